What follows belongs to an exercise in optimizing a design on an open flow for small area, a short achievable clock period and few clock cycles; a production flow would make more cautious choices. At most, simulation tests tie the RTL to the original design; equivalence was not proved. The runs stand in the order in which they began. Some may have run side by side, so a run need not build on the results above it, and the first need not be the original design. Not every run is shown, and edits may drop behaviour that the tests do not exercise. For runs 2, 9, 10, 12 and 16, only the layout was checked, not whether the RTL still works.

==> design/flow/design.v <==
module Bin2BCD #(parameter DATA_WIDTH=32, parameter NUM_DIGS=10)(
	input wire clk,         			 
	input wire rst,      	  			 
	input wire en,         				 
	input wire [DATA_WIDTH-1:0] din,	 
	output reg [4*NUM_DIGS-1:0] digs,    
	output reg done        				 
);
	localparam IDLE_STATE = 1'b0;
	localparam CONVERT_STATE = 1'b1;
	reg state;
	reg [DATA_WIDTH-1:0] data_reg;     
	reg [$clog2(4*NUM_DIGS)-1:0] dig_index; 	 
    always @(posedge clk)
    begin
		if(!rst)
		begin
			done <= 0;
			state <= IDLE_STATE;
			data_reg <= 0;
			digs <= 0;
			dig_index <= 0;
		end
		else
		begin
			case (state)
				IDLE_STATE :
				begin
					done <= 0;
					if (en)
					begin
					  state <= CONVERT_STATE;
					  data_reg <= din;
					  dig_index <= 0;
					end
					else
					begin
					  state <= IDLE_STATE;
					end
				end
				CONVERT_STATE:
				begin
				  digs[(dig_index*4) +: 4] <= data_reg % 10;
                    data_reg <= data_reg / 10;
                    if (dig_index == NUM_DIGS-1) begin
                        done <= 1;
                        state <= IDLE_STATE;
                    end else begin
                        dig_index <= dig_index + 1;
                    end
				end
			endcase
		end
    end   
endmodule
==> design/flow/run.sh <==
#!/bin/bash
# synth_recipe.tcl (not shown) runs the flow's synth.tcl, then flattens the netlist and writes it again
# the make line also repeats each setting of config.mk as NAME=value (left out here)
make -C /OpenROAD-flow-scripts/flow DESIGN_CONFIG=/design/flow/config.mk WORK_HOME=/design/flow/orfs CLKGATE_MAP_FILE= SYNTH_SCRIPT=/design/flow/synth_recipe.tcl finish
==> design/flow/config.mk <==
export PLATFORM = sky130hd
export DESIGN_NAME = Bin2BCD
export DESIGN_NICKNAME = Bin2BCD
export VERILOG_FILES = /design/flow/design.v
export SDC_FILE = /design/flow/constraint.sdc
export NUM_CORES = 4
export LEC_CHECK = 0
export CAP_MARGIN = 20
export CORE_MARGIN = 2
export CORE_UTILIZATION = 40
export SLEW_MARGIN = 20
==> design/flow/constraint.sdc <==
create_clock -name core_clock -period 15.0 [get_ports {clk}]
set_input_delay 3.0000 -clock core_clock [delete_from_list [all_inputs] [get_ports {clk}]]
set_output_delay 3.0000 -clock core_clock [all_outputs]
set_load 0.01 [all_outputs]
==> results.sh, run 1 <==
export IMPL_crit_type="flip-flop to flip-flop"
export IMPL_vias=9187
export IMPL_io_buffers=75
export IMPL_path_clk_slew_ns=0.06
export IMPL_wl_per_cell_microns=17.21
export IMPL_hpwl_microns=17840
export IMPL_antenna_found_initial=0
export IMPL_yosysWarnings=1
export IMPL_min_period_ns=13.58
export IMPL_grt_setup_unrepaired="no"
export IMPL_yosys_area_top_type="dfxtp_1"
export IMPL_slew_violations=0
export IMPL_die_x_microns=152.7
export IMPL_fp_row_count=54
export IMPL_setup_viol=0
export IMPL_area_growth_pct=11.15
export IMPL_status="timing/DRC/antenna clean"
export IMPL_cts_root_buf="clkbuf_16"
export IMPL_synth_area_leaders="dfxtp_1 18%, mux2i_1 6.0%, o21ai_0 4.7%"
export IMPL_worstMarginPinSlew_ns=1.079
export IMPL_synthDominantCellAreaShare_pct=18.11
export IMPL_ys_types=117
export IMPL_grt_ovfl_total=0
export IMPL_synth_seq_area_share_pct=18.11
export IMPL_core_area_sq_um=21760
export IMPL_synth_common_cells="107 x nor2_1, 104 x nand2_1, 83 x o21ai_0, 80 x dfxtp_1, 76 x a21oi_1"
export IMPL_drive_gt1_share_pct=8.237
export IMPL_syn_avg_cell_area_sq_um=7.278
export IMPL_final_nets=1249
export IMPL_fin_tns_setup_ns=0
export IMPL_crit_path_end_kind="flip-flop"
export IMPL_grt_pass1_vias=8415
export IMPL_syn_area_sq_um=8842
export IMPL_drtPass1Iterations=5
export IMPL_post_cts_buffers=0
export IMPL_wl_microns=25720
export IMPL_cts_max_level=3
export IMPL_grt_max_degree=77
export IMPL_fillCellCount=2204
export IMPL_maxCapViolCount=0
export IMPL_chipHeight_microns=152.7
export IMPL_io_pins=76
export IMPL_synthFlopType="dfxtp_1"
export IMPL_initial_core_util_pct=40.64
export IMPL_max_stage_delay_ns=0.89
export IMPL_diodes=0
export IMPL_remaining_drc_errors=0
export IMPL_avgViaCountPerCell=6.149
export IMPL_critPathSlowestCell="a2111oi_4"
export IMPL_drtIter0Drc=764
export IMPL_gp_congestion=0.8985
export IMPL_insertion_delay_ns=0.34
export IMPL_max_freq_mhz=73.62
export IMPL_synthMostInstantiatedCell="nor2_1"
export IMPL_clock_skew_ns=0.007650
export IMPL_cpMostUsedCell="nor4_1"
export IMPL_largest_register_ffs=40
export IMPL_cts_sinks=80
export IMPL_postSynthCellCount=1215
export IMPL_grt_usage_pct=21.24
export IMPL_async_reset_ff_share_pct=0
export IMPL_cts_made_buffers=9
export IMPL_ys_seq_elements=80
export IMPL_ant_nets=0
export IMPL_synth_nets=1255
export IMPL_period_share_pct=90.55
export IMPL_cts_path_max_buffers=2
export IMPL_start_kind="flip-flop"
export IMPL_slew_limit_headroom_pct=28.03
export IMPL_crit_path_max_fanout=17
export IMPL_grt_pass1_wl_microns=42790
export IMPL_critPathArrivalTime_ns=13.82
export IMPL_die_area_sq_um=23310
export IMPL_post_cts_resized=0
export IMPL_final_hold_viol_count=0
export IMPL_tritoncts="built"
export IMPL_required_ns=15.23
export IMPL_synth_edf_count=0
export IMPL_cts_hold_buf=0
export IMPL_hp_class="flip-flop to flip-flop"
[final timing paths]
kind	start	endpoint	slack [ns]	cells past startpoint
worst max register to register	data_reg[27]	digs[3]	1.42	42
worst max-delay path	data_reg[27]	digs[3]	1.42	42
worst min register to register	digs[2]	digs[2]	0.54	1
worst min-delay path	digs[2]	digs[2]	0.54	1
[metal layers]
| layer | part of all wire, % | global-route usage, % | routed length [microns] | up-vias |
|---|---|---|---|---|
| li1 | - | - | - | 4603 |
| met4 | 1.5 | 4.982 | 389 | 0 |
| met3 | 7.3 | 5.148 | 1874 | 34 |
| met5 | 0 | 0 | 0 | - |
| met1 | 47 | 30.32 | 12070 | 4222 |
| met2 | 44 | 32.27 | 11390 | 328 |
[cell type report]
cell class                      count  area, sq um  share of cell area (%)
Timing Repair Buffer               81        785.8                   7.995
Clock inverter                      7        53.80                  0.5474
Tap cell                          280        350.3                   3.565
Clock buffer                        9        225.2                   2.292
Sequential cell                    80         1603                   16.31
Multi-Input combinational cell    993         6645                   67.61
Inverter                           44        165.2                   1.680
[cells in the final DEF, fill, tap and decap left out, types with 6 or more instances in the layout]
| cell | Yosys | layout |
|---|---|---|
| nor2_1 | 107 | 107 |
| nand2_1 | 104 | 104 |
| o21ai_0 | 83 | 83 |
| dfxtp_1 | 80 | 79 |
| a21oi_1 | 76 | 76 |
| clkdlybuf4s50_1 | 0 | 73 |
| mux2i_1 | 53 | 52 |
| nand3_1 | 48 | 48 |
| nor3_1 | 45 | 45 |
| inv_1 | 38 | 38 |
| and2_1 | 36 | 36 |
| nor4_1 | 27 | 27 |
| xnor2_1 | 22 | 22 |
| nor2b_1 | 21 | 21 |
| a31oi_1 | 20 | 20 |
| and3_1 | 13 | 13 |
| o211a_1 | 13 | 13 |
| o211ai_1 | 13 | 13 |
| a211oi_1 | 13 | 13 |
| nand4_1 | 12 | 12 |
| o221a_1 | 12 | 12 |
| o22ai_1 | 11 | 11 |
| o21a_1 | 10 | 10 |
| a21o_1 | 9 | 9 |
| mux2_2 | 9 | 9 |
| clkbuf_16 | 0 | 9 |
| a211o_1 | 8 | 8 |
| nor3b_1 | 8 | 8 |
| a22oi_1 | 7 | 7 |
| o31ai_1 | 7 | 7 |
| or3_1 | 7 | 7 |
| o32ai_1 | 6 | 6 |
| a32oi_1 | 6 | 6 |
| buf_4 | 5 | 6 |
[worst max-delay path: cells and delay by family (launching register included)]
family / cells / cell delay (ns)
DFF: 1 / 0.64
adders and majority gates: 1 / 0.20
and+or+nand+nor: 13 / 4.51
AOI/OAI and AO/OA: 20 / 5.75
muxes: 3 / 1.21
xor gates and xnor gates: 3 / 0.77
buffers and inverters: 2 / 0.40
[through the flow]
step	hold WS (ns)	utilization (%)	instances	setup WS (ns)	cell area, sq um
5_1_grt	0.5775	45.17	1494	0.2749	9828
4_1_cts	0.5377	45.17	1494	1.635	9828
2_1_floorplan	0.5281	-	1215	4.650	8842
3_3_place_gp	0.5161	43.89	1478	1.780	9549
6_report	0.5436	45.17	1494	1.417	9828
3_5_place_dp	0.5231	43.89	1478	1.684	9549
[logic make-up after synthesis]
group | synth area share (%)
and+or+nand+nor | 28.60
DFF | 18.11
buffers and inverters | 6.778
adders and majority gates | 0.8207
xor gates and xnor gates | 2.858
muxes | 7.528
AOI/OAI and AO/OA | 35.30
Testbench counts, summed over its fixed seeds: cycles 35,208.
Power of run 1 is not shown: default switching activity piles up to over one toggle a cycle in this logic, so the estimate is an artifact.
==> run 2: changes to the inputs <==
==> design/flow/design.v (replaced) <==
module Bin2BCD(input wire clk, input wire rst, input wire en, input wire [31:0] din,
  output wire [39:0] digs, output reg done);
  wire [0:0] i_q0 = 1'b0, i_q1 = 1'b0, i_q2 = 1'b0;
  wire [0:0] i_c = din[31];
  wire [0:0] x1_h, x1_q0, x1_q1, x1_q2;
  assign x1_h[0] = 1'b0;
  assign x1_q0[0] = i_c[0];
  assign x1_q1[0] = 1'b0;
  assign x1_q2[0] = 1'b0;
  wire [0:0] x1_c = din[30];
  wire [0:0] x1_Q0 = x1_q0;
  wire [0:0] x1_Q1 = x1_q1;
  wire [0:0] x1_Q2 = x1_q2;
  wire [0:0] x2_h, x2_q0, x2_q1, x2_q2;
  assign x2_h[0] = 1'b0;
  assign x2_q0[0] = ~((x1_Q0[0] & x1_c[0]) | ~(x1_Q0[0] | x1_c[0]));
  assign x2_q1[0] = ~(~x1_Q0[0] | x1_c[0]);
  assign x2_q2[0] = (x1_Q0[0] & x1_c[0]);
  wire [0:0] x2_c = din[29];
  wire [0:0] x2_Q0 = x2_q0;
  wire [0:0] x2_Q1 = x2_q1;
  wire [0:0] x2_Q2 = x2_q2;
  wire [0:0] x3_h, x3_q0, x3_q1, x3_q2;
  assign x3_h[0] = ((x2_Q1[0] & x2_c[0]) | x2_Q2[0]);
  assign x3_q0[0] = ~((x2_Q0[0] & x2_c[0]) | ~(x2_Q0[0] | x2_Q2[0] | x2_c[0]) | x2_Q1[0]);
  assign x3_q1[0] = ~((x2_Q0[0] & x2_c[0]) | ~((x2_Q2[0] & x2_c[0]) | x2_Q0[0]));
  assign x3_q2[0] = ~((x2_Q1[0] & x2_c[0]) | ~((x2_Q1[0] | x2_c[0]) & x2_Q0[0]));
  wire [1:0] x3_c = {x3_h[0:0], din[28]};
  wire [1:0] x3_Q0 = {1'b0, x3_q0};
  wire [1:0] x3_Q1 = {1'b0, x3_q1};
  wire [1:0] x3_Q2 = {1'b0, x3_q2};
  wire [1:0] x4_h, x4_q0, x4_q1, x4_q2;
  assign x4_h[0:0] = ((x3_Q1[0:0] & x3_c[0:0]) | x3_Q2[0:0]);
  assign x4_q0[0:0] = ~((x3_Q0[0:0] & x3_c[0:0]) | ~(x3_Q0[0:0] | x3_Q2[0:0] | x3_c[0:0]) | x3_Q1[0:0]);
  assign x4_q1[0:0] = ~((x3_Q0[0:0] & x3_c[0:0]) | ~((x3_Q2[0:0] & x3_c[0:0]) | x3_Q0[0:0]));
  assign x4_q2[0:0] = ~((x3_Q0[0:0] & x3_Q1[0:0] & x3_c[0:0]) | ~((x3_Q0[0:0] & x3_c[0:0]) | x3_Q1[0:0]));
  assign x4_h[1] = 1'b0;
  assign x4_q0[1] = x3_c[1];
  assign x4_q1[1] = 1'b0;
  assign x4_q2[1] = 1'b0;
  wire [1:0] x4_c = {x4_h[0:0], din[27]};
  wire [1:0] x4_Q0 = x4_q0;
  wire [1:0] x4_Q1 = x4_q1;
  wire [1:0] x4_Q2 = x4_q2;
  wire [1:0] x5_h, x5_q0, x5_q1, x5_q2;
  assign x5_h[0:0] = ((x4_Q1[0:0] & x4_c[0:0]) | x4_Q2[0:0]);
  assign x5_q0[0:0] = ~((x4_Q0[0:0] & x4_c[0:0]) | ~(x4_Q0[0:0] | x4_Q2[0:0] | x4_c[0:0]) | x4_Q1[0:0]);
  assign x5_q1[0:0] = ~((x4_Q0[0:0] & x4_c[0:0]) | ~((x4_Q2[0:0] & x4_c[0:0]) | x4_Q0[0:0]));
  assign x5_q2[0:0] = ~((x4_Q0[0:0] & x4_Q1[0:0] & x4_c[0:0]) | ~((x4_Q0[0:0] & x4_c[0:0]) | x4_Q1[0:0]));
  assign x5_h[1] = 1'b0;
  assign x5_q0[1] = ~((x4_Q0[1] & x4_c[1]) | ~(x4_Q0[1] | x4_c[1]));
  assign x5_q1[1] = ~(~x4_Q0[1] | x4_c[1]);
  assign x5_q2[1] = (x4_Q0[1] & x4_c[1]);
  wire [1:0] x5_c = {x5_h[0:0], din[26]};
  wire [1:0] x5_Q0 = x5_q0;
  wire [1:0] x5_Q1 = x5_q1;
  wire [1:0] x5_Q2 = x5_q2;
  wire [1:0] x6_h, x6_q0, x6_q1, x6_q2;
  assign x6_h[0:0] = ((x5_Q1[0:0] & x5_c[0:0]) | x5_Q2[0:0]);
  assign x6_q0[0:0] = ~((x5_Q0[0:0] & x5_c[0:0]) | ~(x5_Q0[0:0] | x5_Q2[0:0] | x5_c[0:0]) | x5_Q1[0:0]);
  assign x6_q1[0:0] = ~((x5_Q0[0:0] & x5_c[0:0]) | ~((x5_Q2[0:0] & x5_c[0:0]) | x5_Q0[0:0]));
  assign x6_q2[0:0] = ~((x5_Q0[0:0] & x5_Q1[0:0] & x5_c[0:0]) | ~((x5_Q0[0:0] & x5_c[0:0]) | x5_Q1[0:0]));
  assign x6_h[1] = ((x5_Q1[1] & x5_c[1]) | x5_Q2[1]);
  assign x6_q0[1] = ~((x5_Q0[1] & x5_c[1]) | ~(x5_Q0[1] | x5_Q2[1] | x5_c[1]) | x5_Q1[1]);
  assign x6_q1[1] = ~(~x5_Q0[1] | x5_c[1]);
  assign x6_q2[1] = ~((x5_Q1[1] & x5_c[1]) | ~((x5_Q1[1] | x5_c[1]) & x5_Q0[1]));
  wire [2:0] x6_c = {x6_h[1:0], din[25]};
  wire [2:0] x6_Q0 = {1'b0, x6_q0};
  wire [2:0] x6_Q1 = {1'b0, x6_q1};
  wire [2:0] x6_Q2 = {1'b0, x6_q2};
  wire [2:0] x7_h, x7_q0, x7_q1, x7_q2;
  assign x7_h[1:0] = ((x6_Q1[1:0] & x6_c[1:0]) | x6_Q2[1:0]);
  assign x7_q0[1:0] = ~((x6_Q0[1:0] & x6_c[1:0]) | ~(x6_Q0[1:0] | x6_Q2[1:0] | x6_c[1:0]) | x6_Q1[1:0]);
  assign x7_q1[1:0] = ~((x6_Q0[1:0] & x6_c[1:0]) | ~((x6_Q2[1:0] & x6_c[1:0]) | x6_Q0[1:0]));
  assign x7_q2[1:0] = ~((x6_Q0[1:0] & x6_Q1[1:0] & x6_c[1:0]) | ~((x6_Q0[1:0] & x6_c[1:0]) | x6_Q1[1:0]));
  assign x7_h[2] = 1'b0;
  assign x7_q0[2] = x6_c[2];
  assign x7_q1[2] = 1'b0;
  assign x7_q2[2] = 1'b0;
  wire [2:0] x7_c = {x7_h[1:0], din[24]};
  wire [2:0] x7_Q0 = x7_q0;
  wire [2:0] x7_Q1 = x7_q1;
  wire [2:0] x7_Q2 = x7_q2;
  wire [2:0] x8_h, x8_q0, x8_q1, x8_q2;
  assign x8_h[1:0] = ((x7_Q1[1:0] & x7_c[1:0]) | x7_Q2[1:0]);
  assign x8_q0[1:0] = ~((x7_Q0[1:0] & x7_c[1:0]) | ~(x7_Q0[1:0] | x7_Q2[1:0] | x7_c[1:0]) | x7_Q1[1:0]);
  assign x8_q1[1:0] = ~((x7_Q0[1:0] & x7_c[1:0]) | ~((x7_Q2[1:0] & x7_c[1:0]) | x7_Q0[1:0]));
  assign x8_q2[1:0] = ~((x7_Q0[1:0] & x7_Q1[1:0] & x7_c[1:0]) | ~((x7_Q0[1:0] & x7_c[1:0]) | x7_Q1[1:0]));
  assign x8_h[2] = 1'b0;
  assign x8_q0[2] = (x7_Q0[2] | x7_c[2]);
  assign x8_q1[2] = x7_Q0[2];
  assign x8_q2[2] = 1'b0;
  wire [2:0] x8_c = {x8_h[1:0], din[23]};
  wire [2:0] x8_Q0 = x8_q0;
  wire [2:0] x8_Q1 = x8_q1;
  wire [2:0] x8_Q2 = x8_q2;
  wire [2:0] x9_h, x9_q0, x9_q1, x9_q2;
  assign x9_h[1:0] = ((x8_Q1[1:0] & x8_c[1:0]) | x8_Q2[1:0]);
  assign x9_q0[1:0] = ~((x8_Q0[1:0] & x8_c[1:0]) | ~(x8_Q0[1:0] | x8_Q2[1:0] | x8_c[1:0]) | x8_Q1[1:0]);
  assign x9_q1[1:0] = ~((x8_Q0[1:0] & x8_c[1:0]) | ~((x8_Q2[1:0] & x8_c[1:0]) | x8_Q0[1:0]));
  assign x9_q2[1:0] = ~((x8_Q0[1:0] & x8_Q1[1:0] & x8_c[1:0]) | ~((x8_Q0[1:0] & x8_c[1:0]) | x8_Q1[1:0]));
  assign x9_h[2] = (x8_Q0[2] & x8_Q1[2] & x8_c[2]);
  assign x9_q0[2] = ~((x8_Q0[2] & x8_c[2]) | ~(x8_Q0[2] | x8_c[2]) | x8_Q1[2]);
  assign x9_q1[2] = ~(~x8_Q0[2] | x8_c[2]);
  assign x9_q2[2] = ~((x8_Q1[2] & x8_c[2]) | ~((x8_Q1[2] | x8_c[2]) & x8_Q0[2]));
  wire [3:0] x9_c = {x9_h[2:0], din[22]};
  wire [3:0] x9_Q0 = {1'b0, x9_q0};
  wire [3:0] x9_Q1 = {1'b0, x9_q1};
  wire [3:0] x9_Q2 = {1'b0, x9_q2};
  wire [3:0] x10_h, x10_q0, x10_q1, x10_q2;
  assign x10_h[2:0] = ((x9_Q1[2:0] & x9_c[2:0]) | x9_Q2[2:0]);
  assign x10_q0[2:0] = ~((x9_Q0[2:0] & x9_c[2:0]) | ~(x9_Q0[2:0] | x9_Q2[2:0] | x9_c[2:0]) | x9_Q1[2:0]);
  assign x10_q1[2:0] = ~((x9_Q0[2:0] & x9_c[2:0]) | ~((x9_Q2[2:0] & x9_c[2:0]) | x9_Q0[2:0]));
  assign x10_q2[2:0] = ~((x9_Q0[2:0] & x9_Q1[2:0] & x9_c[2:0]) | ~((x9_Q0[2:0] & x9_c[2:0]) | x9_Q1[2:0]));
  assign x10_h[3] = 1'b0;
  assign x10_q0[3] = x9_c[3];
  assign x10_q1[3] = 1'b0;
  assign x10_q2[3] = 1'b0;
  wire [3:0] x10_c = {x10_h[2:0], din[21]};
  wire [3:0] x10_Q0 = x10_q0;
  wire [3:0] x10_Q1 = x10_q1;
  wire [3:0] x10_Q2 = x10_q2;
  wire [3:0] x11_h, x11_q0, x11_q1, x11_q2;
  assign x11_h[2:0] = ((x10_Q1[2:0] & x10_c[2:0]) | x10_Q2[2:0]);
  assign x11_q0[2:0] = ~((x10_Q0[2:0] & x10_c[2:0]) | ~(x10_Q0[2:0] | x10_Q2[2:0] | x10_c[2:0]) | x10_Q1[2:0]);
  assign x11_q1[2:0] = ~((x10_Q0[2:0] & x10_c[2:0]) | ~((x10_Q2[2:0] & x10_c[2:0]) | x10_Q0[2:0]));
  assign x11_q2[2:0] = ~((x10_Q0[2:0] & x10_Q1[2:0] & x10_c[2:0]) | ~((x10_Q0[2:0] & x10_c[2:0]) | x10_Q1[2:0]));
  assign x11_h[3] = 1'b0;
  assign x11_q0[3] = (x10_Q0[3] | x10_c[3]);
  assign x11_q1[3] = x10_Q0[3];
  assign x11_q2[3] = 1'b0;
  wire [3:0] x11_c = {x11_h[2:0], din[20]};
  wire [3:0] x11_Q0 = x11_q0;
  wire [3:0] x11_Q1 = x11_q1;
  wire [3:0] x11_Q2 = x11_q2;
  wire [3:0] x12_h, x12_q0, x12_q1, x12_q2;
  assign x12_h[2:0] = ((x11_Q1[2:0] & x11_c[2:0]) | x11_Q2[2:0]);
  assign x12_q0[2:0] = ~((x11_Q0[2:0] & x11_c[2:0]) | ~(x11_Q0[2:0] | x11_Q2[2:0] | x11_c[2:0]) | x11_Q1[2:0]);
  assign x12_q1[2:0] = ~((x11_Q0[2:0] & x11_c[2:0]) | ~((x11_Q2[2:0] & x11_c[2:0]) | x11_Q0[2:0]));
  assign x12_q2[2:0] = ~((x11_Q0[2:0] & x11_Q1[2:0] & x11_c[2:0]) | ~((x11_Q0[2:0] & x11_c[2:0]) | x11_Q1[2:0]));
  assign x12_h[3] = 1'b0;
  assign x12_q0[3] = ~((x11_Q0[3] & x11_c[3]) | ~(x11_Q0[3] | x11_c[3]) | x11_Q1[3]);
  assign x12_q1[3] = ~(~x11_Q0[3] | x11_c[3]);
  assign x12_q2[3] = ((x11_Q1[3] | x11_c[3]) & x11_Q0[3]);
  wire [3:0] x12_c = {x12_h[2:0], din[19]};
  wire [3:0] x12_Q0 = x12_q0;
  wire [3:0] x12_Q1 = x12_q1;
  wire [3:0] x12_Q2 = x12_q2;
  wire [3:0] x13_h, x13_q0, x13_q1, x13_q2;
  assign x13_h[2:0] = ((x12_Q1[2:0] & x12_c[2:0]) | x12_Q2[2:0]);
  assign x13_q0[2:0] = ~((x12_Q0[2:0] & x12_c[2:0]) | ~(x12_Q0[2:0] | x12_Q2[2:0] | x12_c[2:0]) | x12_Q1[2:0]);
  assign x13_q1[2:0] = ~((x12_Q0[2:0] & x12_c[2:0]) | ~((x12_Q2[2:0] & x12_c[2:0]) | x12_Q0[2:0]));
  assign x13_q2[2:0] = ~((x12_Q0[2:0] & x12_Q1[2:0] & x12_c[2:0]) | ~((x12_Q0[2:0] & x12_c[2:0]) | x12_Q1[2:0]));
  assign x13_h[3] = ((x12_Q1[3] & x12_c[3]) | x12_Q2[3]);
  assign x13_q0[3] = ~((x12_Q0[3] & x12_c[3]) | ~(x12_Q0[3] | x12_Q2[3] | x12_c[3]) | x12_Q1[3]);
  assign x13_q1[3] = ~((x12_Q0[3] & x12_c[3]) | ~((x12_Q2[3] & x12_c[3]) | x12_Q0[3]));
  assign x13_q2[3] = ~((x12_Q1[3] & x12_c[3]) | ~((x12_Q0[3] & x12_c[3]) | x12_Q1[3]));
  wire [4:0] x13_c = {x13_h[3:0], din[18]};
  wire [4:0] x13_Q0 = {1'b0, x13_q0};
  wire [4:0] x13_Q1 = {1'b0, x13_q1};
  wire [4:0] x13_Q2 = {1'b0, x13_q2};
  wire [4:0] x14_h, x14_q0, x14_q1, x14_q2;
  assign x14_h[3:0] = ((x13_Q1[3:0] & x13_c[3:0]) | x13_Q2[3:0]);
  assign x14_q0[3:0] = ~((x13_Q0[3:0] & x13_c[3:0]) | ~(x13_Q0[3:0] | x13_Q2[3:0] | x13_c[3:0]) | x13_Q1[3:0]);
  assign x14_q1[3:0] = ~((x13_Q0[3:0] & x13_c[3:0]) | ~((x13_Q2[3:0] & x13_c[3:0]) | x13_Q0[3:0]));
  assign x14_q2[3:0] = ~((x13_Q0[3:0] & x13_Q1[3:0] & x13_c[3:0]) | ~((x13_Q0[3:0] & x13_c[3:0]) | x13_Q1[3:0]));
  assign x14_h[4] = 1'b0;
  assign x14_q0[4] = x13_c[4];
  assign x14_q1[4] = 1'b0;
  assign x14_q2[4] = 1'b0;
  wire [4:0] x14_c = {x14_h[3:0], din[17]};
  wire [4:0] x14_Q0 = x14_q0;
  wire [4:0] x14_Q1 = x14_q1;
  wire [4:0] x14_Q2 = x14_q2;
  wire [4:0] x15_h, x15_q0, x15_q1, x15_q2;
  assign x15_h[3:0] = ((x14_Q1[3:0] & x14_c[3:0]) | x14_Q2[3:0]);
  assign x15_q0[3:0] = ~((x14_Q0[3:0] & x14_c[3:0]) | ~(x14_Q0[3:0] | x14_Q2[3:0] | x14_c[3:0]) | x14_Q1[3:0]);
  assign x15_q1[3:0] = ~((x14_Q0[3:0] & x14_c[3:0]) | ~((x14_Q2[3:0] & x14_c[3:0]) | x14_Q0[3:0]));
  assign x15_q2[3:0] = ~((x14_Q0[3:0] & x14_Q1[3:0] & x14_c[3:0]) | ~((x14_Q0[3:0] & x14_c[3:0]) | x14_Q1[3:0]));
  assign x15_h[4] = 1'b0;
  assign x15_q0[4] = ~((x14_Q0[4] & x14_c[4]) | ~(x14_Q0[4] | x14_c[4]));
  assign x15_q1[4] = ~(~x14_Q0[4] | x14_c[4]);
  assign x15_q2[4] = (x14_Q0[4] & x14_c[4]);
  wire [4:0] x15_c = {x15_h[3:0], din[16]};
  wire [4:0] x15_Q0 = x15_q0;
  wire [4:0] x15_Q1 = x15_q1;
  wire [4:0] x15_Q2 = x15_q2;
  always @(posedge clk) done <= rst & en;
  reg [4:0] r_q0, r_q1, r_q2, r_c;
  reg [15:0] r_lo;
  always @(posedge clk) begin
    r_q0 <= x15_Q0; r_q1 <= x15_Q1; r_q2 <= x15_Q2; r_c <= x15_c;
    r_lo <= din[15:0];
  end
  wire [4:0] y16_h, y16_q0, y16_q1, y16_q2;
  assign y16_h[3:0] = ((r_q1[3:0] & r_c[3:0]) | r_q2[3:0]);
  assign y16_q0[3:0] = ~((r_q0[3:0] & r_c[3:0]) | ~(r_q0[3:0] | r_q2[3:0] | r_c[3:0]) | r_q1[3:0]);
  assign y16_q1[3:0] = ~((r_q0[3:0] & r_c[3:0]) | ~((r_q2[3:0] & r_c[3:0]) | r_q0[3:0]));
  assign y16_q2[3:0] = ~((r_q0[3:0] & r_q1[3:0] & r_c[3:0]) | ~((r_q0[3:0] & r_c[3:0]) | r_q1[3:0]));
  assign y16_h[4] = ((r_q1[4] & r_c[4]) | r_q2[4]);
  assign y16_q0[4] = ~((r_q0[4] & r_c[4]) | ~(r_q0[4] | r_q2[4] | r_c[4]) | r_q1[4]);
  assign y16_q1[4] = ~(~r_q0[4] | r_c[4]);
  assign y16_q2[4] = ~((r_q1[4] & r_c[4]) | ~((r_q1[4] | r_c[4]) & r_q0[4]));
  wire [5:0] y16_c = {y16_h[4:0], r_lo[15]};
  wire [5:0] y16_Q0 = {1'b0, y16_q0};
  wire [5:0] y16_Q1 = {1'b0, y16_q1};
  wire [5:0] y16_Q2 = {1'b0, y16_q2};
  wire [5:0] y17_h, y17_q0, y17_q1, y17_q2;
  assign y17_h[4:0] = ((y16_Q1[4:0] & y16_c[4:0]) | y16_Q2[4:0]);
  assign y17_q0[4:0] = ~((y16_Q0[4:0] & y16_c[4:0]) | ~(y16_Q0[4:0] | y16_Q2[4:0] | y16_c[4:0]) | y16_Q1[4:0]);
  assign y17_q1[4:0] = ~((y16_Q0[4:0] & y16_c[4:0]) | ~((y16_Q2[4:0] & y16_c[4:0]) | y16_Q0[4:0]));
  assign y17_q2[4:0] = ~((y16_Q0[4:0] & y16_Q1[4:0] & y16_c[4:0]) | ~((y16_Q0[4:0] & y16_c[4:0]) | y16_Q1[4:0]));
  assign y17_h[5] = 1'b0;
  assign y17_q0[5] = y16_c[5];
  assign y17_q1[5] = 1'b0;
  assign y17_q2[5] = 1'b0;
  wire [5:0] y17_c = {y17_h[4:0], r_lo[14]};
  wire [5:0] y17_Q0 = y17_q0;
  wire [5:0] y17_Q1 = y17_q1;
  wire [5:0] y17_Q2 = y17_q2;
  wire [5:0] y18_h, y18_q0, y18_q1, y18_q2;
  assign y18_h[4:0] = ((y17_Q1[4:0] & y17_c[4:0]) | y17_Q2[4:0]);
  assign y18_q0[4:0] = ~((y17_Q0[4:0] & y17_c[4:0]) | ~(y17_Q0[4:0] | y17_Q2[4:0] | y17_c[4:0]) | y17_Q1[4:0]);
  assign y18_q1[4:0] = ~((y17_Q0[4:0] & y17_c[4:0]) | ~((y17_Q2[4:0] & y17_c[4:0]) | y17_Q0[4:0]));
  assign y18_q2[4:0] = ~((y17_Q0[4:0] & y17_Q1[4:0] & y17_c[4:0]) | ~((y17_Q0[4:0] & y17_c[4:0]) | y17_Q1[4:0]));
  assign y18_h[5] = 1'b0;
  assign y18_q0[5] = (y17_Q0[5] | y17_c[5]);
  assign y18_q1[5] = y17_Q0[5];
  assign y18_q2[5] = 1'b0;
  wire [5:0] y18_c = {y18_h[4:0], r_lo[13]};
  wire [5:0] y18_Q0 = y18_q0;
  wire [5:0] y18_Q1 = y18_q1;
  wire [5:0] y18_Q2 = y18_q2;
  wire [5:0] y19_h, y19_q0, y19_q1, y19_q2;
  assign y19_h[4:0] = ((y18_Q1[4:0] & y18_c[4:0]) | y18_Q2[4:0]);
  assign y19_q0[4:0] = ~((y18_Q0[4:0] & y18_c[4:0]) | ~(y18_Q0[4:0] | y18_Q2[4:0] | y18_c[4:0]) | y18_Q1[4:0]);
  assign y19_q1[4:0] = ~((y18_Q0[4:0] & y18_c[4:0]) | ~((y18_Q2[4:0] & y18_c[4:0]) | y18_Q0[4:0]));
  assign y19_q2[4:0] = ~((y18_Q0[4:0] & y18_Q1[4:0] & y18_c[4:0]) | ~((y18_Q0[4:0] & y18_c[4:0]) | y18_Q1[4:0]));
  assign y19_h[5] = (y18_Q0[5] & y18_Q1[5] & y18_c[5]);
  assign y19_q0[5] = ~((y18_Q0[5] & y18_c[5]) | ~(y18_Q0[5] | y18_c[5]) | y18_Q1[5]);
  assign y19_q1[5] = ~(~y18_Q0[5] | y18_c[5]);
  assign y19_q2[5] = ~((y18_Q1[5] & y18_c[5]) | ~((y18_Q1[5] | y18_c[5]) & y18_Q0[5]));
  wire [6:0] y19_c = {y19_h[5:0], r_lo[12]};
  wire [6:0] y19_Q0 = {1'b0, y19_q0};
  wire [6:0] y19_Q1 = {1'b0, y19_q1};
  wire [6:0] y19_Q2 = {1'b0, y19_q2};
  wire [6:0] y20_h, y20_q0, y20_q1, y20_q2;
  assign y20_h[5:0] = ((y19_Q1[5:0] & y19_c[5:0]) | y19_Q2[5:0]);
  assign y20_q0[5:0] = ~((y19_Q0[5:0] & y19_c[5:0]) | ~(y19_Q0[5:0] | y19_Q2[5:0] | y19_c[5:0]) | y19_Q1[5:0]);
  assign y20_q1[5:0] = ~((y19_Q0[5:0] & y19_c[5:0]) | ~((y19_Q2[5:0] & y19_c[5:0]) | y19_Q0[5:0]));
  assign y20_q2[5:0] = ~((y19_Q0[5:0] & y19_Q1[5:0] & y19_c[5:0]) | ~((y19_Q0[5:0] & y19_c[5:0]) | y19_Q1[5:0]));
  assign y20_h[6] = 1'b0;
  assign y20_q0[6] = y19_c[6];
  assign y20_q1[6] = 1'b0;
  assign y20_q2[6] = 1'b0;
  wire [6:0] y20_c = {y20_h[5:0], r_lo[11]};
  wire [6:0] y20_Q0 = y20_q0;
  wire [6:0] y20_Q1 = y20_q1;
  wire [6:0] y20_Q2 = y20_q2;
  wire [6:0] y21_h, y21_q0, y21_q1, y21_q2;
  assign y21_h[5:0] = ((y20_Q1[5:0] & y20_c[5:0]) | y20_Q2[5:0]);
  assign y21_q0[5:0] = ~((y20_Q0[5:0] & y20_c[5:0]) | ~(y20_Q0[5:0] | y20_Q2[5:0] | y20_c[5:0]) | y20_Q1[5:0]);
  assign y21_q1[5:0] = ~((y20_Q0[5:0] & y20_c[5:0]) | ~((y20_Q2[5:0] & y20_c[5:0]) | y20_Q0[5:0]));
  assign y21_q2[5:0] = ~((y20_Q0[5:0] & y20_Q1[5:0] & y20_c[5:0]) | ~((y20_Q0[5:0] & y20_c[5:0]) | y20_Q1[5:0]));
  assign y21_h[6] = 1'b0;
  assign y21_q0[6] = (y20_Q0[6] | y20_c[6]);
  assign y21_q1[6] = y20_Q0[6];
  assign y21_q2[6] = 1'b0;
  wire [6:0] y21_c = {y21_h[5:0], r_lo[10]};
  wire [6:0] y21_Q0 = y21_q0;
  wire [6:0] y21_Q1 = y21_q1;
  wire [6:0] y21_Q2 = y21_q2;
  wire [6:0] y22_h, y22_q0, y22_q1, y22_q2;
  assign y22_h[5:0] = ((y21_Q1[5:0] & y21_c[5:0]) | y21_Q2[5:0]);
  assign y22_q0[5:0] = ~((y21_Q0[5:0] & y21_c[5:0]) | ~(y21_Q0[5:0] | y21_Q2[5:0] | y21_c[5:0]) | y21_Q1[5:0]);
  assign y22_q1[5:0] = ~((y21_Q0[5:0] & y21_c[5:0]) | ~((y21_Q2[5:0] & y21_c[5:0]) | y21_Q0[5:0]));
  assign y22_q2[5:0] = ~((y21_Q0[5:0] & y21_Q1[5:0] & y21_c[5:0]) | ~((y21_Q0[5:0] & y21_c[5:0]) | y21_Q1[5:0]));
  assign y22_h[6] = 1'b0;
  assign y22_q0[6] = ~((y21_Q0[6] & y21_c[6]) | ~(y21_Q0[6] | y21_c[6]) | y21_Q1[6]);
  assign y22_q1[6] = ~(~y21_Q0[6] | y21_c[6]);
  assign y22_q2[6] = ((y21_Q1[6] | y21_c[6]) & y21_Q0[6]);
  wire [6:0] y22_c = {y22_h[5:0], r_lo[9]};
  wire [6:0] y22_Q0 = y22_q0;
  wire [6:0] y22_Q1 = y22_q1;
  wire [6:0] y22_Q2 = y22_q2;
  wire [6:0] y23_h, y23_q0, y23_q1, y23_q2;
  assign y23_h[5:0] = ((y22_Q1[5:0] & y22_c[5:0]) | y22_Q2[5:0]);
  assign y23_q0[5:0] = ~((y22_Q0[5:0] & y22_c[5:0]) | ~(y22_Q0[5:0] | y22_Q2[5:0] | y22_c[5:0]) | y22_Q1[5:0]);
  assign y23_q1[5:0] = ~((y22_Q0[5:0] & y22_c[5:0]) | ~((y22_Q2[5:0] & y22_c[5:0]) | y22_Q0[5:0]));
  assign y23_q2[5:0] = ~((y22_Q0[5:0] & y22_Q1[5:0] & y22_c[5:0]) | ~((y22_Q0[5:0] & y22_c[5:0]) | y22_Q1[5:0]));
  assign y23_h[6] = ((y22_Q1[6] & y22_c[6]) | y22_Q2[6]);
  assign y23_q0[6] = ~((y22_Q0[6] & y22_c[6]) | ~(y22_Q0[6] | y22_Q2[6] | y22_c[6]) | y22_Q1[6]);
  assign y23_q1[6] = ~((y22_Q0[6] & y22_c[6]) | ~((y22_Q2[6] & y22_c[6]) | y22_Q0[6]));
  assign y23_q2[6] = ~((y22_Q1[6] & y22_c[6]) | ~((y22_Q0[6] & y22_c[6]) | y22_Q1[6]));
  wire [7:0] y23_c = {y23_h[6:0], r_lo[8]};
  wire [7:0] y23_Q0 = {1'b0, y23_q0};
  wire [7:0] y23_Q1 = {1'b0, y23_q1};
  wire [7:0] y23_Q2 = {1'b0, y23_q2};
  wire [7:0] y24_h, y24_q0, y24_q1, y24_q2;
  assign y24_h[6:0] = ((y23_Q1[6:0] & y23_c[6:0]) | y23_Q2[6:0]);
  assign y24_q0[6:0] = ~((y23_Q0[6:0] & y23_c[6:0]) | ~(y23_Q0[6:0] | y23_Q2[6:0] | y23_c[6:0]) | y23_Q1[6:0]);
  assign y24_q1[6:0] = ~((y23_Q0[6:0] & y23_c[6:0]) | ~((y23_Q2[6:0] & y23_c[6:0]) | y23_Q0[6:0]));
  assign y24_q2[6:0] = ~((y23_Q0[6:0] & y23_Q1[6:0] & y23_c[6:0]) | ~((y23_Q0[6:0] & y23_c[6:0]) | y23_Q1[6:0]));
  assign y24_h[7] = 1'b0;
  assign y24_q0[7] = y23_c[7];
  assign y24_q1[7] = 1'b0;
  assign y24_q2[7] = 1'b0;
  wire [7:0] y24_c = {y24_h[6:0], r_lo[7]};
  wire [7:0] y24_Q0 = y24_q0;
  wire [7:0] y24_Q1 = y24_q1;
  wire [7:0] y24_Q2 = y24_q2;
  wire [7:0] y25_h, y25_q0, y25_q1, y25_q2;
  assign y25_h[6:0] = ((y24_Q1[6:0] & y24_c[6:0]) | y24_Q2[6:0]);
  assign y25_q0[6:0] = ~((y24_Q0[6:0] & y24_c[6:0]) | ~(y24_Q0[6:0] | y24_Q2[6:0] | y24_c[6:0]) | y24_Q1[6:0]);
  assign y25_q1[6:0] = ~((y24_Q0[6:0] & y24_c[6:0]) | ~((y24_Q2[6:0] & y24_c[6:0]) | y24_Q0[6:0]));
  assign y25_q2[6:0] = ~((y24_Q0[6:0] & y24_Q1[6:0] & y24_c[6:0]) | ~((y24_Q0[6:0] & y24_c[6:0]) | y24_Q1[6:0]));
  assign y25_h[7] = 1'b0;
  assign y25_q0[7] = ~((y24_Q0[7] & y24_c[7]) | ~(y24_Q0[7] | y24_c[7]));
  assign y25_q1[7] = ~(~y24_Q0[7] | y24_c[7]);
  assign y25_q2[7] = (y24_Q0[7] & y24_c[7]);
  wire [7:0] y25_c = {y25_h[6:0], r_lo[6]};
  wire [7:0] y25_Q0 = y25_q0;
  wire [7:0] y25_Q1 = y25_q1;
  wire [7:0] y25_Q2 = y25_q2;
  wire [7:0] y26_h, y26_q0, y26_q1, y26_q2;
  assign y26_h[6:0] = ((y25_Q1[6:0] & y25_c[6:0]) | y25_Q2[6:0]);
  assign y26_q0[6:0] = ~((y25_Q0[6:0] & y25_c[6:0]) | ~(y25_Q0[6:0] | y25_Q2[6:0] | y25_c[6:0]) | y25_Q1[6:0]);
  assign y26_q1[6:0] = ~((y25_Q0[6:0] & y25_c[6:0]) | ~((y25_Q2[6:0] & y25_c[6:0]) | y25_Q0[6:0]));
  assign y26_q2[6:0] = ~((y25_Q0[6:0] & y25_Q1[6:0] & y25_c[6:0]) | ~((y25_Q0[6:0] & y25_c[6:0]) | y25_Q1[6:0]));
  assign y26_h[7] = ((y25_Q1[7] & y25_c[7]) | y25_Q2[7]);
  assign y26_q0[7] = ~((y25_Q0[7] & y25_c[7]) | ~(y25_Q0[7] | y25_Q2[7] | y25_c[7]) | y25_Q1[7]);
  assign y26_q1[7] = ~(~y25_Q0[7] | y25_c[7]);
  assign y26_q2[7] = ~((y25_Q1[7] & y25_c[7]) | ~((y25_Q1[7] | y25_c[7]) & y25_Q0[7]));
  wire [8:0] y26_c = {y26_h[7:0], r_lo[5]};
  wire [8:0] y26_Q0 = {1'b0, y26_q0};
  wire [8:0] y26_Q1 = {1'b0, y26_q1};
  wire [8:0] y26_Q2 = {1'b0, y26_q2};
  wire [8:0] y27_h, y27_q0, y27_q1, y27_q2;
  assign y27_h[7:0] = ((y26_Q1[7:0] & y26_c[7:0]) | y26_Q2[7:0]);
  assign y27_q0[7:0] = ~((y26_Q0[7:0] & y26_c[7:0]) | ~(y26_Q0[7:0] | y26_Q2[7:0] | y26_c[7:0]) | y26_Q1[7:0]);
  assign y27_q1[7:0] = ~((y26_Q0[7:0] & y26_c[7:0]) | ~((y26_Q2[7:0] & y26_c[7:0]) | y26_Q0[7:0]));
  assign y27_q2[7:0] = ~((y26_Q0[7:0] & y26_Q1[7:0] & y26_c[7:0]) | ~((y26_Q0[7:0] & y26_c[7:0]) | y26_Q1[7:0]));
  assign y27_h[8] = 1'b0;
  assign y27_q0[8] = y26_c[8];
  assign y27_q1[8] = 1'b0;
  assign y27_q2[8] = 1'b0;
  wire [8:0] y27_c = {y27_h[7:0], r_lo[4]};
  wire [8:0] y27_Q0 = y27_q0;
  wire [8:0] y27_Q1 = y27_q1;
  wire [8:0] y27_Q2 = y27_q2;
  wire [8:0] y28_h, y28_q0, y28_q1, y28_q2;
  assign y28_h[7:0] = ((y27_Q1[7:0] & y27_c[7:0]) | y27_Q2[7:0]);
  assign y28_q0[7:0] = ~((y27_Q0[7:0] & y27_c[7:0]) | ~(y27_Q0[7:0] | y27_Q2[7:0] | y27_c[7:0]) | y27_Q1[7:0]);
  assign y28_q1[7:0] = ~((y27_Q0[7:0] & y27_c[7:0]) | ~((y27_Q2[7:0] & y27_c[7:0]) | y27_Q0[7:0]));
  assign y28_q2[7:0] = ~((y27_Q0[7:0] & y27_Q1[7:0] & y27_c[7:0]) | ~((y27_Q0[7:0] & y27_c[7:0]) | y27_Q1[7:0]));
  assign y28_h[8] = 1'b0;
  assign y28_q0[8] = (y27_Q0[8] | y27_c[8]);
  assign y28_q1[8] = y27_Q0[8];
  assign y28_q2[8] = 1'b0;
  wire [8:0] y28_c = {y28_h[7:0], r_lo[3]};
  wire [8:0] y28_Q0 = y28_q0;
  wire [8:0] y28_Q1 = y28_q1;
  wire [8:0] y28_Q2 = y28_q2;
  wire [8:0] y29_h, y29_q0, y29_q1, y29_q2;
  assign y29_h[7:0] = ((y28_Q1[7:0] & y28_c[7:0]) | y28_Q2[7:0]);
  assign y29_q0[7:0] = ~((y28_Q0[7:0] & y28_c[7:0]) | ~(y28_Q0[7:0] | y28_Q2[7:0] | y28_c[7:0]) | y28_Q1[7:0]);
  assign y29_q1[7:0] = ~((y28_Q0[7:0] & y28_c[7:0]) | ~((y28_Q2[7:0] & y28_c[7:0]) | y28_Q0[7:0]));
  assign y29_q2[7:0] = ~((y28_Q0[7:0] & y28_Q1[7:0] & y28_c[7:0]) | ~((y28_Q0[7:0] & y28_c[7:0]) | y28_Q1[7:0]));
  assign y29_h[8] = (y28_Q0[8] & y28_Q1[8] & y28_c[8]);
  assign y29_q0[8] = ~((y28_Q0[8] & y28_c[8]) | ~(y28_Q0[8] | y28_c[8]) | y28_Q1[8]);
  assign y29_q1[8] = ~(~y28_Q0[8] | y28_c[8]);
  assign y29_q2[8] = ~((y28_Q1[8] & y28_c[8]) | ~((y28_Q1[8] | y28_c[8]) & y28_Q0[8]));
  wire [9:0] y29_c = {y29_h[8:0], r_lo[2]};
  wire [9:0] y29_Q0 = {1'b0, y29_q0};
  wire [9:0] y29_Q1 = {1'b0, y29_q1};
  wire [9:0] y29_Q2 = {1'b0, y29_q2};
  wire [9:0] y30_h, y30_q0, y30_q1, y30_q2;
  assign y30_h[8:0] = ((y29_Q1[8:0] & y29_c[8:0]) | y29_Q2[8:0]);
  assign y30_q0[8:0] = ~((y29_Q0[8:0] & y29_c[8:0]) | ~(y29_Q0[8:0] | y29_Q2[8:0] | y29_c[8:0]) | y29_Q1[8:0]);
  assign y30_q1[8:0] = ~((y29_Q0[8:0] & y29_c[8:0]) | ~((y29_Q2[8:0] & y29_c[8:0]) | y29_Q0[8:0]));
  assign y30_q2[8:0] = ~((y29_Q0[8:0] & y29_Q1[8:0] & y29_c[8:0]) | ~((y29_Q0[8:0] & y29_c[8:0]) | y29_Q1[8:0]));
  assign y30_h[9] = 1'b0;
  assign y30_q0[9] = y29_c[9];
  assign y30_q1[9] = 1'b0;
  assign y30_q2[9] = 1'b0;
  wire [9:0] y30_c = {y30_h[8:0], r_lo[1]};
  wire [9:0] y30_Q0 = y30_q0;
  wire [9:0] y30_Q1 = y30_q1;
  wire [9:0] y30_Q2 = y30_q2;
  wire [9:0] y31_h, y31_q0, y31_q1, y31_q2;
  assign y31_h[8:0] = ((y30_Q1[8:0] & y30_c[8:0]) | y30_Q2[8:0]);
  assign y31_q0[8:0] = ~((y30_Q0[8:0] & y30_c[8:0]) | ~(y30_Q0[8:0] | y30_Q2[8:0] | y30_c[8:0]) | y30_Q1[8:0]);
  assign y31_q1[8:0] = ~((y30_Q0[8:0] & y30_c[8:0]) | ~((y30_Q2[8:0] & y30_c[8:0]) | y30_Q0[8:0]));
  assign y31_q2[8:0] = ~((y30_Q0[8:0] & y30_Q1[8:0] & y30_c[8:0]) | ~((y30_Q0[8:0] & y30_c[8:0]) | y30_Q1[8:0]));
  assign y31_h[9] = 1'b0;
  assign y31_q0[9] = (y30_Q0[9] | y30_c[9]);
  assign y31_q1[9] = y30_Q0[9];
  assign y31_q2[9] = 1'b0;
  wire [9:0] y31_c = {y31_h[8:0], r_lo[0]};
  wire [9:0] y31_Q0 = y31_q0;
  wire [9:0] y31_Q1 = y31_q1;
  wire [9:0] y31_Q2 = y31_q2;
  wire [9:0] o_b0 = ~(~(y31_Q0 | y31_Q2) | y31_Q1);
  wire [9:0] o_b1 = ~((y31_Q1 & y31_Q2) | ~(y31_Q1 | y31_Q2));
  wire [9:0] o_b2 = ~(~y31_Q1 | y31_Q0);
  assign digs = {o_b2[9], o_b1[9], o_b0[9], y31_c[9], o_b2[8], o_b1[8], o_b0[8], y31_c[8], o_b2[7], o_b1[7], o_b0[7], y31_c[7], o_b2[6], o_b1[6], o_b0[6], y31_c[6], o_b2[5], o_b1[5], o_b0[5], y31_c[5], o_b2[4], o_b1[4], o_b0[4], y31_c[4], o_b2[3], o_b1[3], o_b0[3], y31_c[3], o_b2[2], o_b1[2], o_b0[2], y31_c[2], o_b2[1], o_b1[1], o_b0[1], y31_c[1], o_b2[0], o_b1[0], o_b0[0], y31_c[0]};
endmodule
==> design/flow/flow/run.sh (new file) <==
#!/bin/bash
set -euo pipefail
W=$PWD
rm -rf "$W/scripts_abc"
cp -r "$FLOW_HOME/scripts" "$W/scripts_abc"
cp "$W/flow/abc.script" "$W/scripts_abc/abc_speed.script"
bash "$W/standard.sh" SCRIPTS_DIR="$W/scripts_abc" ADDER_MAP_FILE= finish > "$W/standard_flow.log" 2>&1
==> design/flow/flow/abc.script (new file) <==
strash
dc2
dch -f
amap
==> design/flow/standard.sh (new file) <==
#!/bin/bash
# synth_recipe.tcl (not shown) runs the flow's synth.tcl, then flattens the netlist and writes it again
# the make line also repeats each setting of config.mk as NAME=value (left out here)
make -C /OpenROAD-flow-scripts/flow DESIGN_CONFIG=/design/flow/config.mk WORK_HOME=/design/flow/orfs CLKGATE_MAP_FILE= SYNTH_SCRIPT=/design/flow/synth_recipe.tcl "${@:-finish}"
removed: design/flow/run.sh
==> results.sh, run 2 <==
export IMPL_io_buffers=74
export IMPL_initial_core_util_pct=40.56
export IMPL_antenna_found_initial=0
export IMPL_synth_area_leaders="o21ai_0 15%, nor2_1 14%, dfxtp_1 11%"
export IMPL_required_ns=12.00
export IMPL_busiest_layer="met2"
export IMPL_cts_root_buf="clkbuf_16"
export IMPL_synthDominantCellAreaShare_pct=14.78
export IMPL_grt_pass1_wl_microns=26430
export IMPL_yosys_area_top_type="o21ai_0"
export IMPL_die_x_microns=135.7
export IMPL_use_met1_pct=21.28
export IMPL_slew_limit_headroom_pct=60.38
export IMPL_syn_area_sq_um=6942
export IMPL_max_stage_delay_ns=0.53
export IMPL_diodes=0
export IMPL_drive_gt1_share_pct=0.5861
export IMPL_cts_max_level=2
export IMPL_grt_pass1_vias=6907
export IMPL_crit_path_end_kind="output port"
export IMPL_synthMostInstantiatedCell="nor2_1"
export IMPL_fp_row_count=48
export IMPL_cts_sinks=37
export IMPL_cpMostUsedCell="clkinv_1"
export IMPL_layout_cells_non_filler=1590
export IMPL_chipHeight_microns=135.7
export IMPL_cts_hold_buf=0
export IMPL_grt_usage_pct=16.00
export IMPL_maxCapViolCount=0
export IMPL_period_share_pct=78.37
export IMPL_synth_nets=1320
export IMPL_status="timing/DRC/antenna clean"
export IMPL_ys_seq_elements=37
export IMPL_gp_congestion=0.7589
export IMPL_core_area_sq_um=17120
export IMPL_max_freq_mhz=85.06
export IMPL_ant_nets=0
export IMPL_min_period_ns=11.76
export IMPL_drtIter0Drc=287
export IMPL_synthFlopType="dfxtp_1"
export IMPL_final_cell_mix="261 x nor2_1, 205 x o21ai_0, 187 x clkinv_1, 130 x nand2_1, 86 x a21oi_1"
export IMPL_synth_seq_area_share_pct=10.67
export IMPL_grt_max_degree=14
export IMPL_path_clk_slew_ns=0.06
export IMPL_hpwl_microns=12370
export IMPL_fillCellCount=1829
export IMPL_wl_per_cell_microns=9.306
export IMPL_largest_register="r_lo"
export IMPL_post_cts_resized=0
export IMPL_grt_met2_usage_pct=28.45
export IMPL_setup_viol=0
export IMPL_final_nets=1399
export IMPL_fin_worst_hold_slack_ns=3.155
export IMPL_hp_class="primary input to flip-flop"
export IMPL_vias=8257
export IMPL_post_cts_buffers=0
export IMPL_placed_cells=1582
export IMPL_synth_common_cells="261 x nor2_1, 205 x o21ai_0, 187 x clkinv_1, 130 x nand2_1, 86 x a21oi_1"
export IMPL_met3_usage_pct=2.132
export IMPL_ys_types=34
export IMPL_final_common_cell="nor2_1"
export IMPL_cts_path_max_buffers=2
export IMPL_start_kind="flip-flop"
export IMPL_grt_setup_unrepaired="no"
export IMPL_crit_type="flip-flop to output port"
export IMPL_slew_violations=0
export IMPL_cts_made_buffers=5
export IMPL_synth_edf_count=0
export IMPL_grt_ovfl_total=0
export IMPL_avgViaCountPerCell=5.193
export IMPL_postSynthCellCount=1285
export IMPL_remaining_drc_errors=0
export IMPL_final_hold_viol_count=0
export IMPL_area_growth_pct=16.98
export IMPL_die_area_sq_um=18420
export IMPL_crit_path_max_fanout=4
export IMPL_critPathArrivalTime_ns=8.76
export IMPL_drtPass1Iterations=5
export IMPL_async_reset_ff_share_pct=0
export IMPL_critPathSlowestCell="clkdlybuf4s50_1"
export IMPL_largest_register_ffs=16
export IMPL_tritoncts="built"
export IMPL_yosysWarnings=1
export IMPL_worstMarginPinSlew_ns=0.5880
export IMPL_fin_tns_setup_ns=0
export IMPL_io_pins=76
export IMPL_wl_microns=14800
export IMPL_syn_avg_cell_area_sq_um=5.402
-- run 2: changes by cell type after synthesis, sizes merged, moves of 51 or more --
cell	change
nor2	+150
a31oi	+51
clkinv	+182
mux2i	-53
o21ai	+114
o21a	+66
clkbuf	-62
-- run 2: worst paths after layout --
check                   start  endpoint  slack (ns)  cells after the start
worst min-delay path  din[16]    r_c[0]        3.15                      1
worst max-delay path   r_c[2]  digs[10]        3.24                     43
-- run 2: logic make-up (layout without fill, tap and decap cells) --
logic type / after synthesis / in the layout / share of synthesized area (%)
AO/OA/AOI/OAI: 574 / 574 / 49.68
buffers and inverters: 189 / 269 / 10.33
other: 1 / 1 / 0.05402
AND/OR/NAND/NOR: 484 / 484 / 29.27
flip-flops: 37 / 37 / 10.67
-- run 2: final cells by class --
cell class                      count  area (sq um)  area share (%)
Timing Repair Buffer               74         740.7           9.122
Inverter                          187         701.9           8.644
Clock buffer                        5         125.1           1.541
Sequential cell                    37         740.7           9.122
Tap cell                          225         281.5           3.467
Multi-Input combinational cell   1059          5484           67.53
Clock inverter                      3         46.29          0.5701
-- run 2: critical path: cells and delay by family (launching register included) --
family          cells  cell delay [ns]
compound gates     18             4.25
simple gates       16             2.37
flops               1             0.32
buf+inv             9             1.53
-- run 2: routing by layer --
metal / vias up / share of wire, %
met5: - / 0
met4: 0 / 0.60
met3: 9 / 2.5
met2: 68 / 45
met1: 3470 / 52
li1: 4710 / -
-- run 2: metrics by stage --
stage                     setup slack, ns  utilization (%)  instance area, sq um
final                               3.244            47.44                  8120
after global routing                2.051            47.44                  8120
after CTS                           3.288            47.44                  8120
after detailed placement            3.635            46.44                  7949
after global placement              3.767            46.44                  7949
after floorplan                     4.962                -                  6942
Power of run 2 is left out for the same reason.
==> run 3: changes to the inputs <==
--- a/design/flow/design.v
+++ b/design/flow/design.v
@@ -187,57 +187,57 @@
   wire [4:0] x15_Q2 = x15_q2;
+  wire [4:0] x16_h, x16_q0, x16_q1, x16_q2;
+  assign x16_h[3:0] = ((x15_Q1[3:0] & x15_c[3:0]) | x15_Q2[3:0]);
+  assign x16_q0[3:0] = ~((x15_Q0[3:0] & x15_c[3:0]) | ~(x15_Q0[3:0] | x15_Q2[3:0] | x15_c[3:0]) | x15_Q1[3:0]);
+  assign x16_q1[3:0] = ~((x15_Q0[3:0] & x15_c[3:0]) | ~((x15_Q2[3:0] & x15_c[3:0]) | x15_Q0[3:0]));
+  assign x16_q2[3:0] = ~((x15_Q0[3:0] & x15_Q1[3:0] & x15_c[3:0]) | ~((x15_Q0[3:0] & x15_c[3:0]) | x15_Q1[3:0]));
+  assign x16_h[4] = ((x15_Q1[4] & x15_c[4]) | x15_Q2[4]);
+  assign x16_q0[4] = ~((x15_Q0[4] & x15_c[4]) | ~(x15_Q0[4] | x15_Q2[4] | x15_c[4]) | x15_Q1[4]);
+  assign x16_q1[4] = ~(~x15_Q0[4] | x15_c[4]);
+  assign x16_q2[4] = ~((x15_Q1[4] & x15_c[4]) | ~((x15_Q1[4] | x15_c[4]) & x15_Q0[4]));
+  wire [5:0] x16_c = {x16_h[4:0], din[15]};
+  wire [5:0] x16_Q0 = {1'b0, x16_q0};
+  wire [5:0] x16_Q1 = {1'b0, x16_q1};
+  wire [5:0] x16_Q2 = {1'b0, x16_q2};
+  wire [5:0] x17_h, x17_q0, x17_q1, x17_q2;
+  assign x17_h[4:0] = ((x16_Q1[4:0] & x16_c[4:0]) | x16_Q2[4:0]);
+  assign x17_q0[4:0] = ~((x16_Q0[4:0] & x16_c[4:0]) | ~(x16_Q0[4:0] | x16_Q2[4:0] | x16_c[4:0]) | x16_Q1[4:0]);
+  assign x17_q1[4:0] = ~((x16_Q0[4:0] & x16_c[4:0]) | ~((x16_Q2[4:0] & x16_c[4:0]) | x16_Q0[4:0]));
+  assign x17_q2[4:0] = ~((x16_Q0[4:0] & x16_Q1[4:0] & x16_c[4:0]) | ~((x16_Q0[4:0] & x16_c[4:0]) | x16_Q1[4:0]));
+  assign x17_h[5] = 1'b0;
+  assign x17_q0[5] = x16_c[5];
+  assign x17_q1[5] = 1'b0;
+  assign x17_q2[5] = 1'b0;
+  wire [5:0] x17_c = {x17_h[4:0], din[14]};
+  wire [5:0] x17_Q0 = x17_q0;
+  wire [5:0] x17_Q1 = x17_q1;
+  wire [5:0] x17_Q2 = x17_q2;
+  wire [5:0] x18_h, x18_q0, x18_q1, x18_q2;
+  assign x18_h[4:0] = ((x17_Q1[4:0] & x17_c[4:0]) | x17_Q2[4:0]);
+  assign x18_q0[4:0] = ~((x17_Q0[4:0] & x17_c[4:0]) | ~(x17_Q0[4:0] | x17_Q2[4:0] | x17_c[4:0]) | x17_Q1[4:0]);
+  assign x18_q1[4:0] = ~((x17_Q0[4:0] & x17_c[4:0]) | ~((x17_Q2[4:0] & x17_c[4:0]) | x17_Q0[4:0]));
+  assign x18_q2[4:0] = ~((x17_Q0[4:0] & x17_Q1[4:0] & x17_c[4:0]) | ~((x17_Q0[4:0] & x17_c[4:0]) | x17_Q1[4:0]));
+  assign x18_h[5] = 1'b0;
+  assign x18_q0[5] = (x17_Q0[5] | x17_c[5]);
+  assign x18_q1[5] = x17_Q0[5];
+  assign x18_q2[5] = 1'b0;
+  wire [5:0] x18_c = {x18_h[4:0], din[13]};
+  wire [5:0] x18_Q0 = x18_q0;
+  wire [5:0] x18_Q1 = x18_q1;
+  wire [5:0] x18_Q2 = x18_q2;
   always @(posedge clk) done <= rst & en;
-  reg [4:0] r_q0, r_q1, r_q2, r_c;
-  reg [15:0] r_lo;
+  reg [5:0] r_q0, r_q1, r_q2, r_c;
+  reg [12:0] r_lo;
   always @(posedge clk) begin
-    r_q0 <= x15_Q0; r_q1 <= x15_Q1; r_q2 <= x15_Q2; r_c <= x15_c;
-    r_lo <= din[15:0];
+    r_q0 <= x18_Q0; r_q1 <= x18_Q1; r_q2 <= x18_Q2; r_c <= x18_c;
+    r_lo <= din[12:0];
   end
-  wire [4:0] y16_h, y16_q0, y16_q1, y16_q2;
-  assign y16_h[3:0] = ((r_q1[3:0] & r_c[3:0]) | r_q2[3:0]);
-  assign y16_q0[3:0] = ~((r_q0[3:0] & r_c[3:0]) | ~(r_q0[3:0] | r_q2[3:0] | r_c[3:0]) | r_q1[3:0]);
-  assign y16_q1[3:0] = ~((r_q0[3:0] & r_c[3:0]) | ~((r_q2[3:0] & r_c[3:0]) | r_q0[3:0]));
-  assign y16_q2[3:0] = ~((r_q0[3:0] & r_q1[3:0] & r_c[3:0]) | ~((r_q0[3:0] & r_c[3:0]) | r_q1[3:0]));
-  assign y16_h[4] = ((r_q1[4] & r_c[4]) | r_q2[4]);
-  assign y16_q0[4] = ~((r_q0[4] & r_c[4]) | ~(r_q0[4] | r_q2[4] | r_c[4]) | r_q1[4]);
-  assign y16_q1[4] = ~(~r_q0[4] | r_c[4]);
-  assign y16_q2[4] = ~((r_q1[4] & r_c[4]) | ~((r_q1[4] | r_c[4]) & r_q0[4]));
-  wire [5:0] y16_c = {y16_h[4:0], r_lo[15]};
-  wire [5:0] y16_Q0 = {1'b0, y16_q0};
-  wire [5:0] y16_Q1 = {1'b0, y16_q1};
-  wire [5:0] y16_Q2 = {1'b0, y16_q2};
-  wire [5:0] y17_h, y17_q0, y17_q1, y17_q2;
-  assign y17_h[4:0] = ((y16_Q1[4:0] & y16_c[4:0]) | y16_Q2[4:0]);
-  assign y17_q0[4:0] = ~((y16_Q0[4:0] & y16_c[4:0]) | ~(y16_Q0[4:0] | y16_Q2[4:0] | y16_c[4:0]) | y16_Q1[4:0]);
-  assign y17_q1[4:0] = ~((y16_Q0[4:0] & y16_c[4:0]) | ~((y16_Q2[4:0] & y16_c[4:0]) | y16_Q0[4:0]));
-  assign y17_q2[4:0] = ~((y16_Q0[4:0] & y16_Q1[4:0] & y16_c[4:0]) | ~((y16_Q0[4:0] & y16_c[4:0]) | y16_Q1[4:0]));
-  assign y17_h[5] = 1'b0;
-  assign y17_q0[5] = y16_c[5];
-  assign y17_q1[5] = 1'b0;
-  assign y17_q2[5] = 1'b0;
-  wire [5:0] y17_c = {y17_h[4:0], r_lo[14]};
-  wire [5:0] y17_Q0 = y17_q0;
-  wire [5:0] y17_Q1 = y17_q1;
-  wire [5:0] y17_Q2 = y17_q2;
-  wire [5:0] y18_h, y18_q0, y18_q1, y18_q2;
-  assign y18_h[4:0] = ((y17_Q1[4:0] & y17_c[4:0]) | y17_Q2[4:0]);
-  assign y18_q0[4:0] = ~((y17_Q0[4:0] & y17_c[4:0]) | ~(y17_Q0[4:0] | y17_Q2[4:0] | y17_c[4:0]) | y17_Q1[4:0]);
-  assign y18_q1[4:0] = ~((y17_Q0[4:0] & y17_c[4:0]) | ~((y17_Q2[4:0] & y17_c[4:0]) | y17_Q0[4:0]));
-  assign y18_q2[4:0] = ~((y17_Q0[4:0] & y17_Q1[4:0] & y17_c[4:0]) | ~((y17_Q0[4:0] & y17_c[4:0]) | y17_Q1[4:0]));
-  assign y18_h[5] = 1'b0;
-  assign y18_q0[5] = (y17_Q0[5] | y17_c[5]);
-  assign y18_q1[5] = y17_Q0[5];
-  assign y18_q2[5] = 1'b0;
-  wire [5:0] y18_c = {y18_h[4:0], r_lo[13]};
-  wire [5:0] y18_Q0 = y18_q0;
-  wire [5:0] y18_Q1 = y18_q1;
-  wire [5:0] y18_Q2 = y18_q2;
   wire [5:0] y19_h, y19_q0, y19_q1, y19_q2;
-  assign y19_h[4:0] = ((y18_Q1[4:0] & y18_c[4:0]) | y18_Q2[4:0]);
-  assign y19_q0[4:0] = ~((y18_Q0[4:0] & y18_c[4:0]) | ~(y18_Q0[4:0] | y18_Q2[4:0] | y18_c[4:0]) | y18_Q1[4:0]);
-  assign y19_q1[4:0] = ~((y18_Q0[4:0] & y18_c[4:0]) | ~((y18_Q2[4:0] & y18_c[4:0]) | y18_Q0[4:0]));
-  assign y19_q2[4:0] = ~((y18_Q0[4:0] & y18_Q1[4:0] & y18_c[4:0]) | ~((y18_Q0[4:0] & y18_c[4:0]) | y18_Q1[4:0]));
-  assign y19_h[5] = (y18_Q0[5] & y18_Q1[5] & y18_c[5]);
-  assign y19_q0[5] = ~((y18_Q0[5] & y18_c[5]) | ~(y18_Q0[5] | y18_c[5]) | y18_Q1[5]);
-  assign y19_q1[5] = ~(~y18_Q0[5] | y18_c[5]);
-  assign y19_q2[5] = ~((y18_Q1[5] & y18_c[5]) | ~((y18_Q1[5] | y18_c[5]) & y18_Q0[5]));
+  assign y19_h[4:0] = ((r_q1[4:0] & r_c[4:0]) | r_q2[4:0]);
+  assign y19_q0[4:0] = ~((r_q0[4:0] & r_c[4:0]) | ~(r_q0[4:0] | r_q2[4:0] | r_c[4:0]) | r_q1[4:0]);
+  assign y19_q1[4:0] = ~((r_q0[4:0] & r_c[4:0]) | ~((r_q2[4:0] & r_c[4:0]) | r_q0[4:0]));
+  assign y19_q2[4:0] = ~((r_q0[4:0] & r_q1[4:0] & r_c[4:0]) | ~((r_q0[4:0] & r_c[4:0]) | r_q1[4:0]));
+  assign y19_h[5] = (r_q0[5] & r_q1[5] & r_c[5]);
+  assign y19_q0[5] = ~((r_q0[5] & r_c[5]) | ~(r_q0[5] | r_c[5]) | r_q1[5]);
+  assign y19_q1[5] = ~(~r_q0[5] | r_c[5]);
+  assign y19_q2[5] = ~((r_q1[5] & r_c[5]) | ~((r_q1[5] | r_c[5]) & r_q0[5]));
   wire [6:0] y19_c = {y19_h[5:0], r_lo[12]};
==> results.sh, run 3 <==
export IMPL_die_x_microns=134.9
export IMPL_synth_area_leaders="o21ai_0 17%, nor2_1 13%, dfxtp_1 11%"
export IMPL_status="timing/DRC/antenna clean"
export IMPL_max_stage_delay_ns=0.54
export IMPL_slew_limit_headroom_pct=61.29
export IMPL_fin_tns_setup_ns=0
export IMPL_post_cts_buffers=0
export IMPL_grt_usage_pct=16.30
export IMPL_drtIter0Drc=302
export IMPL_yosys_area_top_type="o21ai_0"
export IMPL_synthFlopType="dfxtp_1"
export IMPL_final_hold_viol_count=0
export IMPL_remaining_drc_errors=0
export IMPL_area_growth_pct=16.82
export IMPL_ant_nets=0
export IMPL_fp_row_count=47
export IMPL_synth_compound_area_share_pct=49.47
export IMPL_crit_buf_inv=10
export IMPL_final_cell_mix="238 x nor2_1, 228 x o21ai_0, 176 x clkinv_1, 152 x nand2_1, 100 x a21oi_1"
export IMPL_crit_type="flip-flop to output port"
export IMPL_cts_hold_buf=0
export IMPL_critPathSlowestCell="clkdlybuf4s50_1"
export IMPL_drive_gt1_share_pct=0.5908
export IMPL_finish_instance_area_sq_um=8010
export IMPL_wl_microns=14530
export IMPL_critPathArrivalTime_ns=7.37
export IMPL_synth_nets=1309
export IMPL_post_cts_resized=0
export IMPL_seq_area_sq_um=740.7
export IMPL_cts_sinks=37
export IMPL_synth_common_cells="238 x nor2_1, 228 x o21ai_0, 176 x clkinv_1, 152 x nand2_1, 100 x a21oi_1"
export IMPL_tritoncts="built"
export IMPL_crit_path_max_fanout=5
export IMPL_cts_root_buf="clkbuf_16"
export IMPL_crit_family="compound AO/OA/AOI/OAI gates"
export IMPL_synth_xor_area_share_pct=0
export IMPL_synth_top_family_by_area="compound AO/OA/AOI/OAI gates"
export IMPL_synth_simple_area_share_pct=29.82
export IMPL_hpwl_microns=12240
export IMPL_grt_ovfl_total=0
export IMPL_slew_violations=0
export IMPL_min_period_ns=10.37
export IMPL_hp_class="primary input to flip-flop"
export IMPL_fillCellCount=1800
export IMPL_syn_area_sq_um=6857
export IMPL_grt_max_degree=13
export IMPL_yosys_area_share_adder_pct=0
export IMPL_multiInputGateArea_sq_um=5440
export IMPL_core_area_sq_um=16640
export IMPL_final_common_cell="nor2_1"
export IMPL_crit_path_end_kind="output port"
export IMPL_maxCapViolCount=0
export IMPL_largest_register="r_lo"
export IMPL_wl_per_cell_microns=9.233
export IMPL_cts_path_max_buffers=2
export IMPL_synthDominantCellAreaShare_pct=16.64
export IMPL_period_share_pct=69.11
export IMPL_antenna_found_initial=0
export IMPL_setup_viol=0
export IMPL_avgViaCountPerCell=5.207
export IMPL_cts_made_buffers=5
export IMPL_synth_seq_area_share_pct=10.80
export IMPL_diodes=0
export IMPL_io_buffers=74
export IMPL_path_clk_slew_ns=0.06
export IMPL_grt_pass1_wl_microns=26840
export IMPL_ys_seq_elements=37
export IMPL_start_kind="flip-flop"
export IMPL_largest_register_ffs=13
export IMPL_drtPass1Iterations=5
export IMPL_final_nets=1388
export IMPL_io_pins=76
export IMPL_grt_pass1_vias=7081
export IMPL_place_area_sq_um=7858
export IMPL_synth_edf_count=0
export IMPL_die_area_sq_um=18200
export IMPL_synth_mux_area_share_pct=0
export IMPL_ys_types=35
export IMPL_max_freq_mhz=96.47
export IMPL_chipHeight_microns=134.9
export IMPL_cts_max_level=2
export IMPL_vias=8196
export IMPL_gp_congestion=0.7520
export IMPL_initial_core_util_pct=41.20
export IMPL_synthMostInstantiatedCell="nor2_1"
export IMPL_yosysWarnings=1
export IMPL_grt_setup_unrepaired="no"
export IMPL_worstMarginPinSlew_ns=0.5733
export IMPL_async_reset_ff_share_pct=0
export IMPL_required_ns=12.00
export IMPL_postSynthCellCount=1274
export IMPL_syn_avg_cell_area_sq_um=5.382
==> run 3: final cells by class <==
type / instances / area share (%)
sequential: 37 / 9.247
multi-input combinational: 1059 / 67.92
inverter: 176 / 8.247
timing repair buffer: 74 / 9.247
tap: 220 / 3.436
clock buffer: 6 / 1.734
clock inverter: 2 / 0.1718
==> run 3: worst paths after layout <==
kind	endpoint	cells past startpoint	startpoint
hold / removal	r_lo[7]	1	din[7]
setup / recovery	digs[22]	37	r_c[4]
==> run 3: metal layers <==
layer | global-route usage (%) | part of all wire (%) | up-vias | routed length [microns]
li1 | - | - | 4664 | -
met1 | 21.19 | 53 | 3454 | 7681
met2 | 29.53 | 44 | 74 | 6423
met3 | 2.252 | 2.6 | 4 | 384
met4 | 1.637 | 0.30 | 0 | 44
met5 | 0 | 0 | - | 0
==> run 3: stage by stage <==
stage | std cells | worst slack (ns) | hold slack (ns) | util [%]
3_5_place_dp | 1566 | 4.714 | 3.452 | 47.21
6_report | 1574 | 4.634 | 3.161 | 48.13
3_3_place_gp | 1566 | 4.959 | 3.451 | 47.21
5_1_grt | 1574 | 3.526 | 3.152 | 48.13
4_1_cts | 1574 | 4.710 | 3.157 | 48.13
2_1_floorplan | 1274 | 6.199 | 3.028 | -
==> run 3: kinds of logic after synthesis <==
family                 after synthesis
other                                1
AOI/OAI and AO/OA                  572
DFF                                 37
and+or+nand+nor                    486
buffers and inverters              178
Testbench counts for the RTL of run 3, summed over its fixed seeds: cycles 3,208.
Power of run 3 is left out for the same reason.
==> run 4: changes to the inputs <==
--- a/design/flow/config.mk
+++ b/design/flow/config.mk
@@ -9,3 +9,4 @@
 export CORE_MARGIN = 2
-export CORE_UTILIZATION = 40
+export CORE_UTILIZATION = 70
+export SETUP_SLACK_MARGIN = 4
 export SLEW_MARGIN = 20
==> results.sh, run 4 <==
export IMPL_status="timing/DRC/antenna clean"
export IMPL_die_area_sq_um=10600
export IMPL_io_buffers=74
export IMPL_final_nets=1388
export IMPL_worstMarginPinSlew_ns=0.6314
export IMPL_yosysWarnings=1
export IMPL_drtIter0Drc=272
export IMPL_grt_usage_pct=28.23
export IMPL_diodes=0
export IMPL_final_hold_viol_count=0
export IMPL_critPathArrivalTime_ns=7.19
export IMPL_synthMostInstantiatedCell="nor2_1"
export IMPL_grt_pass1_vias=6986
export IMPL_crit_path_end_kind="output port"
export IMPL_grt_pass1_wl_microns=26030
export IMPL_cts_path_max_buffers=2
export IMPL_wl_microns=15100
export IMPL_multiInputGateArea_sq_um=5469
export IMPL_ant_nets=0
export IMPL_slew_limit_headroom_pct=57.46
export IMPL_chipHeight_microns=103.0
export IMPL_max_stage_delay_ns=0.55
export IMPL_ys_seq_elements=37
export IMPL_max_freq_mhz=98.10
export IMPL_synth_nets=1309
export IMPL_grt_max_degree=13
export IMPL_cts_root_buf="clkbuf_8"
export IMPL_fp_row_count=36
export IMPL_required_ns=12.00
export IMPL_remaining_drc_errors=0
export IMPL_yosys_area_top_type="o21ai_0"
export IMPL_seq_area_sq_um=740.7
export IMPL_io_pins=76
export IMPL_cts_sinks=37
export IMPL_min_period_ns=10.19
export IMPL_path_clk_slew_ns=0.08
export IMPL_final_common_cell="nor2_1"
export IMPL_crit_family="simple AND/OR/NAND/NOR gates"
export IMPL_largest_register_ffs=13
export IMPL_fillCellCount=779
export IMPL_cts_max_level=2
export IMPL_synth_seq_area_share_pct=10.80
export IMPL_largest_register="r_lo"
export IMPL_synthFlopType="dfxtp_1"
export IMPL_synth_edf_count=0
export IMPL_start_kind="flip-flop"
export IMPL_syn_avg_cell_area_sq_um=5.382
export IMPL_synth_area_leaders="o21ai_0 17%, nor2_1 13%, dfxtp_1 11%"
export IMPL_ys_types=35
export IMPL_core_area_sq_um=9639
export IMPL_postSynthCellCount=1274
export IMPL_hpwl_microns=12410
export IMPL_fin_tns_setup_ns=0
export IMPL_grt_ovfl_total=0
export IMPL_tritoncts="built"
export IMPL_async_reset_ff_share_pct=0
export IMPL_synth_common_cells="238 x nor2_1, 228 x o21ai_0, 176 x clkinv_1, 152 x nand2_1, 100 x a21oi_1"
export IMPL_period_share_pct=67.96
export IMPL_finalCoreUtilization_pct=81.68
export IMPL_holdPathEnd="r_lo[8]"
export IMPL_cpMostUsedCell="nand2_1"
export IMPL_maxCapViolCount=0
export IMPL_cts_made_buffers=5
export IMPL_antenna_found_initial=0
export IMPL_crit_buf_inv=5
export IMPL_critPathSlowestCell="clkdlybuf4s50_1"
export IMPL_avgViaCountPerCell=5.714
export IMPL_hp_start="din[8]"
export IMPL_syn_area_sq_um=6857
export IMPL_crit_type="flip-flop to output port"
export IMPL_wl_per_cell_microns=10.15
export IMPL_final_cell_mix="238 x nor2_1, 211 x o21ai_0, 176 x clkinv_1, 152 x nand2_1, 100 x a21oi_1"
export IMPL_vias=8497
export IMPL_gp_congestion=0.8687
export IMPL_crit_path_max_fanout=4
export IMPL_drive_gt1_share_pct=1.034
export IMPL_hp_class="primary input to flip-flop"
export IMPL_area_growth_pct=14.84
export IMPL_grt_setup_unrepaired="yes"
export IMPL_hold_depth=1
export IMPL_drtPass1Iterations=5
export IMPL_initial_core_util_pct=71.13
export IMPL_die_x_microns=103.0
export IMPL_slew_violations=0
export IMPL_synthDominantCellAreaShare_pct=16.64
export IMPL_setup_viol=0
-- run 4: metal layers --
layer	vias to the layer above	wire length [microns]	track usage [%]
met5	-	0	0
li1	4663	-	-
met4	0	162	5.972
met2	108	7315	53.65
met3	18	398	4.000
met1	3708	7221	33.43
-- run 4: metrics by stage --
stage / instance area, sq um / setup slack, ns / hold WS [ns] / instances
after floorplan: 6857 / 6.199 / 3.028 / 1274
after global placement: 7749 / 5.034 / 3.451 / 1479
after detailed placement: 7749 / 4.713 / 3.452 / 1479
after CTS: 7845 / 4.544 / 3.131 / 1487
after global routing: 7874 / 3.996 / 3.126 / 1487
final: 7874 / 4.807 / 3.134 / 1487
-- run 4: repair_timing --
action,4_1_cts,5_1_grt
setup buffers,0,0
setup endpoints to repair,0,32
resized for setup,0,24
hold endpoints to repair,0,0
hold buffers,0,0
-- run 4: how the worst max path moves through the flow --
stage	from	endpoint	slack, ns	cells after the start
6_report	r_c[0]	digs[10]	4.81	40
3_5_place_dp	din[29]	r_q2[2]	4.71	39
2_1_floorplan	din[31]	r_q2[1]	6.20	37
5_1_grt	r_c[4]	digs[22]	4.00	39
3_3_place_gp	din[29]	r_q2[2]	5.03	38
4_1_cts	r_c[4]	digs[26]	4.54	38
-- run 4: kinds of logic after synthesis --
logic type             synth area share, %
AOI/OAI and AO/OA                    49.47
buffers and inverters                9.854
other                              0.05469
DFF                                  10.80
and+or+nand+nor                      29.82
-- run 4: layout make-up --
type                       count  area share [%]
timing repair buffer          74           9.407
inverter                     176           8.390
tap                          133           2.113
clock inverter                 2          0.1748
multi-input combinational   1059           69.46
clock buffer                   6           1.049
sequential                    37           9.407
Power of run 4 is left out for the same reason.
==> run 5: changes to the inputs <==
--- a/design/flow/config.mk
+++ b/design/flow/config.mk
@@ -10,3 +10,3 @@
 export CORE_UTILIZATION = 70
-export SETUP_SLACK_MARGIN = 4
+export SETUP_SLACK_MARGIN = 5
 export SLEW_MARGIN = 20
==> results.sh, run 5 <==
export IMPL_status="did not finish"
export IMPL_lastStage="global routing"
export IMPL_error="[ERROR GRT-0232] Routing congestion too high. Check the congestion heatmap in the GUI."
export IMPL_cts_max_level=2
export IMPL_syn_area_sq_um=6857
export IMPL_io_pins=76
export IMPL_cts_hold_buf=0
export IMPL_synth_edf_count=0
export IMPL_synthFlopType="dfxtp_1"
export IMPL_synth_seq_area_share_pct=10.80
export IMPL_grt_usage_pct=84.49
export IMPL_chipHeight_microns=103.0
export IMPL_placed_cells=1479
export IMPL_postSynthCellCount=1274
export IMPL_syn_avg_cell_area_sq_um=5.382
export IMPL_worst_path_end_type="top-level output"
export IMPL_grt_worst_endpoint="digs[14]"
export IMPL_die_x_microns=103.0
export IMPL_hpwl_microns=12410
export IMPL_fp_row_count=36
export IMPL_async_reset_ff_share_pct=0
export IMPL_cts_sinks=37
export IMPL_cts_path_max_buffers=2
export IMPL_ys_types=35
export IMPL_yosysWarnings=1
export IMPL_initial_core_util_pct=71.13
export IMPL_ys_seq_elements=37
export IMPL_grt_max_degree=13
export IMPL_synth_nets=1309
export IMPL_cts_made_buffers=5
export IMPL_cts_root_buf="clkbuf_8"
export IMPL_synth_common_cells="238 x nor2_1, 228 x o21ai_0, 176 x clkinv_1, 152 x nand2_1, 100 x a21oi_1"
export IMPL_grt_ovfl_total=263
export IMPL_synthDominantCellAreaShare_pct=16.64
export IMPL_io_buffers=74
export IMPL_yosys_area_top_type="o21ai_0"
export IMPL_synthMostInstantiatedCell="nor2_1"
export IMPL_gp_congestion=0.8687
export IMPL_synth_area_leaders="o21ai_0 17%, nor2_1 13%, dfxtp_1 11%"
[run 5: cell counts after synthesis]
Identical to the previous run, type by type.
[run 5: worst min path at each step]
stage                     startpoint      end  slack [ns]
after CTS                     din[1]  r_lo[1]        3.13
after detailed placement      din[1]  r_lo[1]        3.45
after floorplan              din[13]   r_c[0]        3.03
after global placement        din[0]  r_lo[0]        3.45
[run 5: metal layers]
| metal | global-route usage [%] | GRT overflow |
|---|---|---|
| met1 | 76.69 | 3 |
| met2 | 105.7 | 184 |
| met3 | 68.27 | 4 |
| met4 | 96.86 | 72 |
| met5 | 28.37 | 0 |
[run 5: cells by family after synthesis]
family | synth area share, %
DFF | 10.80
and+or+nand+nor | 29.82
AOI/OAI and AO/OA | 49.47
other | 0.05469
buffers and inverters | 9.854
[run 5: timing repair]
action	4_1_cts
resized for setup	20
cloned	0
setup buffers	1
pin swaps	1
setup endpoints to repair	26
[run 5: through the flow]
step / setup slack, ns / hold slack, ns / utilization [%] / area [sq um]
CTS: 5.010 / 3.131 / 81.83 / 7888
detailed placement: 4.713 / 3.452 / 80.39 / 7749
global placement: 5.034 / 3.451 / 80.39 / 7749
floorplan: 6.199 / 3.028 / - / 6857
==> run 6: changes to the inputs <==
==> design/flow/flow/abc.script (replaced) <==
strash
balance
rewrite
refactor
balance
rewrite
rewrite -z
balance
refactor -z
rewrite -z
balance
dch -f
amap
--- a/design/flow/config.mk
+++ b/design/flow/config.mk
@@ -10,3 +10,3 @@
 export CORE_UTILIZATION = 70
-export SETUP_SLACK_MARGIN = 5
+export SETUP_SLACK_MARGIN = 4
 export SLEW_MARGIN = 20
==> results.sh, run 6 <==
export IMPL_die_area_sq_um=10230
export IMPL_synth_edf_count=0
export IMPL_slew_limit_headroom_pct=65.11
export IMPL_cts_made_buffers=5
export IMPL_tritoncts="built"
export IMPL_multiInputGateArea_sq_um=5228
export IMPL_cts_root_buf="clkbuf_8"
export IMPL_max_freq_mhz=101.7
export IMPL_postSynthCellCount=1267
export IMPL_worstMarginPinSlew_ns=0.5179
export IMPL_yosys_area_top_type="o21ai_0"
export IMPL_largest_register="r_lo"
export IMPL_wl_microns=13880
export IMPL_synth_common_cells="305 x nor2_1, 240 x o21ai_0, 169 x a21oi_1, 166 x clkinv_1, 141 x nand2_1"
export IMPL_setup_viol=0
export IMPL_final_hold_viol_count=0
export IMPL_hpwl_microns=11510
export IMPL_gp_congestion=0.8281
export IMPL_final_nets=1381
export IMPL_critPathSlowestCell="clkdlybuf4s50_1"
export IMPL_critPathArrivalTime_ns=10.06
export IMPL_grt_ovfl_total=0
export IMPL_drtPass1Iterations=5
export IMPL_min_period_ns=9.828
export IMPL_place_area_sq_um=7471
export IMPL_syn_avg_cell_area_sq_um=5.214
export IMPL_grt_setup_unrepaired="no"
export IMPL_cpMostUsedCell="nor2_1"
export IMPL_slew_violations=0
export IMPL_period_share_pct=65.52
export IMPL_ys_seq_elements=37
export IMPL_grt_max_degree=13
export IMPL_largest_register_ffs=13
export IMPL_hp_class="primary input to flip-flop"
export IMPL_io_buffers=74
export IMPL_finalCoreUtilization_pct=82.29
export IMPL_ant_nets=0
export IMPL_final_cell_mix="305 x nor2_1, 239 x o21ai_0, 169 x a21oi_1, 166 x clkinv_1, 141 x nand2_1"
export IMPL_max_stage_delay_ns=0.57
export IMPL_drive_gt1_share_pct=0.5939
export IMPL_status="timing/DRC/antenna clean"
export IMPL_initial_core_util_pct=71.84
export IMPL_synthFlopType="dfxtp_1"
export IMPL_syn_area_sq_um=6606
export IMPL_synth_seq_area_share_pct=11.21
export IMPL_fp_row_count=35
export IMPL_finish_instance_area_sq_um=7567
export IMPL_remaining_drc_errors=0
export IMPL_grt_usage_pct=27.77
export IMPL_synthMostInstantiatedCell="nor2_1"
export IMPL_grt_pass1_vias=6924
export IMPL_yosysWarnings=1
export IMPL_path_clk_slew_ns=0.08
export IMPL_die_x_microns=101.1
export IMPL_crit_family="compound AO/OA/AOI/OAI gates"
export IMPL_synth_area_leaders="o21ai_0 18%, nor2_1 17%, a21oi_1 13%"
export IMPL_antenna_found_initial=0
export IMPL_synth_nets=1302
export IMPL_io_pins=76
export IMPL_drtIter0Drc=229
export IMPL_chipHeight_microns=101.1
export IMPL_grt_pass1_wl_microns=25340
export IMPL_crit_path_end_kind="flip-flop"
export IMPL_fin_tns_setup_ns=0
export IMPL_fillCellCount=740
export IMPL_cts_max_level=2
export IMPL_synthDominantCellAreaShare_pct=18.18
export IMPL_crit_type="primary input to flip-flop"
export IMPL_async_reset_ff_share_pct=0
export IMPL_vias=8149
export IMPL_required_ns=15.23
export IMPL_maxCapViolCount=0
export IMPL_start_kind="primary input"
export IMPL_diodes=0
export IMPL_area_growth_pct=14.55
export IMPL_cts_hold_buf=0
export IMPL_cts_sinks=37
export IMPL_core_area_sq_um=9196
export IMPL_crit_buf_inv=3
export IMPL_final_common_cell="nor2_1"
export IMPL_avgViaCountPerCell=5.589
export IMPL_wl_per_cell_microns=9.519
export IMPL_cts_path_max_buffers=2
export IMPL_crit_path_max_fanout=7
export IMPL_seq_area_sq_um=740.7
export IMPL_ys_types=32
## run 6: changes by cell type after synthesis, moves of 11 or more
cell,change
a21oi_1,+69
o21a_1,+45
or2_0,-27
o21ai_0,+12
nand2_1,-11
nor2b_1,-25
a31oi_1,-58
o22ai_1,-28
nor2_1,+67
o31ai_1,-19
## run 6: final timing paths
| path | cells past startpoint | slack [ns] | start | endpoint |
|---|---|---|---|---|
| setup / recovery | 39 | 5.17 | din[30] | r_q2[2] |
| hold / removal | 1 | 3.14 | din[7] | r_lo[7] |
## run 6: per-stage QoR
stage / worst slack, ns / hold slack [ns] / instances
global placement: 5.493 / 3.451 / 1450
CTS: 5.217 / 3.139 / 1458
global route: 4.034 / 3.132 / 1458
floorplan: 6.474 / 3.028 / 1267
finish: 5.172 / 3.141 / 1458
detailed placement: 5.097 / 3.454 / 1450
## run 6: cell families after synthesis
kind of cell	Yosys count	share of synthesized area (%)
flip-flops	37	11.21
buffers and inverters	168	9.659
AO/OA/AOI/OAI	583	50.87
AND/OR/NAND/NOR	478	28.20
other	1	0.05676
## run 6: final cells by class
cell class                      count  area share [%]
Inverter                          166           8.234
Tap cell                          111           1.835
Multi-Input combinational cell   1062           69.08
Sequential cell                    37           9.788
Clock inverter                      2          0.1819
Timing Repair Buffer               74           9.788
Clock buffer                        6           1.091
## run 6: metal layers
metal	vias to the layer above	wire length (microns)	GRT usage [%]
met3	14	394	2.968
met1	3481	6936	33.45
met4	0	122	4.470
met2	109	6426	53.54
met5	-	0	0
li1	4545	-	-
## run 6: repair_timing
item | CTS | global route
setup endpoints to repair | 0 | 2
setup buffers | 0 | 0
hold endpoints to repair | 0 | 0
gates resized for setup | 0 | 1
Power of run 6 is left out for the same reason.
==> run 7: changes to the inputs <==
--- a/design/flow/config.mk
+++ b/design/flow/config.mk
@@ -9,4 +9,3 @@
 export CORE_MARGIN = 2
-export CORE_UTILIZATION = 70
-export SETUP_SLACK_MARGIN = 4
+export CORE_UTILIZATION = 60
 export SLEW_MARGIN = 20
==> results.sh, run 7 <==
export IMPL_status="timing/DRC/antenna clean"
export IMPL_vias=7968
export IMPL_async_reset_ff_share_pct=0
export IMPL_ys_types=32
export IMPL_grt_pass1_wl_microns=23290
export IMPL_slew_violations=0
export IMPL_slew_limit_headroom_pct=66.72
export IMPL_final_hold_viol_count=0
export IMPL_hp_start="din[7]"
export IMPL_critPathArrivalTime_ns=6.79
export IMPL_final_common_cell="nor2_1"
export IMPL_period_share_pct=65.27
export IMPL_yosysWarnings=1
export IMPL_synth_common_cells="305 x nor2_1, 240 x o21ai_0, 169 x a21oi_1, 166 x clkinv_1, 141 x nand2_1"
export IMPL_hpwl_microns=11230
export IMPL_synth_edf_count=0
export IMPL_area_growth_pct=15.09
export IMPL_fin_tns_setup_ns=0
export IMPL_use_met1_pct=28.32
export IMPL_io_pins=76
export IMPL_largest_register="r_lo"
export IMPL_final_nets=1381
export IMPL_antenna_found_initial=0
export IMPL_ys_seq_elements=37
export IMPL_synth_nets=1302
export IMPL_drtPass1Iterations=5
export IMPL_met3_usage_pct=2.690
export IMPL_syn_avg_cell_area_sq_um=5.214
export IMPL_die_area_sq_um=11870
export IMPL_ant_nets=0
export IMPL_chipHeight_microns=108.9
export IMPL_max_stage_delay_ns=0.58
export IMPL_synthFlopType="dfxtp_1"
export IMPL_max_freq_mhz=102.1
export IMPL_grt_usage_pct=22.32
export IMPL_grt_max_degree=13
export IMPL_cts_made_buffers=5
export IMPL_hp_class="primary input to flip-flop"
export IMPL_grt_pass1_vias=6426
export IMPL_setup_viol=0
export IMPL_post_cts_buffers=0
export IMPL_remaining_drc_errors=0
export IMPL_finalCoreUtilization_pct=70.45
export IMPL_start_kind="flip-flop"
export IMPL_fp_row_count=38
export IMPL_tritoncts="built"
export IMPL_drive_gt1_share_pct=0.5939
export IMPL_largest_register_ffs=13
export IMPL_syn_area_sq_um=6606
export IMPL_crit_path_max_fanout=3
export IMPL_synthMostInstantiatedCell="nor2_1"
export IMPL_final_cell_mix="305 x nor2_1, 240 x o21ai_0, 169 x a21oi_1, 166 x clkinv_1, 141 x nand2_1"
export IMPL_io_buffers=74
export IMPL_critPathSlowestCell="clkdlybuf4s50_1"
export IMPL_required_ns=12.00
export IMPL_cts_root_buf="clkbuf_8"
export IMPL_wl_per_cell_microns=8.880
export IMPL_crit_type="flip-flop to output port"
export IMPL_avgViaCountPerCell=5.358
export IMPL_post_cts_resized=0
export IMPL_fillCellCount=1067
export IMPL_finish_instance_area_sq_um=7604
export IMPL_postSynthCellCount=1267
export IMPL_cts_max_level=2
export IMPL_synthDominantCellAreaShare_pct=18.18
export IMPL_synth_area_leaders="o21ai_0 18%, nor2_1 17%, a21oi_1 13%"
export IMPL_grt_ovfl_total=0
export IMPL_hold_depth=1
export IMPL_crit_buf_inv=3
export IMPL_cts_path_max_buffers=2
export IMPL_busiest_layer="met2"
export IMPL_wl_microns=13200
export IMPL_cts_sinks=37
export IMPL_path_clk_slew_ns=0.09
export IMPL_core_area_sq_um=10790
export IMPL_cts_hold_buf=0
export IMPL_cpMostUsedCell="o21ai_0"
export IMPL_die_x_microns=108.9
export IMPL_synth_seq_area_share_pct=11.21
export IMPL_min_period_ns=9.791
export IMPL_crit_path_end_kind="output port"
export IMPL_maxCapViolCount=0
export IMPL_worstMarginPinSlew_ns=0.4940
export IMPL_initial_core_util_pct=61.21
export IMPL_place_area_sq_um=7507
export IMPL_crit_family="compound AO/OA/AOI/OAI gates"
export IMPL_grt_setup_unrepaired="no"
export IMPL_yosys_area_top_type="o21ai_0"
export IMPL_gp_congestion=0.7756
export IMPL_diodes=0
export IMPL_holdPathEnd="r_lo[7]"
export IMPL_drtIter0Drc=326
export IMPL_grt_met2_usage_pct=40.95
-- run 7: cell counts after synthesis --
No cell type changed its count.
-- run 7: kinds of logic after synthesis --
logic type             Yosys count  share of synthesized area, %
DFF                             37                         11.21
and+or+nand+nor                478                         28.20
other                            1                       0.05676
buffers and inverters          168                         9.659
AOI/OAI and AO/OA              583                         50.87
-- run 7: routing by layer --
layer	vias up	wire length, microns
met5	-	0
met4	0	106
met3	10	297
met2	81	5837
met1	3325	6962
li1	4552	-
-- run 7: how the worst max path moves through the flow --
stage / end / slack [ns] / cells past startpoint / startpoint
6_report: digs[5] / 5.21 / 33 / r_c[0]
5_1_grt: digs[5] / 4.21 / 33 / r_c[0]
4_1_cts: digs[5] / 5.26 / 33 / r_c[0]
3_5_place_dp: r_q2[2] / 5.20 / 39 / din[30]
3_3_place_gp: r_q2[2] / 5.47 / 39 / din[30]
2_1_floorplan: r_q0[3] / 6.47 / 38 / din[30]
-- run 7: metrics by stage --
step                      worst slack, ns  instances  hold WS (ns)
final                               5.209       1487         3.128
after global routing                4.207       1487         3.126
after CTS                           5.256       1487         3.129
after detailed placement            5.198       1479         3.452
after global placement              5.474       1479         3.450
after floorplan                     6.474       1267         3.028
-- run 7: cell type report --
cell class	instances	area, sq um	share of cell area [%]
clock inverter	2	13.76	0.1810
tap	140	175.2	2.304
sequential	37	740.7	9.742
clock buffer	6	82.58	1.086
timing repair buffer	74	740.7	9.742
inverter	166	623.1	8.195
multi-input combinational	1062	5228	68.75
Power of run 7 is left out for the same reason.
==> run 8: changes to the inputs <==
==> design/flow/flow/run.sh (replaced) <==
#!/bin/bash
set -euo pipefail
W=$PWD
rm -rf "$W/scripts_abc"
cp -r "$FLOW_HOME/scripts" "$W/scripts_abc"
cp "$W/flow/abc.script" "$W/scripts_abc/abc_speed.script"
bash "$W/standard.sh" SCRIPTS_DIR="$W/scripts_abc" ADDER_MAP_FILE= BUFFER_PORTS_ARGS="-buffer_cell sky130_fd_sc_hd__buf_2" finish > "$W/standard_flow.log" 2>&1
--- a/design/flow/flow/abc.script
+++ b/design/flow/flow/abc.script
@@ -11,2 +11,3 @@
 balance
+dc2
 dch -f
==> results.sh, run 8 <==
export IMPL_ys_types=31
export IMPL_remaining_drc_errors=0
export IMPL_synth_edf_count=0
export IMPL_die_x_microns=108.2
export IMPL_drtPass1Iterations=4
export IMPL_final_cell_mix="306 x nor2_1, 231 x o21ai_0, 188 x a21oi_1, 145 x clkinv_1, 137 x nand2_1"
export IMPL_hp_class="primary input to flip-flop"
export IMPL_synthMostInstantiatedCell="nor2_1"
export IMPL_setup_viol=0
export IMPL_cts_max_level=2
export IMPL_hpwl_microns=10990
export IMPL_initial_core_util_pct=60.92
export IMPL_ys_seq_elements=37
export IMPL_cts_root_buf="clkbuf_8"
export IMPL_antenna_found_initial=0
export IMPL_critPathArrivalTime_ns=6.27
export IMPL_gp_congestion=0.7955
export IMPL_required_ns=12.00
export IMPL_period_share_pct=61.83
export IMPL_largest_register_ffs=13
export IMPL_post_cts_buffers=0
export IMPL_path_clk_slew_ns=0.08
export IMPL_crit_type="flip-flop to output port"
export IMPL_core_area_sq_um=10700
export IMPL_grt_pass1_vias=6325
export IMPL_maxCapViolCount=0
export IMPL_fin_tns_setup_ns=0
export IMPL_max_freq_mhz=107.8
export IMPL_cts_sinks=37
export IMPL_worstMarginPinSlew_ns=0.6944
export IMPL_fp_row_count=38
export IMPL_synthFlopType="dfxtp_1"
export IMPL_synth_nets=1284
export IMPL_synth_common_cells="306 x nor2_1, 231 x o21ai_0, 188 x a21oi_1, 145 x clkinv_1, 137 x nand2_1"
export IMPL_tritoncts="built"
export IMPL_grt_pass1_wl_microns=23540
export IMPL_cpMostUsedCell="o21ai_0"
export IMPL_final_hold_viol_count=0
export IMPL_yosys_area_top_type="o21ai_0"
export IMPL_avgViaCountPerCell=5.300
export IMPL_syn_area_sq_um=6518
export IMPL_area_growth_pct=9.618
export IMPL_wl_per_cell_microns=8.837
export IMPL_grt_setup_unrepaired="no"
export IMPL_crit_path_max_fanout=3
export IMPL_cts_path_max_buffers=2
export IMPL_max_stage_delay_ns=0.33
export IMPL_async_reset_ff_share_pct=0
export IMPL_drtIter0Drc=286
export IMPL_final_nets=1363
export IMPL_start_kind="flip-flop"
export IMPL_die_area_sq_um=11710
export IMPL_synthDominantCellAreaShare_pct=17.74
export IMPL_crit_path_end_kind="output port"
export IMPL_diodes=0
export IMPL_chipHeight_microns=108.2
export IMPL_slew_limit_headroom_pct=52.51
export IMPL_drive_gt1_share_pct=6.170
export IMPL_synth_area_leaders="o21ai_0 18%, nor2_1 18%, a21oi_1 14%"
export IMPL_grt_max_degree=13
export IMPL_cts_made_buffers=5
export IMPL_slew_violations=0
export IMPL_yosysWarnings=1
export IMPL_status="timing/DRC/antenna clean"
export IMPL_io_buffers=74
export IMPL_syn_avg_cell_area_sq_um=5.218
export IMPL_post_cts_resized=0
export IMPL_postSynthCellCount=1249
export IMPL_grt_usage_pct=22.83
export IMPL_cts_hold_buf=0
export IMPL_critPathSlowestCell="dfxtp_1"
export IMPL_grt_ovfl_total=0
export IMPL_vias=7785
export IMPL_wl_microns=12980
export IMPL_synth_seq_area_share_pct=11.36
export IMPL_io_pins=76
export IMPL_final_common_cell="nor2_1"
export IMPL_ant_nets=0
export IMPL_largest_register="r_lo"
export IMPL_finalCoreUtilization_pct=66.78
export IMPL_min_period_ns=9.275
run 8: changes by cell type in the layout (fill, tap and decap cells not counted), sizes merged, moves of 5 or more:
cell,delta
clkinv,-21
clkdlybuf4s50,-74
a21oi,+19
o311ai,-5
o21ai,-9
buf,+74
run 8: worst max-delay path: cells and delay by family, from the launching register on:
kind	cells	cell delay [ns]
AND/OR/NAND/NOR	16	1.91
AO/OA/AOI/OAI	14	3.58
buffers and inverters	1	0.16
flip-flops	1	0.33
run 8: layout make-up:
cell class / instances / area, sq um
fill: 1112 / 3553
multi-input combinational: 1065 / 5218
tap: 140 / 175.2
timing repair buffer: 74 / 370.4
inverter: 145 / 544.3
sequential: 37 / 740.7
clock inverter: 2 / 13.76
clock buffer: 6 / 82.58
run 8: final timing paths:
check	from	end	slack [ns]	depth (start not counted)
hold / removal	din[11]	r_lo[11]	2.80	1
setup / recovery	r_c[3]	digs[13]	5.73	31
run 8: cell families (layout without fill, tap and decap cells):
group	Yosys count	after routing	synth area share, %
flip-flops	37	37	11.36
AND/OR/NAND/NOR	482	482	29.05
buffers and inverters	147	227	8.581
other	1	1	0.05754
AO/OA/AOI/OAI	582	582	50.95
run 8: per-layer routing:
layer	global-route usage, %	vias to the layer above	part of all wire [%]
met2	40.43	67	44
met1	29.68	3231	53
met5	0	-	0
met3	3.617	2	2.8
met4	3.571	0	0.29
li1	-	4485	-
run 8: metrics by stage:
step	std cells	setup WS [ns]	hold slack (ns)	instance area (sq um)
2_1_floorplan	1249	6.619	3.028	6518
3_3_place_gp	1461	6.008	3.103	7048
3_5_place_dp	1461	5.829	3.104	7048
4_1_cts	1469	5.744	2.795	7144
5_1_grt	1469	4.625	2.782	7144
6_report	1469	5.725	2.804	7144
Power of run 8 is left out for the same reason.
==> run 9: changes to the inputs <==
--- a/design/flow/design.v
+++ b/design/flow/design.v
@@ -226,29 +226,29 @@
   wire [5:0] x18_Q2 = x18_q2;
+  wire [5:0] x19_h, x19_q0, x19_q1, x19_q2;
+  assign x19_h[4:0] = ((x18_Q1[4:0] & x18_c[4:0]) | x18_Q2[4:0]);
+  assign x19_q0[4:0] = ~((x18_Q0[4:0] & x18_c[4:0]) | ~(x18_Q0[4:0] | x18_Q2[4:0] | x18_c[4:0]) | x18_Q1[4:0]);
+  assign x19_q1[4:0] = ~((x18_Q0[4:0] & x18_c[4:0]) | ~((x18_Q2[4:0] & x18_c[4:0]) | x18_Q0[4:0]));
+  assign x19_q2[4:0] = ~((x18_Q0[4:0] & x18_Q1[4:0] & x18_c[4:0]) | ~((x18_Q0[4:0] & x18_c[4:0]) | x18_Q1[4:0]));
+  assign x19_h[5] = (x18_Q0[5] & x18_Q1[5] & x18_c[5]);
+  assign x19_q0[5] = ~((x18_Q0[5] & x18_c[5]) | ~(x18_Q0[5] | x18_c[5]) | x18_Q1[5]);
+  assign x19_q1[5] = ~(~x18_Q0[5] | x18_c[5]);
+  assign x19_q2[5] = ~((x18_Q1[5] & x18_c[5]) | ~((x18_Q1[5] | x18_c[5]) & x18_Q0[5]));
+  wire [6:0] x19_c = {x19_h[5:0], din[12]};
+  wire [6:0] x19_Q0 = {1'b0, x19_q0};
+  wire [6:0] x19_Q1 = {1'b0, x19_q1};
+  wire [6:0] x19_Q2 = {1'b0, x19_q2};
   always @(posedge clk) done <= rst & en;
-  reg [5:0] r_q0, r_q1, r_q2, r_c;
-  reg [12:0] r_lo;
+  reg [6:0] r_q0, r_q1, r_q2, r_c;
+  reg [11:0] r_lo;
   always @(posedge clk) begin
-    r_q0 <= x18_Q0; r_q1 <= x18_Q1; r_q2 <= x18_Q2; r_c <= x18_c;
-    r_lo <= din[12:0];
+    r_q0 <= x19_Q0; r_q1 <= x19_Q1; r_q2 <= x19_Q2; r_c <= x19_c;
+    r_lo <= din[11:0];
   end
-  wire [5:0] y19_h, y19_q0, y19_q1, y19_q2;
-  assign y19_h[4:0] = ((r_q1[4:0] & r_c[4:0]) | r_q2[4:0]);
-  assign y19_q0[4:0] = ~((r_q0[4:0] & r_c[4:0]) | ~(r_q0[4:0] | r_q2[4:0] | r_c[4:0]) | r_q1[4:0]);
-  assign y19_q1[4:0] = ~((r_q0[4:0] & r_c[4:0]) | ~((r_q2[4:0] & r_c[4:0]) | r_q0[4:0]));
-  assign y19_q2[4:0] = ~((r_q0[4:0] & r_q1[4:0] & r_c[4:0]) | ~((r_q0[4:0] & r_c[4:0]) | r_q1[4:0]));
-  assign y19_h[5] = (r_q0[5] & r_q1[5] & r_c[5]);
-  assign y19_q0[5] = ~((r_q0[5] & r_c[5]) | ~(r_q0[5] | r_c[5]) | r_q1[5]);
-  assign y19_q1[5] = ~(~r_q0[5] | r_c[5]);
-  assign y19_q2[5] = ~((r_q1[5] & r_c[5]) | ~((r_q1[5] | r_c[5]) & r_q0[5]));
-  wire [6:0] y19_c = {y19_h[5:0], r_lo[12]};
-  wire [6:0] y19_Q0 = {1'b0, y19_q0};
-  wire [6:0] y19_Q1 = {1'b0, y19_q1};
-  wire [6:0] y19_Q2 = {1'b0, y19_q2};
   wire [6:0] y20_h, y20_q0, y20_q1, y20_q2;
-  assign y20_h[5:0] = ((y19_Q1[5:0] & y19_c[5:0]) | y19_Q2[5:0]);
-  assign y20_q0[5:0] = ~((y19_Q0[5:0] & y19_c[5:0]) | ~(y19_Q0[5:0] | y19_Q2[5:0] | y19_c[5:0]) | y19_Q1[5:0]);
-  assign y20_q1[5:0] = ~((y19_Q0[5:0] & y19_c[5:0]) | ~((y19_Q2[5:0] & y19_c[5:0]) | y19_Q0[5:0]));
-  assign y20_q2[5:0] = ~((y19_Q0[5:0] & y19_Q1[5:0] & y19_c[5:0]) | ~((y19_Q0[5:0] & y19_c[5:0]) | y19_Q1[5:0]));
+  assign y20_h[5:0] = ((r_q1[5:0] & r_c[5:0]) | r_q2[5:0]);
+  assign y20_q0[5:0] = ~((r_q0[5:0] & r_c[5:0]) | ~(r_q0[5:0] | r_q2[5:0] | r_c[5:0]) | r_q1[5:0]);
+  assign y20_q1[5:0] = ~((r_q0[5:0] & r_c[5:0]) | ~((r_q2[5:0] & r_c[5:0]) | r_q0[5:0]));
+  assign y20_q2[5:0] = ~((r_q0[5:0] & r_q1[5:0] & r_c[5:0]) | ~((r_q0[5:0] & r_c[5:0]) | r_q1[5:0]));
   assign y20_h[6] = 1'b0;
-  assign y20_q0[6] = y19_c[6];
+  assign y20_q0[6] = r_c[6];
   assign y20_q1[6] = 1'b0;
==> design/flow/flow/run.sh (replaced) <==
#!/bin/bash
set -euo pipefail
W=$PWD
rm -rf "$W/scripts_abc"
cp -r "$FLOW_HOME/scripts" "$W/scripts_abc"
cp "$W/flow/abc.script" "$W/scripts_abc/abc_speed.script"
bash "$W/standard.sh" SCRIPTS_DIR="$W/scripts_abc" ADDER_MAP_FILE= BUFFER_PORTS_ARGS="-buffer_cell sky130_fd_sc_hd__buf_1" finish > "$W/standard_flow.log" 2>&1
==> results.sh, run 9 <==
export IMPL_finish_instance_area_sq_um=7092
export IMPL_ys_seq_elements=38
export IMPL_seq_area_sq_um=760.7
export IMPL_maxCapViolCount=0
export IMPL_min_period_ns=9.471
export IMPL_path_clk_slew_ns=0.08
export IMPL_chipHeight_microns=108.4
export IMPL_grt_pass1_wl_microns=23130
export IMPL_initial_core_util_pct=60.86
export IMPL_largest_register="r_lo"
export IMPL_synth_area_leaders="nor2_1 18%, o21ai_0 17%, a21oi_1 14%"
export IMPL_io_buffers=74
export IMPL_critPathArrivalTime_ns=9.71
export IMPL_start_kind="primary input"
export IMPL_syn_area_sq_um=6540
export IMPL_avgViaCountPerCell=5.288
export IMPL_holdPathEnd="r_lo[0]"
export IMPL_cpMostUsedCell="nor2_1"
export IMPL_vias=7794
export IMPL_grt_pass1_vias=6317
export IMPL_cts_hold_buf=0
export IMPL_synth_seq_area_share_pct=11.63
export IMPL_diodes=0
export IMPL_yosysWarnings=1
export IMPL_max_freq_mhz=105.6
export IMPL_cts_sinks=38
export IMPL_grt_usage_pct=22.27
export IMPL_hold_depth=1
export IMPL_area_growth_pct=8.437
export IMPL_critPathSlowestCell="o32ai_1"
export IMPL_synth_common_cells="321 x nor2_1, 218 x o21ai_0, 187 x a21oi_1, 147 x clkinv_1, 139 x nand2_1"
export IMPL_die_x_microns=108.4
export IMPL_max_stage_delay_ns=0.50
export IMPL_gp_congestion=0.8243
export IMPL_hpwl_microns=10760
export IMPL_final_nets=1368
export IMPL_syn_avg_cell_area_sq_um=5.215
export IMPL_synthMostInstantiatedCell="nor2_1"
export IMPL_cts_path_max_buffers=2
export IMPL_die_area_sq_um=11750
export IMPL_grt_setup_unrepaired="no"
export IMPL_post_cts_resized=0
export IMPL_grt_ovfl_total=0
export IMPL_ys_types=29
export IMPL_drtPass1Iterations=5
export IMPL_worstMarginPinSlew_ns=0.5035
export IMPL_slew_limit_headroom_pct=66.33
export IMPL_async_reset_ff_share_pct=0
export IMPL_fp_row_count=38
export IMPL_final_common_cell="nor2_1"
export IMPL_ant_nets=0
export IMPL_fin_tns_setup_ns=0
export IMPL_yosys_area_top_type="nor2_1"
export IMPL_multiInputGateArea_sq_um=5213
export IMPL_place_area_sq_um=6978
export IMPL_hp_class="primary input to flip-flop"
export IMPL_crit_type="primary input to flip-flop"
export IMPL_antenna_found_initial=0
export IMPL_grt_max_degree=14
export IMPL_cts_root_buf="clkbuf_8"
export IMPL_crit_path_max_fanout=6
export IMPL_dp_worst_setup_slack_ns=5.304
export IMPL_post_cts_buffers=0
export IMPL_synth_edf_count=0
export IMPL_largest_register_ffs=12
export IMPL_wl_microns=12610
export IMPL_final_cell_mix="321 x nor2_1, 218 x o21ai_0, 187 x a21oi_1, 147 x clkinv_1, 139 x nand2_1"
export IMPL_core_area_sq_um=10750
export IMPL_tritoncts="built"
export IMPL_hp_start="din[0]"
export IMPL_setup_ws_ns=5.529
export IMPL_crit_path_end_kind="flip-flop"
export IMPL_cts_max_level=2
export IMPL_period_share_pct=63.14
export IMPL_slew_violations=0
export IMPL_drive_gt1_share_pct=0.5997
export IMPL_status="timing/DRC/antenna clean"
export IMPL_wl_per_cell_microns=8.558
export IMPL_io_pins=76
export IMPL_postSynthCellCount=1254
export IMPL_synthDominantCellAreaShare_pct=18.42
export IMPL_fillCellCount=1081
export IMPL_required_ns=15.24
export IMPL_cts_made_buffers=5
export IMPL_remaining_drc_errors=0
export IMPL_setup_viol=0
export IMPL_drtIter0Drc=276
export IMPL_final_hold_viol_count=0
export IMPL_synth_nets=1289
export IMPL_synthFlopType="dfxtp_1"
[run 9: cell count changes after synthesis, sizes merged, moves of 2 or more]
| cell | previous run | this run |
|---|---|---|
| clkinv | 145 | 147 |
| nor3 | 9 | 6 |
| nor2b | 8 | 5 |
| o21ai | 231 | 218 |
| nand2 | 137 | 139 |
| a211oi | 3 | 1 |
| nor2 | 306 | 321 |
| a31oi | 2 | 4 |
| o22ai | 6 | 9 |
| or2 | 13 | 15 |
| o21bai | 9 | 11 |
| o32ai | 0 | 2 |
| or3 | 2 | 0 |
[run 9: through the flow]
stage | instances | util [%] | hold WS [ns]
after floorplan | 1254 | - | 3.028
after global placement | 1466 | 64.94 | 3.092
after detailed placement | 1466 | 64.94 | 3.093
after CTS | 1474 | 66.00 | 2.777
after global routing | 1474 | 66.00 | 2.766
final | 1474 | 66.00 | 2.784
[run 9: critical path, delay by kind of cell]
kind                   cells  cell delay (ns)
AOI/OAI and AO/OA         21             4.35
and+or+nand+nor           15             1.70
buffers and inverters      5             0.64
[run 9: layout make-up]
type,instances,area share (%)
repair buffers,74,3.917
clock buffers,5,0.9704
clock inverters,3,0.6351
multi-input cells,1067,73.50
well taps,140,2.470
inverters,147,7.781
flip-flops and latches,38,10.73
[run 9: worst max-delay path by stage]
stage	from	end	slack, ns	depth (start not counted)
CTS	din[30]	r_q0[4]	5.58	41
floorplan	din[30]	r_q0[2]	6.38	38
detailed placement	din[30]	r_q0[5]	5.30	40
global route	din[30]	r_q0[2]	4.39	40
finish	din[30]	r_q0[4]	5.53	41
global placement	din[30]	r_q0[4]	5.63	41
[run 9: metal layers]
metal / track usage (%) / share of wire, %
met4: 3.297 / 0.54
met3: 2.954 / 2.3
met5: 0 / 0
met1: 29.34 / 54
met2: 39.38 / 43
[run 9: cells by family after synthesis]
logic type             synth area share [%]
flip-flops                            11.63
other                               0.05734
AO/OA/AOI/OAI                         50.32
buffers and inverters                 8.666
AND/OR/NAND/NOR                       29.33
Power of run 9 is left out for the same reason.
==> run 10: changes to the inputs <==
--- a/design/flow/config.mk
+++ b/design/flow/config.mk
@@ -9,3 +9,3 @@
 export CORE_MARGIN = 2
-export CORE_UTILIZATION = 60
+export CORE_UTILIZATION = 75
 export SLEW_MARGIN = 20
==> results.sh, run 10 <==
export IMPL_required_ns=15.24
export IMPL_status="timing/DRC/antenna clean"
export IMPL_critPathArrivalTime_ns=9.60
export IMPL_crit_family="compound AO/OA/AOI/OAI gates"
export IMPL_io_buffers=74
export IMPL_syn_avg_cell_area_sq_um=5.215
export IMPL_cts_max_level=2
export IMPL_synthDominantCellAreaShare_pct=18.42
export IMPL_gp_congestion=0.8771
export IMPL_crit_path_max_fanout=6
export IMPL_post_cts_resized=0
export IMPL_syn_area_sq_um=6540
export IMPL_vias=8142
export IMPL_ys_types=29
export IMPL_area_growth_pct=8.265
export IMPL_start_kind="primary input"
export IMPL_slew_violations=0
export IMPL_crit_type="primary input to flip-flop"
export IMPL_ant_nets=0
export IMPL_synth_seq_area_share_pct=11.63
export IMPL_chipHeight_microns=97.38
export IMPL_core_area_sq_um=8593
export IMPL_min_period_ns=9.367
export IMPL_antenna_found_initial=0
export IMPL_grt_ovfl_total=0
export IMPL_initial_core_util_pct=76.11
export IMPL_hp_class="primary input to flip-flop"
export IMPL_remaining_drc_errors=0
export IMPL_avgViaCountPerCell=5.646
export IMPL_ys_seq_elements=38
export IMPL_final_cell_mix="321 x nor2_1, 218 x o21ai_0, 187 x a21oi_1, 147 x clkinv_1, 139 x nand2_1"
export IMPL_io_pins=76
export IMPL_grt_max_degree=13
export IMPL_largest_register="r_lo"
export IMPL_setup_viol=0
export IMPL_use_met1_pct=34.49
export IMPL_wl_per_cell_microns=9.477
export IMPL_crit_path_end_kind="flip-flop"
export IMPL_synth_area_leaders="nor2_1 18%, o21ai_0 17%, a21oi_1 14%"
export IMPL_seq_area_sq_um=760.7
export IMPL_synth_nets=1289
export IMPL_grt_pass1_vias=7288
export IMPL_fin_tns_setup_ns=0
export IMPL_cts_sinks=38
export IMPL_cts_path_max_buffers=2
export IMPL_die_x_microns=97.38
export IMPL_fp_row_count=34
export IMPL_critPathSlowestCell="o32ai_1"
export IMPL_max_freq_mhz=106.8
export IMPL_path_clk_slew_ns=0.08
export IMPL_setup_ws_ns=5.633
export IMPL_grt_usage_pct=30.00
export IMPL_grt_met2_usage_pct=58.57
export IMPL_diodes=0
export IMPL_yosys_area_top_type="nor2_1"
export IMPL_synthFlopType="dfxtp_1"
export IMPL_drive_gt1_share_pct=0.5997
export IMPL_hpwl_microns=11200
export IMPL_grt_setup_unrepaired="no"
export IMPL_crit_buf_inv=5
export IMPL_cpMostUsedCell="nor2_1"
export IMPL_dp_worst_setup_slack_ns=5.387
export IMPL_cts_hold_buf=0
export IMPL_cts_root_buf="clkbuf_8"
export IMPL_die_area_sq_um=9483
export IMPL_wl_microns=13670
export IMPL_multiInputGateArea_sq_um=5213
export IMPL_grt_pass1_wl_microns=26080
export IMPL_postSynthCellCount=1254
export IMPL_final_hold_viol_count=0
export IMPL_period_share_pct=62.45
export IMPL_tritoncts="built"
export IMPL_final_nets=1368
export IMPL_post_cts_buffers=0
export IMPL_synth_edf_count=0
export IMPL_met3_usage_pct=4.101
export IMPL_drtPass1Iterations=5
export IMPL_max_stage_delay_ns=0.46
export IMPL_async_reset_ff_share_pct=0
export IMPL_drtIter0Drc=218
export IMPL_cts_made_buffers=5
export IMPL_yosysWarnings=1
export IMPL_final_common_cell="nor2_1"
export IMPL_maxCapViolCount=0
export IMPL_busiest_layer="met2"
export IMPL_largest_register_ffs=12
export IMPL_synth_common_cells="321 x nor2_1, 218 x o21ai_0, 187 x a21oi_1, 147 x clkinv_1, 139 x nand2_1"
export IMPL_synthMostInstantiatedCell="nor2_1"
export IMPL_fillCellCount=669
==> run 10: cell counts after synthesis <==
No cell type changed its count.
==> run 10: kinds of logic after synthesis <==
group	Yosys count	synth area share, %
flip-flops	38	11.63
AND/OR/NAND/NOR	492	29.33
AO/OA/AOI/OAI	574	50.32
other	1	0.05734
buffers and inverters	149	8.666
==> run 10: final cells by class <==
type,instances,area share [%]
multi-input combinational,1067,73.62
sequential,38,10.74
inverter,147,7.793
timing repair buffer,74,3.923
tap,108,1.908
clock buffer,6,1.166
clock inverter,2,0.8482
==> run 10: path summary, 6_finish.rpt <==
check	start	endpoint	slack, ns	depth (start not counted)
worst min-delay path	din[3]	r_lo[3]	2.79	1
worst max-delay path	din[30]	r_q0[4]	5.63	41
==> run 10: per-stage QoR <==
| stage | hold slack (ns) | std cells | utilization [%] | cell area [sq um] |
|---|---|---|---|---|
| floorplan | 3.028 | 1254 | - | 6540 |
| CTS | 2.785 | 1442 | 82.40 | 7081 |
| global route | 2.780 | 1442 | 82.40 | 7081 |
| detailed placement | 3.093 | 1434 | 80.74 | 6938 |
| finish | 2.786 | 1442 | 82.40 | 7081 |
| global placement | 3.091 | 1434 | 80.74 | 6938 |
==> run 10: per-layer routing <==
metal	up-vias	share of wire, %	routed length, microns
met4	0	0.70	95
met5	-	0	0
met3	11	2.7	375
met2	101	48	6527
li1	4504	-	-
met1	3526	49	6667
Power of run 10 is left out for the same reason.
==> run 11: changes to the inputs <==
==> design/flow/design.v: back to that of run 3 <==
--- a/design/flow/config.mk
+++ b/design/flow/config.mk
@@ -9,3 +9,3 @@
 export CORE_MARGIN = 2
-export CORE_UTILIZATION = 75
+export CORE_UTILIZATION = 60
 export SLEW_MARGIN = 20
==> results.sh, run 11 <==
export IMPL_status="timing/DRC/antenna clean"
export IMPL_synth_simple_area_share_pct=29.05
export IMPL_cts_sinks=37
export IMPL_crit_type="flip-flop to output port"
export IMPL_die_x_microns=108.2
export IMPL_critPathArrivalTime_ns=6.41
export IMPL_area_growth_pct=8.197
export IMPL_io_buffers=74
export IMPL_wl_microns=12950
export IMPL_cts_max_level=2
export IMPL_largest_register="r_lo"
export IMPL_gp_congestion=0.8003
export IMPL_path_clk_slew_ns=0.07
export IMPL_final_nets=1363
export IMPL_avgViaCountPerCell=5.319
export IMPL_cts_path_max_buffers=2
export IMPL_final_common_cell="nor2_1"
export IMPL_start_kind="flip-flop"
export IMPL_slew_limit_headroom_pct=51.06
export IMPL_final_cell_mix="306 x nor2_1, 231 x o21ai_0, 188 x a21oi_1, 145 x clkinv_1, 137 x nand2_1"
export IMPL_yosys_area_top_type="o21ai_0"
export IMPL_synth_nets=1284
export IMPL_fin_tns_setup_ns=0
export IMPL_synth_compound_area_share_pct=50.95
export IMPL_ys_seq_elements=37
export IMPL_largest_register_ffs=13
export IMPL_synth_edf_count=0
export IMPL_synth_xor_area_share_pct=0
export IMPL_syn_avg_cell_area_sq_um=5.218
export IMPL_maxCapViolCount=0
export IMPL_initial_core_util_pct=60.92
export IMPL_drtPass1Iterations=7
export IMPL_worstMarginPinSlew_ns=0.7156
export IMPL_synth_area_leaders="o21ai_0 18%, nor2_1 18%, a21oi_1 14%"
export IMPL_grt_pass1_wl_microns=23520
export IMPL_tritoncts="built"
export IMPL_slew_violations=0
export IMPL_antenna_found_initial=0
export IMPL_diodes=0
export IMPL_grt_pass1_vias=6540
export IMPL_finalCoreUtilization_pct=65.92
export IMPL_syn_area_sq_um=6518
export IMPL_fp_row_count=38
export IMPL_hp_class="primary input to flip-flop"
export IMPL_grt_ovfl_total=0
export IMPL_max_stage_delay_ns=0.34
export IMPL_grt_usage_pct=22.79
export IMPL_cts_root_buf="clkbuf_8"
export IMPL_final_hold_viol_count=0
export IMPL_grt_setup_unrepaired="no"
export IMPL_synth_seq_area_share_pct=11.36
export IMPL_yosysWarnings=1
export IMPL_synthMostInstantiatedCell="nor2_1"
export IMPL_synthDominantCellAreaShare_pct=17.74
export IMPL_max_freq_mhz=106.3
export IMPL_min_period_ns=9.406
export IMPL_io_pins=76
export IMPL_dp_worst_setup_slack_ns=5.739
export IMPL_drtIter0Drc=208
export IMPL_ant_nets=0
export IMPL_hpwl_microns=11010
export IMPL_async_reset_ff_share_pct=0
export IMPL_synth_mux_area_share_pct=0
export IMPL_crit_path_max_fanout=3
export IMPL_core_area_sq_um=10700
export IMPL_cpMostUsedCell="o21ai_0"
export IMPL_die_area_sq_um=11710
export IMPL_synthFlopType="dfxtp_1"
export IMPL_post_cts_resized=0
export IMPL_required_ns=12.00
export IMPL_critPathSlowestCell="o21ai_0"
export IMPL_synth_common_cells="306 x nor2_1, 231 x o21ai_0, 188 x a21oi_1, 145 x clkinv_1, 137 x nand2_1"
export IMPL_drive_gt1_share_pct=0.6020
export IMPL_post_cts_buffers=0
export IMPL_period_share_pct=62.70
export IMPL_wl_per_cell_microns=8.816
export IMPL_yosys_area_share_adder_pct=0
export IMPL_setup_ws_ns=5.594
export IMPL_vias=7813
export IMPL_cts_made_buffers=5
export IMPL_chipHeight_microns=108.2
export IMPL_setup_viol=0
export IMPL_cts_hold_buf=0
export IMPL_synth_top_family_by_area="compound AO/OA/AOI/OAI gates"
export IMPL_grt_max_degree=13
export IMPL_postSynthCellCount=1249
export IMPL_remaining_drc_errors=0
export IMPL_crit_path_end_kind="output port"
export IMPL_ys_types=31
run 11: worst max-delay path, delay by kind of cell (launching register included):
kind	cells	cell delay, ns
compound gates	14	3.67
buf+inv	1	0.17
simple gates	16	1.92
flops	1	0.33
run 11: cell type report:
type                            instances  area, sq um
Timing Repair Buffer                   74        277.8
Inverter                              145        544.3
Multi-Input combinational cell       1065         5218
Clock inverter                          2        13.76
Tap cell                              140        175.2
Clock buffer                            6        82.58
Fill cell                            1118         3646
Sequential cell                        37        740.7
run 11: final timing paths:
path / from / end / cells past startpoint
worst max-delay path: r_c[2] / digs[9] / 31
worst min-delay path: din[4] / r_lo[4] / 1
run 11: per-layer routing:
metal | part of all wire [%] | vias up | track usage [%]
met4 | 0.45 | 0 | 3.022
met5 | 0 | - | 0
met2 | 44 | 58 | 42.50
met1 | 53 | 3275 | 27.67
met3 | 2.7 | 4 | 4.340
li1 | - | 4476 | -
run 11: through the flow:
stage                     hold slack, ns  cell area [sq um]  instances
after global routing               2.761               7052       1469
after global placement             3.094               6955       1461
after detailed placement           3.093               6955       1461
final                              2.781               7052       1469
after floorplan                    3.028               6518       1249
after CTS                          2.773               7052       1469
run 11: kinds of logic (layout without fill, tap and decap cells):
| logic type | count (synthesis) | after routing |
|---|---|---|
| and+or+nand+nor | 482 | 482 |
| DFF | 37 | 37 |
| AOI/OAI and AO/OA | 582 | 582 |
| other | 1 | 1 |
| buffers and inverters | 147 | 227 |
Testbench counts for the RTL of run 11, summed over its fixed seeds: cycles 3,208.
Power of run 11 is left out for the same reason.
==> run 12: changes to the inputs <==
--- a/design/flow/design.v
+++ b/design/flow/design.v
@@ -213,31 +213,31 @@
   wire [5:0] x17_Q2 = x17_q2;
-  wire [5:0] x18_h, x18_q0, x18_q1, x18_q2;
-  assign x18_h[4:0] = ((x17_Q1[4:0] & x17_c[4:0]) | x17_Q2[4:0]);
-  assign x18_q0[4:0] = ~((x17_Q0[4:0] & x17_c[4:0]) | ~(x17_Q0[4:0] | x17_Q2[4:0] | x17_c[4:0]) | x17_Q1[4:0]);
-  assign x18_q1[4:0] = ~((x17_Q0[4:0] & x17_c[4:0]) | ~((x17_Q2[4:0] & x17_c[4:0]) | x17_Q0[4:0]));
-  assign x18_q2[4:0] = ~((x17_Q0[4:0] & x17_Q1[4:0] & x17_c[4:0]) | ~((x17_Q0[4:0] & x17_c[4:0]) | x17_Q1[4:0]));
-  assign x18_h[5] = 1'b0;
-  assign x18_q0[5] = (x17_Q0[5] | x17_c[5]);
-  assign x18_q1[5] = x17_Q0[5];
-  assign x18_q2[5] = 1'b0;
-  wire [5:0] x18_c = {x18_h[4:0], din[13]};
-  wire [5:0] x18_Q0 = x18_q0;
-  wire [5:0] x18_Q1 = x18_q1;
-  wire [5:0] x18_Q2 = x18_q2;
   always @(posedge clk) done <= rst & en;
   reg [5:0] r_q0, r_q1, r_q2, r_c;
-  reg [12:0] r_lo;
+  reg [13:0] r_lo;
   always @(posedge clk) begin
-    r_q0 <= x18_Q0; r_q1 <= x18_Q1; r_q2 <= x18_Q2; r_c <= x18_c;
-    r_lo <= din[12:0];
+    r_q0 <= x17_Q0; r_q1 <= x17_Q1; r_q2 <= x17_Q2; r_c <= x17_c;
+    r_lo <= din[13:0];
   end
+  wire [5:0] y18_h, y18_q0, y18_q1, y18_q2;
+  assign y18_h[4:0] = ((r_q1[4:0] & r_c[4:0]) | r_q2[4:0]);
+  assign y18_q0[4:0] = ~((r_q0[4:0] & r_c[4:0]) | ~(r_q0[4:0] | r_q2[4:0] | r_c[4:0]) | r_q1[4:0]);
+  assign y18_q1[4:0] = ~((r_q0[4:0] & r_c[4:0]) | ~((r_q2[4:0] & r_c[4:0]) | r_q0[4:0]));
+  assign y18_q2[4:0] = ~((r_q0[4:0] & r_q1[4:0] & r_c[4:0]) | ~((r_q0[4:0] & r_c[4:0]) | r_q1[4:0]));
+  assign y18_h[5] = 1'b0;
+  assign y18_q0[5] = (r_q0[5] | r_c[5]);
+  assign y18_q1[5] = r_q0[5];
+  assign y18_q2[5] = 1'b0;
+  wire [5:0] y18_c = {y18_h[4:0], r_lo[13]};
+  wire [5:0] y18_Q0 = y18_q0;
+  wire [5:0] y18_Q1 = y18_q1;
+  wire [5:0] y18_Q2 = y18_q2;
   wire [5:0] y19_h, y19_q0, y19_q1, y19_q2;
-  assign y19_h[4:0] = ((r_q1[4:0] & r_c[4:0]) | r_q2[4:0]);
-  assign y19_q0[4:0] = ~((r_q0[4:0] & r_c[4:0]) | ~(r_q0[4:0] | r_q2[4:0] | r_c[4:0]) | r_q1[4:0]);
-  assign y19_q1[4:0] = ~((r_q0[4:0] & r_c[4:0]) | ~((r_q2[4:0] & r_c[4:0]) | r_q0[4:0]));
-  assign y19_q2[4:0] = ~((r_q0[4:0] & r_q1[4:0] & r_c[4:0]) | ~((r_q0[4:0] & r_c[4:0]) | r_q1[4:0]));
-  assign y19_h[5] = (r_q0[5] & r_q1[5] & r_c[5]);
-  assign y19_q0[5] = ~((r_q0[5] & r_c[5]) | ~(r_q0[5] | r_c[5]) | r_q1[5]);
-  assign y19_q1[5] = ~(~r_q0[5] | r_c[5]);
-  assign y19_q2[5] = ~((r_q1[5] & r_c[5]) | ~((r_q1[5] | r_c[5]) & r_q0[5]));
+  assign y19_h[4:0] = ((y18_Q1[4:0] & y18_c[4:0]) | y18_Q2[4:0]);
+  assign y19_q0[4:0] = ~((y18_Q0[4:0] & y18_c[4:0]) | ~(y18_Q0[4:0] | y18_Q2[4:0] | y18_c[4:0]) | y18_Q1[4:0]);
+  assign y19_q1[4:0] = ~((y18_Q0[4:0] & y18_c[4:0]) | ~((y18_Q2[4:0] & y18_c[4:0]) | y18_Q0[4:0]));
+  assign y19_q2[4:0] = ~((y18_Q0[4:0] & y18_Q1[4:0] & y18_c[4:0]) | ~((y18_Q0[4:0] & y18_c[4:0]) | y18_Q1[4:0]));
+  assign y19_h[5] = (y18_Q0[5] & y18_Q1[5] & y18_c[5]);
+  assign y19_q0[5] = ~((y18_Q0[5] & y18_c[5]) | ~(y18_Q0[5] | y18_c[5]) | y18_Q1[5]);
+  assign y19_q1[5] = ~(~y18_Q0[5] | y18_c[5]);
+  assign y19_q2[5] = ~((y18_Q1[5] & y18_c[5]) | ~((y18_Q1[5] | y18_c[5]) & y18_Q0[5]));
   wire [6:0] y19_c = {y19_h[5:0], r_lo[12]};
@@ -391,7 +391,7 @@
   assign y31_h[8:0] = ((y30_Q1[8:0] & y30_c[8:0]) | y30_Q2[8:0]);
-  assign y31_q0[8:0] = ~((y30_Q0[8:0] & y30_c[8:0]) | ~(y30_Q0[8:0] | y30_Q2[8:0] | y30_c[8:0]) | y30_Q1[8:0]);
-  assign y31_q1[8:0] = ~((y30_Q0[8:0] & y30_c[8:0]) | ~((y30_Q2[8:0] & y30_c[8:0]) | y30_Q0[8:0]));
-  assign y31_q2[8:0] = ~((y30_Q0[8:0] & y30_Q1[8:0] & y30_c[8:0]) | ~((y30_Q0[8:0] & y30_c[8:0]) | y30_Q1[8:0]));
+  assign y31_q0[8:0] = ((y30_Q2[8:0] | y30_c[8:0]) & ~((y30_Q1[8:0] | y30_Q2[8:0]) & y30_c[8:0]));
+  assign y31_q1[8:0] = ~(~((y30_Q2[8:0] & y30_c[8:0]) | y30_Q0[8:0]) ^ y30_Q1[8:0]);
+  assign y31_q2[8:0] = ~((y30_Q0[8:0] & y30_c[8:0]) | ~((y30_Q0[8:0] | y30_c[8:0]) & y30_Q1[8:0]));
   assign y31_h[9] = 1'b0;
-  assign y31_q0[9] = (y30_Q0[9] | y30_c[9]);
+  assign y31_q0[9] = y30_c[9];
   assign y31_q1[9] = y30_Q0[9];
@@ -402,6 +402,3 @@
   wire [9:0] y31_Q2 = y31_q2;
-  wire [9:0] o_b0 = ~(~(y31_Q0 | y31_Q2) | y31_Q1);
-  wire [9:0] o_b1 = ~((y31_Q1 & y31_Q2) | ~(y31_Q1 | y31_Q2));
-  wire [9:0] o_b2 = ~(~y31_Q1 | y31_Q0);
-  assign digs = {o_b2[9], o_b1[9], o_b0[9], y31_c[9], o_b2[8], o_b1[8], o_b0[8], y31_c[8], o_b2[7], o_b1[7], o_b0[7], y31_c[7], o_b2[6], o_b1[6], o_b0[6], y31_c[6], o_b2[5], o_b1[5], o_b0[5], y31_c[5], o_b2[4], o_b1[4], o_b0[4], y31_c[4], o_b2[3], o_b1[3], o_b0[3], y31_c[3], o_b2[2], o_b1[2], o_b0[2], y31_c[2], o_b2[1], o_b1[1], o_b0[1], y31_c[1], o_b2[0], o_b1[0], o_b0[0], y31_c[0]};
+  assign digs = {y31_Q2[9], y31_Q1[9], y31_Q0[9], y31_c[9], y31_Q2[8], y31_Q1[8], y31_Q0[8], y31_c[8], y31_Q2[7], y31_Q1[7], y31_Q0[7], y31_c[7], y31_Q2[6], y31_Q1[6], y31_Q0[6], y31_c[6], y31_Q2[5], y31_Q1[5], y31_Q0[5], y31_c[5], y31_Q2[4], y31_Q1[4], y31_Q0[4], y31_c[4], y31_Q2[3], y31_Q1[3], y31_Q0[3], y31_c[3], y31_Q2[2], y31_Q1[2], y31_Q0[2], y31_c[2], y31_Q2[1], y31_Q1[1], y31_Q0[1], y31_c[1], y31_Q2[0], y31_Q1[0], y31_Q0[0], y31_c[0]};
 endmodule
==> results.sh, run 12 <==
export IMPL_status="timing/DRC/antenna clean"
export IMPL_antenna_found_initial=0
export IMPL_required_ns=12.00
export IMPL_avgViaCountPerCell=5.392
export IMPL_use_met1_pct=29.67
export IMPL_post_cts_resized=0
export IMPL_largest_register="r_lo"
export IMPL_worstMarginPinSlew_ns=0.6059
export IMPL_path_clk_slew_ns=0.07
export IMPL_synth_edf_count=0
export IMPL_finish_instance_area_sq_um=6924
export IMPL_place_area_sq_um=6828
export IMPL_core_area_sq_um=10320
export IMPL_synth_seq_area_share_pct=11.58
export IMPL_wl_per_cell_microns=8.937
export IMPL_vias=7743
export IMPL_cts_root_buf="clkbuf_8"
export IMPL_ys_types=38
export IMPL_finalCoreUtilization_pct=67.07
export IMPL_grt_ovfl_total=0
export IMPL_met3_usage_pct=3.647
export IMPL_synthFlopType="dfxtp_1"
export IMPL_max_freq_mhz=103.8
export IMPL_hold_depth=1
export IMPL_hpwl_microns=10740
export IMPL_synthDominantCellAreaShare_pct=19.02
export IMPL_yosysWarnings=1
export IMPL_post_cts_buffers=0
export IMPL_ys_seq_elements=37
export IMPL_initial_core_util_pct=61.94
export IMPL_fp_row_count=37
export IMPL_grt_met2_usage_pct=42.13
export IMPL_drtIter0Drc=279
export IMPL_tritoncts="built"
export IMPL_final_hold_viol_count=0
export IMPL_async_reset_ff_share_pct=0
export IMPL_cts_made_buffers=5
export IMPL_final_common_cell="nor2_1"
export IMPL_cts_sinks=37
export IMPL_gp_congestion=0.7999
export IMPL_slew_limit_headroom_pct=59.18
export IMPL_holdPathEnd="r_lo[11]"
export IMPL_drive_gt1_share_pct=0.6154
export IMPL_period_share_pct=64.20
export IMPL_final_cell_mix="312 x nor2_1, 243 x o21ai_0, 151 x a21oi_1, 138 x nand2_1, 129 x clkinv_1"
export IMPL_die_x_microns=107.2
export IMPL_synth_common_cells="312 x nor2_1, 243 x o21ai_0, 151 x a21oi_1, 138 x nand2_1, 129 x clkinv_1"
export IMPL_io_buffers=74
export IMPL_fin_tns_setup_ns=0
export IMPL_synth_area_leaders="o21ai_0 19%, nor2_1 18%, a21oi_1 12%"
export IMPL_slew_violations=0
export IMPL_setup_viol=0
export IMPL_cts_max_level=2
export IMPL_ant_nets=0
export IMPL_largest_register_ffs=14
export IMPL_crit_path_max_fanout=4
export IMPL_hp_class="primary input to flip-flop"
export IMPL_synthMostInstantiatedCell="nor2_1"
export IMPL_hp_start="din[11]"
export IMPL_syn_area_sq_um=6395
export IMPL_crit_type="flip-flop to output port"
export IMPL_grt_pass1_wl_microns=23790
export IMPL_postSynthCellCount=1220
export IMPL_busiest_layer="met2"
export IMPL_syn_avg_cell_area_sq_um=5.242
export IMPL_remaining_drc_errors=0
export IMPL_grt_usage_pct=23.24
export IMPL_diodes=0
export IMPL_critPathSlowestCell="or3_1"
export IMPL_final_nets=1334
export IMPL_die_area_sq_um=11500
export IMPL_critPathArrivalTime_ns=6.63
export IMPL_wl_microns=12830
export IMPL_max_stage_delay_ns=0.41
export IMPL_grt_pass1_vias=6508
export IMPL_cts_hold_buf=0
export IMPL_yosys_area_top_type="o21ai_0"
export IMPL_io_pins=76
export IMPL_grt_max_degree=13
export IMPL_grt_setup_unrepaired="no"
export IMPL_chipHeight_microns=107.2
export IMPL_maxCapViolCount=0
export IMPL_start_kind="flip-flop"
export IMPL_min_period_ns=9.631
export IMPL_synth_nets=1255
export IMPL_fillCellCount=1026
export IMPL_area_growth_pct=8.276
export IMPL_drtPass1Iterations=5
export IMPL_crit_path_end_kind="output port"
export IMPL_cpMostUsedCell="o21ai_0"
export IMPL_crit_start="r_c[4]"
export IMPL_cts_path_max_buffers=2
[run 12: cell types whose count changed in the layout (fill, tap and decap cells not counted), moves of 9 or more]
cell      before  now
o21a_1       104   88
o21ai_0      231  243
clkinv_1     145  129
a21o_1        10    1
a21oi_1      188  151
o22ai_1        6   15
[run 12: layer usage]
| metal | vias up | part of all wire (%) |
|---|---|---|
| li1 | 4417 | - |
| met1 | 3258 | 54 |
| met2 | 60 | 43 |
| met3 | 8 | 2.2 |
| met4 | 0 | 0.64 |
| met5 | - | 0 |
[run 12: area by class of cell]
cell class,count,area [sq um],area share [%]
sequential,37,740.7,10.70
inverter,129,484.2,6.993
timing repair buffer,74,277.8,4.012
clock inverter,2,13.76,0.1988
tap,136,170.2,2.458
multi-input combinational,1052,5155,74.45
clock buffer,6,82.58,1.193
[run 12: cells by family after synthesis]
group / after synthesis / share of synthesized area [%]
compound gates: 554 / 49.64
xor+xnor: 1 / 0.1370
buf+inv: 131 / 7.807
flops: 37 / 11.58
other cells: 1 / 0.05864
simple gates: 496 / 30.78
[run 12: how the worst max path moves through the flow]
| stage | to | slack [ns] | cells past startpoint |
|---|---|---|---|
| global route | digs[15] | 4.38 | 28 |
| global placement | r_q0[3] | 5.82 | 31 |
| detailed placement | r_q0[3] | 5.49 | 34 |
| finish | digs[23] | 5.37 | 33 |
| CTS | digs[23] | 5.43 | 33 |
| floorplan | digs[23] | 6.44 | 32 |
[run 12: worst max-delay path, delay by kind of cell, from the launching register on]
family / cells / cell delay (ns)
buf+inv: 5 / 0.60
simple gates: 12 / 2.04
compound gates: 16 / 3.36
flops: 1 / 0.34
[run 12: per-stage QoR]
step	hold slack, ns	instances	setup WS, ns
5_1_grt	2.781	1436	4.382
3_5_place_dp	3.094	1428	5.494
6_report	2.789	1436	5.369
3_3_place_gp	3.093	1428	5.820
4_1_cts	2.781	1436	5.433
2_1_floorplan	3.028	1220	6.445
Power of run 12 is left out for the same reason.
==> run 13: changes to the inputs <==
--- a/design/flow/design.v
+++ b/design/flow/design.v
@@ -213,31 +213,31 @@
   wire [5:0] x17_Q2 = x17_q2;
+  wire [5:0] x18_h, x18_q0, x18_q1, x18_q2;
+  assign x18_h[4:0] = ((x17_Q1[4:0] & x17_c[4:0]) | x17_Q2[4:0]);
+  assign x18_q0[4:0] = ~((x17_Q0[4:0] & x17_c[4:0]) | ~(x17_Q0[4:0] | x17_Q2[4:0] | x17_c[4:0]) | x17_Q1[4:0]);
+  assign x18_q1[4:0] = ~((x17_Q0[4:0] & x17_c[4:0]) | ~((x17_Q2[4:0] & x17_c[4:0]) | x17_Q0[4:0]));
+  assign x18_q2[4:0] = ~((x17_Q0[4:0] & x17_Q1[4:0] & x17_c[4:0]) | ~((x17_Q0[4:0] & x17_c[4:0]) | x17_Q1[4:0]));
+  assign x18_h[5] = 1'b0;
+  assign x18_q0[5] = (x17_Q0[5] | x17_c[5]);
+  assign x18_q1[5] = x17_Q0[5];
+  assign x18_q2[5] = 1'b0;
+  wire [5:0] x18_c = {x18_h[4:0], din[13]};
+  wire [5:0] x18_Q0 = x18_q0;
+  wire [5:0] x18_Q1 = x18_q1;
+  wire [5:0] x18_Q2 = x18_q2;
   always @(posedge clk) done <= rst & en;
   reg [5:0] r_q0, r_q1, r_q2, r_c;
-  reg [13:0] r_lo;
+  reg [12:0] r_lo;
   always @(posedge clk) begin
-    r_q0 <= x17_Q0; r_q1 <= x17_Q1; r_q2 <= x17_Q2; r_c <= x17_c;
-    r_lo <= din[13:0];
+    r_q0 <= x18_Q0; r_q1 <= x18_Q1; r_q2 <= x18_Q2; r_c <= x18_c;
+    r_lo <= din[12:0];
   end
-  wire [5:0] y18_h, y18_q0, y18_q1, y18_q2;
-  assign y18_h[4:0] = ((r_q1[4:0] & r_c[4:0]) | r_q2[4:0]);
-  assign y18_q0[4:0] = ~((r_q0[4:0] & r_c[4:0]) | ~(r_q0[4:0] | r_q2[4:0] | r_c[4:0]) | r_q1[4:0]);
-  assign y18_q1[4:0] = ~((r_q0[4:0] & r_c[4:0]) | ~((r_q2[4:0] & r_c[4:0]) | r_q0[4:0]));
-  assign y18_q2[4:0] = ~((r_q0[4:0] & r_q1[4:0] & r_c[4:0]) | ~((r_q0[4:0] & r_c[4:0]) | r_q1[4:0]));
-  assign y18_h[5] = 1'b0;
-  assign y18_q0[5] = (r_q0[5] | r_c[5]);
-  assign y18_q1[5] = r_q0[5];
-  assign y18_q2[5] = 1'b0;
-  wire [5:0] y18_c = {y18_h[4:0], r_lo[13]};
-  wire [5:0] y18_Q0 = y18_q0;
-  wire [5:0] y18_Q1 = y18_q1;
-  wire [5:0] y18_Q2 = y18_q2;
   wire [5:0] y19_h, y19_q0, y19_q1, y19_q2;
-  assign y19_h[4:0] = ((y18_Q1[4:0] & y18_c[4:0]) | y18_Q2[4:0]);
-  assign y19_q0[4:0] = ~((y18_Q0[4:0] & y18_c[4:0]) | ~(y18_Q0[4:0] | y18_Q2[4:0] | y18_c[4:0]) | y18_Q1[4:0]);
-  assign y19_q1[4:0] = ~((y18_Q0[4:0] & y18_c[4:0]) | ~((y18_Q2[4:0] & y18_c[4:0]) | y18_Q0[4:0]));
-  assign y19_q2[4:0] = ~((y18_Q0[4:0] & y18_Q1[4:0] & y18_c[4:0]) | ~((y18_Q0[4:0] & y18_c[4:0]) | y18_Q1[4:0]));
-  assign y19_h[5] = (y18_Q0[5] & y18_Q1[5] & y18_c[5]);
-  assign y19_q0[5] = ~((y18_Q0[5] & y18_c[5]) | ~(y18_Q0[5] | y18_c[5]) | y18_Q1[5]);
-  assign y19_q1[5] = ~(~y18_Q0[5] | y18_c[5]);
-  assign y19_q2[5] = ~((y18_Q1[5] & y18_c[5]) | ~((y18_Q1[5] | y18_c[5]) & y18_Q0[5]));
+  assign y19_h[4:0] = ((r_q1[4:0] & r_c[4:0]) | r_q2[4:0]);
+  assign y19_q0[4:0] = ~((r_q0[4:0] & r_c[4:0]) | ~(r_q0[4:0] | r_q2[4:0] | r_c[4:0]) | r_q1[4:0]);
+  assign y19_q1[4:0] = ~((r_q0[4:0] & r_c[4:0]) | ~((r_q2[4:0] & r_c[4:0]) | r_q0[4:0]));
+  assign y19_q2[4:0] = ~((r_q0[4:0] & r_q1[4:0] & r_c[4:0]) | ~((r_q0[4:0] & r_c[4:0]) | r_q1[4:0]));
+  assign y19_h[5] = (r_q0[5] & r_q1[5] & r_c[5]);
+  assign y19_q0[5] = ~((r_q0[5] & r_c[5]) | ~(r_q0[5] | r_c[5]) | r_q1[5]);
+  assign y19_q1[5] = ~(~r_q0[5] | r_c[5]);
+  assign y19_q2[5] = ~((r_q1[5] & r_c[5]) | ~((r_q1[5] | r_c[5]) & r_q0[5]));
   wire [6:0] y19_c = {y19_h[5:0], r_lo[12]};
==> results.sh, run 13 <==
export IMPL_io_buffers=74
export IMPL_grt_pass1_wl_microns=23520
export IMPL_synthDominantCellAreaShare_pct=18.95
export IMPL_synth_edf_count=0
export IMPL_crit_path_end_kind="output port"
export IMPL_crit_path_max_fanout=4
export IMPL_grt_pass1_vias=6397
export IMPL_ant_nets=0
export IMPL_remaining_drc_errors=0
export IMPL_path_clk_slew_ns=0.08
export IMPL_cts_made_buffers=5
export IMPL_post_cts_buffers=0
export IMPL_synth_area_leaders="o21ai_0 19%, nor2_1 18%, a21oi_1 13%"
export IMPL_max_freq_mhz=108.7
export IMPL_max_stage_delay_ns=0.50
export IMPL_crit_family="compound AO/OA/AOI/OAI gates"
export IMPL_area_growth_pct=8.314
export IMPL_critPathSlowestCell="o311ai_0"
export IMPL_grt_setup_unrepaired="no"
export IMPL_ys_seq_elements=37
export IMPL_crit_type="flip-flop to output port"
export IMPL_required_ns=12.00
export IMPL_worstMarginPinSlew_ns=0.5413
export IMPL_ys_types=35
export IMPL_final_common_cell="nor2_1"
export IMPL_syn_avg_cell_area_sq_um=5.214
export IMPL_vias=7763
export IMPL_cpMostUsedCell="o21ai_0"
export IMPL_cts_root_buf="clkbuf_8"
export IMPL_postSynthCellCount=1221
export IMPL_hp_class="primary input to flip-flop"
export IMPL_critPathArrivalTime_ns=6.20
export IMPL_crit_buf_inv=4
export IMPL_grt_max_degree=13
export IMPL_post_cts_resized=0
export IMPL_tritoncts="built"
export IMPL_final_hold_viol_count=0
export IMPL_drive_gt1_share_pct=0.6149
export IMPL_setup_viol=0
export IMPL_synthMostInstantiatedCell="nor2_1"
export IMPL_chipHeight_microns=107.0
export IMPL_cts_sinks=37
export IMPL_antenna_found_initial=0
export IMPL_async_reset_ff_share_pct=0
export IMPL_gp_congestion=0.8152
export IMPL_final_nets=1335
export IMPL_largest_register_ffs=13
export IMPL_fin_tns_setup_ns=0
export IMPL_final_cell_mix="313 x nor2_1, 241 x o21ai_0, 168 x a21oi_1, 136 x clkinv_1, 130 x nand2_1"
export IMPL_wl_microns=12880
export IMPL_wl_per_cell_microns=8.965
export IMPL_drtPass1Iterations=5
export IMPL_maxCapViolCount=0
export IMPL_status="timing/DRC/antenna clean"
export IMPL_grt_usage_pct=22.97
export IMPL_yosysWarnings=1
export IMPL_slew_violations=0
export IMPL_grt_ovfl_total=0
export IMPL_crit_path_end="digs[19]"
export IMPL_synthFlopType="dfxtp_1"
export IMPL_crit_cells=31
export IMPL_slew_limit_headroom_pct=63.46
export IMPL_core_area_sq_um=10320
export IMPL_min_period_ns=9.195
export IMPL_diodes=0
export IMPL_synth_nets=1256
export IMPL_cts_path_max_buffers=2
export IMPL_yosys_area_top_type="o21ai_0"
export IMPL_die_x_microns=107.0
export IMPL_synth_common_cells="313 x nor2_1, 241 x o21ai_0, 168 x a21oi_1, 136 x clkinv_1, 130 x nand2_1"
export IMPL_crit_start="r_q0[4]"
export IMPL_die_area_sq_um=11450
export IMPL_period_share_pct=61.30
export IMPL_fp_row_count=37
export IMPL_largest_register="r_lo"
export IMPL_io_pins=76
export IMPL_cts_hold_buf=0
export IMPL_drtIter0Drc=298
export IMPL_avgViaCountPerCell=5.402
export IMPL_hp_start="din[11]"
export IMPL_initial_core_util_pct=61.67
export IMPL_start_kind="flip-flop"
export IMPL_cts_max_level=2
export IMPL_synth_seq_area_share_pct=11.64
export IMPL_syn_area_sq_um=6366
export IMPL_hpwl_microns=10950
==> run 13: final cells by class <==
cell class / count / area, sq um
multi-input combinational: 1046 / 5100
inverter: 136 / 510.5
sequential: 37 / 740.7
tap: 136 / 170.2
fill: 1074 / 3428
timing repair buffer: 74 / 277.8
clock buffer: 6 / 82.58
clock inverter: 2 / 13.76
==> run 13: through the flow <==
step	cells	util (%)	instance area (sq um)	setup WS, ns	hold WS, ns
after floorplan	1221	-	6366	6.753	3.028
after global placement	1429	65.86	6799	6.058	3.092
after detailed placement	1429	65.86	6799	5.777	3.095
after CTS	1437	66.79	6895	5.800	2.790
after global routing	1437	66.79	6895	4.770	2.777
final	1437	66.79	6895	5.805	2.787
==> run 13: cells by family (layout without fill, tap and decap cells) <==
family | Yosys count | count (layout) | share of synthesized area, %
buffers and inverters | 138 | 218 | 8.255
other | 1 | 1 | 0.05891
AO/OA/AOI/OAI | 564 | 564 | 50.43
AND/OR/NAND/NOR | 481 | 481 | 29.62
flip-flops | 37 | 37 | 11.64
==> run 13: worst min-delay path by stage <==
| stage | end | slack [ns] | cells past startpoint |
|---|---|---|---|
| final | r_lo[11] | 2.79 | 1 |
| after global routing | r_lo[5] | 2.78 | 1 |
| after CTS | r_lo[11] | 2.79 | 1 |
| after detailed placement | r_lo[7] | 3.09 | 1 |
| after global placement | r_lo[0] | 3.09 | 1 |
| after floorplan | r_c[0] | 3.03 | 0 |
==> run 13: per-layer routing <==
layer  wire length, microns  GRT usage (%)  vias up
met3                    268          2.979        7
met5                      0              0        -
met1                   6742          28.88     3270
met4                     40          2.505        0
met2                   5831          42.90       62
li1                       -              -     4424
Testbench counts for the RTL of run 13, summed over its fixed seeds: cycles 3,208.
Power of run 13 is left out for the same reason.
==> run 14: changes to the inputs <==
==> design/flow/flow/run.sh (replaced) <==
#!/bin/bash
set -euo pipefail
W=$PWD
rm -rf "$W/scripts_abc"
cp -r "$FLOW_HOME/scripts" "$W/scripts_abc"
cp "$W/flow/abc.script" "$W/scripts_abc/abc_speed.script"
bash "$W/standard.sh" SCRIPTS_DIR="$W/scripts_abc" ADDER_MAP_FILE= BUFFER_PORTS_ARGS="-buffer_cell sky130_fd_sc_hd__buf_1" SETUP_SLACK_MARGIN=7 SETUP_MOVE_SEQUENCE=sizeup,swap SKIP_INCREMENTAL_REPAIR=1 finish > "$W/standard_flow.log" 2>&1
==> results.sh, run 14 <==
export IMPL_hpwl_microns=10780
export IMPL_critPathArrivalTime_ns=5.76
export IMPL_synth_seq_area_share_pct=11.64
export IMPL_grt_ovfl_total=0
export IMPL_gp_congestion=0.8583
export IMPL_placed_cells=1429
export IMPL_syn_area_sq_um=6366
export IMPL_grt_max_degree=12
export IMPL_setup_viol=0
export IMPL_grt_pass1_vias=7650
export IMPL_yosys_area_share_adder_pct=0
export IMPL_largest_register="r_lo"
export IMPL_status="timing/DRC/antenna clean"
export IMPL_max_freq_mhz=114.1
export IMPL_crit_start="r_c[3]"
export IMPL_holdPathEnd="r_lo[9]"
export IMPL_start_kind="flip-flop"
export IMPL_diodes=0
export IMPL_io_pins=76
export IMPL_crit_path_max_fanout=5
export IMPL_cts_hold_buf=0
export IMPL_yosysWarnings=1
export IMPL_ys_seq_elements=37
export IMPL_synth_top_family_by_area="compound AO/OA/AOI/OAI gates"
export IMPL_yosys_area_top_type="o21ai_0"
export IMPL_fp_row_count=37
export IMPL_tritoncts="built"
export IMPL_drive_gt1_share_pct=25.69
export IMPL_cts_sinks=37
export IMPL_area_growth_pct=29.28
export IMPL_drtPass1Iterations=5
export IMPL_worstMarginPinSlew_ns=0.5151
export IMPL_hp_start="din[9]"
export IMPL_min_period_ns=8.763
export IMPL_final_common_cell="nor2_1"
export IMPL_chipHeight_microns=107.0
export IMPL_avgViaCountPerCell=5.820
export IMPL_fin_tns_setup_ns=0
export IMPL_cts_made_buffers=5
export IMPL_synth_compound_area_share_pct=50.43
export IMPL_required_ns=12.00
export IMPL_hp_class="primary input to flip-flop"
export IMPL_synth_area_leaders="o21ai_0 19%, nor2_1 18%, a21oi_1 13%"
export IMPL_synthMostInstantiatedCell="nor2_1"
export IMPL_synth_mux_area_share_pct=0
export IMPL_remaining_drc_errors=0
export IMPL_grt_usage_pct=29.37
export IMPL_synth_common_cells="313 x nor2_1, 241 x o21ai_0, 168 x a21oi_1, 136 x clkinv_1, 130 x nand2_1"
export IMPL_post_cts_buffers=0
export IMPL_async_reset_ff_share_pct=0
export IMPL_cts_path_max_buffers=2
export IMPL_synth_nets=1256
export IMPL_critPathSlowestCell="or3_1"
export IMPL_crit_type="flip-flop to output port"
export IMPL_layout_cells_non_filler=1436
export IMPL_antenna_found_initial=0
export IMPL_crit_path_end_kind="output port"
export IMPL_wl_microns=16590
export IMPL_path_clk_slew_ns=0.09
export IMPL_io_buffers=74
export IMPL_synth_xor_area_share_pct=0
export IMPL_final_hold_viol_count=0
export IMPL_hold_depth=1
export IMPL_synthDominantCellAreaShare_pct=18.95
export IMPL_final_nets=1335
export IMPL_drtIter0Drc=374
export IMPL_slew_limit_headroom_pct=65.66
export IMPL_largest_register_ffs=13
export IMPL_vias=8358
export IMPL_grt_pass1_wl_microns=29600
export IMPL_postSynthCellCount=1221
export IMPL_synthFlopType="dfxtp_1"
export IMPL_synth_edf_count=0
export IMPL_cpMostUsedCell="o21a_1"
export IMPL_initial_core_util_pct=61.67
export IMPL_wl_per_cell_microns=11.55
export IMPL_cts_max_level=2
export IMPL_synth_simple_area_share_pct=29.62
export IMPL_post_cts_resized=490
export IMPL_final_cell_mix="224 x nor2_1, 125 x clkinv_1, 121 x nand2_1, 100 x o21ai_0, 85 x o21a_1"
export IMPL_max_stage_delay_ns=0.37
export IMPL_syn_avg_cell_area_sq_um=5.214
export IMPL_maxCapViolCount=0
export IMPL_ys_types=35
export IMPL_die_area_sq_um=11450
export IMPL_slew_violations=0
export IMPL_ant_nets=0
export IMPL_die_x_microns=107.0
export IMPL_period_share_pct=58.42
export IMPL_cts_root_buf="clkbuf_8"
export IMPL_core_area_sq_um=10320
==> run 14: cell families after synthesis <==
logic type	count (synthesis)
DFF	37
other	1
and+or+nand+nor	481
AOI/OAI and AO/OA	564
buffers and inverters	138
==> run 14: worst max-delay path by stage <==
stage	endpoint	slack [ns]	cells past startpoint
after floorplan	digs[19]	7.01	30
after global placement	r_q0[4]	6.23	40
after detailed placement	r_q0[4]	5.99	40
after CTS	r_q0[0]	6.66	48
after global routing	r_q0[0]	5.57	46
final	digs[22]	6.24	29
==> run 14: routing by layer <==
layer  up-vias  share of wire, %  GRT usage [%]
met2       147                51          58.05
li1       4437                 -              -
met5         -                 0              0
met3        39               2.8          4.012
met4         0               1.8          6.679
met1      3735                45          32.82
==> run 14: critical path: cells and delay by family, from the launching register on <==
kind	cells	cell delay [ns]
buffers and inverters	2	0.32
and+or+nand+nor	14	2.33
DFF	1	0.35
AOI/OAI and AO/OA	13	2.45
==> run 14: metrics by stage <==
step	hold slack, ns	util [%]	worst slack (ns)	instance area [sq um]
CTS	2.790	79.72	6.664	8230
finish	2.787	79.72	6.237	8230
floorplan	3.028	-	7.007	6427
global route	2.780	79.72	5.566	8230
global placement	3.092	66.45	6.228	6860
detailed placement	3.095	66.45	5.989	6860
==> run 14: area by class of cell <==
cell class / count / area [sq um]
Tap cell: 136 / 170.2
Sequential cell: 37 / 747.0
Clock inverter: 2 / 35.03
Inverter: 136 / 524.3
Fill cell: 787 / 2093
Timing Repair Buffer: 74 / 312.8
Multi-Input combinational cell: 1046 / 6372
Clock buffer: 5 / 68.82
Power of run 14 is left out for the same reason.
==> run 15: changes to the inputs <==
==> design/flow/flow/run.sh (replaced) <==
#!/bin/bash
set -euo pipefail
W=$PWD
rm -rf "$W/scripts_abc"
cp -r "$FLOW_HOME/scripts" "$W/scripts_abc"
cp "$W/flow/abc.script" "$W/scripts_abc/abc_speed.script"
bash "$W/standard.sh" SCRIPTS_DIR="$W/scripts_abc" ADDER_MAP_FILE= BUFFER_PORTS_ARGS="-buffer_cell sky130_fd_sc_hd__buf_1" SETUP_SLACK_MARGIN=6 SETUP_MOVE_SEQUENCE=sizeup,swap SKIP_INCREMENTAL_REPAIR=1 finish > "$W/standard_flow.log" 2>&1
==> results.sh, run 15 <==
export IMPL_status="timing/DRC/antenna clean"
export IMPL_cts_hold_buf=0
export IMPL_synth_area_leaders="o21ai_0 19%, nor2_1 18%, a21oi_1 13%"
export IMPL_synth_seq_area_share_pct=11.64
export IMPL_async_reset_ff_share_pct=0
export IMPL_synth_simple_area_share_pct=29.62
export IMPL_synth_mux_area_share_pct=0
export IMPL_wl_met3_microns=267
export IMPL_synthDominantCellAreaShare_pct=18.95
export IMPL_cts_made_buffers=5
export IMPL_fin_worst_hold_slack_ns=2.787
export IMPL_cts_max_level=2
export IMPL_synthMostInstantiatedCell="nor2_1"
export IMPL_yosysWarnings=1
export IMPL_drive_gt1_share_pct=0.6149
export IMPL_path_clk_slew_ns=0.08
export IMPL_grt_max_degree=13
export IMPL_chipHeight_microns=107.0
export IMPL_setup_ws_ns=5.957
export IMPL_fillCellCount=1074
export IMPL_initial_core_util_pct=61.67
export IMPL_area_growth_pct=8.314
export IMPL_wl_met2_microns=5825
export IMPL_synthFlopType="dfxtp_1"
export IMPL_ys_seq_elements=37
export IMPL_crit_path_end_kind="flip-flop"
export IMPL_max_stage_delay_ns=0.37
export IMPL_hp_class="primary input to flip-flop"
export IMPL_yosys_area_top_type="o21ai_0"
export IMPL_grt_usage_pct=22.96
export IMPL_slew_violations=0
export IMPL_max_freq_mhz=110.6
export IMPL_cpMostUsedCell="nor2_1"
export IMPL_die_area_sq_um=11450
export IMPL_synth_common_cells="313 x nor2_1, 241 x o21ai_0, 168 x a21oi_1, 136 x clkinv_1, 130 x nand2_1"
export IMPL_setup_viol=0
export IMPL_drtPass1Iterations=5
export IMPL_post_cts_resized=7
export IMPL_crit_start="din[30]"
export IMPL_synth_edf_count=0
export IMPL_ant_nets=0
export IMPL_antenna_found_initial=0
export IMPL_synth_nets=1256
export IMPL_grt_pass1_wl_microns=23500
export IMPL_core_area_sq_um=10320
export IMPL_diodes=0
export IMPL_grt_pass1_vias=6391
export IMPL_gp_congestion=0.8152
export IMPL_grt_ovfl_total=0
export IMPL_min_period_ns=9.043
export IMPL_critPathSlowestCell="a311oi_1"
export IMPL_drtIter0Drc=289
export IMPL_maxCapViolCount=0
export IMPL_crit_type="primary input to flip-flop"
export IMPL_dr_max_layer_used="met4"
export IMPL_syn_avg_cell_area_sq_um=5.214
export IMPL_fp_row_count=37
export IMPL_io_pins=76
export IMPL_crit_path_max_fanout=6
export IMPL_cts_root_buf="clkbuf_8"
export IMPL_dp_worst_setup_slack_ns=5.777
export IMPL_crit_buf_inv=1
export IMPL_largest_register_ffs=13
export IMPL_remaining_drc_errors=0
export IMPL_wl_met1_microns=6746
export IMPL_final_nets=1335
export IMPL_final_common_cell="nor2_1"
export IMPL_synth_top_family_by_area="compound AO/OA/AOI/OAI gates"
export IMPL_required_ns=15.18
export IMPL_final_hold_viol_count=0
export IMPL_critPathArrivalTime_ns=9.23
export IMPL_synth_compound_area_share_pct=50.43
export IMPL_cts_path_max_buffers=2
export IMPL_cts_sinks=37
export IMPL_tritoncts="built"
export IMPL_finalCoreUtilization_pct=66.79
export IMPL_avgViaCountPerCell=5.404
export IMPL_crit_family="compound AO/OA/AOI/OAI gates"
export IMPL_wl_microns=12880
export IMPL_start_kind="primary input"
export IMPL_ys_types=35
export IMPL_final_cell_mix="313 x nor2_1, 235 x o21ai_0, 168 x a21oi_1, 136 x clkinv_1, 130 x nand2_1"
export IMPL_syn_area_sq_um=6366
export IMPL_io_buffers=74
export IMPL_postSynthCellCount=1221
export IMPL_hpwl_microns=10950
export IMPL_die_x_microns=107.0
export IMPL_wl_per_cell_microns=8.963
export IMPL_period_share_pct=60.29
export IMPL_hp_start="din[11]"
export IMPL_fin_tns_setup_ns=0
export IMPL_yosys_area_share_adder_pct=0
export IMPL_post_cts_buffers=0
export IMPL_synth_xor_area_share_pct=0
export IMPL_largest_register="r_lo"
export IMPL_vias=7765
run 15: cell types whose count changed in the layout (fill, tap and decap cells not counted), sizes merged:
cell / previous run / this run
clkinv: 137 / 138
clkbuf: 5 / 6
bufinv: 1 / 0
run 15: per-stage QoR:
step,std cells,instance area [sq um]
detailed placement,1429,6799
global route,1437,6895
floorplan,1221,6366
finish,1437,6895
global placement,1429,6799
CTS,1437,6895
run 15: cell families after synthesis:
group | after synthesis
DFF | 37
other | 1
buffers and inverters | 138
and+or+nand+nor | 481
AOI/OAI and AO/OA | 564
run 15: area by class of cell:
class	count	area (sq um)	share of cell area, %
flip-flops and latches	37	740.7	10.74
inverters	136	510.5	7.403
clock inverters	2	13.76	0.1996
multi-input cells	1046	5100	73.96
clock buffers	6	82.58	1.198
well taps	136	170.2	2.468
repair buffers	74	277.8	4.028
run 15: final timing paths:
path                   end  slack [ns]  cells after the start
setup / recovery    r_c[4]        5.96                     36
hold / removal    r_lo[11]        2.79                      1
run 15: layer usage:
layer | GRT usage, % | vias to the layer above
li1 | - | 4427
met1 | 28.88 | 3269
met2 | 42.86 | 62
met3 | 2.979 | 7
met4 | 2.505 | 0
met5 | 0 | -
Power of run 15 is left out for the same reason.
==> run 16: changes to the inputs <==
==> design/flow/design.v: back to that of run 12 <==
==> design/flow/flow/run.sh (replaced) <==
#!/bin/bash
set -euo pipefail
W=$PWD
rm -rf "$W/scripts_abc"
cp -r "$FLOW_HOME/scripts" "$W/scripts_abc"
cp "$W/flow/abc.script" "$W/scripts_abc/abc_speed.script"
bash "$W/standard.sh" SCRIPTS_DIR="$W/scripts_abc" ADDER_MAP_FILE= BUFFER_PORTS_ARGS="-buffer_cell sky130_fd_sc_hd__buf_1" SETUP_SLACK_MARGIN=6.5 SETUP_MOVE_SEQUENCE=sizeup,swap SKIP_INCREMENTAL_REPAIR=1 finish > "$W/standard_flow.log" 2>&1
==> results.sh, run 16 <==
export IMPL_final_hold_viol_count=0
export IMPL_async_reset_ff_share_pct=0
export IMPL_grt_pass1_wl_microns=24990
export IMPL_critPathSlowestCell="or3_1"
export IMPL_drive_gt1_share_pct=9.077
export IMPL_hpwl_microns=10910
export IMPL_hp_class="primary input to flip-flop"
export IMPL_drtIter0Drc=300
export IMPL_ant_nets=0
export IMPL_wl_per_cell_microns=9.478
export IMPL_cts_made_buffers=5
export IMPL_slew_violations=0
export IMPL_tritoncts="built"
export IMPL_required_ns=12.00
export IMPL_synth_common_cells="312 x nor2_1, 243 x o21ai_0, 151 x a21oi_1, 138 x nand2_1, 129 x clkinv_1"
export IMPL_crit_path_end_kind="output port"
export IMPL_cts_hold_buf=0
export IMPL_die_area_sq_um=11500
export IMPL_max_freq_mhz=113.5
export IMPL_synthMostInstantiatedCell="nor2_1"
export IMPL_io_buffers=74
export IMPL_final_cell_mix="286 x nor2_1, 156 x o21ai_0, 135 x nand2_1, 135 x a21oi_1, 124 x clkinv_1"
export IMPL_min_period_ns=8.809
export IMPL_yosys_area_top_type="o21ai_0"
export IMPL_synthFlopType="dfxtp_1"
export IMPL_grt_pass1_vias=6803
export IMPL_crit_path_max_fanout=4
export IMPL_synth_seq_area_share_pct=11.58
export IMPL_gp_congestion=0.7790
export IMPL_grt_ovfl_total=0
export IMPL_finish_instance_area_sq_um=7340
export IMPL_io_pins=76
export IMPL_synth_area_leaders="o21ai_0 19%, nor2_1 18%, a21oi_1 12%"
export IMPL_ys_seq_elements=37
export IMPL_largest_register_ffs=14
export IMPL_initial_core_util_pct=61.94
export IMPL_fp_row_count=37
export IMPL_maxCapViolCount=0
export IMPL_area_growth_pct=14.77
export IMPL_path_clk_slew_ns=0.07
export IMPL_core_area_sq_um=10320
export IMPL_synth_nets=1255
export IMPL_cpMostUsedCell="nor2_1"
export IMPL_cts_path_max_buffers=2
export IMPL_cts_sinks=37
export IMPL_post_cts_buffers=0
export IMPL_start_kind="flip-flop"
export IMPL_synth_edf_count=0
export IMPL_grt_usage_pct=24.47
export IMPL_antenna_found_initial=0
export IMPL_cts_root_buf="clkbuf_8"
export IMPL_final_common_cell="nor2_1"
export IMPL_status="timing/DRC/antenna clean"
export IMPL_avgViaCountPerCell=5.495
export IMPL_drtPass1Iterations=6
export IMPL_crit_type="flip-flop to output port"
export IMPL_place_area_sq_um=6838
export IMPL_period_share_pct=58.73
export IMPL_remaining_drc_errors=0
export IMPL_chipHeight_microns=107.2
export IMPL_yosysWarnings=1
export IMPL_largest_register="r_lo"
export IMPL_grt_max_degree=13
export IMPL_fillCellCount=991
export IMPL_syn_area_sq_um=6395
export IMPL_max_stage_delay_ns=0.34
export IMPL_critPathArrivalTime_ns=5.81
export IMPL_setup_viol=0
export IMPL_cts_max_level=2
export IMPL_fin_tns_setup_ns=0
export IMPL_vias=7891
export IMPL_dp_worst_setup_slack_ns=5.513
export IMPL_diodes=0
export IMPL_post_cts_resized=212
export IMPL_synthDominantCellAreaShare_pct=19.02
export IMPL_postSynthCellCount=1220
export IMPL_wl_microns=13610
export IMPL_setup_ws_ns=6.191
export IMPL_ys_types=38
export IMPL_final_nets=1334
export IMPL_die_x_microns=107.2
export IMPL_syn_avg_cell_area_sq_um=5.242
-- run 16: metal layers --
layer | vias up | share of wire (%) | track usage, %
met5 | - | 0 | 0
met4 | 0 | 0.59 | 3.896
met3 | 10 | 2.5 | 3.343
met2 | 71 | 47 | 46.38
met1 | 3371 | 50 | 29.51
li1 | 4439 | - | -
-- run 16: final timing paths --
check	start	endpoint	slack [ns]	depth (start not counted)
min	din[0]	r_lo[0]	2.79	1
max	r_c[4]	digs[27]	6.19	33
-- run 16: area by class of cell --
class                   instances  area (sq um)  area share, %
clock inverters                 2         13.76         0.1875
clock buffers                   6         82.58          1.125
multi-input cells            1052          5550          75.62
flip-flops and latches         37         743.2          10.13
inverters                     129         490.5          6.683
well taps                     136         170.2          2.318
repair buffers                 74         289.0          3.938
-- run 16: worst max-delay path: cells and delay by family (launching register included) --
family | cells | cell delay, ns
AND/OR/NAND/NOR | 16 | 2.32
flip-flops | 1 | 0.33
AO/OA/AOI/OAI | 14 | 2.48
buffers and inverters | 3 | 0.35
-- run 16: logic make-up (layout without fill, tap and decap cells) --
family	Yosys count	in the layout	share of synthesized area, %
other	1	1	0.05864
buffers and inverters	131	211	7.807
AND/OR/NAND/NOR	496	496	30.78
flip-flops	37	37	11.58
XOR/XNOR	1	1	0.1370
AO/OA/AOI/OAI	554	554	49.64
-- run 16: through the flow --
step	hold WS [ns]	util (%)	instances
3_5_place_dp	3.094	66.23	1428
4_1_cts	2.778	71.09	1436
2_1_floorplan	3.028	-	1220
3_3_place_gp	3.091	66.23	1428
6_report	2.786	71.09	1436
5_1_grt	2.782	71.09	1436
Power of run 16 is left out for the same reason.
==> run 17: changes to the inputs <==
==> design/flow/design.v: back to that of run 13 <==
==> results.sh, run 17 <==
export IMPL_synth_nets=1256
export IMPL_largest_register="r_lo"
export IMPL_synth_seq_area_share_pct=11.64
export IMPL_slew_violations=0
export IMPL_wl_microns=13270
export IMPL_max_freq_mhz=114.6
export IMPL_wl_per_cell_microns=9.237
export IMPL_path_clk_slew_ns=0.08
export IMPL_gp_congestion=0.8152
export IMPL_drtPass1Iterations=5
export IMPL_grt_usage_pct=23.71
export IMPL_period_share_pct=58.17
export IMPL_drtIter0Drc=281
export IMPL_setup_viol=0
export IMPL_synthDominantCellAreaShare_pct=18.95
export IMPL_drive_gt1_share_pct=4.535
export IMPL_hpwl_microns=10950
export IMPL_post_cts_resized=109
export IMPL_avgViaCountPerCell=5.415
export IMPL_chipHeight_microns=107.0
export IMPL_cts_max_level=2
export IMPL_grt_ovfl_total=0
export IMPL_crit_path_end_kind="flip-flop"
export IMPL_yosys_area_top_type="o21ai_0"
export IMPL_cts_path_max_buffers=2
export IMPL_syn_avg_cell_area_sq_um=5.214
export IMPL_critPathArrivalTime_ns=8.91
export IMPL_diodes=0
export IMPL_required_ns=15.19
export IMPL_fp_row_count=37
export IMPL_core_area_sq_um=10320
export IMPL_initial_core_util_pct=61.67
export IMPL_final_common_cell="nor2_1"
export IMPL_area_growth_pct=11.40
export IMPL_ys_seq_elements=37
export IMPL_synthMostInstantiatedCell="nor2_1"
export IMPL_ant_nets=0
export IMPL_fin_worst_hold_slack_ns=2.788
export IMPL_tritoncts="built"
export IMPL_crit_path_max_fanout=4
export IMPL_synth_area_leaders="o21ai_0 19%, nor2_1 18%, a21oi_1 13%"
export IMPL_placed_cells=1429
export IMPL_layout_cells_non_filler=1437
export IMPL_synth_edf_count=0
export IMPL_io_pins=76
export IMPL_seq_area_sq_um=740.7
export IMPL_fin_tns_setup_ns=0
export IMPL_fillCellCount=1053
export IMPL_remaining_drc_errors=0
export IMPL_min_period_ns=8.725
export IMPL_cts_root_buf="clkbuf_8"
export IMPL_die_area_sq_um=11450
export IMPL_yosysWarnings=1
export IMPL_max_stage_delay_ns=0.26
export IMPL_final_cell_mix="300 x nor2_1, 189 x o21ai_0, 146 x a21oi_1, 136 x clkinv_1, 130 x nand2_1"
export IMPL_cts_hold_buf=0
export IMPL_critPathSlowestCell="o21ai_0"
export IMPL_cpMostUsedCell="nor2_1"
export IMPL_die_x_microns=107.0
export IMPL_postSynthCellCount=1221
export IMPL_syn_area_sq_um=6366
export IMPL_grt_max_degree=13
export IMPL_hp_class="primary input to flip-flop"
export IMPL_maxCapViolCount=0
export IMPL_synthFlopType="dfxtp_1"
export IMPL_grt_pass1_vias=6569
export IMPL_async_reset_ff_share_pct=0
export IMPL_io_buffers=74
export IMPL_crit_start="din[31]"
export IMPL_vias=7781
export IMPL_antenna_found_initial=0
export IMPL_start_kind="primary input"
export IMPL_cts_sinks=37
export IMPL_multiInputGateArea_sq_um=5295
export IMPL_synth_common_cells="313 x nor2_1, 241 x o21ai_0, 168 x a21oi_1, 136 x clkinv_1, 130 x nand2_1"
export IMPL_crit_type="primary input to flip-flop"
export IMPL_ys_types=35
export IMPL_grt_pass1_wl_microns=24230
export IMPL_largest_register_ffs=13
export IMPL_final_hold_viol_count=0
export IMPL_final_nets=1335
export IMPL_post_cts_buffers=0
export IMPL_crit_path_end="r_q0[0]"
export IMPL_cts_made_buffers=5
export IMPL_status="timing/DRC/antenna clean"
-- run 17: final cells by class --
type	count	share of cell area (%)
multi-input cells	1046	74.66
flip-flops and latches	37	10.44
inverters	136	7.198
repair buffers	74	3.934
well taps	136	2.399
clock buffers	6	1.164
clock inverters	2	0.1941
-- run 17: routing by layer --
| metal | track usage, % | vias up | routed length [microns] |
|---|---|---|---|
| li1 | - | 4423 | - |
| met1 | 29.29 | 3278 | 6835 |
| met2 | 44.90 | 74 | 6136 |
| met3 | 3.040 | 6 | 259 |
| met4 | 2.690 | 0 | 43 |
| met5 | 0 | - | 0 |
-- run 17: worst min-delay path by stage --
stage | start | end | cells past startpoint
global route | din[5] | r_lo[5] | 1
finish | din[11] | r_lo[11] | 1
CTS | din[11] | r_lo[11] | 1
detailed placement | din[7] | r_lo[7] | 1
global placement | din[0] | r_lo[0] | 1
floorplan | din[13] | r_c[0] | 0
-- run 17: through the flow --
step                setup slack, ns  util (%)  cell area [sq um]
floorplan                     6.753         -               6366
global placement              6.058     65.86               6799
detailed placement            5.777     65.86               6799
CTS                           6.442     68.69               7092
global route                  5.160     68.69               7092
finish                        6.275     68.69               7092
-- run 17: cell families after synthesis --
| kind of cell | Yosys count | synth area share (%) |
|---|---|---|
| other | 1 | 0.05891 |
| AOI/OAI and AO/OA | 564 | 50.43 |
| DFF | 37 | 11.64 |
| buffers and inverters | 138 | 8.255 |
| and+or+nand+nor | 481 | 29.62 |
-- run 17: critical path, delay by kind of cell --
family	cells	cell delay, ns
compound gates	16	2.28
buf+inv	1	0.14
simple gates	30	3.49
Testbench counts for the RTL of run 17, summed over its fixed seeds: cycles 3,208.
Power of run 17 is left out for the same reason.
==> run 18: changes to the inputs <==
--- a/design/flow/config.mk
+++ b/design/flow/config.mk
@@ -10,2 +10,4 @@
 export CORE_UTILIZATION = 60
+export CTS_BUF_LIST = sky130_fd_sc_hd__clkbuf_4 sky130_fd_sc_hd__clkbuf_8
+export CTS_CLUSTER_SIZE = 20
 export SLEW_MARGIN = 20
==> results.sh, run 18 <==
export IMPL_path_clk_slew_ns=0.08
export IMPL_slew_violations=0
export IMPL_cpMostUsedCell="nor2_1"
export IMPL_crit_type="primary input to flip-flop"
export IMPL_ant_nets=0
export IMPL_yosysWarnings=1
export IMPL_hp_class="primary input to flip-flop"
export IMPL_final_hold_viol_count=0
export IMPL_ys_seq_elements=37
export IMPL_post_cts_resized=109
export IMPL_grt_pass1_wl_microns=24230
export IMPL_drtIter0Drc=281
export IMPL_cts_path_max_buffers=2
export IMPL_crit_buf_inv=1
export IMPL_ys_types=35
export IMPL_final_common_cell="nor2_1"
export IMPL_max_freq_mhz=114.6
export IMPL_wl_met1_microns=6835
export IMPL_cts_max_level=2
export IMPL_avgViaCountPerCell=5.415
export IMPL_wl_per_cell_microns=9.237
export IMPL_critPathSlowestCell="o21ai_0"
export IMPL_cts_made_buffers=5
export IMPL_maxCapViolCount=0
export IMPL_core_area_sq_um=10320
export IMPL_syn_area_sq_um=6366
export IMPL_syn_avg_cell_area_sq_um=5.214
export IMPL_io_buffers=74
export IMPL_gp_congestion=0.8152
export IMPL_setup_viol=0
export IMPL_die_area_sq_um=11450
export IMPL_antenna_found_initial=0
export IMPL_synth_edf_count=0
export IMPL_synth_seq_area_share_pct=11.64
export IMPL_grt_pass1_vias=6569
export IMPL_cts_root_buf="clkbuf_8"
export IMPL_fin_tns_setup_ns=0
export IMPL_final_nets=1335
export IMPL_cts_hold_buf=0
export IMPL_drtPass1Iterations=5
export IMPL_hpwl_microns=10950
export IMPL_area_growth_pct=11.40
export IMPL_largest_register_ffs=13
export IMPL_async_reset_ff_share_pct=0
export IMPL_wl_met2_microns=6136
export IMPL_period_share_pct=58.17
export IMPL_chipHeight_microns=107.0
export IMPL_required_ns=15.19
export IMPL_grt_max_degree=13
export IMPL_synth_area_leaders="o21ai_0 19%, nor2_1 18%, a21oi_1 13%"
export IMPL_yosys_area_top_type="o21ai_0"
export IMPL_crit_family="simple AND/OR/NAND/NOR gates"
export IMPL_largest_register="r_lo"
export IMPL_fp_row_count=37
export IMPL_drive_gt1_share_pct=4.535
export IMPL_vias=7781
export IMPL_grt_ovfl_total=0
export IMPL_tritoncts="built"
export IMPL_crit_path_max_fanout=4
export IMPL_die_x_microns=107.0
export IMPL_critPathArrivalTime_ns=8.91
export IMPL_diodes=0
export IMPL_synth_common_cells="313 x nor2_1, 241 x o21ai_0, 168 x a21oi_1, 136 x clkinv_1, 130 x nand2_1"
export IMPL_status="timing/DRC/antenna clean"
export IMPL_dr_max_layer_used="met4"
export IMPL_min_period_ns=8.725
export IMPL_synthFlopType="dfxtp_1"
export IMPL_post_cts_buffers=0
export IMPL_postSynthCellCount=1221
export IMPL_start_kind="primary input"
export IMPL_grt_usage_pct=23.71
export IMPL_max_stage_delay_ns=0.26
export IMPL_wl_microns=13270
export IMPL_crit_path_end_kind="flip-flop"
export IMPL_synthDominantCellAreaShare_pct=18.95
export IMPL_synth_nets=1256
export IMPL_remaining_drc_errors=0
export IMPL_cts_sinks=37
export IMPL_synthMostInstantiatedCell="nor2_1"
export IMPL_place_area_sq_um=6799
export IMPL_wl_met3_microns=259
export IMPL_final_cell_mix="300 x nor2_1, 189 x o21ai_0, 146 x a21oi_1, 136 x clkinv_1, 130 x nand2_1"
export IMPL_initial_core_util_pct=61.67
export IMPL_finish_instance_area_sq_um=7092
export IMPL_io_pins=76
[run 18: cells by family (layout without fill, tap and decap cells)]
logic type	count (synthesis)	after routing	synth area share, %
simple gates	481	481	29.62
compound gates	564	564	50.43
buf+inv	138	218	8.255
other cells	1	1	0.05891
flops	37	37	11.64
[run 18: metal layers]
layer  track usage (%)  up-vias
li1                  -     4423
met3             3.040        6
met4             2.690        0
met1             29.29     3278
met2             44.90       74
met5                 0        -
[run 18: metrics by stage]
stage | hold WS, ns | utilization (%) | setup WS, ns | cells
floorplan | 3.028 | - | 6.753 | 1221
global placement | 3.092 | 65.86 | 6.058 | 1429
detailed placement | 3.095 | 65.86 | 5.777 | 1429
CTS | 2.790 | 68.69 | 6.442 | 1437
global route | 2.777 | 68.69 | 5.160 | 1437
finish | 2.788 | 68.69 | 6.275 | 1437
[run 18: layout make-up]
cell class                 instances  area (sq um)
tap                              136         170.2
inverter                         136         510.5
sequential                        37         740.7
fill                            1053          3232
timing repair buffer              74         279.0
multi-input combinational       1046          5295
clock inverter                     2         13.76
clock buffer                       6         82.58
[run 18: worst paths after layout]
| path | startpoint | end | slack (ns) | cells after the start |
|---|---|---|---|---|
| setup / recovery | din[31] | r_q0[0] | 6.27 | 47 |
| hold / removal | din[11] | r_lo[11] | 2.79 | 1 |
Power of run 18 is left out for the same reason.
==> run 19: changes to the inputs <==
--- a/design/flow/config.mk
+++ b/design/flow/config.mk
@@ -9,4 +9,4 @@
 export CORE_MARGIN = 2
-export CORE_UTILIZATION = 60
-export CTS_BUF_LIST = sky130_fd_sc_hd__clkbuf_4 sky130_fd_sc_hd__clkbuf_8
+export CORE_UTILIZATION = 75
+export CTS_BUF_LIST = sky130_fd_sc_hd__clkbuf_4
 export CTS_CLUSTER_SIZE = 20
==> results.sh, run 19 <==
export IMPL_drive_gt1_share_pct=3.305
export IMPL_syn_avg_cell_area_sq_um=5.214
export IMPL_cts_hold_buf=0
export IMPL_largest_register="r_lo"
export IMPL_crit_family="compound AO/OA/AOI/OAI gates"
export IMPL_avgViaCountPerCell=5.795
export IMPL_largest_register_ffs=13
export IMPL_post_cts_buffers=0
export IMPL_drtPass1Iterations=8
export IMPL_async_reset_ff_share_pct=0
export IMPL_place_area_sq_um=6760
export IMPL_synthFlopType="dfxtp_1"
export IMPL_drtIter0Drc=246
export IMPL_synthMostInstantiatedCell="nor2_1"
export IMPL_cts_path_max_buffers=2
export IMPL_diodes=0
export IMPL_cts_made_buffers=5
export IMPL_maxCapViolCount=0
export IMPL_cts_sinks=37
export IMPL_tritoncts="built"
export IMPL_wl_microns=14220
export IMPL_wl_per_cell_microns=10.11
export IMPL_cpMostUsedCell="nor2_1"
export IMPL_final_cell_mix="305 x nor2_1, 178 x o21ai_0, 155 x a21oi_1, 137 x clkinv_1, 130 x nand2_1"
export IMPL_max_freq_mhz=113.7
export IMPL_crit_path_end="r_c[4]"
export IMPL_die_x_microns=96.13
export IMPL_fin_tns_setup_ns=0
export IMPL_syn_area_sq_um=6366
export IMPL_initial_core_util_pct=77.48
export IMPL_finalCoreUtilization_pct=84.64
export IMPL_synth_area_leaders="o21ai_0 19%, nor2_1 18%, a21oi_1 13%"
export IMPL_crit_cells=39
export IMPL_grt_usage_pct=31.54
export IMPL_core_area_sq_um=8217
export IMPL_setup_viol=0
export IMPL_required_ns=15.23
export IMPL_hp_class="primary input to flip-flop"
export IMPL_critPathSlowestCell="o21ai_1"
export IMPL_grt_ovfl_total=0
export IMPL_yosys_area_top_type="o21ai_0"
export IMPL_status="timing/DRC/antenna clean"
export IMPL_slew_violations=0
export IMPL_post_cts_resized=104
export IMPL_synth_edf_count=0
export IMPL_ys_seq_elements=37
export IMPL_slew_limit_headroom_pct=66.02
export IMPL_start_kind="primary input"
export IMPL_hpwl_microns=11190
export IMPL_die_area_sq_um=9241
export IMPL_postSynthCellCount=1221
export IMPL_area_growth_pct=9.237
export IMPL_max_stage_delay_ns=0.30
export IMPL_crit_type="primary input to flip-flop"
export IMPL_ant_nets=0
export IMPL_period_share_pct=58.65
export IMPL_fp_row_count=33
export IMPL_synthDominantCellAreaShare_pct=18.95
export IMPL_path_clk_slew_ns=0.12
export IMPL_yosysWarnings=1
export IMPL_min_period_ns=8.797
export IMPL_cts_root_buf="clkbuf_4"
export IMPL_io_pins=76
export IMPL_remaining_drc_errors=0
export IMPL_grt_pass1_wl_microns=25250
export IMPL_synth_common_cells="313 x nor2_1, 241 x o21ai_0, 168 x a21oi_1, 136 x clkinv_1, 130 x nand2_1"
export IMPL_chipHeight_microns=96.13
export IMPL_final_common_cell="nor2_1"
export IMPL_final_hold_viol_count=0
export IMPL_crit_start="din[30]"
export IMPL_io_buffers=74
export IMPL_grt_pass1_vias=6919
export IMPL_grt_max_degree=13
export IMPL_gp_congestion=0.8455
export IMPL_crit_path_end_kind="flip-flop"
export IMPL_crit_path_max_fanout=6
export IMPL_hold_depth=1
export IMPL_worstMarginPinSlew_ns=0.5098
export IMPL_final_nets=1335
export IMPL_synth_seq_area_share_pct=11.64
export IMPL_crit_buf_inv=1
export IMPL_vias=8148
export IMPL_cts_max_level=2
export IMPL_critPathArrivalTime_ns=9.03
export IMPL_antenna_found_initial=0
export IMPL_finish_instance_area_sq_um=6954
export IMPL_fin_worst_hold_slack_ns=2.736
export IMPL_synth_nets=1256
export IMPL_ys_types=35
[run 19: cell counts after synthesis]
No cell type changed its count.
[run 19: per-stage QoR]
stage | cells | setup slack (ns)
after floorplan | 1221 | 6.753
after global placement | 1398 | 6.120
after global routing | 1406 | 5.095
after CTS | 1406 | 6.476
after detailed placement | 1398 | 5.686
final | 1406 | 6.203
[run 19: cell type report]
type | count | area, sq um
Tap cell | 105 | 131.4
Clock inverter | 3 | 17.52
Inverter | 136 | 510.5
Multi-Input combinational cell | 1046 | 5238
Clock buffer | 5 | 37.54
Fill cell | 635 | 1262
Timing Repair Buffer | 74 | 277.8
Sequential cell | 37 | 742.0
[run 19: routing by layer]
metal  vias up  share of wire [%]  track usage, %
met5         -                  0               0
met4         0                1.2           9.405
met3        24                3.6           4.385
met2       143                 48           60.71
met1      3544                 47           35.41
li1       4437                  -               -
[run 19: cell families after synthesis]
group / share of synthesized area, %
AO/OA/AOI/OAI: 50.43
AND/OR/NAND/NOR: 29.62
buffers and inverters: 8.255
flip-flops: 11.64
other: 0.05891
[run 19: worst min-delay path by stage]
stage | endpoint | slack (ns) | from
detailed placement | r_lo[2] | 3.10 | din[2]
global route | r_lo[2] | 2.72 | din[2]
CTS | r_lo[2] | 2.73 | din[2]
floorplan | r_c[0] | 3.03 | din[13]
finish | r_lo[2] | 2.74 | din[2]
global placement | r_c[0] | 3.09 | din[13]
Power of run 19 is left out for the same reason.

-- separate check: timing with driven ports --
How much do the figures lean on ideal ports? The routed layouts below were timed once more, with nothing changed but the port constraints. Step 1, drivers: a clkbuf_16 drives clk and a buf_2 each remaining input, both assumed. Step 2, shift: input delay + t, output delay - t, t = (earliest + latest rising clock arrival at the registers) / 2. This alone moves slack from input paths to output paths. Slacks: ideal ports / drivers / drivers and shift; pairs: ideal ports / drivers.
run	shift t [ns]	slack for setup (ns)	worst hold slack (ns)	worst slew at a driven data input, ns	pins driven straight from the clock port
run 1	0.376	1.417 / 1.417 / 1.417	0.544 / 0.544 / 0.544	0.07	1
run 2	0.319	3.244 / 3.204 / 3.523	3.155 / 3.136 / 3.454	0.05	1
run 3	0.314	4.634 / 4.596 / 4.677	3.161 / 3.147 / 3.461	0.05	1
run 4	0.329	4.807 / 4.773 / 4.685	3.134 / 3.126 / 3.455	0.04	1
run 6	0.321	5.172 / 5.183 / 4.862	3.141 / 3.136 / 3.457	0.04	1
run 7	0.326	5.209 / 5.178 / 5.123	3.128 / 3.124 / 3.450	0.05	1
run 8	0.328	5.725 / 5.689 / 5.784	2.804 / 2.793 / 3.120	0.03	1
run 9	0.328	5.529 / 5.541 / 5.213	2.784 / 2.776 / 3.104	0.03	1
run 10	0.328	5.633 / 5.646 / 5.318	2.786 / 2.774 / 3.101	0.03	1
run 11	0.336	5.594 / 5.560 / 5.709	2.781 / 2.772 / 3.108	0.04	1
run 12	0.329	5.369 / 5.335 / 5.328	2.789 / 2.779 / 3.107	0.04	1
run 13	0.322	5.805 / 5.774 / 5.645	2.787 / 2.782 / 3.103	0.04	1
run 14	0.328	6.237 / 6.201 / 6.061	2.787 / 2.775 / 3.103	0.05	1
run 15	0.322	5.957 / 5.967 / 5.645	2.787 / 2.783 / 3.104	0.04	1
run 16	0.328	6.191 / 6.158 / 6.094	2.786 / 2.777 / 3.105	0.03	1
run 17	0.322	6.275 / 6.284 / 5.962	2.787 / 2.783 / 3.105	0.04	1
run 18	0.322	6.275 / 6.284 / 5.962	2.787 / 2.783 / 3.105	0.04	1
run 19	0.366	6.203 / 6.212 / 5.846	2.736 / 2.733 / 3.099	0.04	1
After both steps every run listed still meets setup and hold. For run 19, which loses most, drivers alone change the setup slack by +0.009 ns; drivers and shift together by -0.357 ns.
